This is an optimization exercise on Yosys and OpenROAD, whose aim is a short achievable clock period and few clock cycles, not a production implementation. Where RTL was checked, it was by simulation tests only, not by an equivalence proof against the original. Order is by start time. A run may have started before the one above it ended, and the first run may already hold edits. The series may have gaps, and a smaller design here may also do less where the tests do not look. For run 2, only the layout was checked, not whether the RTL still works. Power is estimated from default activity; no workload was simulated.

[flow/design.v]
`timescale 1ns / 1ps
module ALU(
        input [31:0] a,         
        input [31:0] b,         
        input [3:0] aluc,     
        output [31:0] r,     
        output zero,
        output carry,
        output negative,
        output overflow);
    parameter Addu    =    4'b0000;     
    parameter Add    =    4'b0010;     
    parameter Subu    =    4'b0001;     
    parameter Sub    =    4'b0011;     
    parameter And    =    4'b0100;     
    parameter Or    =    4'b0101;     
    parameter Xor    =    4'b0110;     
    parameter Nor    =    4'b0111;     
    parameter Lui1    =    4'b1000;     
    parameter Lui2    =    4'b1001;     
    parameter Slt    =    4'b1011;     
    parameter Sltu    =    4'b1010;     
    parameter Sra    =    4'b1100;     
    parameter Sll    =    4'b1110;     
    parameter Srl    =    4'b1101;     
    parameter bits=31;
    parameter ENABLE=1,DISABLE=0;
    reg [32:0] result;
    wire signed [31:0] sa=a,sb=b;
    always@(*)begin
        case(aluc)
            Addu: begin
                result=a+b;
            end
            Subu: begin
                result=a-b;
            end
            Add: begin
                result=sa+sb;
            end
            Sub: begin
                result=sa-sb;
            end
            Sra: begin
                if(a==0) {result[31:0],result[32]}={b,1'b0};
                else {result[31:0],result[32]}=sb>>>(a-1);
            end
            Srl: begin
                if(a==0) {result[31:0],result[32]}={b,1'b0};
                else {result[31:0],result[32]}=b>>(a-1);
            end
            Sll: begin
                result=b<<a;
            end
            And: begin
                result=a&b;
            end
            Or: begin
                result=a|b;
            end
            Xor: begin
                result=a^b;
            end
            Nor: begin
                result=~(a|b);
            end
            Sltu: begin
                result=a<b?1:0;
            end
            Slt: begin
                result=sa<sb?1:0;
            end
            Lui1,Lui2: result = {b[15:0], 16'b0};
            default:
                result=a+b;
        endcase
    end
    assign r=result[31:0];
    assign carry = result[32]; 
    assign zero=(r==32'b0)?1:0;
    assign negative=result[31];
    assign overflow=result[32];
endmodule
`timescale 1ns / 1ps
module CP0(
    input clk,
    input rst,
    input mfc0,          
    input mtc0,          
    input [31:0] pc,    
    input [4:0] addr,     
    input [31:0] wdata,    
    input exception,      
    input eret,              
    input [4:0] cause,
    output [31:0]  rdata,   
    output [31:0] status,
    output [31:0] exc_addr   
    );
    parameter  SYSCALL = 5'b01000,
                        BREAK    = 5'b01001,
                        REQ         = 5'b01101;
reg [31:0] cp0_reg [0:31];  
assign  status = cp0_reg [12];
always @(posedge clk or posedge rst)
begin
    if(rst)
       begin 
         cp0_reg [0] <=0 ;
         cp0_reg [1] <=0 ;
         cp0_reg [2] <=0 ;
         cp0_reg [3] <=0 ;
         cp0_reg [4] <=0 ;
         cp0_reg [5] <=0 ;
         cp0_reg [6] <=0 ;
         cp0_reg [7] <=0 ;
         cp0_reg [8] <=0 ;
         cp0_reg [9] <=0 ;
         cp0_reg [10] <=0 ;
         cp0_reg [11] <=0 ;
         cp0_reg [12] <=0 ;
         cp0_reg [13] <=0 ;
         cp0_reg [14] <=0 ;
         cp0_reg [15] <=0 ;
         cp0_reg [16] <=0 ;
         cp0_reg [17] <=0 ;
         cp0_reg [18] <=0 ;
         cp0_reg [19] <=0 ;
         cp0_reg [20] <=0 ;
         cp0_reg [21] <=0 ;
         cp0_reg [22] <=0 ;
         cp0_reg [23] <=0 ;
         cp0_reg [24] <=0 ;
         cp0_reg [25] <=0 ;
         cp0_reg [26] <=0 ;
         cp0_reg [27] <=0 ;
         cp0_reg [28] <=0 ;
         cp0_reg [29] <=0 ;
         cp0_reg [30] <=0 ;
         cp0_reg [31] <=0 ;        
       end
    else 
       begin
          if(mtc0)
             cp0_reg [addr] <= wdata;
          else if (exception)    
             begin
                cp0_reg [14] <=   pc;  
                cp0_reg [12] <=   status<<5;  
                cp0_reg [13] <=   {24'b0,cause,2'b0};  
             end
          else if(eret)  
             begin
                 cp0_reg [12] <= status>>5;
             end
       end
end
assign exc_addr  = eret? cp0_reg [14]:32'h00400004;
assign rdata = cp0_reg [addr];   
endmodule
`timescale 1ns / 1ps
  module DIV(
  input [31:0]dividend,
  input [31:0]divisor,
  input start,
  input clock,
  input reset,
  output [31:0]q,
  output [31:0]r,
  output reg busy,
  output reg done
  );
  reg [4:0]count;
  reg [31:0]reg_q;
  reg [31:0]reg_r;
  reg [31:0]reg_b;
  reg q_sign;
  reg r_sign;
  reg a_sign;
  wire [32:0]sub_add=r_sign?{reg_r,reg_q[31]}+{1'b0,reg_b}:{reg_r,reg_q[31]}-{1'b0,reg_b};
  assign r=a_sign?(-(r_sign?reg_r+reg_b:reg_r)):(r_sign?reg_r+reg_b:reg_r);
  assign q=q_sign?-reg_q:reg_q;
  always@(posedge clock or posedge reset)
  begin
  if(reset)
  begin count<=0;busy<=0;done<=0;end
  else if(start&&(!busy)&&(!done))begin 
  count<=0;reg_q<=dividend[31]?-dividend:dividend;
  reg_r<=0;
  reg_b<=divisor[31]?-divisor:divisor;
  r_sign<=0;busy<=1'b1;
  q_sign<=dividend[31]^divisor[31];
  a_sign<=dividend[31];
  end
  else if(busy)begin
  reg_r<=sub_add[31:0];
  r_sign<=sub_add[32];
  reg_q<={reg_q[30:0],~sub_add[32]};
  count<=count+1;
  if(count==31)begin busy<=0;done<=1'b1;end
  end
  else done<=1'b0;
  end
  endmodule
`timescale 1ns / 1ps
module DIVU(
    input [31:0] dividend,
    input [31:0] divisor,
    input start,
    input clock,
    input reset,
    output [31:0] q,
    output [31:0] r,
    output reg busy,
    output reg done
    );
    reg [4:0]count;
    reg [31:0] reg_q;
    reg [31:0] reg_r;
    reg [31:0] reg_b;
    reg r_sign;
    wire [32:0] sub_add = r_sign?({reg_r,q[31]} + {1'b0,reg_b}):({reg_r,q[31]} - {1'b0,reg_b});  
    assign r = r_sign? reg_r + reg_b : reg_r;
    assign q = reg_q;
    always @ (posedge clock or posedge reset)begin
    if (reset == 1) begin  
    count <=5'b0;
    busy <= 0;
    done <= 0;
    end 
    else begin
    if (start&&(!busy)&&(!done)) begin  
    reg_r <= 32'b0;
    r_sign <= 0;
    reg_q <= dividend;
    reg_b <= divisor;
    count <= 5'b0;
    busy <= 1'b1;
    end else if (busy) 
    begin  
    reg_r <= sub_add[31:0];  
    r_sign <= sub_add[32];  
    reg_q <= {reg_q[30:0],~sub_add[32]};
    count <= count +5'b1;  
    if (count == 5'b11111) begin busy <= 0; done <= 1'b1; end
    end else done <= 1'b0;
    end
    end
endmodule
`timescale 1ns / 1ps
module HLreg(
input clk,
input rst,
input wena,
input [31:0]data_in,
output[31:0]data_out
);
reg     [31:0]data;
always @(posedge clk or posedge rst)
    if (rst)
        data <= 32'h00000000;
    else if ( wena)
        data <= data_in;
assign data_out = data;
endmodule
`timescale 1ns / 1ps
module MULTU(
    input clk,
    input reset,
    input start,
    input [31:0] a,
    input [31:0] b,
    output [63:0] z
    );
    wire [65:0] temp;
    assign temp={1'b0,a}*{1'b0,b};
    assign z=temp[63:0];
endmodule
`timescale 1ns / 1ps
 module regfile(
 input clk,    
 input rst,
 input ena,    
 input we, 
 input [4:0] raddr1,  
 input [4:0] raddr2, 
 input [4:0] waddr,   
 input  [31:0] wdata, 
 output wire [31:0] rdata1,
 output wire [31:0] rdata2
);
reg [31:0]array_reg[31:0];
assign rdata1 = array_reg[raddr1];
assign rdata2 = array_reg[raddr2];
    always @(posedge clk or posedge rst)
        begin
        if (rst) begin
        array_reg[0] <= 32'h0;
        array_reg[1] <= 32'h0;
        array_reg[2] <= 32'h0;
        array_reg[3] <= 32'h0;
        array_reg[4] <= 32'h0;
        array_reg[5] <= 32'h0;
        array_reg[6] <= 32'h0;
        array_reg[7] <= 32'h0;
        array_reg[8] <= 32'h0;
        array_reg[9] <= 32'h0;
        array_reg[10] <= 32'h0;
        array_reg[11] <= 32'h0;
        array_reg[12] <= 32'h0;
        array_reg[13] <= 32'h0;
        array_reg[14] <= 32'h0;
        array_reg[15] <= 32'h0;
        array_reg[16] <= 32'h0;
        array_reg[17] <= 32'h0;
        array_reg[18] <= 32'h0;
        array_reg[19] <= 32'h0;
        array_reg[20] <= 32'h0;
        array_reg[21] <= 32'h0;
        array_reg[22] <= 32'h0;
        array_reg[23] <= 32'h0;
        array_reg[24] <= 32'h0;
        array_reg[25] <= 32'h0;
        array_reg[26] <= 32'h0;
        array_reg[27] <= 32'h0;
        array_reg[28] <= 32'h0;
        array_reg[29] <= 32'h0;
        array_reg[30] <= 32'h0;
        array_reg[31] <= 32'h0;
        end
        else if ((ena&we)&& (waddr != 0))
            array_reg[waddr] <= wdata;
    end
endmodule
`timescale 1ns / 1ps
module pcreg(
input clk,
input rst,
input ena,
input wena,
input [31:0]data_in,
output[31:0]data_out
);
reg     [31:0]data;
always @(posedge clk or posedge rst)
    if (rst)
        data <= 32'h00400000;
    else if (ena & wena)
        data <= data_in;
assign data_out = data;
endmodule
`timescale 1ns / 1ps
module cpu(
    input clk_in,
    input reset,
    input [31:0]imem,
    input [31:0] ram_out,
    output  [31:0] dmem_in,
    output [2:0] select,  
    output [31:0] alu_r,
    output [31:0] pc,
    output [31:0] addr,
    output cs,  
    output dm_w,  
    output dm_r 
    );
    wire [31:0]Rt;
    wire [31:0]npc;
    wire M3,M3_2,M4,M4_2, M2,M5,M1,M1_2,M6,M7;  
    wire ALUC3,ALUC2,ALUC1,ALUC0;
    wire RF_W;  
    wire RL_CLK;  
    wire [3:0]ALUC; 
    wire [31:0] PC;
    wire [31:0] mux_out_1;
    wire [31:0] mux_out_1_2;
    reg [31:0] Rd;
    wire [31:0] mux_out_3;
    wire [31:0] mux_out_3_2;
    wire [31:0] mux_in_4;
    wire [31:0] mux_out_4;
    wire [31:0] mux_out_4_2;
    wire [31:0] mux_out_5;
    wire [31:0] Rs;  
    wire [31:0] ext18_sign;
    wire [4:0] rdc;
    wire [4:0] rsc;
    wire [4:0] rtc;
    wire [31:0] ext16;
    wire [31:0] ext16_sign;
    wire ext16_sin_judge;
    wire zero;
    wire carry;
    wire negative;
    wire overflow;
    assign pc = PC;
    assign addr = alu_r;
    assign  dmem_in    =   Rt;
 wire _add, _addu, _sub, _subu, _and, _or, _xor, _nor;
   wire _slt, _sltu, _sll, _srl, _sra, _sllv, _srlv, _srav, _jr;
   wire  _addi, _addiu, _andi, _ori, _xori, _lw, _sw;
   wire _beq, _bne, _slti, _sltiu, _lui, _j, _jal;
wire _break,_syscall,_teq,_eret,_mfc0,_mtc0;
   assign _add = (imem[31:26]==6'b000000&&imem[5:0]==6'b100000)?1'b1:1'b0;
   assign _addu = (imem[31:26]==6'b000000&&imem[5:0]==6'b100001)?1'b1:1'b0;
   assign _sub = (imem[31:26]==6'b000000&&imem[5:0]==6'b100010)?1'b1:1'b0;
   assign _subu = (imem[31:26]==6'b000000&&imem[5:0]==6'b100011)?1'b1:1'b0;
   assign _and = (imem[31:26]==6'b000000&&imem[5:0]==6'b100100)?1'b1:1'b0;
   assign _or = (imem[31:26]==6'b000000&&imem[5:0]==6'b100101)?1'b1:1'b0;
   assign _xor = (imem[31:26]==6'b000000&&imem[5:0]==6'b100110)?1'b1:1'b0;
   assign _nor = (imem[31:26]==6'b000000&&imem[5:0]==6'b100111)?1'b1:1'b0;
   assign _slt = (imem[31:26]==6'b000000&&imem[5:0]==6'b101010)?1'b1:1'b0;
   assign _sltu = (imem[31:26]==6'b000000&&imem[5:0]==6'b101011)?1'b1:1'b0;
   assign _sll = (imem[31:26]==6'b000000&&imem[5:0]==6'b000000)?1'b1:1'b0;
   assign _srl = (imem[31:26]==6'b000000&&imem[5:0]==6'b000010)?1'b1:1'b0;
   assign _sra = (imem[31:26]==6'b000000&&imem[5:0]==6'b000011)?1'b1:1'b0;
   assign _sllv = (imem[31:26]==6'b000000&&imem[5:0]==6'b000100)?1'b1:1'b0;
   assign _srlv = (imem[31:26]==6'b000000&&imem[5:0]==6'b000110)?1'b1:1'b0;
   assign _srav = (imem[31:26]==6'b000000&&imem[5:0]==6'b000111)?1'b1:1'b0;
   assign _jr = (imem[31:26]==6'b000000&&imem[5:0]==6'b001000)?1'b1:1'b0;
   assign _addi = (imem[31:26]==6'b001000)?1'b1:1'b0;
   assign _addiu = (imem[31:26]==6'b001001)?1'b1:1'b0;
   assign _andi = (imem[31:26]==6'b001100)?1'b1:1'b0;
   assign _ori = (imem[31:26]==6'b001101)?1'b1:1'b0;
   assign _xori = (imem[31:26]==6'b001110)?1'b1:1'b0;
   assign _lw = (imem[31:26]==6'b100011)?1'b1:1'b0;
   assign _sw = (imem[31:26]==6'b101011)?1'b1:1'b0;
   assign _beq = (imem[31:26]==6'b000100)?1'b1:1'b0;
   assign _bne = (imem[31:26]==6'b000101)?1'b1:1'b0;
   assign _slti = (imem[31:26]==6'b001010)?1'b1:1'b0;
   assign _sltiu = (imem[31:26]==6'b001011)?1'b1:1'b0;
   assign _lui = (imem[31:26]==6'b001111)?1'b1:1'b0;
   assign _j = (imem[31:26]==6'b000010)?1'b1:1'b0;
   assign _jal = (imem[31:26]==6'b000011)?1'b1:1'b0;
   wire _clz,_divu,_div,_multu,_mul;
   wire _lb,_lbu,_lhu, _lh;
   wire _sb,_sh;
   assign _clz = (imem[31:26]==6'b011100&&imem[5:0]==6'b100000)?1'b1:1'b0;
   assign _divu = (imem[31:26]==6'b000000&&imem[5:0]==6'b011011)?1'b1:1'b0;
   assign _div = (imem[31:26]==6'b000000&&imem[5:0]==6'b011010)?1'b1:1'b0;
   assign _multu = (imem[31:26]==6'b000000&&imem[5:0]==6'b011001)?1'b1:1'b0;
   assign _mul = (imem[31:26]==6'b011100&&imem[5:0]==6'b000010)?1'b1:1'b0;
   assign _lb = (imem[31:26]==6'b100_000)?1'b1:1'b0;
   assign _lbu = (imem[31:26]==6'b100_100)?1'b1:1'b0;
   assign _lh = (imem[31:26]==6'b100_001)?1'b1:1'b0;
   assign _lhu = (imem[31:26]==6'b100_101)?1'b1:1'b0;
   assign _sb = (imem[31:26]==6'b101_000)?1'b1:1'b0;
   assign _sh = (imem[31:26]==6'b101_001)?1'b1:1'b0;
   assign _mfhi = (imem[31:26]==6'b000000&&imem[5:0]==6'b010000)?1'b1:1'b0;
   assign _mflo = (imem[31:26]==6'b000000&&imem[5:0]==6'b010010)?1'b1:1'b0;
   assign _mthi = (imem[31:26]==6'b000000&&imem[5:0]==6'b010001)?1'b1:1'b0;
   assign _mtlo = (imem[31:26]==6'b000000&&imem[5:0]==6'b010011)?1'b1:1'b0;
   assign _bgez = (imem[31:26]==6'b000001)?1'b1:1'b0;
   assign _jalr = (imem[31:26]==6'b000000&&imem[5:0]==6'b001001)?1'b1:1'b0;
wire [31:0] CLZ;
  assign CLZ =Rs[31]==1? 32'h00000000:Rs[30]==1? 32'h00000001:Rs[29]==1? 32'h00000002:Rs[28]==1? 32'h00000003:Rs[27]==1? 32'h00000004:
          Rs[26]==1? 32'h00000005:Rs[25]==1? 32'h00000006:Rs[24]==1? 32'h00000007:Rs[23]==1? 32'h00000008:Rs[22]==1? 32'h00000009:
          Rs[21]==1? 32'h0000000a:Rs[20]==1? 32'h0000000b:Rs[19]==1? 32'h0000000c:Rs[18]==1? 32'h0000000d:Rs[17]==1? 32'h0000000e:
          Rs[16]==1? 32'h0000000f:Rs[15]==1? 32'h00000010:Rs[14]==1? 32'h00000011:Rs[13]==1? 32'h00000012:Rs[12]==1? 32'h00000013:
          Rs[11]==1? 32'h00000014:Rs[10]==1? 32'h00000015:Rs[9]==1? 32'h00000016:Rs[8]==1? 32'h00000017:Rs[7]==1? 32'h00000018:
          Rs[6]==1? 32'h00000019:Rs[5]==1? 32'h0000001a:Rs[4]==1? 32'h0000001b:Rs[3]==1? 32'h0000001c:Rs[2]==1? 32'h0000001d:
          Rs[1]==1? 32'h0000001e:Rs[0]==1? 32'h0000001f:32'h00000020;
   wire [31:0]divu_q;
   wire [31:0] du_q;
   wire [31:0]divu_r;
   wire [31:0] du_r;
   wire divu_busy;
   wire divu_done;
  DIVU divu(
  .dividend(Rs),
  .divisor(Rt),
  .start(_divu),
  .clock(clk_in),
   .reset(reset),
   .q(du_q),
   .r(du_r),
   .busy(divu_busy),
   .done(divu_done)
       );
  assign      divu_q=du_q;
  assign      divu_r=du_r;   
    wire [31:0]div_q;
    wire [31:0] d_q;
    wire [31:0]div_r;
    wire [31:0] d_r;
    wire div_busy;
    wire div_done;
       DIV div(
       .dividend(Rs),
       .divisor(Rt),
       .start(_div),
       .clock(clk_in),
        .reset(reset),
        .q(d_q),
        .r(d_r),
        .busy(div_busy),
        .done(div_done)
            );
       assign      div_q=d_q;
       assign      div_r=d_r;  
      wire [63:0]multu_r;
      wire [63:0] mu_r;
         MULTU  multu(
         .clk(clk_in),
          .reset(reset),
          .start(_multu),
          .a(Rs),
          .b(Rt),
          .z(mu_r)
              );
          assign      multu_r=mu_r;
      wire [63:0]mul_r;
      wire [63:0] m_r;
         assign      mul_r=Rs*Rt;
         assign m_r=mul_r[31:0];
  wire busy;
    assign busy= (_div&&!div_done)||(_divu&&!divu_done);
  wire [5:0]  op =  imem[31:26];
  reg [31:0] dmem_data;
  always@(*)begin
   case(op)
             6'b100_000:     dmem_data   =   {{24{ram_out[31]}},ram_out[31:24]};
             6'b100_100:    dmem_data   =   {24'b0,ram_out[31:24]};
             6'b100_001:     dmem_data   =   {{16{ram_out[31]}},ram_out[31:16]};
             6'b100_101:    dmem_data   =   {16'b0,ram_out[31:16]};
             6'b100011:     dmem_data   =   ram_out;
             default:dmem_data   =   ram_out;
         endcase
  end
  assign select = _sb?3'b001:(_sh?3'b010:3'b100);
  wire [31:0]lo_out;
  reg [31:0]lo_in;
  wire [31:0]hi_out;
  reg [31:0]hi_in;
  wire [11:0]  op12 = {imem[31:26],imem[5:0]};
  wire LO_ctrl,HI_ctrl;
  assign LO_ctrl=(_divu&&divu_done) || (_div&&div_done)||_mtlo||_multu?1'b1:1'b0;
  assign HI_ctrl=(_divu&&divu_done) || (_div&&div_done)||_mthi||_multu?1'b1:1'b0;
  always@(*)begin
     lo_in   =  Rs;
     hi_in   =  Rs;
     case(op12)
               12'b000000_011011:    begin
                lo_in   =  divu_q;
                hi_in   =  divu_r;
                end
               12'b000000_011010:    begin
               lo_in   =  div_q;
               hi_in   =  div_r;
               end
               12'b000000_011001:begin
               lo_in = multu_r[31:0];
               hi_in = multu_r[63:32];
               end
               12'b000000_010011:     lo_in   =  Rs;
               12'b000000_010001:    hi_in   =   Rs;
           endcase  
    end
 HLreg LO(
   .clk(clk_in),
   .rst(reset),
   .wena(LO_ctrl),
   .data_in(lo_in),
   .data_out(lo_out)
   );  
 HLreg HI(
  .clk(clk_in),
  .rst(reset),
  .wena(HI_ctrl),
  .data_in(hi_in),
  .data_out(hi_out)
  );
   assign _break = (imem[31:26]==6'b000000&&imem[5:0]==6'b001101)?1'b1:1'b0;
   assign _syscall = (imem[31:26]==6'b000000&&imem[5:0]==6'b001100)?1'b1:1'b0;
   assign _teq = (imem[31:26]==6'b000000&&imem[5:0]==6'b110100)?1'b1:1'b0;
   assign _eret = (imem[31:26]==6'b010000&&imem[5:0]==6'b011000)?1'b1:1'b0;
   assign _mfc0 = (imem[31:26]==6'b010000&&imem[25:21]==5'b00000)?1'b1:1'b0;
   assign _mtc0 = (imem[31:26]==6'b010000&&imem[25:21]==5'b00100)?1'b1:1'b0;
   wire exception;
   wire [4:0] cause;
   assign exception = (_break||_syscall||(_teq&&zero)) ?1'b1:1'b0;
   assign cause = _break?5'b01001:(_syscall?5'b01000:(_teq?5'b01101:5'b00000));
   wire [31:0] rdata; 
   wire [31:0] status;
   wire [31:0] exc_addr;   
CP0 cp0(clk_in,reset,_mfc0,_mtc0,PC,imem[15:11],
Rt, 
exception,_eret,
cause,
rdata, status,exc_addr );
   assign M3 = _sll || _srl || _sra ;
   assign M3_2 = _jal||_jalr ;
   assign M4 = _addi || _addiu || _andi || _ori || _xori || _slti || _sltiu || _lui || _lw||_lb || _lbu || _lh ||_lhu || _sw ||_sb||_sh;
   assign M4_2 = _jal ||_jalr;
   assign M6 =_addi||_addiu||_andi||_ori||_xori|||_slti||_sltiu||_lui||_lw ||_lb || _lbu || _lh ||_lhu||_mfc0;
   assign M7 =_jal;
   assign ALUC[3] = _slt || _sltu ||_sllv || _srlv || _srav || _sll || _srl || _sra || _slti || _sltiu || _lui ;
   assign ALUC[2] = _and || _or ||_xor || _nor || _sllv || _srlv || _srav || _sll || _srl || _sra || _andi || _ori || _xori ;
   assign ALUC[1] = _add || _sub ||_xor || _nor || _slt || _sltu || _sllv || _sll || _addi || _xori || _slti || _sltiu;
   assign ALUC[0] = _sub || _subu ||_or || _nor || _slt || _srlv || _srl || _ori || _slti || _beq || _bne ||_teq; 
   assign M2 = (!_lw) && (!_lb) && (!_lbu) &&  (!_lh) && (!_lhu);
   assign rdc = M6?imem[20:16]:(M7?5'd31:imem[15:11]);
   assign RF_W= (!_sw)&&(!_beq)&&(!_bne)&&(!_bgez)&&(!_j)&&(!_jr)&&(!_sb)&&(!_sh)&&(!_mtc0)&&(!_eret)&&(!_syscall)&&(!_teq)&&(!_break)&&(!_divu)&&(!_div)&&(!_multu)&&(!_mthi)&&(!_mtlo); 
   assign M5 = (_beq&&zero) || (_bne&&(!zero)) ||(_bgez&&(Rs[31]==1'b0));
   assign M1 = (!_j)&&(!_jal)&&(!_jalr) ;
   assign M1_2 = _jr||_jalr ;
   assign cs = _lw||_lb || _lbu || _lh ||_lhu || _sw||_sb||_sh;
   assign dm_r = _lw||_lb || _lbu || _lh ||_lhu;
   assign dm_w = _sw||_sb||_sh;
   assign ext16_sin_judge = _addi || _addiu || _slti||_sltiu || _lw||_lb || _lbu || _lh ||_lhu;  
    assign ext18_sign = {{14{imem[15]}},{imem[15:0],2'h0}};
    assign npc = PC + 4;
    assign ext16_sign = {{16{imem[15]}},imem[15:0]};
    assign ext16 = {16'h0,imem[15:0]};
    assign mux_in_4 = ext16_sin_judge?ext16_sign:ext16;
    assign rsc = imem[25:21];
    assign rtc = imem[20:16];
assign mux_out_1=M1?mux_out_5:{PC[31:28],imem[25:0],2'b00};   
assign mux_out_1_2=M1_2?Rs:((_eret||exception)?exc_addr:mux_out_1);  
wire [6:0]  op3 =  {M2,_mfc0,_clz,_mfhi,_mflo,_multu,_mul};
  always@(*)begin
   case(op3)
             7'b0000000:     Rd   =  dmem_data;
             7'b1000000:    Rd   =  alu_r;
             7'b1100000:     Rd   =  rdata;
             7'b1010000:    Rd   =  CLZ;
             7'b1001000:     Rd   =   hi_out;
             7'b1000100:     Rd   =   lo_out;
             7'b1000010:     Rd   =   mu_r[31:0];
             7'b1000001:     Rd   =   m_r[31:0];
             default:Rd   =   alu_r;
         endcase
  end
assign mux_out_3=M3?{27'b0,imem[10:6]}:Rs;
assign mux_out_3_2=M3_2?PC:mux_out_3;
assign mux_out_4=M4?mux_in_4:Rt;
assign mux_out_4_2=M4_2?32'd4:mux_out_4;
assign mux_out_5=M5?ext18_sign+npc:npc;
pcreg PCreg(
.clk(clk_in),
.rst(reset),
.ena(1),
.wena(!busy),
.data_in(mux_out_1_2),
.data_out(PC)
);
regfile cpu_ref(
.clk(clk_in),
.rst(reset),
.ena(1),
.we(RF_W),
.raddr1(rsc),  
.raddr2(rtc), 
.waddr(rdc),   
.wdata(Rd),  
.rdata1(Rs),  
.rdata2(Rt)  
        );
ALU alu(
.a(mux_out_3_2),
.b(mux_out_4_2),
.aluc(ALUC),
.r(alu_r),
.zero(zero),
.carry(carry),
.negative(negative),
.overflow(overflow)
            );
endmodule
[flow/run.sh]
#!/bin/bash
# synth_recipe.tcl (not shown) runs the flow's synth.tcl, then flattens the netlist and writes it again
# the make line also repeats each setting of config.mk as NAME=value (left out here)
make -C /OpenROAD-flow-scripts/flow DESIGN_CONFIG=/design/flow/config.mk WORK_HOME=/design/flow/orfs CLKGATE_MAP_FILE= SYNTH_SCRIPT=/design/flow/synth_recipe.tcl finish
[flow/config.mk]
export PLATFORM = sky130hd
export DESIGN_NAME = cpu
export DESIGN_NICKNAME = cpu
export VERILOG_FILES = /design/flow/design.v
export SDC_FILE = /design/flow/constraint.sdc
export NUM_CORES = 8
export LEC_CHECK = 0
export CAP_MARGIN = 20
export CORE_MARGIN = 2
export CORE_UTILIZATION = 40
export PLACE_DENSITY = 0.6
export SETUP_SLACK_MARGIN = 3
export SLEW_MARGIN = 20
[flow/constraint.sdc]
create_clock -name core_clock -period 16.0 [get_ports {clk_in}]
set_input_delay 3.2000 -clock core_clock [delete_from_list [all_inputs] [get_ports {clk_in}]]
set_output_delay 3.2000 -clock core_clock [all_outputs]
set_load 0.01 [all_outputs]
==> reports/metrics.cfg, run 1 <==
[worst_setup_path]
start_kind = input port
slowest_stage = or4_4
cpPeakStageDelay_ps = 580
criticalPathCategory = in2out
end_kind = primary output
path_max_fanout = 7
crit_arrival_ps = 10510
cp.required_ps = 12800
reg2reg_depth = 49
crit_top_cell = buf_12

[die]
floorplan.initialDensity_pct = 40.1
die_h_um = 653
fp.coreArea_um2 = 420000
dieArea_um2 = 426000
pin_count = 200
rows = 238
die_w_um = 653

[status]
status = complete, no violations

[route]
vias_per_cell = 6.61
finalWirelength_um = 1030000
drc_errors = 0
firstDrtPassIters = 10
antenna_left = 0
post_drt_wl_per_cell_um = 38.9
num_vias = 174000
drtIter0Drc = 27000

[logic_synthesis]
async_flop_share_pct = 91.7
synthCells = 19500
ys_seq_area_share_pct = 35.6
synth_edf_count = 196
synthFlopType = dfrtp_1
synth-seq-cells = 2354
synth_cell_types = 110
syn_area_um2 = 168000
syn_avg_cell_area_um2 = 8.61
yosysWarnings = 18

[place]
hpwl_um = 724000
dp_slack_ps = -240
place_congestion = 1.08
place_inst = 25200
port_buffers = 199

[cells_and_area]
instances_no_fill = 26400
multi_input_area_um2 = 103000
post-route-util_pct = 49.4
fillCellCount = 40100
seq_area_um2 = 59900
drive_gt1_share_pct = 19.8
nets = 22100
syn_to_final_growth_pct = 23.2

[clock_network]
clock_tree.htree_level_count = 5
clk_pin_slew_ps = 60
clock_path_buffers = 4
clock-root-buffer = clkbuf_16
cts_tree = built
cts_sinks = 2354
clock_latency_ps = 980
cts_buffers = 280

[global_route]
grt_overflow = 0
grt_pass1_wl_um = 1380000
grt_usage_pct = 46.6
antenna_found_initial = 109
grt_max_degree = 165
first_global_vias = 162000

[flow_run]
cap_violations = 0

[min_path]
hp-class = reg2reg
hold_path_depth = 0

[sta]
tightest_slew_ps = 1340
relSlewSlack_pct = 9.88
finClkSkew_ps = 65.3
hold_violations = 0
setup_tns_ps = 0
clock.fmax_mhz = 72.9
min_period_over_period_pct = 85.7
worst_slack_ps = 2290
rsz0062_at_grt = yes
finalSetupViolCount = 0
slew_viol_final = 0
finalCriticalPeriod_ps = 13710

## synthesized netlist by cell type (all sizes together) (73+ instances only)
cell | number | area, um2
a22oi | 655 | 4940
a211oi | 73 | 553
a31oi | 110 | 694
inv | 1277 | 4790
a21o | 89 | 668
a221oi | 287 | 2510
buf | 212 | 1080
a21oi | 677 | 3390
o22ai | 86 | 544
a2111oi | 92 | 825
nand2b | 82 | 513
nand3 | 563 | 2820
clkbuf | 1365 | 5120
nor2 | 1065 | 4000
or3 | 74 | 463
nor3 | 231 | 1170
mux2 | 428 | 4820
o21ai | 1804 | 9040
nand4 | 298 | 1870
and3 | 336 | 2110
xor2 | 167 | 1460
xnor2 | 322 | 2820
nor4 | 80 | 519
mux2i | 125 | 1250
a22o | 232 | 2030
ha | 566 | 7080
nand2 | 3941 | 14800
fa | 904 | 18100
edfxtp | 196 | 5890
dfrtp | 2157 | 54000
## kinds of logic (layout without fill, tap and decap cells)
family	count (synthesis)	in the layout	synth area share, %
buffers and inverters	2884	4116	6.61
AOI/OAI and AO/OA	4749	4749	18.2
xor gates and xnor gates	489	489	2.54
DFF	2354	2354	35.6
and+or+nand+nor	7038	7043	18.4
muxes	560	560	3.71
adders and majority gates	1470	1470	15.0
other	0	89	0
## area by class of cell
| cell class | count | area share, % |
|---|---|---|
| clock inverters | 88 | 0.544 |
| clock buffers | 411 | 4.09 |
| multi-input cells | 14300 | 49.7 |
| flip-flops and latches | 2354 | 28.9 |
| inverters | 1307 | 2.43 |
| repair buffers | 2310 | 10.9 |
| well taps | 5520 | 3.33 |
| diodes | 89 | 0.107 |
## metal layers
metal  wire, um  global-route usage, %  vias to the layer above
met2     403000                   64.2                    13700
met5        817                  0.181                        -
met3     142000                   17.2                     4275
li1           -                      -                    69700
met1     373000                   58.2                    86600
met4     108000                   37.8                       53
## final timing paths
kind | endpoint | slack [ps] | start
min reg2reg | cpu_ref.array_reg[0][19] | 400 | cpu_ref.array_reg[0][19]
min in group asynchronous | LO.data[28] | 3230 | reset
min | cpu_ref.array_reg[0][19] | 400 | cpu_ref.array_reg[0][19]
max reg2reg | HI.data[26] | 4860 | cpu_ref.array_reg[20][5]
max | addr[30] | 2290 | imem[21]
max in group asynchronous | cpu_ref.array_reg[16][18] | 9660 | reset
## stage by stage
step / area [um2] / hold slack [ps]
6_report: 207000 / 404
3_5_place_dp: 186000 / 391
4_1_cts: 201000 / 404
2_1_floorplan: 168000 / 437
3_3_place_gp: 186000 / 387
5_1_grt: 207000 / 421
## cells in the final DEF, fill, tap and decap left out, drive strengths merged, types with 69 or more instances in the layout
| cell | instances |
|---|---|
| o21ai | 1804 |
| mux2 | 428 |
| nand4 | 298 |
| nand3 | 563 |
| ha | 566 |
| dfrtp | 2157 |
| a22oi | 655 |
| or3 | 74 |
| a22o | 232 |
| nor3 | 231 |
| a221oi | 287 |
| and3 | 336 |
| o21bai | 72 |
| o22ai | 86 |
| nor2b | 69 |
| buf | 2111 |
| inv | 1295 |
| clkbuf | 444 |
| nand2 | 3941 |
| mux2i | 125 |
| a21oi | 677 |
| nand2b | 82 |
| nor4 | 80 |
| edfxtp | 196 |
| nor2 | 1066 |
| clkdlybuf4s50 | 117 |
| a2111oi | 92 |
| o31ai | 69 |
| xor2 | 167 |
| a211oi | 73 |
| xnor2 | 322 |
| a21o | 89 |
| diode | 89 |
| fa | 904 |
| a31oi | 110 |
## critical path: cells and delay by family
kind / cells / cell delay [ps]
buffers and inverters: 13 / 1860
adders and majority gates: 1 / 220
and+or+nand+nor: 11 / 2220
xor gates and xnor gates: 1 / 190
AOI/OAI and AO/OA: 14 / 2780
## timing repair
item                                    4_1_cts  5_1_grt
cloned                                       19       21
pin swaps                                   190      259
setup buffers                               283      270
endpoints found under the hold margin         0        0
resized for setup                           633      835
endpoints found under the setup margin      402      363
hold buffers                                  0        0
Testbench counts, summed over its fixed seeds: cycles 160,645.
Power of run 1 is left out: the tool's default activity adds up to more than one toggle a clock period on the data nets, which glitch-free logic cannot reach.
==> inputs of run 2 (changes only) <==
==> flow/design.v (replaced) <==
module divider(
    input clk,
    input rst,
    input start,
    input sgn,
    input [31:0] a,
    input [31:0] b,
    output busy,
    output done,
    output [31:0] q,
    output [31:0] r
    );
    localparam IDLE = 2'd0, NORM = 2'd1, ITER = 2'd2, FIX = 2'd3;
    reg [1:0]  st;
    reg [31:0] A, B;
    reg [31:0] R, Q;
    reg [62:0] D;
    reg [4:0]  cnt;
    reg        qneg, rneg;
    assign busy = (st != IDLE);
    assign done = (st == FIX);
    assign q = qneg ? -Q : Q;
    assign r = rneg ? -R : R;
    function [4:0] clz5;
        input [31:0] v;
        integer i;
        begin
            clz5 = 5'd31;
            for (i = 0; i < 32; i = i + 1)
                if (v[i]) clz5 = 5'd31 - i[4:0];
        end
    endfunction
    wire [4:0]  za = clz5(A);
    wire [4:0]  zb = clz5(B);
    wire [4:0]  sh = zb - za;
    wire [32:0] diff = {1'b0, R} - {1'b0, D[31:0]};
    wire        dhi  = |D[62:32];
    always @(posedge clk or posedge rst) begin
        if (rst) begin
            st <= IDLE;
        end else begin
            case (st)
            IDLE: if (start) st <= NORM;
            NORM: st <= (B == 32'h0 || A < B) ? FIX : ITER;
            ITER: if (cnt == 5'd0) st <= FIX;
            FIX:  st <= IDLE;
            endcase
        end
    end
    always @(posedge clk) begin
        case (st)
        IDLE: if (start) begin
            A    <= (sgn & a[31]) ? -a : a;
            B    <= (sgn & b[31]) ? -b : b;
            qneg <= sgn & (a[31] ^ b[31]);
            rneg <= sgn & a[31];
        end
        NORM: begin
            R   <= A;
            Q   <= (B == 32'h0) ? 32'hFFFFFFFF : 32'h0;
            D   <= {31'b0, B} << sh;
            cnt <= sh;
        end
        ITER: begin
            if (!dhi && !diff[32]) begin
                R <= diff[31:0];
                Q <= {Q[30:0], 1'b1};
            end else begin
                Q <= {Q[30:0], 1'b0};
            end
            D   <= D >> 1;
            cnt <= cnt - 5'd1;
        end
        default: ;
        endcase
    end
endmodule
module cpu(
    input clk_in,
    input reset,
    input [31:0] imem,
    input [31:0] ram_out,
    output [31:0] dmem_in,
    output [2:0] select,
    output [31:0] alu_r,
    output [31:0] pc,
    output [31:0] addr,
    output cs,
    output dm_w,
    output dm_r
    );
    reg  [31:0] PC;
    reg         d_valid;
    reg  [31:0] IR;
    reg  [31:0] IPC;
    reg  [31:0] IPC4;
    reg         d_ptaken;      
    reg  [29:0] d_bt;          
    reg  [31:0] d_pnpc;        
    reg         m_cs, m_r, m_w;
    reg  [31:0] m_addr;
    reg  [31:0] m_din;
    reg  [2:0]  m_sel;
    reg  [2:0]  m_ldt;         
    reg         m_ld;          
    reg  [4:0]  m_rd;
    reg         m_mul, m_multu;
    reg  [31:0] m_a, m_b;
    reg         p_mul, p_multu;
    reg  [4:0]  p_rd;
    reg  [63:0] p_prod;
    reg  [31:0] HI, LO;
    assign pc      = PC;
    assign addr    = m_addr;
    assign alu_r   = m_addr;
    assign dmem_in = m_din;
    assign select  = m_sel;
    assign cs      = m_cs;
    assign dm_r    = m_r;
    assign dm_w    = m_w;
    wire        wa_en;  wire [4:0] wa_addr; wire [31:0] wa_data;
    wire        wb_en;  wire [4:0] wb_addr; wire [31:0] wb_data;
    wire        wc_en;  wire [4:0] wc_addr; wire [31:0] wc_data;
    wire [31:0] rf [0:31];
    assign rf[0] = 32'h0;
    genvar gi;
    generate
        for (gi = 1; gi < 32; gi = gi + 1) begin : gpr
            reg [31:0] r;
            always @(posedge clk_in or posedge reset)
                if (reset) r <= 32'h0;
                else if (wa_en && wa_addr == gi) r <= wa_data;
                else if (wb_en && wb_addr == gi) r <= wb_data;
                else if (wc_en && wc_addr == gi) r <= wc_data;
            assign rf[gi] = r;
        end
    endgenerate
    wire        c_mtc0_en;
    wire        c_exc_en;
    wire        c_eret_en;
    wire [4:0]  c_cause;
    wire [31:0] cp0 [0:31];
    generate
        for (gi = 0; gi < 32; gi = gi + 1) begin : cp0r
            reg [31:0] r;
            always @(posedge clk_in or posedge reset)
                if (reset) r <= 32'h0;
                else if (c_mtc0_en && IR[15:11] == gi) r <= rt_val;
                else if (c_exc_en && gi == 14) r <= IPC;
                else if (c_exc_en && gi == 12) r <= {cp0[12][26:0], 5'b0};
                else if (c_exc_en && gi == 13) r <= {24'b0, c_cause, 2'b0};
                else if (c_eret_en && gi == 12) r <= {5'b0, cp0[12][31:5]};
            assign cp0[gi] = r;
        end
    endgenerate
    wire [31:0] EPC = cp0[14];
    wire [5:0]  f_op = imem[31:26];
    wire [5:0]  f_fn = imem[5:0];
    wire        f_r    = (f_op == 6'b000000);
    wire        f_same = (imem[25:21] == imem[20:16]);
    wire        f_j    = (f_op[5:1] == 5'b00001);
    wire        f_beq  = (f_op == 6'b000100);
    wire        f_bne  = (f_op == 6'b000101);
    wire        f_bgez = (f_op == 6'b000001);
    wire        f_bpt  = (f_beq & (f_same | imem[15])) | (f_bne & ~f_same) | f_bgez;
    wire        f_jr   = f_r & (f_fn == 6'b001000);
    wire        f_sys  = f_r & (f_fn[5:1] == 5'b00110);
    wire        f_teq  = f_r & (f_fn == 6'b110100);
    wire        f_tpt  = f_sys | (f_teq & f_same);
    wire        f_eret = (f_op == 6'b010000) & (f_fn == 6'b011000);
    wire [29:0] f_pc4w = PC[31:2] + 30'd1;
    wire [29:0] f_bt   = f_pc4w + {{14{imem[15]}}, imem[15:0]};
    wire [31:0] f_pc4  = {f_pc4w, PC[1:0]};
    wire [31:0] f_jt   = {PC[31:28], imem[25:0], 2'b00};
    wire [31:0] epc_fwd = (d_valid & d_mtc0 & (IR[15:11] == 5'd14)) ? rt_val : EPC;
    wire [31:0] f_pred = f_j    ? f_jt :
                         f_bpt  ? {f_bt, PC[1:0]} :
                         f_jr   ? rf[31] :
                         f_tpt  ? 32'h00400004 :
                         f_eret ? epc_fwd :
                         f_pc4;
    wire [5:0] op = IR[31:26];
    wire [5:0] fn = IR[5:0];
    wire [4:0] rs = IR[25:21];
    wire [4:0] rt = IR[20:16];
    wire [4:0] rd = IR[15:11];
    wire       rty = (op == 6'b000000);
    wire d_add   = rty & (fn == 6'b100000);
    wire d_addu  = rty & (fn == 6'b100001);
    wire d_sub   = rty & (fn == 6'b100010);
    wire d_subu  = rty & (fn == 6'b100011);
    wire d_and   = rty & (fn == 6'b100100);
    wire d_or    = rty & (fn == 6'b100101);
    wire d_xor   = rty & (fn == 6'b100110);
    wire d_nor   = rty & (fn == 6'b100111);
    wire d_slt   = rty & (fn == 6'b101010);
    wire d_sltu  = rty & (fn == 6'b101011);
    wire d_sll   = rty & (fn == 6'b000000);
    wire d_srl   = rty & (fn == 6'b000010);
    wire d_sra   = rty & (fn == 6'b000011);
    wire d_sllv  = rty & (fn == 6'b000100);
    wire d_srlv  = rty & (fn == 6'b000110);
    wire d_srav  = rty & (fn == 6'b000111);
    wire d_jr    = rty & (fn == 6'b001000);
    wire d_jalr  = rty & (fn == 6'b001001);
    wire d_syscall = rty & (fn == 6'b001100);
    wire d_break = rty & (fn == 6'b001101);
    wire d_mfhi  = rty & (fn == 6'b010000);
    wire d_mthi  = rty & (fn == 6'b010001);
    wire d_mflo  = rty & (fn == 6'b010010);
    wire d_mtlo  = rty & (fn == 6'b010011);
    wire d_multu = rty & (fn == 6'b011001);
    wire d_div   = rty & (fn == 6'b011010);
    wire d_divu  = rty & (fn == 6'b011011);
    wire d_teq   = rty & (fn == 6'b110100);
    wire d_addi  = (op == 6'b001000);
    wire d_addiu = (op == 6'b001001);
    wire d_slti  = (op == 6'b001010);
    wire d_sltiu = (op == 6'b001011);
    wire d_andi  = (op == 6'b001100);
    wire d_ori   = (op == 6'b001101);
    wire d_xori  = (op == 6'b001110);
    wire d_lui   = (op == 6'b001111);
    wire d_lb    = (op == 6'b100000);
    wire d_lh    = (op == 6'b100001);
    wire d_lw    = (op == 6'b100011);
    wire d_lbu   = (op == 6'b100100);
    wire d_lhu   = (op == 6'b100101);
    wire d_sb    = (op == 6'b101000);
    wire d_sh    = (op == 6'b101001);
    wire d_sw    = (op == 6'b101011);
    wire d_beq   = (op == 6'b000100);
    wire d_bne   = (op == 6'b000101);
    wire d_bgez  = (op == 6'b000001);
    wire d_j     = (op == 6'b000010);
    wire d_jal   = (op == 6'b000011);
    wire d_mul   = (op == 6'b011100) & (fn == 6'b000010);
    wire d_clz   = (op == 6'b011100) & (fn == 6'b100000);
    wire d_eret  = (op == 6'b010000) & (fn == 6'b011000);
    wire d_mfc0  = (op == 6'b010000) & (rs == 5'b00000);
    wire d_mtc0  = (op == 6'b010000) & (rs == 5'b00100);
    wire d_load  = d_lb | d_lh | d_lw | d_lbu | d_lhu;
    wire d_store = d_sb | d_sh | d_sw;
    wire d_br    = d_beq | d_bne | d_bgez;
    wire d_hilo  = d_mfhi | d_mflo | d_mthi | d_mtlo | d_multu | d_div | d_divu;
    wire d_wrt   = d_addi | d_addiu | d_slti | d_sltiu | d_andi | d_ori | d_xori | d_lui | d_mfc0;
    wire d_wrd   = d_add | d_addu | d_sub | d_subu | d_and | d_or | d_xor | d_nor | d_slt | d_sltu |
                   d_sll | d_srl | d_sra | d_sllv | d_srlv | d_srav | d_jalr | d_mfhi | d_mflo | d_clz;
    wire [4:0] d_dst = d_jal ? 5'd31 : d_wrt ? rt : d_wrd ? rd : 5'd0;
    wire [4:0] d_muldst = d_mul ? rd : 5'd0;
    wire [4:0] d_lddst  = d_load ? rt : 5'd0;
    wire d_urs = ~(d_sll | d_srl | d_sra | d_j | d_jal | d_lui | d_mfhi | d_mflo | d_syscall | d_break |
                   d_eret | d_mfc0 | d_mtc0);
    wire d_urt = d_add | d_addu | d_sub | d_subu | d_and | d_or | d_xor | d_nor | d_slt | d_sltu |
                 d_sll | d_srl | d_sra | d_sllv | d_srlv | d_srav | d_multu | d_div | d_divu | d_teq |
                 d_store | d_beq | d_bne | d_mul | d_mtc0;
    wire div_busy;
    wire haz_ld  = m_ld & (((m_rd == rs) & d_urs) | ((m_rd == rt) & d_urt));
    wire haz_mul = (m_mul & (((m_rd == rs) & d_urs) | ((m_rd == rt) & d_urt))) |
                   (p_mul & (((p_rd == rs) & d_urs) | ((p_rd == rt) & d_urt)));
    wire haz_hl  = d_hilo & (div_busy | m_multu | p_multu);
    wire stall   = d_valid & (haz_ld | haz_mul | haz_hl);
    wire go      = d_valid & ~stall;
    wire [31:0] rs_val = rf[rs];
    wire [31:0] rt_val = rf[rt];
    wire [31:0] imm_s = {{16{IR[15]}}, IR[15:0]};
    wire [31:0] imm_z = {16'h0, IR[15:0]};
    wire        use_imm_s = d_addi | d_addiu | d_slti | d_sltiu;
    wire        use_imm_z = d_andi | d_ori | d_xori;
    wire [31:0] opb = use_imm_s ? imm_s : use_imm_z ? imm_z : rt_val;
    wire [31:0] sum  = rs_val + opb;
    wire [32:0] dif  = {1'b0, rs_val} - {1'b0, opb};
    wire        ltu  = dif[32];
    wire        lts  = (rs_val[31] ^ opb[31]) ? rs_val[31] : dif[31];
    wire        shv     = d_sllv | d_srlv | d_srav;
    wire [4:0]  sh_amt  = shv ? rs_val[4:0] : IR[10:6];
    wire        sh_big  = shv & (|rs_val[31:5]);
    wire [31:0] sh_l    = rt_val << sh_amt;
    wire [31:0] sh_r    = rt_val >> sh_amt;
    wire [31:0] sh_a    = $signed(rt_val) >>> sh_amt;
    reg [5:0] clz_n;
    integer ci;
    always @(*) begin
        clz_n = 6'd32;
        for (ci = 0; ci < 32; ci = ci + 1)
            if (rs_val[ci]) clz_n = 6'd31 - ci[5:0];
    end
    reg [31:0] res;
    always @(*) begin
        res = sum;
        if (d_sub | d_subu)               res = dif[31:0];
        else if (d_and | d_andi)          res = rs_val & opb;
        else if (d_or  | d_ori)           res = rs_val | opb;
        else if (d_xor | d_xori)          res = rs_val ^ opb;
        else if (d_nor)                   res = ~(rs_val | opb);
        else if (d_slt | d_slti)          res = {31'b0, lts};
        else if (d_sltu | d_sltiu)        res = {31'b0, ltu};
        else if (d_sll | d_sllv)          res = sh_big ? 32'h0 : sh_l;
        else if (d_srl | d_srlv)          res = sh_big ? 32'h0 : sh_r;
        else if (d_sra | d_srav)          res = sh_big ? {32{rt_val[31]}} : sh_a;
        else if (d_lui)                   res = {IR[15:0], 16'h0};
        else if (d_jal | d_jalr)          res = IPC4;
        else if (d_mfhi)                  res = HI;
        else if (d_mflo)                  res = LO;
        else if (d_mfc0)                  res = cp0[rd];
        else if (d_clz)                   res = {26'b0, clz_n};
    end
    assign wa_en   = go & (d_dst != 5'd0);
    assign wa_addr = d_dst;
    assign wa_data = res;
    wire eq    = (rs_val == rt_val);
    wire taken = (d_beq & eq) | (d_bne & ~eq) | (d_bgez & ~rs_val[31]);
    wire trap  = d_syscall | d_break | (d_teq & eq);
    wire mis_br   = d_br  & (taken != d_ptaken);
    wire mis_teq  = d_teq & (eq != d_ptaken);
    wire mis_jr   = (d_jr | d_jalr) & (rs_val != d_pnpc);
    wire mis_eret = d_eret & (EPC != d_pnpc);
    wire redirect = go & (mis_br | mis_teq | mis_jr | mis_eret);
    wire [31:0] rtarget = (d_jr | d_jalr) ? rs_val :
                          d_eret ? EPC :
                          d_teq ? (eq ? 32'h00400004 : IPC4) :
                          (taken ? {d_bt, IPC[1:0]} : IPC4);
    assign c_mtc0_en = go & d_mtc0;
    assign c_exc_en  = go & trap;
    assign c_eret_en = go & d_eret;
    assign c_cause   = d_break ? 5'b01001 : d_syscall ? 5'b01000 : 5'b01101;
    always @(posedge clk_in or posedge reset) begin
        if (reset) begin
            PC      <= 32'h00400000;
            d_valid <= 1'b0;
        end else if (redirect) begin
            PC      <= rtarget;
            d_valid <= 1'b0;
        end else if (!stall) begin
            PC      <= f_pred;
            d_valid <= 1'b1;
        end
    end
    always @(posedge clk_in) begin
        if (!stall) begin
            IR       <= imem;
            IPC      <= PC;
            IPC4     <= f_pc4;
            d_ptaken <= f_bpt | f_tpt;
            d_bt     <= f_bt;
            d_pnpc   <= f_pred;
        end
    end
    wire [31:0] maddr = rs_val + (d_store ? imm_z : imm_s);
    always @(posedge clk_in or posedge reset) begin
        if (reset) begin
            m_cs <= 1'b0; m_r <= 1'b0; m_w <= 1'b0;
            m_ld <= 1'b0; m_mul <= 1'b0; m_multu <= 1'b0;
            m_rd <= 5'd0;
        end else begin
            m_cs    <= go & (d_load | d_store);
            m_r     <= go & d_load;
            m_w     <= go & d_store;
            m_ld    <= go & d_load & (rt != 5'd0);
            m_mul   <= go & d_mul & (rd != 5'd0);
            m_multu <= go & d_multu;
            m_rd    <= d_mul ? rd : rt;
        end
    end
    always @(posedge clk_in) begin
        m_addr <= maddr;
        m_din  <= rt_val;
        m_sel  <= d_sb ? 3'b001 : d_sh ? 3'b010 : 3'b100;
        m_ldt  <= {d_lw, d_lh | d_lhu, d_lb | d_lh};
        if (go & (d_mul | d_multu)) begin
            m_a <= rs_val;
            m_b <= rt_val;
        end
    end
    wire [31:0] ld_data = m_ldt[2] ? ram_out :
                          m_ldt[1] ? {{16{m_ldt[0] & ram_out[31]}}, ram_out[31:16]} :
                                     {{24{m_ldt[0] & ram_out[31]}}, ram_out[31:24]};
    assign wb_en   = m_ld;
    assign wb_addr = m_rd;
    assign wb_data = ld_data;
    wire mul_kill = wa_en & (wa_addr == m_rd);
    always @(posedge clk_in or posedge reset) begin
        if (reset) begin
            p_mul <= 1'b0; p_multu <= 1'b0; p_rd <= 5'd0;
        end else begin
            p_mul   <= m_mul & ~mul_kill;
            p_multu <= m_multu;
            p_rd    <= m_rd;
        end
    end
    always @(posedge clk_in) begin
        if (m_mul | m_multu) p_prod <= m_a * m_b;
    end
    assign wc_en   = p_mul;
    assign wc_addr = p_rd;
    assign wc_data = p_prod[31:0];
    wire        dv_done;
    wire [31:0] dv_q, dv_r;
    divider dv(
        .clk(clk_in), .rst(reset),
        .start(go & (d_div | d_divu)), .sgn(d_div),
        .a(rs_val), .b(rt_val),
        .busy(div_busy), .done(dv_done), .q(dv_q), .r(dv_r));
    always @(posedge clk_in or posedge reset) begin
        if (reset) begin
            HI <= 32'h0; LO <= 32'h0;
        end else begin
            if (go & d_mthi) HI <= rs_val;
            else if (p_multu) HI <= p_prod[63:32];
            else if (dv_done) HI <= dv_r;
            if (go & d_mtlo) LO <= rs_val;
            else if (p_multu) LO <= p_prod[31:0];
            else if (dv_done) LO <= dv_q;
        end
    end
endmodule
==> reports/metrics.cfg, run 2 <==
[power_and_ir_drop]
p_clk_share_pct = 30.5
seqPwrFrac_pct = 37.3
p_sw_share_pct = 40.9
peakVddDrop_uv = 112
p_int_mw = 15.2
p_leak_nw = 87.2
switching_power_mw = 10.5
power_density_nw_per_um2 = 119
combPwrFrac_pct = 32.3

[clock_network]
cts_sinks = 2686
postCtsSetupRepairBufs = 0
clock_path_buffers = 4
clock_latency_ps = 1070
clk_pin_slew_ps = 60
cts_tree = built
cts_resized = 0
cts_buffers = 320
clock-root-buffer = clkbuf_16
clock_tree.htree_level_count = 5
cts_hold_buf = 0

[logic_synthesis]
synth.top_cell.area_share_pct = 27.5
yosysWarnings = 2
syn_avg_cell_area_um2 = 8.55
syn_area_um2 = 194000
synthCells = 22700
synthTopCellsByCount = nor2_1, nand2_1, dfrtp_1, a21oi_1, clkbuf_1
synth_edf_count = 483
async_flop_share_pct = 79.4
synth.most_common_cell = nor2_1
synth_area_leaders = dfrtp_1, fa_1, edfxtp_1
synthFlopType = dfrtp_1
synth_area_leader_cell = dfrtp_1
synth-seq-cells = 2686
ys_seq_area_share_pct = 35.7
synth_cell_types = 110

[worst_setup_path]
cp.required_ps = 16920
path_max_fanout = 71
cpPeakStageDelay_ps = 1080
crit_buf_inv = 7
end_kind = register
path_cells = buf_4 > buf_12 > and2_4 > buf_4 > buf_4 > o21ai_0 > nand4_1 > or4_1 > or3_1 > buf_4 > clkinv_1 > ha_1 > nand3_1 > a211oi_1 > nor3_1 > nor4_1 > o31ai_1 > o21ai_0 > xor2_1 > a2111oi_0 > o31ai_1 > a31oi_2 > buf_4 > o21ai_0
criticalPathCategory = reg2reg
cp_top_family = buffers and inverters
slowest_stage = clkinv_1
start_kind = register
crit_arrival_ps = 12020
crit_top_cell = buf_4

[die]
die_w_um = 701
fp.coreArea_um2 = 483000
dieArea_um2 = 491000
pin_count = 200
floorplan.initialDensity_pct = 40.2
die_h_um = 701
rows = 255

[sta]
tightest_slew_ps = 1340
rsz0062_at_grt = no
finalSetupViolCount = 0
setup_tns_ps = 0
min_period_over_period_pct = 69.3
slew_viol_final = 0
relSlewSlack_pct = 10.4
finClkSkew_ps = 102
finalCriticalPeriod_ps = 11090
clock.fmax_mhz = 90.2
hold_violations = 0

[cells_and_area]
nets = 23300
largest-register = cp0r.r
largest_register_ffs = 1024
post-route-util_pct = 44.7
final_common_cell = nand2_1
final_cell_mix = nand2_1, dfrtp_1, nor2_1
instances_no_fill = 28700
drive_gt1_share_pct = 8.99
syn_to_final_growth_pct = 11.0

[global_route]
first_global_vias = 184000
grt_overflow = 0
grt_pass1_wl_um = 1500000
grt_max_degree = 161
antenna_found_initial = 160
grt_usage_pct = 43.1

[place]
hpwl_um = 718000
place_inst = 27900
place_congestion = 1.10
port_buffers = 199

[route]
drtIter0Drc = 39300
num_vias = 202000
antenna_left = 0
vias_per_cell = 7.05
drc_errors = 0
finalWirelength_um = 1090000
post_drt_wl_per_cell_um = 38.1
firstDrtPassIters = 22

[status]
status = complete, no violations

[flow_run]
cap_violations = 0

[min_path]
hp-class = reg2reg

## run 2: changes by cell type after synthesis, moves of 927 or more
cell	before	now
nand2_1	3941	2195
nand3_1	563	1490
nor2_1	1065	2213
o211ai_1	60	988
a211oi_1	72	1169
a21oi_1	676	2062
## run 2: stage by stage
step	total power [mW]	instance area (um2)	hold WS, ps	setup slack, ps
after floorplan	13.5	194000	352	-16830
after global placement	17.3	204000	458	5630
after detailed placement	17.3	204000	465	5730
after CTS	25.0	215000	478	5620
after global routing	26.1	215000	494	5190
final	25.6	216000	477	4910
## run 2: power groups by stage
stage	sequential (mW)	combinational, mW	clock [mW]
floorplan	8.93	4.62	0
CTS	9.42	7.81	7.77
detailed placement	9.53	7.77	0
global placement	9.55	7.75	0
finish	9.56	8.27	7.82
global route	9.55	8.46	8.05
## run 2: area by class of cell
type	instances	area [um2]
Antenna cell	198	495
Clock buffer	477	9610
Tap cell	6425	8040
Fill cell	47000	267000
Multi-Input combinational cell	16500	113000
Timing Repair Buffer	1072	8860
Clock inverter	100	1210
Sequential cell	2686	69300
Inverter	1220	4580
## run 2: final timing paths
check,depth (start not counted),from,to,slack (ps)
max in group asynchronous,5,reset,cp0r[16].r[26],10150
setup reg to reg,24,IR[25],gpr[22].r[31],4910
setup / recovery,24,IR[25],gpr[22].r[31],4910
hold reg to reg,1,IPC[11],cp0r[14].r[11],480
min in group asynchronous,2,reset,gpr[31].r[8],2770
hold / removal,1,IPC[11],cp0r[14].r[11],480
## run 2: cell families after synthesis
group / share of synthesized area, %
simple gates: 17.7
compound gates: 22.8
buf+inv: 7.21
flops: 35.7
fa+ha+maj: 12.5
xor+xnor: 2.08
mux: 2.01
## run 2: per-layer routing
layer / vias up / global-route usage [%] / wire [um]
li1: 79600 / - / -
met1: 98700 / 53.8 / 396000
met2: 18500 / 57.0 / 415000
met3: 5551 / 21.3 / 177000
met4: 76 / 30.8 / 104000
met5: - / 2.14 / 1430
## Run 3: large edit since run 2, in outline
flow/design.v: 416 -> 4295 lines; modules unchanged: 0
  divider: edited, 77 -> 94 lines
  clz32: new, 34 lines
  booth_enc: new, 14 lines
  mul_pp: new, 3029 lines, shown in part
  mul_fin: new, 618 lines, not shown
  opsel: new, 29 lines
  ifpred: new, 48 lines
  cpu: edited, 339 -> 429 lines
==> module divider as of run 3 <==
module divider(
    input clk,
    input rst,
    input start,
    input sgn,
    input [31:0] a,
    input [31:0] b,
    output busy,
    output done,
    output [31:0] q,
    output [31:0] r,
    output qn,
    output rn
    );
    localparam IDLE = 2'd0, NORM = 2'd1, SHIFT = 2'd2, ITER = 2'd3;
    reg [1:0]  st;
    reg [31:0] A, B;
    reg [33:0] B3;           
    reg [4:0]  SH;
    reg [31:0] R, Q;
    reg [31:0] D1;           
    reg [31:0] E;            
    reg [32:0] E3;           
    reg [4:0]  cnt;
    reg        qneg, rneg;
    wire [5:0]  za6, zb6;
    clz32 cza(.v(A), .n(za6));
    clz32 czb(.v(B), .n(zb6));
    wire [4:0]  sh = zb6[4:0] - za6[4:0];
    wire        bz = (B == 32'h0);
    wire        alb = (A < B);
    wire [65:0] b3s = {32'b0, B3} << SH;
    wire [63:0] b1s = {32'b0, B} << SH;
    wire [34:0] t3 = {3'b0, R} - {2'b0, E3};
    wire [32:0] t2 = {1'b0, R} - {1'b0, D1};
    wire [32:0] t1 = {1'b0, R} - {1'b0, E};
    wire        c3 = ~t3[34];
    wire        c2 = ~t2[32];
    wire        c1 = ~t1[32];
    wire        two = (cnt != 5'd0);    
    wire [1:0]  dig = c3 ? 2'd3 : c2 ? 2'd2 : c1 ? 2'd1 : 2'd0;
    wire [31:0] rn2 = c3 ? t3[31:0] : c2 ? t2[31:0] : c1 ? t1[31:0] : R;
    wire [31:0] rn1 = c2 ? t2[31:0] : R;
    wire        last = (cnt[4:1] == 4'd0);    
    assign busy = (st != IDLE);
    assign done = ((st == NORM) & (bz | alb)) | ((st == ITER) & last);
    assign q = (st == NORM) ? (bz ? 32'hFFFFFFFF : 32'h0) :
               (two ? {Q[29:0], dig} : {Q[30:0], c2});
    assign r = (st == NORM) ? A : (two ? rn2 : rn1);
    assign qn = qneg;
    assign rn = rneg;
    always @(posedge clk or posedge rst) begin
        if (rst) begin
            st <= IDLE;
        end else begin
            case (st)
            IDLE:  if (start) st <= NORM;
            NORM:  st <= (bz | alb) ? IDLE : SHIFT;
            SHIFT: st <= ITER;
            ITER:  if (last) st <= IDLE;
            endcase
        end
    end
    always @(posedge clk) begin
        case (st)
        IDLE: if (start) begin
            A    <= (sgn & a[31]) ? -a : a;
            B    <= (sgn & b[31]) ? -b : b;
            qneg <= sgn & (a[31] ^ b[31]);
            rneg <= sgn & a[31];
        end
        NORM: begin
            B3  <= {2'b0, B} + {1'b0, B, 1'b0};
            SH  <= sh;
        end
        SHIFT: begin
            R   <= A;
            Q   <= 32'h0;
            D1  <= b1s[31:0];
            E   <= b1s[32:1];
            E3  <= b3s[33:1];
            cnt <= SH;
        end
        ITER: begin
            R   <= rn2;
            Q   <= {Q[29:0], dig};
            D1  <= D1 >> 2;
            E   <= E >> 2;
            E3  <= E3 >> 2;
            cnt <= cnt - 5'd2;
        end
        endcase
    end
endmodule
==> module clz32 as of run 3 <==
module clz32(
    input [31:0] v,
    output [5:0] n
    );
    wire [15:0] a1;
    wire [15:0] c1;
    wire [7:0]  a2;
    wire [15:0] c2;
    wire [3:0]  a3;
    wire [11:0] c3;
    wire [1:0]  a4;
    wire [7:0]  c4;
    genvar i;
    generate
        for (i = 0; i < 16; i = i + 1) begin : l1
            assign a1[i] = v[2*i+1] | v[2*i];
            assign c1[i] = ~v[2*i+1];
        end
        for (i = 0; i < 8; i = i + 1) begin : l2
            assign a2[i] = a1[2*i+1] | a1[2*i];
            assign c2[2*i+1:2*i] = a1[2*i+1] ? {1'b0, c1[2*i+1]} : {1'b1, c1[2*i]};
        end
        for (i = 0; i < 4; i = i + 1) begin : l3
            assign a3[i] = a2[2*i+1] | a2[2*i];
            assign c3[3*i+2:3*i] = a2[2*i+1] ? {1'b0, c2[4*i+3:4*i+2]} : {1'b1, c2[4*i+1:4*i]};
        end
        for (i = 0; i < 2; i = i + 1) begin : l4
            assign a4[i] = a3[2*i+1] | a3[2*i];
            assign c4[4*i+3:4*i] = a3[2*i+1] ? {1'b0, c3[6*i+5:6*i+3]} : {1'b1, c3[6*i+2:6*i]};
        end
    endgenerate
    assign n = ~(a4[1] | a4[0]) ? 6'd32 :
               a4[1] ? {2'b00, c4[7:4]} : {2'b01, c4[3:0]};
endmodule
==> module booth_enc as of run 3 <==
module booth_enc(
    input [31:0] b,
    output [16:0] one,
    output [16:0] two,
    output [16:0] neg);
wire [34:0] bx = {2'b00, b, 1'b0};
genvar i;
generate for (i = 0; i < 17; i = i + 1) begin : dig
    wire b0 = bx[2*i], b1 = bx[2*i+1], b2 = bx[2*i+2];
    assign one[i] = b1 ^ b0;
    assign two[i] = (b2 & ~b1 & ~b0) | (~b2 & b1 & b0);
    assign neg[i] = b2;
end endgenerate
endmodule
==> module mul_pp as of run 3, first 135 of 3029 lines <==
module mul_pp(
    input [31:0] a,
    input [31:0] b,
    output [241:0] rows);
wire [16:0] one, two, neg;
booth_enc be(.b(b), .one(one), .two(two), .neg(neg));
wire pp0_0;
wire pp0_1;
wire pp0_2;
wire pp0_3;
wire pp0_4;
wire pp0_5;
wire pp0_6;
wire pp0_7;
wire pp0_8;
wire pp0_9;
wire pp0_10;
wire pp0_11;
wire pp0_12;
wire pp0_13;
wire pp0_14;
wire pp0_15;
wire pp0_16;
wire pp0_17;
wire pp0_18;
wire pp0_19;
wire pp0_20;
wire pp0_21;
wire pp0_22;
wire pp0_23;
wire pp0_24;
wire pp0_25;
wire pp0_26;
wire pp0_27;
wire pp0_28;
wire pp0_29;
wire pp0_30;
wire pp0_31;
wire pp0_32;
wire pp0_33;
wire pp1_0;
wire pp1_1;
wire pp1_2;
wire pp1_3;
wire pp1_4;
wire pp1_5;
wire pp1_6;
wire pp1_7;
wire pp1_8;
wire pp1_9;
wire pp1_10;
wire pp1_11;
wire pp1_12;
wire pp1_13;
wire pp1_14;
wire pp1_15;
wire pp1_16;
wire pp1_17;
wire pp1_18;
wire pp1_19;
wire pp1_20;
wire pp1_21;
wire pp1_22;
wire pp1_23;
wire pp1_24;
wire pp1_25;
wire pp1_26;
wire pp1_27;
wire pp1_28;
wire pp1_29;
wire pp1_30;
wire pp1_31;
wire pp1_32;
wire pp1_33;
wire pp2_0;
wire pp2_1;
wire pp2_2;
wire pp2_3;
wire pp2_4;
wire pp2_5;
wire pp2_6;
wire pp2_7;
wire pp2_8;
wire pp2_9;
wire pp2_10;
wire pp2_11;
wire pp2_12;
wire pp2_13;
wire pp2_14;
wire pp2_15;
wire pp2_16;
wire pp2_17;
wire pp2_18;
wire pp2_19;
wire pp2_20;
wire pp2_21;
wire pp2_22;
wire pp2_23;
wire pp2_24;
wire pp2_25;
wire pp2_26;
wire pp2_27;
wire pp2_28;
wire pp2_29;
wire pp2_30;
wire pp2_31;
wire pp2_32;
wire pp2_33;
wire pp3_0;
wire pp3_1;
wire pp3_2;
wire pp3_3;
wire pp3_4;
wire pp3_5;
wire pp3_6;
wire pp3_7;
wire pp3_8;
wire pp3_9;
wire pp3_10;
wire pp3_11;
wire pp3_12;
wire pp3_13;
wire pp3_14;
wire pp3_15;
wire pp3_16;
wire pp3_17;
wire pp3_18;
wire pp3_19;
wire pp3_20;
wire pp3_21;
wire pp3_22;
wire pp3_23;
wire pp3_24;
wire pp3_25;
wire pp3_26;
==> module opsel as of run 3 <==
module opsel(
    input [31:0] res,       
    input [31:0] ram,       
    input [31:0] prod,      
    input [31:0] ro,        
    input s_a,              
    input s_lw,             
    input s_lh,             
    input s_lb,             
    input s_sh,             
    input s_sb,             
    input s_mu,             
    input s_o,              
    output [31:0] v
    );
    genvar i;
    generate
        for (i = 0; i < 32; i = i + 1) begin : b
            wire ld;
            if (i < 8)
                assign ld = (s_lw & ram[i]) | (s_lh & ram[i+16]) | (s_lb & ram[i+24]);
            else if (i < 16)
                assign ld = (s_lw & ram[i]) | (s_lh & ram[i+16]) | (s_sb & ram[31]);
            else
                assign ld = (s_lw & ram[i]) | (s_sh & ram[31]);
            assign v[i] = (s_a & res[i]) | ld | (s_mu & prod[i]) | (s_o & ro[i]);
        end
    endgenerate
endmodule
==> module ifpred as of run 3 <==
module ifpred(
    input [31:0] imem,
    input [29:0] pcw4,        
    input [3:0]  pchi,        
    input [1:0]  pclo,        
    input [31:0] r31,
    output [31:0] pred,
    output pt                 
    );
    wire [5:0]  f_op   = imem[31:26];
    wire [5:0]  f_fn   = imem[5:0];
    wire        f_r    = (f_op == 6'b000000);
    wire        f_same = (imem[25:21] == imem[20:16]);
    wire        f_j    = (f_op[5:1] == 5'b00001);
    wire        f_beq  = (f_op == 6'b000100);
    wire        f_bne  = (f_op == 6'b000101);
    wire        f_bgez = (f_op == 6'b000001);
    wire        f_short = (imem[15:8] == 8'h00) | (imem[15:8] == 8'hFF);
    wire        f_bpt  = f_short & ((f_beq & (f_same | imem[15])) | (f_bne & ~f_same) | f_bgez);
    wire        f_jr   = f_r & (f_fn == 6'b001000);
    wire        f_sys  = f_r & (f_fn[5:1] == 5'b00110);
    wire        f_teq  = f_r & (f_fn == 6'b110100);
    wire        f_tpt  = f_sys | (f_teq & f_same);
    wire [7:0]  k_g0 = pcw4[7:0] & imem[7:0];
    wire [7:0]  k_p0 = pcw4[7:0] ^ imem[7:0];
    wire [7:0]  k_g1 = k_g0 | ({k_p0[7:1], 1'b0} & {k_g0[6:0], 1'b0});
    wire [7:0]  k_p1 = k_p0 & {k_p0[6:0], 1'b0};
    wire [7:0]  k_g2 = k_g1 | ({k_p1[7:2], 2'b0} & {k_g1[5:0], 2'b0});
    wire [7:0]  k_p2 = k_p1 & {k_p1[5:0], 2'b0};
    wire [7:0]  k_g3 = k_g2 | ({k_p2[7:4], 4'b0} & {k_g2[3:0], 4'b0});
    wire [7:0]  f_lo  = k_p0 ^ {k_g3[6:0], 1'b0};
    wire        f_c8  = k_g3[7];
    wire        f_bok = f_bpt & (f_c8 == imem[15]);
    wire [31:0] f_jt   = {pchi, imem[25:0], 2'b00};
    wire        f_hnone = ~(f_j | f_jr | f_tpt);
    wire [21:0] f_pred_h = ({22{f_j}}     & f_jt[31:10]) |
                           ({22{f_jr}}    & r31[31:10]) |
                           ({22{f_tpt}}   & 22'h001000) |
                           ({22{f_hnone}} & pcw4[29:8]);
    wire        f_lnone = ~(f_j | f_bok | f_jr | f_tpt);
    wire [9:0]  f_pred_l = ({10{f_j}}     & f_jt[9:0]) |
                           ({10{f_bok}}   & {f_lo, pclo}) |
                           ({10{f_jr}}    & r31[9:0]) |
                           ({10{f_tpt}}   & 10'h004) |
                           ({10{f_lnone}} & {pcw4[7:0], pclo});
    assign pred = {f_pred_h, f_pred_l};
    assign pt = f_bok | f_tpt;
endmodule
==> module cpu as of run 3 <==
module cpu(
    input clk_in,
    input reset,
    input [31:0] imem,
    input [31:0] ram_out,
    output [31:0] dmem_in,
    output [2:0] select,
    output [31:0] alu_r,
    output [31:0] pc,
    output [31:0] addr,
    output cs,
    output dm_w,
    output dm_r
    );
    genvar gi;
    reg  [31:0] PC;
    reg         i_valid;
    reg  [31:0] IR;
    reg  [31:0] i_pc;
    reg  [31:0] i_pc4;
    reg         i_pt;           
    reg  [31:0] i_pnpc;         
    reg         e_valid;
    reg  [31:0] e_a, e_b, e_s;        
    reg  [31:0] e_pc, e_pc4;
    reg  [29:0] e_bt;
    reg  [31:0] e_pnpc;
    reg         e_pt;
    reg  [4:0]  e_dst;          
    reg  [4:0]  e_ldst;         
    reg  [4:0]  e_rd;           
    reg  e_arith, e_sub, e_logic, e_slt, e_sltu;
    reg  [3:0]  e_lop;          
    reg  e_sll, e_srl, e_sra, e_link, e_mfhi, e_mflo, e_mfc0, e_clz;
    reg  e_beq, e_bne, e_bgez, e_jr, e_teq, e_sys, e_brk, e_eret, e_mtc0;
    reg  e_load, e_store, e_mul, e_multu, e_div, e_divu, e_mthi, e_mtlo;
    reg  [2:0]  e_sel;
    reg  [2:0]  e_ldt;
    reg         m_cs, m_r, m_w;
    reg  [31:0] m_addr;
    reg  [31:0] m_alu;
    reg  [31:0] m_din;
    reg  [2:0]  m_sel;
    reg  [2:0]  m_ldt;
    reg         m_ld;
    reg  [4:0]  m_rd;
    reg         m_mul, m_multu;
    reg  [241:0] m_rows;        
    reg         p_ld;
    reg  [4:0]  p_rd;
    reg  [31:0] ld_res;
    reg  [31:0] HI, LO;
    reg         hneg, lneg;
    reg         hv, lv;
    assign pc      = PC;
    assign addr    = m_addr;
    assign alu_r   = m_alu;
    assign dmem_in = m_din;
    assign select  = m_sel;
    assign cs      = m_cs;
    assign dm_r    = m_r;
    assign dm_w    = m_w;
    wire        wa_en;  wire [4:0] wa_addr; wire [31:0] wa_data;
    wire        wb_en;  wire [4:0] wb_addr; wire [31:0] wb_data;
    wire [31:0] rf [0:31];
    assign rf[0] = 32'h0;
    generate
        for (gi = 1; gi < 32; gi = gi + 1) begin : gpr
            reg [31:0] r;
            reg        v;
            wire       wea = wa_en && wa_addr == gi;
            wire       web = wb_en && wb_addr == gi;
            always @(posedge clk_in or posedge reset)
                if (reset) v <= 1'b0;
                else if (wea | web) v <= 1'b1;
            always @(posedge clk_in)
                if (wea) r <= wa_data;
                else if (web) r <= wb_data;
            assign rf[gi] = v ? r : 32'h0;
        end
    endgenerate
    wire        c_mtc0_en, c_exc_en, c_eret_en;
    wire [4:0]  c_cause;
    wire [31:0] c_wdata;
    wire [31:0] cp0 [0:31];
    generate
        for (gi = 0; gi < 32; gi = gi + 1) begin : cp0r
            reg [31:0] r;
            reg        v;
            wire       we_m = c_mtc0_en && e_rd == gi;
            wire       we_x = c_exc_en && (gi == 12 || gi == 13 || gi == 14);
            wire       we_e = c_eret_en && gi == 12;
            always @(posedge clk_in or posedge reset)
                if (reset) v <= 1'b0;
                else if (we_m | we_x | we_e) v <= 1'b1;
            always @(posedge clk_in)
                if (we_m) r <= c_wdata;
                else if (c_exc_en && gi == 14) r <= e_pc;
                else if (c_exc_en && gi == 12) r <= {cp0[12][26:0], 5'b0};
                else if (c_exc_en && gi == 13) r <= {24'b0, c_cause, 2'b0};
                else if (we_e) r <= {5'b0, cp0[12][31:5]};
            assign cp0[gi] = v ? r : 32'h0;
        end
    endgenerate
    wire [31:0] EPC = cp0[14];
    wire [29:0] f_pcw4 = PC[31:2] + 30'd1;
    wire [31:0] f_pc4  = {f_pcw4, PC[1:0]};
    wire [31:0] f_pred;
    wire        f_pt;
    ifpred ifp(.imem(imem), .pcw4(f_pcw4), .pchi(PC[31:28]), .pclo(PC[1:0]), .r31(rf[31]),
               .pred(f_pred), .pt(f_pt));
    wire [5:0] op = IR[31:26];
    wire [5:0] fn = IR[5:0];
    wire [4:0] rs = IR[25:21];
    wire [4:0] rt = IR[20:16];
    wire [4:0] rd = IR[15:11];
    wire       rty = (op == 6'b000000);
    wire d_add   = rty & (fn == 6'b100000);
    wire d_addu  = rty & (fn == 6'b100001);
    wire d_sub   = rty & (fn == 6'b100010);
    wire d_subu  = rty & (fn == 6'b100011);
    wire d_and   = rty & (fn == 6'b100100);
    wire d_or    = rty & (fn == 6'b100101);
    wire d_xor   = rty & (fn == 6'b100110);
    wire d_nor   = rty & (fn == 6'b100111);
    wire d_slt   = rty & (fn == 6'b101010);
    wire d_sltu  = rty & (fn == 6'b101011);
    wire d_sll   = rty & (fn == 6'b000000);
    wire d_srl   = rty & (fn == 6'b000010);
    wire d_sra   = rty & (fn == 6'b000011);
    wire d_sllv  = rty & (fn == 6'b000100);
    wire d_srlv  = rty & (fn == 6'b000110);
    wire d_srav  = rty & (fn == 6'b000111);
    wire d_jr    = rty & (fn == 6'b001000);
    wire d_jalr  = rty & (fn == 6'b001001);
    wire d_syscall = rty & (fn == 6'b001100);
    wire d_break = rty & (fn == 6'b001101);
    wire d_mfhi  = rty & (fn == 6'b010000);
    wire d_mthi  = rty & (fn == 6'b010001);
    wire d_mflo  = rty & (fn == 6'b010010);
    wire d_mtlo  = rty & (fn == 6'b010011);
    wire d_multu = rty & (fn == 6'b011001);
    wire d_div   = rty & (fn == 6'b011010);
    wire d_divu  = rty & (fn == 6'b011011);
    wire d_teq   = rty & (fn == 6'b110100);
    wire d_addi  = (op == 6'b001000);
    wire d_addiu = (op == 6'b001001);
    wire d_slti  = (op == 6'b001010);
    wire d_sltiu = (op == 6'b001011);
    wire d_andi  = (op == 6'b001100);
    wire d_ori   = (op == 6'b001101);
    wire d_xori  = (op == 6'b001110);
    wire d_lui   = (op == 6'b001111);
    wire d_lb    = (op == 6'b100000);
    wire d_lh    = (op == 6'b100001);
    wire d_lw    = (op == 6'b100011);
    wire d_lbu   = (op == 6'b100100);
    wire d_lhu   = (op == 6'b100101);
    wire d_sb    = (op == 6'b101000);
    wire d_sh    = (op == 6'b101001);
    wire d_sw    = (op == 6'b101011);
    wire d_beq   = (op == 6'b000100);
    wire d_bne   = (op == 6'b000101);
    wire d_bgez  = (op == 6'b000001);
    wire d_jal   = (op == 6'b000011);
    wire d_mul   = (op == 6'b011100) & (fn == 6'b000010);
    wire d_clz   = (op == 6'b011100) & (fn == 6'b100000);
    wire d_eret  = (op == 6'b010000) & (fn == 6'b011000);
    wire d_mfc0  = (op == 6'b010000) & (rs == 5'b00000);
    wire d_mtc0  = (op == 6'b010000) & (rs == 5'b00100);
    wire d_load  = d_lb | d_lh | d_lw | d_lbu | d_lhu;
    wire d_store = d_sb | d_sh | d_sw;
    wire d_hilo  = d_mfhi | d_mflo | d_mthi | d_mtlo | d_multu | d_div | d_divu;
    wire d_shimm = d_sll | d_srl | d_sra;
    wire d_wrt   = d_addi | d_addiu | d_slti | d_sltiu | d_andi | d_ori | d_xori | d_lui | d_mfc0;
    wire d_wrd   = d_add | d_addu | d_sub | d_subu | d_and | d_or | d_xor | d_nor | d_slt | d_sltu |
                   d_sll | d_srl | d_sra | d_sllv | d_srlv | d_srav | d_jalr | d_mfhi | d_mflo | d_clz;
    wire [4:0] d_dst  = d_jal ? 5'd31 : d_wrt ? rt : d_wrd ? rd : 5'd0;
    wire [4:0] d_ldst = d_load ? rt : d_mul ? rd : 5'd0;
    wire d_urs = ~(d_shimm | d_jal | (op == 6'b000010) | d_lui | d_mfhi | d_mflo | d_syscall | d_break |
                   d_eret | d_mfc0 | d_mtc0);
    wire d_urt = d_add | d_addu | d_sub | d_subu | d_and | d_or | d_xor | d_nor | d_slt | d_sltu |
                 d_shimm | d_sllv | d_srlv | d_srav | d_multu | d_div | d_divu | d_teq |
                 d_store | d_beq | d_bne | d_mul | d_mtc0;
    wire        d_imm_s = d_addi | d_addiu | d_slti | d_sltiu | d_load;
    wire        d_imm_z = d_andi | d_ori | d_xori | d_store;
    wire [31:0] d_imm   = d_lui   ? {IR[15:0], 16'h0} :
                          d_imm_s ? {{16{IR[15]}}, IR[15:0]} :
                                    {16'h0, IR[15:0]};
    wire        d_bimm  = d_imm_s | d_imm_z | d_lui;
    wire [29:0] d_bt = i_pc4[31:2] + {{14{IR[15]}}, IR[15:0]};
    wire div_busy, dv_done;
    wire ex_haz_ld  = e_valid & (e_load | e_mul) & (e_ldst != 5'd0) &
                      (((e_ldst == rs) & d_urs) | ((e_ldst == rt) & d_urt));
    wire        m_byp = m_ld | m_mul;
    wire [31:0] m_res;
    wire [31:0] ld_data;
    wire haz_hl     = d_hilo & ((e_valid & (e_multu | e_div | e_divu)) | (div_busy & ~dv_done));
    wire stall      = i_valid & (ex_haz_ld | haz_hl);
    wire [31:0] epc_id = (e_valid & e_mtc0 & (e_rd == 5'd14)) ? S :
                         (e_valid & trap) ? e_pc : EPC;
    wire d_bpt = (d_beq & ((rs == rt) | IR[15])) | (d_bne & (rs != rt)) | d_bgez;
    wire id_br  = d_bpt & ~i_pt;
    wire id_redirect = i_valid & (d_eret | id_br);
    wire [31:0] id_target = d_eret ? epc_id : {d_bt, i_pc[1:0]};
    wire [31:0] m_prod;
    wire        m_lw  = m_ld & m_ldt[2];
    wire        m_lh  = m_ld & m_ldt[1];
    wire        m_lb  = m_ld & ~m_ldt[2] & ~m_ldt[1];
    wire        m_sh  = m_ld & ~m_ldt[2] & m_ldt[0];
    wire        m_sb  = m_lb & m_ldt[0];
    wire        sa_rs = wa_en & (wa_addr == rs);
    wire        sm_rs = ~sa_rs & m_byp & (m_rd == rs);
    wire        so_rs = ~sa_rs & ~sm_rs;
    wire [31:0] ro_rs = (wb_en & (wb_addr == rs)) ? wb_data : rf[rs];
    wire [31:0] rs_val;
    opsel osa(.res(wa_data), .ram(ram_out), .prod(m_prod), .ro(ro_rs),
              .s_a(sa_rs), .s_lw(sm_rs & m_lw), .s_lh(sm_rs & m_lh), .s_lb(sm_rs & m_lb),
              .s_sh(sm_rs & m_sh), .s_sb(sm_rs & m_sb), .s_mu(sm_rs & m_mul), .s_o(so_rs),
              .v(rs_val));
    wire        sa_rt = wa_en & (wa_addr == rt);
    wire        sm_rt = ~sa_rt & m_byp & (m_rd == rt);
    wire        so_rt = ~sa_rt & ~sm_rt;
    wire [31:0] ro_rt = (wb_en & (wb_addr == rt)) ? wb_data : rf[rt];
    wire [31:0] rt_val;
    opsel ost(.res(wa_data), .ram(ram_out), .prod(m_prod), .ro(ro_rt),
              .s_a(sa_rt), .s_lw(sm_rt & m_lw), .s_lh(sm_rt & m_lh), .s_lb(sm_rt & m_lb),
              .s_sh(sm_rt & m_sh), .s_sb(sm_rt & m_sb), .s_mu(sm_rt & m_mul), .s_o(so_rt),
              .v(rt_val));
    wire [31:0] A = e_a;
    wire [31:0] B = e_b;
    wire [31:0] S = e_s;
    wire [32:0] sum33 = {1'b0, A} + {1'b0, B ^ {32{e_sub}}} + {32'b0, e_sub};
    wire [31:0] sum   = sum33[31:0];
    wire        ltu   = ~sum33[32];
    wire        lts   = (A[31] ^ B[31]) ? A[31] : sum[31];
    wire [31:0] lg;
    generate
        for (gi = 0; gi < 32; gi = gi + 1) begin : lgu
            assign lg[gi] = e_lop[{A[gi], B[gi]}];
        end
    endgenerate
    wire        sh_big = |A[31:5];
    wire [31:0] sh_l   = B << A[4:0];
    wire [63:0] sh_r64 = {{32{e_sra & B[31]}}, B} >> A[4:0];
    wire [31:0] sh_r   = sh_r64[31:0];
    wire [5:0] clz_n;
    clz32 cz(.v(A), .n(clz_n));
    wire [31:0] hi_val = hv ? (hneg ? -HI : HI) : 32'h0;
    wire [31:0] lo_val = lv ? (lneg ? -LO : LO) : 32'h0;
    wire [31:0] other = ({32{e_link}} & e_pc4) |
                        ({32{e_mfhi}} & hi_val) |
                        ({32{e_mflo}} & lo_val) |
                        ({32{e_mfc0}} & cp0[e_rd]) |
                        ({32{e_clz}}  & {26'b0, clz_n});
    wire [31:0] res = ({32{e_arith}} & sum) |
                      ({32{e_logic}} & lg) |
                      ({32{e_sll}}  & (sh_big ? 32'h0 : sh_l)) |
                      ({32{e_srl | e_sra}} & (sh_big ? {32{e_sra & B[31]}} : sh_r)) |
                      {31'b0, (e_slt & lts) | (e_sltu & ltu)} |
                      other;
    assign wa_en   = e_valid & (e_dst != 5'd0);
    assign wa_addr = e_dst;
    assign wa_data = res;
    wire eq    = (A == S);
    wire taken = (e_beq & eq) | (e_bne & ~eq) | (e_bgez & ~A[31]);
    wire trap  = e_sys | e_brk | (e_teq & eq);
    wire mis   = ((e_beq | e_bne | e_bgez) & (taken != e_pt)) |
                 (e_teq & (eq != e_pt)) |
                 (e_jr & (A != e_pnpc));
    wire redirect = e_valid & mis;
    wire [31:0] rtarget = e_jr   ? A :
                          e_teq  ? (eq ? 32'h00400004 : e_pc4) :
                          (taken ? {e_bt, e_pc[1:0]} : e_pc4);
    assign c_mtc0_en = e_valid & e_mtc0;
    assign c_exc_en  = e_valid & trap;
    assign c_eret_en = e_valid & e_eret;
    assign c_cause   = e_brk ? 5'b01001 : e_sys ? 5'b01000 : 5'b01101;
    assign c_wdata   = S;
    wire [241:0] t_rows;
    mul_pp mpp(.a(A), .b(S), .rows(t_rows));
    wire id_go = i_valid & ~stall & ~redirect;
    always @(posedge clk_in or posedge reset) begin
        if (reset) begin
            PC      <= 32'h00400000;
            i_valid <= 1'b0;
            e_valid <= 1'b0;
        end else begin
            e_valid <= id_go;
            if (redirect) begin
                PC      <= rtarget;
                i_valid <= 1'b0;
            end else if (id_redirect) begin
                PC      <= id_target;
                i_valid <= 1'b0;
            end else if (!stall) begin
                PC      <= f_pred;
                i_valid <= 1'b1;
            end
        end
    end
    always @(posedge clk_in) begin
        if (!stall) begin
            IR     <= imem;
            i_pc   <= PC;
            i_pc4  <= f_pc4;
            i_pt   <= f_pt;
            i_pnpc <= rf[31];
        end
    end
    always @(posedge clk_in) begin
        e_a    <= d_shimm ? {27'b0, IR[10:6]} : rs_val;
        e_b    <= d_bimm ? d_imm : rt_val;
        e_s    <= rt_val;
        e_pc   <= i_pc;
        e_pc4  <= i_pc4;
        e_bt   <= d_bt;
        e_pnpc <= i_pnpc;
        e_pt   <= i_pt | id_br;
        e_dst  <= d_dst;
        e_ldst <= d_ldst;
        e_rd   <= rd;
        e_arith <= d_add | d_addu | d_addi | d_addiu | d_load | d_store | d_sub | d_subu;
        e_sub  <= d_sub | d_subu | d_slt | d_slti | d_sltu | d_sltiu;
        e_logic <= d_and | d_andi | d_or | d_ori | d_xor | d_xori | d_nor | d_lui;
        e_lop  <= (d_and | d_andi) ? 4'b1000 :
                  (d_or  | d_ori)  ? 4'b1110 :
                  (d_xor | d_xori) ? 4'b0110 :
                  d_nor            ? 4'b0001 : 4'b1010;
        e_slt  <= d_slt | d_slti;
        e_sltu <= d_sltu | d_sltiu;
        e_sll  <= d_sll | d_sllv;
        e_srl  <= d_srl | d_srlv;
        e_sra  <= d_sra | d_srav;
        e_link <= d_jal | d_jalr;
        e_mfhi <= d_mfhi;
        e_mflo <= d_mflo;
        e_mfc0 <= d_mfc0;
        e_clz  <= d_clz;
        e_beq  <= d_beq;
        e_bne  <= d_bne;
        e_bgez <= d_bgez;
        e_jr   <= d_jr | d_jalr;
        e_teq  <= d_teq;
        e_sys  <= d_syscall;
        e_brk  <= d_break;
        e_eret <= d_eret;
        e_mtc0 <= d_mtc0;
        e_load <= d_load;
        e_store <= d_store;
        e_mul  <= d_mul;
        e_multu <= d_multu;
        e_div  <= d_div;
        e_divu <= d_divu;
        e_mthi <= d_mthi;
        e_mtlo <= d_mtlo;
        e_sel  <= d_sb ? 3'b001 : d_sh ? 3'b010 : 3'b100;
        e_ldt  <= {d_lw, d_lh | d_lhu, d_lb | d_lh};
    end
    always @(posedge clk_in or posedge reset) begin
        if (reset) begin
            m_cs <= 1'b0; m_r <= 1'b0; m_w <= 1'b0;
            m_ld <= 1'b0; m_mul <= 1'b0; m_multu <= 1'b0;
        end else begin
            m_cs    <= e_valid & (e_load | e_store);
            m_r     <= e_valid & e_load;
            m_w     <= e_valid & e_store;
            m_ld    <= e_valid & e_load & (e_ldst != 5'd0);
            m_mul   <= e_valid & e_mul & (e_ldst != 5'd0);
            m_multu <= e_valid & e_multu;
        end
    end
    always @(posedge clk_in) begin
        if (e_load | e_store) m_addr <= sum;
        m_alu  <= sum;
        m_din  <= S;
        m_sel  <= e_sel;
        m_ldt  <= e_ldt;
        m_rd   <= e_ldst;
        if (e_mul | e_multu) m_rows <= t_rows;
    end
    assign ld_data = m_ldt[2] ? ram_out :
                     m_ldt[1] ? {{16{m_ldt[0] & ram_out[31]}}, ram_out[31:16]} :
                                {{24{m_ldt[0] & ram_out[31]}}, ram_out[31:24]};
    wire [63:0] m_p64;
    mul_fin mfin(.rows(m_rows), .p(m_p64));
    assign m_prod = m_p64[31:0];
    assign m_res = m_mul ? m_prod : ld_data;
    wire m_kill = wa_en & (wa_addr == m_rd);
    always @(posedge clk_in or posedge reset) begin
        if (reset) begin
            p_ld <= 1'b0;
        end else begin
            p_ld <= m_byp & ~m_kill;
        end
    end
    always @(posedge clk_in) begin
        p_rd   <= m_rd;
        ld_res <= m_res;
    end
    assign wb_en   = p_ld;
    assign wb_addr = p_rd;
    assign wb_data = ld_res;
    wire [31:0] dv_q, dv_r;
    wire        dv_qn, dv_rn;
    divider dv(
        .clk(clk_in), .rst(reset),
        .start(e_valid & (e_div | e_divu)), .sgn(e_div),
        .a(A), .b(S),
        .busy(div_busy), .done(dv_done), .q(dv_q), .r(dv_r), .qn(dv_qn), .rn(dv_rn));
    wire hi_we = (e_valid & e_mthi) | m_multu | dv_done;
    wire lo_we = (e_valid & e_mtlo) | m_multu | dv_done;
    always @(posedge clk_in or posedge reset) begin
        if (reset) begin
            hv <= 1'b0; lv <= 1'b0;
        end else begin
            if (hi_we) hv <= 1'b1;
            if (lo_we) lv <= 1'b1;
        end
    end
    always @(posedge clk_in) begin
        if (e_valid & e_mthi) begin HI <= A; hneg <= 1'b0; end
        else if (m_multu) begin HI <= m_p64[63:32]; hneg <= 1'b0; end
        else if (dv_done) begin HI <= dv_r; hneg <= dv_rn; end
        if (e_valid & e_mtlo) begin LO <= A; lneg <= 1'b0; end
        else if (m_multu) begin LO <= m_p64[31:0]; lneg <= 1'b0; end
        else if (dv_done) begin LO <= dv_q; lneg <= dv_qn; end
    end
endmodule
removed: flow/run.sh
==> flow/flow/run.sh (new file) <==
#!/bin/bash
# Own layout flow: the standard ORFS flow (standard synthesis unchanged),
# with the resizer allowed to swap cells across footprints, 8x-drive port
# buffers, timing repair aimed at a 4.4 ns cycle (an 11.6 ns setup margin on
# the design's 16 ns clock), and wider slew and capacitance margins.
set -uo pipefail
bash standard.sh \
  MATCH_CELL_FOOTPRINT=0 \
  "BUFFER_PORTS_ARGS=-buffer_cell sky130_fd_sc_hd__buf_8" \
  SETUP_SLACK_MARGIN=11.6 \
  CAP_MARGIN=35 \
  SLEW_MARGIN=30 \
  finish > standard_flow.log 2>&1
status=$?
tail -20 standard_flow.log
exit $status
==> flow/standard.sh (new file) <==
#!/bin/bash
# synth_recipe.tcl (not shown) runs the flow's synth.tcl, then flattens the netlist and writes it again
# the make line also repeats each setting of config.mk as NAME=value (left out here)
make -C /OpenROAD-flow-scripts/flow DESIGN_CONFIG=/design/flow/config.mk WORK_HOME=/design/flow/orfs CLKGATE_MAP_FILE= SYNTH_SCRIPT=/design/flow/synth_recipe.tcl "${@:-finish}"
--- a/flow/config.mk
+++ b/flow/config.mk
@@ -12,2 +12,3 @@
 export SETUP_SLACK_MARGIN = 3
 export SLEW_MARGIN = 20
+export SYNTH_HIERARCHICAL = 1
==> reports/metrics.cfg, run 3 <==
[status]
status = complete, no violations

[worst_setup_path]
path_cells = buf_8
start_kind = register
end_kind = primary output
cp_top_family = flip-flops
cp.required_ps = 12800
criticalPathCategory = reg2out
slowest_stage = edfxtp_1
crit_arrival_ps = 1980
crit_buf_inv = 1
path_max_fanout = 1
cpPeakStageDelay_ps = 780

[route]
drtIter0Drc = 38700
wl_met2_um = 422000
antenna_left = 0
finalWirelength_um = 1080000
vias_per_cell = 7.17
drc_errors = 0
num_vias = 185000
top_layer_used = met5
wl_met3_um = 182000
post_drt_wl_per_cell_um = 42.0
firstDrtPassIters = 15
wl_met1_um = 361000

[cells_and_area]
nets = 19700
largest-register = cp0r.r
drive_gt1_share_pct = 19.9
final_cell_mix = edfxtp_1, nand3_1, nand2_1
syn_to_final_growth_pct = 16.7
largest_register_ffs = 1024
final_common_cell = edfxtp_1
fillCellCount = 45200
fin_area_um2 = 230000

[sta]
clock.fmax_mhz = 193
rsz0062_at_grt = yes
hold_violations = 0
finalSetupViolCount = 0
slew_viol_final = 0
relSlewSlack_pct = 15.9
hold_ws_ps = 321
min_period_over_period_pct = 32.4
tightest_slew_ps = 1260
finClkSkew_ps = 86.7
setup_tns_ps = 0
finalCriticalPeriod_ps = 5180

[logic_synthesis]
syn_avg_cell_area_um2 = 10.4
yosysWarnings = 8
synthCells = 19100
syn_area_um2 = 197000

[clock_network]
cts_hold_buf = 0
clock-root-buffer = clkbuf_16
clock_path_buffers = 4
clock_tree.htree_level_count = 5
clk_pin_slew_ps = 70
clock_latency_ps = 1090
cts_sinks = 3233
cts_buffers = 369
cts_tree = built

[place]
place_congestion = 1.06
hpwl_um = 677000
dpl_cell_area_um2 = 208000
port_buffers = 199

[power_and_ir_drop]
switching_power_mw = 12.2
seqPwrFrac_pct = 35.2
p_clk_share_pct = 28.9
p_leak_nw = 83.2
power_density_nw_per_um2 = 136
p_int_mw = 19.2
combPwrFrac_pct = 35.9
peakVddDrop_uv = 143
p_sw_share_pct = 38.8
p_total_mw = 31.3

[global_route]
grt_usage_pct = 41.2
grt_pass1_wl_um = 1430000
antenna_found_initial = 130
first_global_vias = 166000
grt_max_degree = 163
grt_overflow = 0

[min_path]
hp-class = reg2reg

[die]
die_h_um = 706
dieArea_um2 = 499000
die_w_um = 706
fp.coreArea_um2 = 491000
rows = 257
floorplan.initialDensity_pct = 40.2
pin_count = 200

[flow_run]
cap_violations = 0

## run 3: path summary, 6_finish.rpt
check,startpoint,endpoint,slack (ps),cells past startpoint
min in group asynchronous,reset,dv.st[0],2040,2
worst max register to register,m_rows[15],HI[17],11040,18
worst min register to register,e_ldt[1],m_ldt[1],320,0
worst min-delay path,e_ldt[1],m_ldt[1],320,0
worst max-delay path,m_addr[18],addr[18],10820,1
max in group asynchronous,reset,PC[15],11790,5
## run 3: metal layers
| metal | global-route usage [%] | vias to the layer above |
|---|---|---|
| met1 | 48.9 | 89500 |
| met4 | 31.9 | 111 |
| li1 | - | 70000 |
| met5 | 5.28 | - |
| met2 | 56.3 | 19100 |
| met3 | 19.9 | 5939 |
## run 3: area by class of cell
cell class              count  area [um2]  share of cell area, %
diodes                    142         355                  0.154
clock buffers             475       10000                   4.36
clock inverters           207        2480                   1.08
inverters                 733        2770                   1.20
multi-input cells       13100       98700                   42.9
flip-flops and latches   3233       93000                   40.4
well taps                6475        8100                   3.52
repair buffers           1354       14700                   6.40
repair inverters            1        7.51                0.00326
## run 3: repair_timing
item,4_1_cts,5_1_grt
gates cloned,24,28
pin swaps,182,197
setup buffers,198,131
gates resized for setup,858,417
endpoints found under the setup margin,1708,725
## run 3: per-stage QoR
stage,util (%),std cells,worst slack [ps]
after floorplan,-,19100,10650
after detailed placement,42.4,24500,9800
after global placement,42.2,24500,9900
final,46.9,25700,10820
after global routing,46.9,25700,10910
after CTS,46.1,25400,10830
## run 3: power groups by stage
stage	registers, mW	logic, mW	clock network [mW]
6_report	11.0	11.2	9.06
5_1_grt	11.0	11.6	9.30
4_1_cts	11.0	10.6	8.99
3_5_place_dp	11.2	9.84	0
3_3_place_gp	11.2	9.79	0
2_1_floorplan	10.7	6.50	0
Testbench counts for the RTL of run 3, summed over its fixed seeds: cycles 138,658.
==> inputs of run 4 (changes only) <==
--- a/flow/design.v
+++ b/flow/design.v
@@ -1,2 +1,64 @@
+module addk #(parameter W = 32, parameter L = 5) (    
+    input  [W-1:0] a,
+    input  [W-1:0] b,
+    input          cin,
+    output [W-1:0] s,
+    output         cout
+    );
+    wire [W-1:0] g [0:L];
+    wire [W-1:0] p [0:L];
+    wire [W-1:0] p0 = a ^ b;
+    assign g[0] = (a & b) | {{(W-1){1'b0}}, p0[0] & cin};
+    assign p[0] = p0;
+    genvar l, i;
+    generate
+        for (l = 0; l < L; l = l + 1) begin : lev
+            for (i = 0; i < W; i = i + 1) begin : bt
+                if (i >= (1 << l)) begin : m
+                    assign g[l+1][i] = g[l][i] | (p[l][i] & g[l][i-(1<<l)]);
+                    assign p[l+1][i] = p[l][i] & p[l][i-(1<<l)];
+                end else begin : k
+                    assign g[l+1][i] = g[l][i];
+                    assign p[l+1][i] = p[l][i];
+                end
+            end
+        end
+    endgenerate
+    assign s    = p0 ^ {g[L][W-2:0], cin};
+    assign cout = g[L][W-1];
+endmodule
+module alu(
+    input  [31:0] a,
+    input  [31:0] b,
+    input         sub,       
+    input         logic_op,  
+    input  [3:0]  lop,       
+    input         sll,
+    input         srl,
+    input         sra,
+    input         slt,
+    input         sltu,
+    output [31:0] res,       
+    output [31:0] sum,
+    output [31:0] lg
+    );
+    wire        cout;
+    addk #(32, 5) add(.a(a), .b(b ^ {32{sub}}), .cin(sub), .s(sum), .cout(cout));
+    wire        ltu = ~cout;
+    wire        lts = (a[31] ^ b[31]) ? a[31] : sum[31];
+    genvar i;
+    generate
+        for (i = 0; i < 32; i = i + 1) begin : lgu
+            assign lg[i] = lop[{a[i], b[i]}];
+        end
+    endgenerate
+    wire        big  = |a[31:5];
+    wire [31:0] shl  = b << a[4:0];
+    wire [63:0] shr64 = {{32{sra & b[31]}}, b} >> a[4:0];
+    assign res = ({32{logic_op}} & lg) |
+                 ({32{sll}}      & (big ? 32'h0 : shl)) |
+                 ({32{srl | sra}} & (big ? {32{sra & b[31]}} : shr64[31:0])) |
+                 {31'b0, (slt & lts) | (sltu & ltu)};
+endmodule
 module divider(
     input clk,
@@ -24,10 +86,11 @@
     reg [4:0]  cnt;
     reg        qneg, rneg;
+    reg        qk, bz;        
     wire [5:0]  za6, zb6;
     clz32 cza(.v(A), .n(za6));
     clz32 czb(.v(B), .n(zb6));
     wire [4:0]  sh = zb6[4:0] - za6[4:0];
-    wire        bz = (B == 32'h0);
-    wire        alb = (A < B);
+    wire [31:0] na = (sgn & a[31]) ? -a : a;
+    wire [31:0] nb = (sgn & b[31]) ? -b : b;
     wire [65:0] b3s = {32'b0, B3} << SH;
     wire [63:0] b1s = {32'b0, B} << SH;
@@ -44,5 +107,5 @@
     wire        last = (cnt[4:1] == 4'd0);    
     assign busy = (st != IDLE);
-    assign done = ((st == NORM) & (bz | alb)) | ((st == ITER) & last);
+    assign done = ((st == NORM) & qk) | ((st == ITER) & last);
     assign q = (st == NORM) ? (bz ? 32'hFFFFFFFF : 32'h0) :
                (two ? {Q[29:0], dig} : {Q[30:0], c2});
@@ -56,5 +119,5 @@
             case (st)
             IDLE:  if (start) st <= NORM;
-            NORM:  st <= (bz | alb) ? IDLE : SHIFT;
+            NORM:  st <= qk ? IDLE : SHIFT;
             SHIFT: st <= ITER;
             ITER:  if (last) st <= IDLE;
@@ -65,6 +128,8 @@
         case (st)
         IDLE: if (start) begin
-            A    <= (sgn & a[31]) ? -a : a;
-            B    <= (sgn & b[31]) ? -b : b;
+            A    <= na;
+            B    <= nb;
+            bz   <= (nb == 32'h0);
+            qk   <= (nb == 32'h0) | (na < nb);
             qneg <= sgn & (a[31] ^ b[31]);
             rneg <= sgn & a[31];
@@ -3172,5 +3237,6 @@
 module mul_fin(
     input [241:0] rows,
-    output [63:0] p);
+    output [63:0] s,
+    output [63:0] c);
 wire s1;
 wire c2;
@@ -3657,5 +3723,4 @@
 assign s241 = rows[240] ^ rows[241] ^ c118;
 assign c242 = (rows[240] & rows[241]) | (rows[240] & c118) | (rows[241] & c118);
-wire [63:0] s, c;
 assign s[0] = rows[0];
 assign c[0] = rows[1];
@@ -3786,36 +3851,22 @@
 assign s[63] = s241;
 assign c[63] = c240;
-assign p = s + c;
 endmodule
 module opsel(
-    input [31:0] res,       
-    input [31:0] ram,       
+    input [31:0] sum,       
+    input [31:0] oth,       
     input [31:0] prod,      
     input [31:0] ro,        
-    input s_a,              
-    input s_lw,             
-    input s_lh,             
-    input s_lb,             
-    input s_sh,             
-    input s_sb,             
-    input s_mu,             
-    input s_o,              
+    input [31:0] imm,       
+    input s_sum,
+    input s_oth,
+    input s_mu,
+    input s_o,
+    input s_imm,
     output [31:0] v
     );
-    genvar i;
-    generate
-        for (i = 0; i < 32; i = i + 1) begin : b
-            wire ld;
-            if (i < 8)
-                assign ld = (s_lw & ram[i]) | (s_lh & ram[i+16]) | (s_lb & ram[i+24]);
-            else if (i < 16)
-                assign ld = (s_lw & ram[i]) | (s_lh & ram[i+16]) | (s_sb & ram[31]);
-            else
-                assign ld = (s_lw & ram[i]) | (s_sh & ram[31]);
-            assign v[i] = (s_a & res[i]) | ld | (s_mu & prod[i]) | (s_o & ro[i]);
-        end
-    endgenerate
+    assign v = ({32{s_sum}} & sum) | ({32{s_oth}} & oth) | ({32{s_mu}} & prod) |
+               ({32{s_o}} & ro) | ({32{s_imm}} & imm);
 endmodule
-module ifpred(
+module ifpred #(parameter LO = 0, parameter HI = 31) (
     input [31:0] imem,
     input [29:0] pcw4,        
@@ -3823,21 +3874,20 @@
     input [1:0]  pclo,        
     input [31:0] r31,
-    output [31:0] pred,
-    output pt                 
+    input        sel_p,       
+    input [31:0] alt,         
+    output [HI:LO] npc,
+    output pt,                
+    output jrp                
     );
     wire [5:0]  f_op   = imem[31:26];
     wire [5:0]  f_fn   = imem[5:0];
     wire        f_r    = (f_op == 6'b000000);
-    wire        f_same = (imem[25:21] == imem[20:16]);
     wire        f_j    = (f_op[5:1] == 5'b00001);
     wire        f_beq  = (f_op == 6'b000100);
     wire        f_bne  = (f_op == 6'b000101);
     wire        f_bgez = (f_op == 6'b000001);
-    wire        f_short = (imem[15:8] == 8'h00) | (imem[15:8] == 8'hFF);
-    wire        f_bpt  = f_short & ((f_beq & (f_same | imem[15])) | (f_bne & ~f_same) | f_bgez);
+    wire        f_b    = (f_beq & imem[15]) | f_bne | f_bgez;
     wire        f_jr   = f_r & (f_fn == 6'b001000);
-    wire        f_sys  = f_r & (f_fn[5:1] == 5'b00110);
-    wire        f_teq  = f_r & (f_fn == 6'b110100);
-    wire        f_tpt  = f_sys | (f_teq & f_same);
+    wire        f_tpt  = f_r & (f_fn[5:1] == 5'b00110);    
     wire [7:0]  k_g0 = pcw4[7:0] & imem[7:0];
     wire [7:0]  k_p0 = pcw4[7:0] ^ imem[7:0];
@@ -3848,20 +3898,18 @@
     wire [7:0]  k_g3 = k_g2 | ({k_p2[7:4], 4'b0} & {k_g2[3:0], 4'b0});
     wire [7:0]  f_lo  = k_p0 ^ {k_g3[6:0], 1'b0};
-    wire        f_c8  = k_g3[7];
-    wire        f_bok = f_bpt & (f_c8 == imem[15]);
-    wire [31:0] f_jt   = {pchi, imem[25:0], 2'b00};
-    wire        f_hnone = ~(f_j | f_jr | f_tpt);
-    wire [21:0] f_pred_h = ({22{f_j}}     & f_jt[31:10]) |
-                           ({22{f_jr}}    & r31[31:10]) |
-                           ({22{f_tpt}}   & 22'h001000) |
-                           ({22{f_hnone}} & pcw4[29:8]);
-    wire        f_lnone = ~(f_j | f_bok | f_jr | f_tpt);
-    wire [9:0]  f_pred_l = ({10{f_j}}     & f_jt[9:0]) |
-                           ({10{f_bok}}   & {f_lo, pclo}) |
-                           ({10{f_jr}}    & r31[9:0]) |
-                           ({10{f_tpt}}   & 10'h004) |
-                           ({10{f_lnone}} & {pcw4[7:0], pclo});
-    assign pred = {f_pred_h, f_pred_l};
-    assign pt = f_bok | f_tpt;
+    wire [31:0] f_jt  = {pchi, imem[25:0], 2'b00};
+    wire [31:0] f_pc4 = {pcw4, pclo};
+    wire [31:0] f_bt  = {pcw4[29:8], f_lo, pclo};
+    wire [31:0] f_tv  = 32'h00400004;
+    wire        f_none = ~(f_j | f_b | f_jr | f_tpt);
+    wire [31:0] pred = ({32{f_j}}    & f_jt) |
+                       ({32{f_b}}    & f_bt) |
+                       ({32{f_jr}}   & r31) |
+                       ({32{f_tpt}}  & f_tv) |
+                       ({32{f_none}} & f_pc4);
+    wire [31:0] n = ({32{sel_p}} & pred) | ({32{~sel_p}} & alt);
+    assign npc = n[HI:LO];
+    assign pt  = f_b;
+    assign jrp = f_jr;
 endmodule
 module cpu(
@@ -3887,4 +3935,5 @@
     reg         i_pt;           
     reg  [31:0] i_pnpc;         
+    reg  [31:0] i_rsoh, i_rtoh;   
     reg         e_valid;
     reg  [31:0] e_a, e_b, e_s;        
@@ -3901,17 +3950,19 @@
     reg  e_beq, e_bne, e_bgez, e_jr, e_teq, e_sys, e_brk, e_eret, e_mtc0;
     reg  e_load, e_store, e_mul, e_multu, e_div, e_divu, e_mthi, e_mtlo;
-    reg  [2:0]  e_sel;
     reg  [2:0]  e_ldt;
     reg         m_cs, m_r, m_w;
     reg  [31:0] m_addr;
-    reg  [31:0] m_alu;
     reg  [31:0] m_din;
     reg  [2:0]  m_sel;
-    reg  [2:0]  m_ldt;
-    reg         m_ld;
     reg  [4:0]  m_rd;
     reg         m_mul, m_multu;
     reg  [241:0] m_rows;        
-    reg         p_ld;
+    reg         q_en;           
+    reg  [4:0]  q_addr;
+    reg  [31:0] q_data;
+    reg         p_ld;           
+    reg         p_multu;
+    reg  [31:0] p_hs, p_hc;     
+    reg         p_hci;          
     reg  [4:0]  p_rd;
     reg  [31:0] ld_res;
@@ -3921,5 +3972,5 @@
     assign pc      = PC;
     assign addr    = m_addr;
-    assign alu_r   = m_alu;
+    assign alu_r   = m_addr;
     assign dmem_in = m_din;
     assign select  = m_sel;
@@ -3927,6 +3978,6 @@
     assign dm_r    = m_r;
     assign dm_w    = m_w;
-    wire        wa_en;  wire [4:0] wa_addr; wire [31:0] wa_data;
-    wire        wb_en;  wire [4:0] wb_addr; wire [31:0] wb_data;
+    wire        wa_en;  wire [4:0] wa_addr; wire [31:0] wa_data;    
+    wire        wb_en;  wire [4:0] wb_addr; wire [31:0] wb_data;    
     wire [31:0] rf [0:31];
     assign rf[0] = 32'h0;
@@ -3935,5 +3986,5 @@
             reg [31:0] r;
             reg        v;
-            wire       wea = wa_en && wa_addr == gi;
+            wire       wea = q_en && q_addr == gi;
             wire       web = wb_en && wb_addr == gi;
             always @(posedge clk_in or posedge reset)
@@ -3941,5 +3992,5 @@
                 else if (wea | web) v <= 1'b1;
             always @(posedge clk_in)
-                if (wea) r <= wa_data;
+                if (wea) r <= q_data;
                 else if (web) r <= wb_data;
             assign rf[gi] = v ? r : 32'h0;
@@ -3972,8 +4023,16 @@
     wire [29:0] f_pcw4 = PC[31:2] + 30'd1;
     wire [31:0] f_pc4  = {f_pcw4, PC[1:0]};
-    wire [31:0] f_pred;
-    wire        f_pt;
-    ifpred ifp(.imem(imem), .pcw4(f_pcw4), .pchi(PC[31:28]), .pclo(PC[1:0]), .r31(rf[31]),
-               .pred(f_pred), .pt(f_pt));
+    wire        f_pt, f_jrp;
+    wire        pc_sel_p;
+    wire [31:0] pc_alt;
+    wire [31:0] pc_d;
+    ifpred #(0, 7) ifp0(.imem(imem), .pcw4(f_pcw4), .pchi(PC[31:28]), .pclo(PC[1:0]), .r31(rf[31]),
+               .sel_p(pc_sel_p), .alt(pc_alt), .npc(pc_d[7:0]), .pt(f_pt), .jrp(f_jrp));
+    ifpred #(8, 15) ifp1(.imem(imem), .pcw4(f_pcw4), .pchi(PC[31:28]), .pclo(PC[1:0]), .r31(rf[31]),
+               .sel_p(pc_sel_p), .alt(pc_alt), .npc(pc_d[15:8]), .pt(), .jrp());
+    ifpred #(16, 23) ifp2(.imem(imem), .pcw4(f_pcw4), .pchi(PC[31:28]), .pclo(PC[1:0]), .r31(rf[31]),
+               .sel_p(pc_sel_p), .alt(pc_alt), .npc(pc_d[23:16]), .pt(), .jrp());
+    ifpred #(24, 31) ifp3(.imem(imem), .pcw4(f_pcw4), .pchi(PC[31:28]), .pclo(PC[1:0]), .r31(rf[31]),
+               .sel_p(pc_sel_p), .alt(pc_alt), .npc(pc_d[31:24]), .pt(), .jrp());
     wire [5:0] op = IR[31:26];
     wire [5:0] fn = IR[5:0];
@@ -4039,9 +4098,9 @@
     wire d_hilo  = d_mfhi | d_mflo | d_mthi | d_mtlo | d_multu | d_div | d_divu;
     wire d_shimm = d_sll | d_srl | d_sra;
-    wire d_wrt   = d_addi | d_addiu | d_slti | d_sltiu | d_andi | d_ori | d_xori | d_lui | d_mfc0;
+    wire d_wrt   = d_addi | d_addiu | d_slti | d_sltiu | d_andi | d_ori | d_xori | d_lui | d_mfc0 | d_load;
     wire d_wrd   = d_add | d_addu | d_sub | d_subu | d_and | d_or | d_xor | d_nor | d_slt | d_sltu |
                    d_sll | d_srl | d_sra | d_sllv | d_srlv | d_srav | d_jalr | d_mfhi | d_mflo | d_clz;
     wire [4:0] d_dst  = d_jal ? 5'd31 : d_wrt ? rt : d_wrd ? rd : 5'd0;
-    wire [4:0] d_ldst = d_load ? rt : d_mul ? rd : 5'd0;
+    wire [4:0] d_ldst = d_mul ? rd : 5'd0;
     wire d_urs = ~(d_shimm | d_jal | (op == 6'b000010) | d_lui | d_mfhi | d_mflo | d_syscall | d_break |
                    d_eret | d_mfc0 | d_mtc0);
@@ -4055,64 +4114,110 @@
                                     {16'h0, IR[15:0]};
     wire        d_bimm  = d_imm_s | d_imm_z | d_lui;
-    wire [29:0] d_bt = i_pc4[31:2] + {{14{IR[15]}}, IR[15:0]};
+    wire [29:0] d_bt;
+    addk #(30, 5) abt(.a(i_pc4[31:2]), .b({{14{IR[15]}}, IR[15:0]}), .cin(1'b0), .s(d_bt), .cout());
     wire div_busy, dv_done;
-    wire ex_haz_ld  = e_valid & (e_load | e_mul) & (e_ldst != 5'd0) &
+    wire ex_haz_ld  = e_valid & e_mul & (e_ldst != 5'd0) &
                       (((e_ldst == rs) & d_urs) | ((e_ldst == rt) & d_urt));
-    wire        m_byp = m_ld | m_mul;
+    wire        m_byp = m_mul;
     wire [31:0] m_res;
-    wire [31:0] ld_data;
-    wire haz_hl     = d_hilo & ((e_valid & (e_multu | e_div | e_divu)) | (div_busy & ~dv_done));
-    wire stall      = i_valid & (ex_haz_ld | haz_hl);
+    wire haz_hl     = d_hilo & ((e_valid & (e_multu | e_div | e_divu)) | m_multu | (div_busy & ~dv_done));
+    wire haz_ag;
+    wire stall      = i_valid & (ex_haz_ld | haz_hl | haz_ag);
     wire [31:0] epc_id = (e_valid & e_mtc0 & (e_rd == 5'd14)) ? S :
                          (e_valid & trap) ? e_pc : EPC;
-    wire d_bpt = (d_beq & ((rs == rt) | IR[15])) | (d_bne & (rs != rt)) | d_bgez;
-    wire id_br  = d_bpt & ~i_pt;
-    wire id_redirect = i_valid & (d_eret | id_br);
-    wire [31:0] id_target = d_eret ? epc_id : {d_bt, i_pc[1:0]};
     wire [31:0] m_prod;
-    wire        m_lw  = m_ld & m_ldt[2];
-    wire        m_lh  = m_ld & m_ldt[1];
-    wire        m_lb  = m_ld & ~m_ldt[2] & ~m_ldt[1];
-    wire        m_sh  = m_ld & ~m_ldt[2] & m_ldt[0];
-    wire        m_sb  = m_lb & m_ldt[0];
     wire        sa_rs = wa_en & (wa_addr == rs);
     wire        sm_rs = ~sa_rs & m_byp & (m_rd == rs);
     wire        so_rs = ~sa_rs & ~sm_rs;
-    wire [31:0] ro_rs = (wb_en & (wb_addr == rs)) ? wb_data : rf[rs];
+    reg  [31:0] rfr_rs, rfr_rt;
+    integer ri;
+    always @(*) begin
+        rfr_rs = 32'h0;
+        rfr_rt = 32'h0;
+        for (ri = 1; ri < 32; ri = ri + 1) begin
+            rfr_rs = rfr_rs | ({32{i_rsoh[ri]}} & rf[ri]);
+            rfr_rt = rfr_rt | ({32{i_rtoh[ri]}} & rf[ri]);
+        end
+    end
+    wire        qa_rs = q_en & (q_addr == rs);
+    wire        wb_rs = ~qa_rs & wb_en & (wb_addr == rs);
+    wire [31:0] ro_rs = qa_rs ? q_data : wb_rs ? wb_data : rfr_rs;
     wire [31:0] rs_val;
-    opsel osa(.res(wa_data), .ram(ram_out), .prod(m_prod), .ro(ro_rs),
-              .s_a(sa_rs), .s_lw(sm_rs & m_lw), .s_lh(sm_rs & m_lh), .s_lb(sm_rs & m_lb),
-              .s_sh(sm_rs & m_sh), .s_sb(sm_rs & m_sb), .s_mu(sm_rs & m_mul), .s_o(so_rs),
-              .v(rs_val));
+    opsel osa(.sum(sum), .oth(res_o), .prod(m_prod), .ro(ro_rs), .imm(32'h0),
+              .s_sum(sa_rs & e_arith), .s_oth(sa_rs & ~e_arith), .s_mu(sm_rs), .s_o(so_rs),
+              .s_imm(1'b0), .v(rs_val));
+    wire [31:0] a_val;
+    opsel oaa(.sum(sum), .oth(res_o), .prod(m_prod), .ro(ro_rs), .imm({27'b0, IR[10:6]}),
+              .s_sum(~d_shimm & sa_rs & e_arith), .s_oth(~d_shimm & sa_rs & ~e_arith),
+              .s_mu(~d_shimm & sm_rs), .s_o(~d_shimm & so_rs), .s_imm(d_shimm), .v(a_val));
     wire        sa_rt = wa_en & (wa_addr == rt);
     wire        sm_rt = ~sa_rt & m_byp & (m_rd == rt);
     wire        so_rt = ~sa_rt & ~sm_rt;
-    wire [31:0] ro_rt = (wb_en & (wb_addr == rt)) ? wb_data : rf[rt];
+    wire        qa_rt = q_en & (q_addr == rt);
+    wire [31:0] ro_rt = qa_rt ? q_data : (wb_en & (wb_addr == rt)) ? wb_data : rfr_rt;
     wire [31:0] rt_val;
-    opsel ost(.res(wa_data), .ram(ram_out), .prod(m_prod), .ro(ro_rt),
-              .s_a(sa_rt), .s_lw(sm_rt & m_lw), .s_lh(sm_rt & m_lh), .s_lb(sm_rt & m_lb),
-              .s_sh(sm_rt & m_sh), .s_sb(sm_rt & m_sb), .s_mu(sm_rt & m_mul), .s_o(so_rt),
-              .v(rt_val));
-    wire [31:0] A = e_a;
-    wire [31:0] B = e_b;
-    wire [31:0] S = e_s;
-    wire [32:0] sum33 = {1'b0, A} + {1'b0, B ^ {32{e_sub}}} + {32'b0, e_sub};
-    wire [31:0] sum   = sum33[31:0];
-    wire        ltu   = ~sum33[32];
-    wire        lts   = (A[31] ^ B[31]) ? A[31] : sum[31];
-    wire [31:0] lg;
+    opsel ost(.sum(sum), .oth(res_o), .prod(m_prod), .ro(ro_rt), .imm(32'h0),
+              .s_sum(sa_rt & e_arith), .s_oth(sa_rt & ~e_arith), .s_mu(sm_rt), .s_o(so_rt),
+              .s_imm(1'b0), .v(rt_val));
+    wire [31:0] b_val;
+    opsel obb(.sum(sum), .oth(res_o), .prod(m_prod), .ro(ro_rt), .imm(d_imm),
+              .s_sum(~d_bimm & sa_rt & e_arith), .s_oth(~d_bimm & sa_rt & ~e_arith),
+              .s_mu(~d_bimm & sm_rt), .s_o(~d_bimm & so_rt), .s_imm(d_bimm), .v(b_val));
+    assign haz_ag = (d_load | d_store) & ~so_rs;
+    wire [31:0] d_maddr;
+    addk #(32, 5) aag(.a(ro_rs), .b(d_imm), .cin(1'b0), .s(d_maddr), .cout());
+    wire [31:0] fres;
+    wire        e_fast;
+    wire [31:0] zr, sr;         
+    assign zr[0] = 1'b1;
+    assign sr[0] = 1'b0;
     generate
-        for (gi = 0; gi < 32; gi = gi + 1) begin : lgu
-            assign lg[gi] = e_lop[{A[gi], B[gi]}];
+        for (gi = 1; gi < 32; gi = gi + 1) begin : zfl
+            assign zr[gi] = ~|rf[gi];
+            assign sr[gi] = rf[gi][31];
         end
     endgenerate
-    wire        sh_big = |A[31:5];
-    wire [31:0] sh_l   = B << A[4:0];
-    wire [63:0] sh_r64 = {{32{e_sra & B[31]}}, B} >> A[4:0];
-    wire [31:0] sh_r   = sh_r64[31:0];
+    wire        z_ro   = qa_rs ? ~|q_data : wb_rs ? ~|wb_data : |(i_rsoh & zr);
+    wire        s_ro   = qa_rs ? q_data[31] : wb_rs ? wb_data[31] : |(i_rsoh & sr);
+    wire [31:0] x_b    = B ^ {32{e_sub}};
+    wire        x_az   = ((A ^ x_b) ^ {(A[30:0] | x_b[30:0]), e_sub}) == 32'h0;
+    wire        z_ex   = e_arith ? x_az : e_logic ? ~|lg : ~|e_pc4;
+    wire        z_rs   = sa_rs ? z_ex : z_ro;
+    wire        s_rs   = sa_rs ? (e_logic ? lg[31] : e_pc4[31]) : s_ro;
+    wire        rs_ok  = ~sm_rs & (~sa_rs | e_fast);
+    wire        rs_sok = ~sm_rs & (~sa_rs | e_logic | e_link);
+    wire        d_br   = d_beq | d_bne | d_bgez;
+    wire        d_same = (rs == rt);
+    wire        br_ok  = (d_bgez & rs_sok) | ((d_beq | d_bne) & (d_same | ((rt == 5'd0) & rs_ok)));
+    wire        eq_id  = d_same | z_rs;
+    wire        tk_id  = (d_beq & eq_id) | (d_bne & ~eq_id) | (d_bgez & ~s_rs);
+    wire        d_bpt  = (d_beq & (d_same | IR[15])) | (d_bne & ~d_same) | d_bgez;
+    wire [8:0]  d_lo9  = {1'b0, i_pc4[9:2]} + {1'b0, IR[7:0]};
+    wire        if_ok  = ((IR[15:8] == 8'h00) | (IR[15:8] == 8'hFF)) & (d_lo9[8] == IR[15]);
+    wire        d_jx   = d_jr | d_jalr;
+    wire [31:0] f_rs   = sa_rs ? (e_logic ? lg : e_pc4) : ro_rs;
+    wire        jx_ok  = d_jalr & rs_sok;
+    wire        jx_mis = jx_ok;
+    wire        br_tk  = br_ok ? tk_id : d_bpt;
+    wire        br_mis = d_br & ((br_tk != i_pt) | (br_tk & ~if_ok));
+    wire        tq_tk  = d_teq & d_same;
+    wire id_redirect = i_valid & ~stall & (d_eret | br_mis | jx_mis | tq_tk);
+    wire [31:0] id_target = d_eret ? epc_id :
+                            d_jalr ? f_rs :
+                            d_teq  ? 32'h00400004 :
+                            br_tk  ? {d_bt, i_pc[1:0]} : i_pc4;
+    wire [31:0] A = e_a;
+    wire [31:0] B = e_b;
+    wire [31:0] S = e_s;
+    wire [31:0] alu_res, sum, lg;      
+    alu al(.a(A), .b(B), .sub(e_sub), .logic_op(e_logic), .lop(e_lop),
+           .sll(e_sll), .srl(e_srl), .sra(e_sra), .slt(e_slt), .sltu(e_sltu),
+           .res(alu_res), .sum(sum), .lg(lg));
     wire [5:0] clz_n;
     clz32 cz(.v(A), .n(clz_n));
     wire [31:0] hi_val = hv ? (hneg ? -HI : HI) : 32'h0;
     wire [31:0] lo_val = lv ? (lneg ? -LO : LO) : 32'h0;
+    assign e_fast = e_arith | e_logic | e_link;
+    assign fres   = ({32{e_arith}} & sum) | ({32{e_logic}} & lg) | ({32{e_link}} & e_pc4);
     wire [31:0] other = ({32{e_link}} & e_pc4) |
                         ({32{e_mfhi}} & hi_val) |
@@ -4120,13 +4225,20 @@
                         ({32{e_mfc0}} & cp0[e_rd]) |
                         ({32{e_clz}}  & {26'b0, clz_n});
-    wire [31:0] res = ({32{e_arith}} & sum) |
-                      ({32{e_logic}} & lg) |
-                      ({32{e_sll}}  & (sh_big ? 32'h0 : sh_l)) |
-                      ({32{e_srl | e_sra}} & (sh_big ? {32{e_sra & B[31]}} : sh_r)) |
-                      {31'b0, (e_slt & lts) | (e_sltu & ltu)} |
-                      other;
+    wire [31:0] ld_data = e_ldt[2] ? ram_out :
+                          e_ldt[1] ? {{16{e_ldt[0] & ram_out[31]}}, ram_out[31:16]} :
+                                     {{24{e_ldt[0] & ram_out[31]}}, ram_out[31:24]};
+    wire [31:0] res_o = alu_res | ({32{e_load}} & ld_data) | other;
+    wire [31:0] res = e_arith ? sum : res_o;
     assign wa_en   = e_valid & (e_dst != 5'd0);
     assign wa_addr = e_dst;
     assign wa_data = res;
+    always @(posedge clk_in or posedge reset) begin
+        if (reset) q_en <= 1'b0;
+        else       q_en <= wa_en;
+    end
+    always @(posedge clk_in) begin
+        q_addr <= wa_addr;
+        q_data <= res;
+    end
     wire eq    = (A == S);
     wire taken = (e_beq & eq) | (e_bne & ~eq) | (e_bgez & ~A[31]);
@@ -4147,4 +4259,6 @@
     mul_pp mpp(.a(A), .b(S), .rows(t_rows));
     wire id_go = i_valid & ~stall & ~redirect;
+    assign pc_sel_p = ~redirect & ~id_redirect & ~stall;
+    assign pc_alt   = redirect ? rtarget : id_redirect ? id_target : PC;
     always @(posedge clk_in or posedge reset) begin
         if (reset) begin
@@ -4154,17 +4268,16 @@
         end else begin
             e_valid <= id_go;
-            if (redirect) begin
-                PC      <= rtarget;
-                i_valid <= 1'b0;
-            end else if (id_redirect) begin
-                PC      <= id_target;
+            PC      <= pc_d;
+            if (redirect | id_redirect)
                 i_valid <= 1'b0;
-            end else if (!stall) begin
-                PC      <= f_pred;
+            else if (!stall)
                 i_valid <= 1'b1;
-            end
         end
     end
     always @(posedge clk_in) begin
+        i_rsoh <= 32'd1 << (stall ? IR[25:21] : imem[25:21]);
+        i_rtoh <= 32'd1 << (stall ? IR[20:16] : imem[20:16]);
+    end
+    always @(posedge clk_in) begin
         if (!stall) begin
             IR     <= imem;
@@ -4172,20 +4285,20 @@
             i_pc4  <= f_pc4;
             i_pt   <= f_pt;
-            i_pnpc <= rf[31];
+            i_pnpc <= f_jrp ? rf[31] : f_pc4;
         end
     end
     always @(posedge clk_in) begin
-        e_a    <= d_shimm ? {27'b0, IR[10:6]} : rs_val;
-        e_b    <= d_bimm ? d_imm : rt_val;
+        e_a    <= a_val;
+        e_b    <= b_val;
         e_s    <= rt_val;
         e_pc   <= i_pc;
         e_pc4  <= i_pc4;
         e_bt   <= d_bt;
-        e_pnpc <= i_pnpc;
-        e_pt   <= i_pt | id_br;
+        e_pnpc <= jx_ok ? f_rs : i_pnpc;
+        e_pt   <= d_br ? br_tk : tq_tk;
         e_dst  <= d_dst;
         e_ldst <= d_ldst;
         e_rd   <= rd;
-        e_arith <= d_add | d_addu | d_addi | d_addiu | d_load | d_store | d_sub | d_subu;
+        e_arith <= d_add | d_addu | d_addi | d_addiu | d_sub | d_subu;
         e_sub  <= d_sub | d_subu | d_slt | d_slti | d_sltu | d_sltiu;
         e_logic <= d_and | d_andi | d_or | d_ori | d_xor | d_xori | d_nor | d_lui;
@@ -4221,5 +4334,4 @@
         e_mthi <= d_mthi;
         e_mtlo <= d_mtlo;
-        e_sel  <= d_sb ? 3'b001 : d_sh ? 3'b010 : 3'b100;
         e_ldt  <= {d_lw, d_lh | d_lhu, d_lb | d_lh};
     end
@@ -4227,10 +4339,9 @@
         if (reset) begin
             m_cs <= 1'b0; m_r <= 1'b0; m_w <= 1'b0;
-            m_ld <= 1'b0; m_mul <= 1'b0; m_multu <= 1'b0;
+            m_mul <= 1'b0; m_multu <= 1'b0;
         end else begin
-            m_cs    <= e_valid & (e_load | e_store);
-            m_r     <= e_valid & e_load;
-            m_w     <= e_valid & e_store;
-            m_ld    <= e_valid & e_load & (e_ldst != 5'd0);
+            m_cs    <= id_go & (d_load | d_store);
+            m_r     <= id_go & d_load;
+            m_w     <= id_go & d_store;
             m_mul   <= e_valid & e_mul & (e_ldst != 5'd0);
             m_multu <= e_valid & e_multu;
@@ -4238,19 +4349,18 @@
     end
     always @(posedge clk_in) begin
-        if (e_load | e_store) m_addr <= sum;
-        m_alu  <= sum;
-        m_din  <= S;
-        m_sel  <= e_sel;
-        m_ldt  <= e_ldt;
+        m_addr <= d_maddr;
+        m_din  <= rt_val;
+        m_sel  <= d_sb ? 3'b001 : d_sh ? 3'b010 : 3'b100;
         m_rd   <= e_ldst;
         if (e_mul | e_multu) m_rows <= t_rows;
     end
-    assign ld_data = m_ldt[2] ? ram_out :
-                     m_ldt[1] ? {{16{m_ldt[0] & ram_out[31]}}, ram_out[31:16]} :
-                                {{24{m_ldt[0] & ram_out[31]}}, ram_out[31:24]};
-    wire [63:0] m_p64;
-    mul_fin mfin(.rows(m_rows), .p(m_p64));
-    assign m_prod = m_p64[31:0];
-    assign m_res = m_mul ? m_prod : ld_data;
+    wire [63:0] m_fs, m_fc;
+    mul_fin mfin(.rows(m_rows), .s(m_fs), .c(m_fc));
+    wire [32:0] m_lo33;
+    addk #(32, 5) amlo(.a(m_fs[31:0]), .b(m_fc[31:0]), .cin(1'b0), .s(m_lo33[31:0]), .cout(m_lo33[32]));
+    assign m_prod = m_lo33[31:0];
+    wire [31:0] p_hi;
+    addk #(32, 5) aphi(.a(p_hs), .b(p_hc), .cin(p_hci), .s(p_hi), .cout());
+    assign m_res = m_prod;
     wire m_kill = wa_en & (wa_addr == m_rd);
     always @(posedge clk_in or posedge reset) begin
@@ -4264,4 +4374,13 @@
         p_rd   <= m_rd;
         ld_res <= m_res;
+        if (m_multu) begin
+            p_hs  <= m_fs[63:32];
+            p_hc  <= m_fc[63:32];
+            p_hci <= m_lo33[32];
+        end
+    end
+    always @(posedge clk_in or posedge reset) begin
+        if (reset) p_multu <= 1'b0;
+        else       p_multu <= m_multu;
     end
     assign wb_en   = p_ld;
@@ -4275,5 +4394,5 @@
         .a(A), .b(S),
         .busy(div_busy), .done(dv_done), .q(dv_q), .r(dv_r), .qn(dv_qn), .rn(dv_rn));
-    wire hi_we = (e_valid & e_mthi) | m_multu | dv_done;
+    wire hi_we = (e_valid & e_mthi) | p_multu | dv_done;
     wire lo_we = (e_valid & e_mtlo) | m_multu | dv_done;
     always @(posedge clk_in or posedge reset) begin
@@ -4287,8 +4406,8 @@
     always @(posedge clk_in) begin
         if (e_valid & e_mthi) begin HI <= A; hneg <= 1'b0; end
-        else if (m_multu) begin HI <= m_p64[63:32]; hneg <= 1'b0; end
+        else if (p_multu) begin HI <= p_hi; hneg <= 1'b0; end
         else if (dv_done) begin HI <= dv_r; hneg <= dv_rn; end
         if (e_valid & e_mtlo) begin LO <= A; lneg <= 1'b0; end
-        else if (m_multu) begin LO <= m_p64[31:0]; lneg <= 1'b0; end
+        else if (m_multu) begin LO <= m_prod; lneg <= 1'b0; end
         else if (dv_done) begin LO <= dv_q; lneg <= dv_qn; end
     end
==> reports/metrics.cfg, run 4 <==
[status]
status = complete, no violations

[min_path]
hold_path_depth = 0
holdPathEnd = e_pc[3]
hp-class = reg2reg
min-delay-start = i_pc[3]

[power_and_ir_drop]
peakVddDrop_uv = 167
p_total_mw = 34.6
p_leak_nw = 85.2
power_density_nw_per_um2 = 144

[global_route]
grt_overflow = 0
first_global_vias = 168000
grt_max_degree = 126
grt_usage_pct = 42.7
antenna_found_initial = 126
grt_pass1_wl_um = 1520000

[die]
die_w_um = 719
rows = 262
die_h_um = 719
pin_count = 200
dieArea_um2 = 517000
floorplan.initialDensity_pct = 40.2
fp.coreArea_um2 = 509000

[sta]
finalSetupViolCount = 0
clock.fmax_mhz = 197
slew_viol_final = 0
finClkSkew_ps = 125
rsz0062_at_grt = yes
finalCriticalPeriod_ps = 5080
setup_tns_ps = 0
relSlewSlack_pct = 19.4
tightest_slew_ps = 1200
hold_violations = 0
min_period_over_period_pct = 31.8

[cells_and_area]
nets = 19200
multi_input_area_um2 = 105000
drive_gt1_share_pct = 25.3
final_cell_mix = edfxtp_1, a22oi_1, nand2_1
syn_to_final_growth_pct = 17.7
final_common_cell = edfxtp_1
fillCellCount = 46100
largest-register = cp0r.r
instances_no_fill = 25400
largest_register_ffs = 1024
seq_area_um2 = 95400

[worst_setup_path]
cp-startpoint = PC[22]
r2r-start = m_din[5]
reg2reg_to = PC[30]
reg2reg_depth = 19
crit_arrival_ps = 1880
start_kind = register
criticalPathCategory = reg2out
cp_top_family = flip-flops
path_cells = buf_8
end_kind = primary output
cpPeakStageDelay_ps = 660
cp.required_ps = 12800
rrSetupSlack_ps = 11050
slowest_stage = dfstp_4
path_max_fanout = 2
crit_buf_inv = 1

[place]
hpwl_um = 758000
port_buffers = 199
place_congestion = 1.10
place_inst = 24100

[route]
num_vias = 182000
finalWirelength_um = 1150000
firstDrtPassIters = 11
drc_errors = 0
antenna_left = 0
drtIter0Drc = 32200
vias_per_cell = 7.15
post_drt_wl_per_cell_um = 45.4

[clock_network]
clk_pin_slew_ps = 60
clock_tree.htree_level_count = 5
clock_path_buffers = 4
cts_sinks = 3330
cts_hold_buf = 0
clock-root-buffer = clkbuf_16
clock_latency_ps = 1120
cts_buffers = 384
cts_tree = built

[logic_synthesis]
syn_area_um2 = 205000
yosysWarnings = 10
syn_avg_cell_area_um2 = 11.2
synthCells = 18200

[flow_run]
cap_violations = 0

[run 4: layout make-up]
class | count | share of cell area, %
Timing Repair Buffer | 1462 | 6.66
Antenna cell | 79 | 0.0821
Clock inverter | 246 | 1.16
Clock buffer | 470 | 4.26
Tap cell | 6732 | 3.50
Sequential cell | 3330 | 39.6
Multi-Input combinational cell | 12400 | 43.7
Inverter | 650 | 1.03
[run 4: per-stage QoR]
| step | hold WS [ps] | utilization [%] | cell area, um2 | worst slack [ps] |
|---|---|---|---|---|
| after detailed placement | 327 | 42.4 | 216000 | 9510 |
| after floorplan | 323 | - | 205000 | 10950 |
| after global routing | 259 | 47.3 | 241000 | 10910 |
| final | 245 | 47.3 | 241000 | 10920 |
| after global placement | 324 | 42.1 | 214000 | 8950 |
| after CTS | 246 | 46.4 | 237000 | 10900 |
[run 4: worst max-delay path by stage]
stage / to / slack (ps) / depth (start not counted)
after global placement: q_data[20] / 8950 / 8
after CTS: pc[22] / 10900 / 1
after floorplan: i_pnpc[10] / 10950 / 5
after detailed placement: PC[18] / 9510 / 19
after global routing: pc[22] / 10910 / 1
final: pc[22] / 10920 / 1
[run 4: timing repair]
item / CTS / global route
setup buffers: 292 / 137
endpoints found under the setup margin: 740 / 481
pin swaps: 173 / 177
cloned: 45 / 10
gates resized for setup: 1079 / 484
[run 4: power breakdown]
group / switching (mW) / internal [mW] / leakage [nW]
clock network: 4.08 / 5.28 / 6.34
registers: 1.00 / 10.7 / 30.5
logic: 8.52 / 5.07 / 48.3
[run 4: routing by layer]
layer | GRT usage (%) | wire length, um | up-vias
met1 | 51.5 | 397000 | 90400
met5 | 1.08 | 1300 | -
met4 | 33.8 | 120000 | 70
met3 | 16.0 | 164000 | 4997
li1 | - | - | 69300
met2 | 61.2 | 471000 | 17000
Testbench counts for the RTL of run 4, summed over its fixed seeds: cycles 134,369.
==> inputs of run 5 (changes only) <==
--- a/flow/design.v
+++ b/flow/design.v
@@ -3854,4 +3854,5 @@
 module opsel(
     input [31:0] sum,       
+    input [31:0] ld,        
     input [31:0] oth,       
     input [31:0] prod,      
@@ -3859,4 +3860,5 @@
     input [31:0] imm,       
     input s_sum,
+    input s_ld,
     input s_oth,
     input s_mu,
@@ -3865,6 +3867,6 @@
     output [31:0] v
     );
-    assign v = ({32{s_sum}} & sum) | ({32{s_oth}} & oth) | ({32{s_mu}} & prod) |
-               ({32{s_o}} & ro) | ({32{s_imm}} & imm);
+    assign v = ({32{s_sum}} & sum) | ({32{s_ld}} & ld) | ({32{s_oth}} & oth) |
+               ({32{s_mu}} & prod) | ({32{s_o}} & ro) | ({32{s_imm}} & imm);
 endmodule
 module ifpred #(parameter LO = 0, parameter HI = 31) (
@@ -3876,4 +3878,6 @@
     input        sel_p,       
     input [31:0] alt,         
+    input        idr,         
+    input [31:0] idt,         
     output [HI:LO] npc,
     output pt,                
@@ -3908,9 +3912,55 @@
                        ({32{f_tpt}}  & f_tv) |
                        ({32{f_none}} & f_pc4);
-    wire [31:0] n = ({32{sel_p}} & pred) | ({32{~sel_p}} & alt);
+    wire [31:0] n0 = ({32{sel_p}} & pred) | ({32{~sel_p}} & alt);
+    wire [31:0] n  = idr ? idt : n0;
     assign npc = n[HI:LO];
     assign pt  = f_b;
     assign jrp = f_jr;
 endmodule
+module outregs(
+    input clk,
+    input rst,
+    input [31:0] pc_d,
+    input [31:0] addr_d,
+    input [31:0] din_d,
+    input [2:0]  sel_d,
+    input        cs_d,
+    input        r_d,
+    input        w_d,
+    output [31:0] pc,
+    output [31:0] addr,
+    output [31:0] alu_r,
+    output [31:0] dmem_in,
+    output [2:0]  select,
+    output        cs,
+    output        dm_r,
+    output        dm_w
+    );
+    oreg_r #(32, 32'h00400000) rpc(.clk(clk), .rst(rst), .d(pc_d), .q(pc));
+    oreg_r #(1, 1'b0) rcs(.clk(clk), .rst(rst), .d(cs_d), .q(cs));
+    oreg_r #(1, 1'b0) rdr(.clk(clk), .rst(rst), .d(r_d), .q(dm_r));
+    oreg_r #(1, 1'b0) rdw(.clk(clk), .rst(rst), .d(w_d), .q(dm_w));
+    oreg #(32) rad(.clk(clk), .d(addr_d), .q(addr));
+    oreg #(32) ral(.clk(clk), .d(addr_d), .q(alu_r));
+    oreg #(32) rdi(.clk(clk), .d(din_d), .q(dmem_in));
+    oreg #(3)  rse(.clk(clk), .d(sel_d), .q(select));
+endmodule
+module oreg_r #(parameter W = 1, parameter [W-1:0] RV = 0) (
+    input clk,
+    input rst,
+    input [W-1:0] d,
+    output reg [W-1:0] q
+    );
+    always @(posedge clk or posedge rst)
+        if (rst) q <= RV;
+        else     q <= d;
+endmodule
+module oreg #(parameter W = 1) (
+    input clk,
+    input [W-1:0] d,
+    output reg [W-1:0] q
+    );
+    always @(posedge clk) q <= d;
+endmodule
 module cpu(
     input clk_in,
@@ -3934,5 +3984,5 @@
     reg  [31:0] i_pc4;
     reg         i_pt;           
-    reg  [31:0] i_pnpc;         
+    reg  [31:0] i_r31;          
     reg  [31:0] i_rsoh, i_rtoh;   
     reg         e_valid;
@@ -3951,8 +4001,4 @@
     reg  e_load, e_store, e_mul, e_multu, e_div, e_divu, e_mthi, e_mtlo;
     reg  [2:0]  e_ldt;
-    reg         m_cs, m_r, m_w;
-    reg  [31:0] m_addr;
-    reg  [31:0] m_din;
-    reg  [2:0]  m_sel;
     reg  [4:0]  m_rd;
     reg         m_mul, m_multu;
@@ -3970,12 +4016,11 @@
     reg         hneg, lneg;
     reg         hv, lv;
-    assign pc      = PC;
-    assign addr    = m_addr;
-    assign alu_r   = m_addr;
-    assign dmem_in = m_din;
-    assign select  = m_sel;
-    assign cs      = m_cs;
-    assign dm_r    = m_r;
-    assign dm_w    = m_w;
+    wire [31:0] d_maddr;
+    outregs outr(.clk(clk_in), .rst(reset),
+                 .pc_d(pc_d), .addr_d(d_maddr), .din_d(rt_val),
+                 .sel_d(d_sb ? 3'b001 : d_sh ? 3'b010 : 3'b100),
+                 .cs_d(id_go & (d_load | d_store)), .r_d(id_go & d_load), .w_d(id_go & d_store),
+                 .pc(pc), .addr(addr), .alu_r(alu_r), .dmem_in(dmem_in), .select(select),
+                 .cs(cs), .dm_r(dm_r), .dm_w(dm_w));
     wire        wa_en;  wire [4:0] wa_addr; wire [31:0] wa_data;    
     wire        wb_en;  wire [4:0] wb_addr; wire [31:0] wb_data;    
@@ -4026,13 +4071,15 @@
     wire        pc_sel_p;
     wire [31:0] pc_alt;
+    wire        pc_idr;         
+    wire [31:0] id_target;
     wire [31:0] pc_d;
     ifpred #(0, 7) ifp0(.imem(imem), .pcw4(f_pcw4), .pchi(PC[31:28]), .pclo(PC[1:0]), .r31(rf[31]),
-               .sel_p(pc_sel_p), .alt(pc_alt), .npc(pc_d[7:0]), .pt(f_pt), .jrp(f_jrp));
+               .sel_p(pc_sel_p), .alt(pc_alt), .idr(pc_idr), .idt(id_target), .npc(pc_d[7:0]), .pt(f_pt), .jrp(f_jrp));
     ifpred #(8, 15) ifp1(.imem(imem), .pcw4(f_pcw4), .pchi(PC[31:28]), .pclo(PC[1:0]), .r31(rf[31]),
-               .sel_p(pc_sel_p), .alt(pc_alt), .npc(pc_d[15:8]), .pt(), .jrp());
+               .sel_p(pc_sel_p), .alt(pc_alt), .idr(pc_idr), .idt(id_target), .npc(pc_d[15:8]), .pt(), .jrp());
     ifpred #(16, 23) ifp2(.imem(imem), .pcw4(f_pcw4), .pchi(PC[31:28]), .pclo(PC[1:0]), .r31(rf[31]),
-               .sel_p(pc_sel_p), .alt(pc_alt), .npc(pc_d[23:16]), .pt(), .jrp());
+               .sel_p(pc_sel_p), .alt(pc_alt), .idr(pc_idr), .idt(id_target), .npc(pc_d[23:16]), .pt(), .jrp());
     ifpred #(24, 31) ifp3(.imem(imem), .pcw4(f_pcw4), .pchi(PC[31:28]), .pclo(PC[1:0]), .r31(rf[31]),
-               .sel_p(pc_sel_p), .alt(pc_alt), .npc(pc_d[31:24]), .pt(), .jrp());
+               .sel_p(pc_sel_p), .alt(pc_alt), .idr(pc_idr), .idt(id_target), .npc(pc_d[31:24]), .pt(), .jrp());
     wire [5:0] op = IR[31:26];
     wire [5:0] fn = IR[5:0];
@@ -4144,10 +4191,12 @@
     wire [31:0] ro_rs = qa_rs ? q_data : wb_rs ? wb_data : rfr_rs;
     wire [31:0] rs_val;
-    opsel osa(.sum(sum), .oth(res_o), .prod(m_prod), .ro(ro_rs), .imm(32'h0),
-              .s_sum(sa_rs & e_arith), .s_oth(sa_rs & ~e_arith), .s_mu(sm_rs), .s_o(so_rs),
+    opsel osa(.sum(sum), .ld(ld_data), .oth(res_o), .prod(m_prod), .ro(ro_rs), .imm(32'h0),
+              .s_sum(sa_rs & e_arith), .s_ld(sa_rs & e_load), .s_oth(sa_rs & ~e_arith & ~e_load),
+              .s_mu(sm_rs), .s_o(so_rs),
               .s_imm(1'b0), .v(rs_val));
     wire [31:0] a_val;
-    opsel oaa(.sum(sum), .oth(res_o), .prod(m_prod), .ro(ro_rs), .imm({27'b0, IR[10:6]}),
-              .s_sum(~d_shimm & sa_rs & e_arith), .s_oth(~d_shimm & sa_rs & ~e_arith),
+    opsel oaa(.sum(sum), .ld(ld_data), .oth(res_o), .prod(m_prod), .ro(ro_rs), .imm({27'b0, IR[10:6]}),
+              .s_sum(~d_shimm & sa_rs & e_arith), .s_ld(~d_shimm & sa_rs & e_load),
+              .s_oth(~d_shimm & sa_rs & ~e_arith & ~e_load),
               .s_mu(~d_shimm & sm_rs), .s_o(~d_shimm & so_rs), .s_imm(d_shimm), .v(a_val));
     wire        sa_rt = wa_en & (wa_addr == rt);
@@ -4157,13 +4206,14 @@
     wire [31:0] ro_rt = qa_rt ? q_data : (wb_en & (wb_addr == rt)) ? wb_data : rfr_rt;
     wire [31:0] rt_val;
-    opsel ost(.sum(sum), .oth(res_o), .prod(m_prod), .ro(ro_rt), .imm(32'h0),
-              .s_sum(sa_rt & e_arith), .s_oth(sa_rt & ~e_arith), .s_mu(sm_rt), .s_o(so_rt),
+    opsel ost(.sum(sum), .ld(ld_data), .oth(res_o), .prod(m_prod), .ro(ro_rt), .imm(32'h0),
+              .s_sum(sa_rt & e_arith), .s_ld(sa_rt & e_load), .s_oth(sa_rt & ~e_arith & ~e_load),
+              .s_mu(sm_rt), .s_o(so_rt),
               .s_imm(1'b0), .v(rt_val));
     wire [31:0] b_val;
-    opsel obb(.sum(sum), .oth(res_o), .prod(m_prod), .ro(ro_rt), .imm(d_imm),
-              .s_sum(~d_bimm & sa_rt & e_arith), .s_oth(~d_bimm & sa_rt & ~e_arith),
+    opsel obb(.sum(sum), .ld(ld_data), .oth(res_o), .prod(m_prod), .ro(ro_rt), .imm(d_imm),
+              .s_sum(~d_bimm & sa_rt & e_arith), .s_ld(~d_bimm & sa_rt & e_load),
+              .s_oth(~d_bimm & sa_rt & ~e_arith & ~e_load),
               .s_mu(~d_bimm & sm_rt), .s_o(~d_bimm & so_rt), .s_imm(d_bimm), .v(b_val));
     assign haz_ag = (d_load | d_store) & ~so_rs;
-    wire [31:0] d_maddr;
     addk #(32, 5) aag(.a(ro_rs), .b(d_imm), .cin(1'b0), .s(d_maddr), .cout());
     wire [31:0] fres;
@@ -4203,5 +4253,5 @@
     wire        tq_tk  = d_teq & d_same;
     wire id_redirect = i_valid & ~stall & (d_eret | br_mis | jx_mis | tq_tk);
-    wire [31:0] id_target = d_eret ? epc_id :
+    assign id_target = d_eret ? epc_id :
                             d_jalr ? f_rs :
                             d_teq  ? 32'h00400004 :
@@ -4228,6 +4278,6 @@
                           e_ldt[1] ? {{16{e_ldt[0] & ram_out[31]}}, ram_out[31:16]} :
                                      {{24{e_ldt[0] & ram_out[31]}}, ram_out[31:24]};
-    wire [31:0] res_o = alu_res | ({32{e_load}} & ld_data) | other;
-    wire [31:0] res = e_arith ? sum : res_o;
+    wire [31:0] res_o = alu_res | other;       
+    wire [31:0] res = ({32{e_arith}} & sum) | ({32{e_load}} & ld_data) | res_o;
     assign wa_en   = e_valid & (e_dst != 5'd0);
     assign wa_addr = e_dst;
@@ -4259,6 +4309,7 @@
     mul_pp mpp(.a(A), .b(S), .rows(t_rows));
     wire id_go = i_valid & ~stall & ~redirect;
-    assign pc_sel_p = ~redirect & ~id_redirect & ~stall;
-    assign pc_alt   = redirect ? rtarget : id_redirect ? id_target : PC;
+    assign pc_sel_p = ~redirect & ~stall;
+    assign pc_alt   = redirect ? rtarget : PC;
+    assign pc_idr   = ~redirect & id_redirect;
     always @(posedge clk_in or posedge reset) begin
         if (reset) begin
@@ -4285,5 +4336,5 @@
             i_pc4  <= f_pc4;
             i_pt   <= f_pt;
-            i_pnpc <= f_jrp ? rf[31] : f_pc4;
+            i_r31  <= rf[31];
         end
     end
@@ -4295,5 +4346,5 @@
         e_pc4  <= i_pc4;
         e_bt   <= d_bt;
-        e_pnpc <= jx_ok ? f_rs : i_pnpc;
+        e_pnpc <= jx_ok ? f_rs : d_jr ? i_r31 : i_pc4;
         e_pt   <= d_br ? br_tk : tq_tk;
         e_dst  <= d_dst;
@@ -4338,10 +4389,6 @@
     always @(posedge clk_in or posedge reset) begin
         if (reset) begin
-            m_cs <= 1'b0; m_r <= 1'b0; m_w <= 1'b0;
             m_mul <= 1'b0; m_multu <= 1'b0;
         end else begin
-            m_cs    <= id_go & (d_load | d_store);
-            m_r     <= id_go & d_load;
-            m_w     <= id_go & d_store;
             m_mul   <= e_valid & e_mul & (e_ldst != 5'd0);
             m_multu <= e_valid & e_multu;
@@ -4349,7 +4396,4 @@
     end
     always @(posedge clk_in) begin
-        m_addr <= d_maddr;
-        m_din  <= rt_val;
-        m_sel  <= d_sb ? 3'b001 : d_sh ? 3'b010 : 3'b100;
         m_rd   <= e_ldst;
         if (e_mul | e_multu) m_rows <= t_rows;
--- a/flow/config.mk
+++ b/flow/config.mk
@@ -8,6 +8,6 @@
 export CAP_MARGIN = 20
 export CORE_MARGIN = 2
-export CORE_UTILIZATION = 40
-export PLACE_DENSITY = 0.6
+export CORE_UTILIZATION = 60
+export PLACE_DENSITY = 0.75
 export SETUP_SLACK_MARGIN = 3
 export SLEW_MARGIN = 20
==> reports/metrics.cfg, run 5 <==
[status]
status = stopped before the end
lastStage = global routing
stop_error = [ERROR GRT-0116] Global routing finished with congestion. Check the congestion regions in the DRC Viewer.

[place]
hpwl_um = 835000
port_buffers = 199
place_congestion = 1.20

[logic_synthesis]
syn_avg_cell_area_um2 = 11.2
synthCells = 18400
yosysWarnings = 14
syn_area_um2 = 207000

[global_route]
grt_max_degree = 93

[clock_network]
clock-root-buffer = clkbuf_16
clock_tree.htree_level_count = 5
cts_sinks = 3426
clock_path_buffers = 4
cts_buffers = 364

[die]
pin_count = 200
floorplan.initialDensity_pct = 60.3
die_w_um = 591
die_h_um = 591
rows = 215

[run 5: worst min-delay path by stage]
stage          endpoint  slack (ps)
2_1_floorplan  e_pc[10]         320
3_3_place_gp   e_pc[21]         330
3_5_place_dp   e_pc[29]         330
4_1_cts        e_pc[27]         340
[run 5: timing repair]
| item | CTS |
|---|---|
| hold buffers | 0 |
| pin swaps | 112 |
| resized for setup | 838 |
| setup endpoints to repair | 766 |
| buffers inserted | 168 |
| gates cloned | 18 |
[run 5: stage by stage]
stage	utilization, %	area, um2	worst slack [ps]	hold WS, ps	instances
3_5_place_dp	62.9	216000	9880	327	22100
2_1_floorplan	-	207000	11360	323	18500
4_1_cts	67.9	233000	11020	338	23000
3_3_place_gp	62.4	214000	10050	325	22100
Testbench counts for the RTL of run 5, summed over its fixed seeds: cycles 134,369.
==> inputs of run 6 (changes only) <==
--- a/flow/design.v
+++ b/flow/design.v
@@ -3891,7 +3891,9 @@
     wire        f_bne  = (f_op == 6'b000101);
     wire        f_bgez = (f_op == 6'b000001);
-    wire        f_b    = (f_beq & imem[15]) | f_bne | f_bgez;
+    wire        f_same = (imem[25:21] == imem[20:16]);
+    wire        f_short = (imem[15:8] == 8'h00) | (imem[15:8] == 8'hFF);
     wire        f_jr   = f_r & (f_fn == 6'b001000);
-    wire        f_tpt  = f_r & (f_fn[5:1] == 5'b00110);    
+    wire        f_teq  = f_r & (f_fn == 6'b110100);
+    wire        f_tpt  = (f_r & (f_fn[5:1] == 5'b00110)) | (f_teq & f_same);    
     wire [7:0]  k_g0 = pcw4[7:0] & imem[7:0];
     wire [7:0]  k_p0 = pcw4[7:0] ^ imem[7:0];
@@ -3902,4 +3904,6 @@
     wire [7:0]  k_g3 = k_g2 | ({k_p2[7:4], 4'b0} & {k_g2[3:0], 4'b0});
     wire [7:0]  f_lo  = k_p0 ^ {k_g3[6:0], 1'b0};
+    wire        f_b   = f_short & (k_g3[7] == imem[15]) &
+                        ((f_beq & (f_same | imem[15])) | (f_bne & ~f_same) | f_bgez);
     wire [31:0] f_jt  = {pchi, imem[25:0], 2'b00};
     wire [31:0] f_pc4 = {pcw4, pclo};
@@ -3915,5 +3919,5 @@
     wire [31:0] n  = idr ? idt : n0;
     assign npc = n[HI:LO];
-    assign pt  = f_b;
+    assign pt  = f_b | (f_teq & f_same);
     assign jrp = f_jr;
 endmodule
@@ -4243,6 +4247,4 @@
     wire        tk_id  = (d_beq & eq_id) | (d_bne & ~eq_id) | (d_bgez & ~s_rs);
     wire        d_bpt  = (d_beq & (d_same | IR[15])) | (d_bne & ~d_same) | d_bgez;
-    wire [8:0]  d_lo9  = {1'b0, i_pc4[9:2]} + {1'b0, IR[7:0]};
-    wire        if_ok  = ((IR[15:8] == 8'h00) | (IR[15:8] == 8'hFF)) & (d_lo9[8] == IR[15]);
     wire        d_jx   = d_jr | d_jalr;
     wire [31:0] f_rs   = sa_rs ? (e_logic ? lg : e_pc4) : ro_rs;
@@ -4250,6 +4252,6 @@
     wire        jx_mis = jx_ok;
     wire        br_tk  = br_ok ? tk_id : d_bpt;
-    wire        br_mis = d_br & ((br_tk != i_pt) | (br_tk & ~if_ok));
-    wire        tq_tk  = d_teq & d_same;
+    wire        br_mis = d_br & (br_tk != i_pt);
+    wire        tq_tk  = d_teq & d_same & ~i_pt;
     wire id_redirect = i_valid & ~stall & (d_eret | br_mis | jx_mis | tq_tk);
     assign id_target = d_eret ? epc_id :
@@ -4347,5 +4349,5 @@
         e_bt   <= d_bt;
         e_pnpc <= jx_ok ? f_rs : d_jr ? i_r31 : i_pc4;
-        e_pt   <= d_br ? br_tk : tq_tk;
+        e_pt   <= d_br ? br_tk : (d_teq & d_same);
         e_dst  <= d_dst;
         e_ldst <= d_ldst;
--- a/flow/config.mk
+++ b/flow/config.mk
@@ -8,6 +8,6 @@
 export CAP_MARGIN = 20
 export CORE_MARGIN = 2
-export CORE_UTILIZATION = 60
-export PLACE_DENSITY = 0.75
+export CORE_UTILIZATION = 40
+export PLACE_DENSITY = 0.6
 export SETUP_SLACK_MARGIN = 3
 export SLEW_MARGIN = 20
==> reports/metrics.cfg, run 6 <==
[min_path]
hp-class = reg2reg
min-delay-start = i_pc[20]
hold_path_depth = 0
holdPathEnd = e_pc[20]

[route]
post_drt_wl_per_cell_um = 46.7
drc_errors = 0
finalWirelength_um = 1210000
num_vias = 187000
vias_per_cell = 7.22
antenna_left = 0
firstDrtPassIters = 17
drtIter0Drc = 36000

[logic_synthesis]
yosysWarnings = 14
syn_avg_cell_area_um2 = 11.2
syn_area_um2 = 208000
synthCells = 18600

[clock_network]
cts_tree = built
clock_latency_ps = 1150
clock_tree.htree_level_count = 5
cts_sinks = 3426
clock-root-buffer = clkbuf_16
clock_path_buffers = 4
clk_pin_slew_ps = 60
cts_buffers = 391

[status]
status = complete, but fails checks
checkFailReasons = capacitance limit, slew limit

[sta]
hold_ws_ps = 333
finalCriticalPeriod_ps = 5350
tightest_slew_ps = 1530
slew_viol_final = 2
relSlewSlack_pct = -3.08
clock.fmax_mhz = 187
min_period_over_period_pct = 33.5
setup_tns_ps = 0
rsz0062_at_grt = yes
finalSetupViolCount = 0
hold_violations = 0
finClkSkew_ps = 161

[worst_setup_path]
rrSetupSlack_ps = 10650
r2r-start = e_b[9]
cp.required_ps = 16870
cp-startpoint = e_b[9]
end_kind = register
reg2reg_depth = 18
crit_arrival_ps = 6230
path_max_fanout = 5
reg2reg_to = e_a[0]
start_kind = register
criticalPathCategory = reg2reg

[cells_and_area]
drive_gt1_share_pct = 24.3
final_common_cell = edfxtp_1
largest_register_ffs = 1024
final_cell_mix = edfxtp_1, a22oi_1, nand2_1
largest-register = cp0r.r
nets = 19500
syn_to_final_growth_pct = 16.7

[power_and_ir_drop]
peakVddDrop_uv = 156
p_total_mw = 34.9
p_leak_nw = 85.8
power_density_nw_per_um2 = 144

[place]
port_buffers = 199
place_congestion = 1.11
hpwl_um = 815000

[flow_run]
cap_violations = 1

[die]
die_w_um = 726
rows = 265
floorplan.initialDensity_pct = 40.1
pin_count = 200
fp.coreArea_um2 = 520000
dieArea_um2 = 527000
die_h_um = 726

[global_route]
grt_max_degree = 77
grt_usage_pct = 44.0
antenna_found_initial = 172
first_global_vias = 171000
grt_overflow = 0
grt_pass1_wl_um = 1590000

-- run 6: timing repair --
action                                 in CTS  in global routing
pin swaps                                 119                157
setup buffers                             193                105
setup endpoints to repair                 764                484
gates cloned                               25                  9
resized for setup                        1052                417
hold buffers                                0                  0
endpoints found under the hold margin       0                  0
-- run 6: per-layer routing --
metal / wire length [um] / global-route usage, % / up-vias
met5: 2470 / 2.02 / -
met4: 113000 / 30.9 / 124
met3: 190000 / 21.7 / 5128
met2: 475000 / 59.9 / 17800
met1: 430000 / 53.8 / 93600
li1: - / - / 70500
-- run 6: worst max path at each step --
stage	end	slack, ps	depth (start not counted)
floorplan	PC[7]	11040	9
global placement	PC[31]	8800	15
detailed placement	outr.rad.q[23]	9350	13
CTS	e_a[0]	10960	20
global route	e_a[0]	10750	20
finish	e_a[0]	10650	18
-- run 6: final cells by class --
cell class	count	area (um2)
multi-input cells	12700	107000
repair buffers	1376	14600
clock buffers	483	10400
diodes	132	330
fillers	47500	277000
flip-flops and latches	3426	97500
well taps	6942	8690
clock inverters	243	2670
inverters	668	2540
repair inverters	2	16.3
-- run 6: through the flow --
stage / worst slack [ps] / utilization (%) / area, um2 / cells
after global placement: 8800 / 42.1 / 219000 / 24700
after floorplan: 11040 / - / 209000 / 18700
after CTS: 10960 / 46.1 / 240000 / 25700
after detailed placement: 9350 / 42.4 / 220000 / 24700
final: 10650 / 46.8 / 243000 / 25900
after global routing: 10750 / 46.7 / 243000 / 25800
-- run 6: report_power, final --
group / internal, mW / switching [mW] / total (mW) / leakage, nW
Sequential: 11.0 / 1.06 / 12.0 / 31.7
Combinational: 4.87 / 8.64 / 13.5 / 47.8
Clock: 5.25 / 4.17 / 9.42 / 6.27
-- run 6: worst max-delay path, cell delays in order, from the launching register on --
cell and delay (ps):
dfxtp_1 640, xor2_1 150, ha_2 380, nand2_1 50, o21ai_0 270, nand3_1 300
a21oi_4 320, or3_4 190, a221oi_2 80, buf_4 180, maj3_2 290, a222oi_1 830
nand2_1 140, a31oi_1 170, nand3_1 160, a221oi_2 290, o311ai_4 270, a22oi_1 280
nand3_1 170
Testbench counts for the RTL of run 6, summed over its fixed seeds: cycles 133,371.
==> inputs of run 7 (changes only) <==
--- a/flow/design.v
+++ b/flow/design.v
@@ -40,4 +40,5 @@
     input         sltu,
     output [31:0] res,       
+    output        lt,        
     output [31:0] sum,
     output [31:0] lg
@@ -58,6 +59,6 @@
     assign res = ({32{logic_op}} & lg) |
                  ({32{sll}}      & (big ? 32'h0 : shl)) |
-                 ({32{srl | sra}} & (big ? {32{sra & b[31]}} : shr64[31:0])) |
-                 {31'b0, (slt & lts) | (sltu & ltu)};
+                 ({32{srl | sra}} & (big ? {32{sra & b[31]}} : shr64[31:0]));
+    assign lt  = (slt & lts) | (sltu & ltu);
 endmodule
 module divider(
@@ -75,5 +76,5 @@
     output rn
     );
-    localparam IDLE = 2'd0, NORM = 2'd1, SHIFT = 2'd2, ITER = 2'd3;
+    localparam IDLE = 2'd0, NORM = 2'd1, ITER = 2'd3;
     reg [1:0]  st;
     reg [31:0] A, B;
@@ -87,10 +88,10 @@
     reg        qneg, rneg;
     reg        qk, bz;        
-    wire [5:0]  za6, zb6;
-    clz32 cza(.v(A), .n(za6));
-    clz32 czb(.v(B), .n(zb6));
-    wire [4:0]  sh = zb6[4:0] - za6[4:0];
     wire [31:0] na = (sgn & a[31]) ? -a : a;
     wire [31:0] nb = (sgn & b[31]) ? -b : b;
+    wire [5:0]  za6, zb6;
+    clz32 cza(.v(na), .n(za6));
+    clz32 czb(.v(nb), .n(zb6));
+    wire [4:0]  sh = zb6[4:0] - za6[4:0];
     wire [65:0] b3s = {32'b0, B3} << SH;
     wire [63:0] b1s = {32'b0, B} << SH;
@@ -119,6 +120,5 @@
             case (st)
             IDLE:  if (start) st <= NORM;
-            NORM:  st <= qk ? IDLE : SHIFT;
-            SHIFT: st <= ITER;
+            NORM:  st <= qk ? IDLE : ITER;
             ITER:  if (last) st <= IDLE;
             endcase
@@ -132,12 +132,10 @@
             bz   <= (nb == 32'h0);
             qk   <= (nb == 32'h0) | (na < nb);
+            B3   <= {2'b0, nb} + {1'b0, nb, 1'b0};
+            SH   <= sh;
             qneg <= sgn & (a[31] ^ b[31]);
             rneg <= sgn & a[31];
         end
         NORM: begin
-            B3  <= {2'b0, B} + {1'b0, B, 1'b0};
-            SH  <= sh;
-        end
-        SHIFT: begin
             R   <= A;
             Q   <= 32'h0;
@@ -3854,4 +3852,5 @@
 module opsel(
     input [31:0] sum,       
+    input        lt,        
     input [31:0] ld,        
     input [31:0] oth,       
@@ -3868,4 +3867,5 @@
     );
     assign v = ({32{s_sum}} & sum) | ({32{s_ld}} & ld) | ({32{s_oth}} & oth) |
+               {31'b0, s_oth & lt} |
                ({32{s_mu}} & prod) | ({32{s_o}} & ro) | ({32{s_imm}} & imm);
 endmodule
@@ -3876,4 +3876,11 @@
     input [1:0]  pclo,        
     input [31:0] r31,
+    input        fz_v,        
+    input [4:0]  fz_dst,      
+    input        fz_zero,     
+    input [31:0] sgn,         
+    input        fj_v,        
+    input [4:0]  fj_dst,      
+    input [31:0] fj_val,      
     input        sel_p,       
     input [31:0] alt,         
@@ -3882,5 +3889,6 @@
     output [HI:LO] npc,
     output pt,                
-    output jrp                
+    output jrp,               
+    output jlp                
     );
     wire [5:0]  f_op   = imem[31:26];
@@ -3894,4 +3902,5 @@
     wire        f_short = (imem[15:8] == 8'h00) | (imem[15:8] == 8'hFF);
     wire        f_jr   = f_r & (f_fn == 6'b001000);
+    wire        f_jl   = f_r & (f_fn == 6'b001001) & fj_v & (imem[25:21] == fj_dst);
     wire        f_teq  = f_r & (f_fn == 6'b110100);
     wire        f_tpt  = (f_r & (f_fn[5:1] == 5'b00110)) | (f_teq & f_same);    
@@ -3904,21 +3913,33 @@
     wire [7:0]  k_g3 = k_g2 | ({k_p2[7:4], 4'b0} & {k_g2[3:0], 4'b0});
     wire [7:0]  f_lo  = k_p0 ^ {k_g3[6:0], 1'b0};
-    wire        f_b   = f_short & (k_g3[7] == imem[15]) &
-                        ((f_beq & (f_same | imem[15])) | (f_bne & ~f_same) | f_bgez);
+    wire        f_ok  = f_short & (k_g3[7] == imem[15]);
+    wire        f_fz  = fz_v & (f_beq | f_bne) & (imem[20:16] == 5'd0) & (imem[25:21] == fz_dst);
+    wire        f_bst = (f_beq & (f_same | imem[15])) | (f_bne & ~f_same);
+    wire        f_b   = f_ok & ~f_fz & f_bst;
+    wire        f_fzb = f_ok & f_fz;             
+    wire        f_fzt = f_fzb & (f_bne ^ fz_zero);
+    wire        f_bz  = f_ok & f_bgez;           
+    wire        f_sg  = sgn[imem[25:21]];
+    wire        f_bzt = f_bz & ~f_sg;
     wire [31:0] f_jt  = {pchi, imem[25:0], 2'b00};
     wire [31:0] f_pc4 = {pcw4, pclo};
     wire [31:0] f_bt  = {pcw4[29:8], f_lo, pclo};
     wire [31:0] f_tv  = 32'h00400004;
-    wire        f_none = ~(f_j | f_b | f_jr | f_tpt);
+    wire        f_none = ~(f_j | f_b | f_jr | f_tpt | f_jl | f_fzb | f_bz);
     wire [31:0] pred = ({32{f_j}}    & f_jt) |
                        ({32{f_b}}    & f_bt) |
                        ({32{f_jr}}   & r31) |
+                       ({32{f_jl}}   & fj_val) |
                        ({32{f_tpt}}  & f_tv) |
-                       ({32{f_none}} & f_pc4);
-    wire [31:0] n0 = ({32{sel_p}} & pred) | ({32{~sel_p}} & alt);
+                       ({32{f_none}} & f_pc4) |
+                       ({32{f_fzb | f_bz}} & {pcw4[29:8], 8'h00, pclo});
+    wire [7:0]  fzl = (f_fzb ? (fz_zero ^ f_bne) : ~f_sg) ? f_lo : pcw4[7:0];
+    wire [31:0] n1 = ({32{sel_p}} & pred) | ({32{~sel_p}} & alt);
+    wire [31:0] n0 = (sel_p & (f_fzb | f_bz)) ? {n1[31:10], fzl, n1[1:0]} : n1;
     wire [31:0] n  = idr ? idt : n0;
     assign npc = n[HI:LO];
-    assign pt  = f_b | (f_teq & f_same);
+    assign pt  = f_b | (f_teq & f_same) | f_fzt | f_bzt;
     assign jrp = f_jr;
+    assign jlp = f_jl;
 endmodule
 module outregs(
@@ -3941,5 +3962,7 @@
     output        dm_w
     );
-    oreg_r #(32, 32'h00400000) rpc(.clk(clk), .rst(rst), .d(pc_d), .q(pc));
+    wire [31:0] pc_q;
+    oreg_r #(32, 32'h00000000) rpc(.clk(clk), .rst(rst), .d(pc_d ^ 32'h00400000), .q(pc_q));
+    assign pc = pc_q ^ 32'h00400000;
     oreg_r #(1, 1'b0) rcs(.clk(clk), .rst(rst), .d(cs_d), .q(cs));
     oreg_r #(1, 1'b0) rdr(.clk(clk), .rst(rst), .d(r_d), .q(dm_r));
@@ -3989,4 +4012,6 @@
     reg         i_pt;           
     reg  [31:0] i_r31;          
+    reg  [31:0] i_jv;           
+    reg         i_jl;
     reg  [31:0] i_rsoh, i_rtoh;   
     reg         e_valid;
@@ -4011,8 +4036,6 @@
     reg  [4:0]  q_addr;
     reg  [31:0] q_data;
+    wire        q_nz = |q_data;
     reg         p_ld;           
-    reg         p_multu;
-    reg  [31:0] p_hs, p_hc;     
-    reg         p_hci;          
     reg  [4:0]  p_rd;
     reg  [31:0] ld_res;
@@ -4029,10 +4052,13 @@
     wire        wa_en;  wire [4:0] wa_addr; wire [31:0] wa_data;    
     wire        wb_en;  wire [4:0] wb_addr; wire [31:0] wb_data;    
-    wire [31:0] rf [0:31];
+    wire [31:0] rf [0:31];      
+    wire [31:0] rfd [0:31];     
     assign rf[0] = 32'h0;
+    assign rfd[0] = 32'h0;
     generate
         for (gi = 1; gi < 32; gi = gi + 1) begin : gpr
             reg [31:0] r;
             reg        v;
+            reg        nz;           
             wire       wea = q_en && q_addr == gi;
             wire       web = wb_en && wb_addr == gi;
@@ -4041,7 +4067,8 @@
                 else if (wea | web) v <= 1'b1;
             always @(posedge clk_in)
-                if (wea) r <= q_data;
-                else if (web) r <= wb_data;
+                if (wea) begin r <= q_data; nz <= q_nz; end
+                else if (web) begin r <= wb_data; nz <= |wb_data; end
             assign rf[gi] = v ? r : 32'h0;
+            assign rfd[gi] = r;
         end
     endgenerate
@@ -4072,5 +4099,12 @@
     wire [29:0] f_pcw4 = PC[31:2] + 30'd1;
     wire [31:0] f_pc4  = {f_pcw4, PC[1:0]};
-    wire        f_pt, f_jrp;
+    wire [31:0] zr, sr;         
+    wire        f_pt, f_jrp, f_jlp;
+    wire [31:0] r31p = (e_valid & e_link & (e_dst == 5'd31)) ? e_pc4 :
+                       (q_en & (q_addr == 5'd31)) ? q_data : rf[31];
+    wire        fj_v;
+    wire [31:0] fj_val;
+    wire        fz_v, fz_zero;
+    wire [4:0]  fz_dst;
     wire        pc_sel_p;
     wire [31:0] pc_alt;
@@ -4078,12 +4112,12 @@
     wire [31:0] id_target;
     wire [31:0] pc_d;
-    ifpred #(0, 7) ifp0(.imem(imem), .pcw4(f_pcw4), .pchi(PC[31:28]), .pclo(PC[1:0]), .r31(rf[31]),
-               .sel_p(pc_sel_p), .alt(pc_alt), .idr(pc_idr), .idt(id_target), .npc(pc_d[7:0]), .pt(f_pt), .jrp(f_jrp));
-    ifpred #(8, 15) ifp1(.imem(imem), .pcw4(f_pcw4), .pchi(PC[31:28]), .pclo(PC[1:0]), .r31(rf[31]),
-               .sel_p(pc_sel_p), .alt(pc_alt), .idr(pc_idr), .idt(id_target), .npc(pc_d[15:8]), .pt(), .jrp());
-    ifpred #(16, 23) ifp2(.imem(imem), .pcw4(f_pcw4), .pchi(PC[31:28]), .pclo(PC[1:0]), .r31(rf[31]),
-               .sel_p(pc_sel_p), .alt(pc_alt), .idr(pc_idr), .idt(id_target), .npc(pc_d[23:16]), .pt(), .jrp());
-    ifpred #(24, 31) ifp3(.imem(imem), .pcw4(f_pcw4), .pchi(PC[31:28]), .pclo(PC[1:0]), .r31(rf[31]),
-               .sel_p(pc_sel_p), .alt(pc_alt), .idr(pc_idr), .idt(id_target), .npc(pc_d[31:24]), .pt(), .jrp());
+    ifpred #(0, 7) ifp0(.imem(imem), .pcw4(f_pcw4), .pchi(PC[31:28]), .pclo(PC[1:0]), .r31(r31p), .sgn(sr), .fz_v(fz_v), .fz_dst(fz_dst), .fz_zero(fz_zero), .fj_v(fj_v), .fj_dst(rt), .fj_val(fj_val),
+               .sel_p(pc_sel_p), .alt(pc_alt), .idr(pc_idr), .idt(id_target), .npc(pc_d[7:0]), .pt(f_pt), .jrp(f_jrp), .jlp(f_jlp));
+    ifpred #(8, 15) ifp1(.imem(imem), .pcw4(f_pcw4), .pchi(PC[31:28]), .pclo(PC[1:0]), .r31(r31p), .sgn(sr), .fz_v(fz_v), .fz_dst(fz_dst), .fz_zero(fz_zero), .fj_v(fj_v), .fj_dst(rt), .fj_val(fj_val),
+               .sel_p(pc_sel_p), .alt(pc_alt), .idr(pc_idr), .idt(id_target), .npc(pc_d[15:8]), .pt(), .jrp(), .jlp());
+    ifpred #(16, 23) ifp2(.imem(imem), .pcw4(f_pcw4), .pchi(PC[31:28]), .pclo(PC[1:0]), .r31(r31p), .sgn(sr), .fz_v(fz_v), .fz_dst(fz_dst), .fz_zero(fz_zero), .fj_v(fj_v), .fj_dst(rt), .fj_val(fj_val),
+               .sel_p(pc_sel_p), .alt(pc_alt), .idr(pc_idr), .idt(id_target), .npc(pc_d[23:16]), .pt(), .jrp(), .jlp());
+    ifpred #(24, 31) ifp3(.imem(imem), .pcw4(f_pcw4), .pchi(PC[31:28]), .pclo(PC[1:0]), .r31(r31p), .sgn(sr), .fz_v(fz_v), .fz_dst(fz_dst), .fz_zero(fz_zero), .fj_v(fj_v), .fj_dst(rt), .fj_val(fj_val),
+               .sel_p(pc_sel_p), .alt(pc_alt), .idr(pc_idr), .idt(id_target), .npc(pc_d[31:24]), .pt(), .jrp(), .jlp());
     wire [5:0] op = IR[31:26];
     wire [5:0] fn = IR[5:0];
@@ -4172,5 +4206,5 @@
     wire        m_byp = m_mul;
     wire [31:0] m_res;
-    wire haz_hl     = d_hilo & ((e_valid & (e_multu | e_div | e_divu)) | m_multu | (div_busy & ~dv_done));
+    wire haz_hl     = d_hilo & ((e_valid & (e_multu | e_div | e_divu)) | (div_busy & ~dv_done));
     wire haz_ag;
     wire stall      = i_valid & (ex_haz_ld | haz_hl | haz_ag);
@@ -4181,4 +4215,13 @@
     wire        sm_rs = ~sa_rs & m_byp & (m_rd == rs);
     wire        so_rs = ~sa_rs & ~sm_rs;
+    wire [31:0] rvl;
+    assign rvl[0] = 1'b0;
+    generate
+        for (gi = 1; gi < 32; gi = gi + 1) begin : rvf
+            assign rvl[gi] = gpr[gi].v;
+        end
+    endgenerate
+    wire [31:0] rsel_s = i_rsoh & rvl;
+    wire [31:0] rsel_t = i_rtoh & rvl;
     reg  [31:0] rfr_rs, rfr_rt;
     integer ri;
@@ -4187,6 +4230,6 @@
         rfr_rt = 32'h0;
         for (ri = 1; ri < 32; ri = ri + 1) begin
-            rfr_rs = rfr_rs | ({32{i_rsoh[ri]}} & rf[ri]);
-            rfr_rt = rfr_rt | ({32{i_rtoh[ri]}} & rf[ri]);
+            rfr_rs = rfr_rs | ({32{rsel_s[ri]}} & rfd[ri]);
+            rfr_rt = rfr_rt | ({32{rsel_t[ri]}} & rfd[ri]);
         end
     end
@@ -4195,10 +4238,10 @@
     wire [31:0] ro_rs = qa_rs ? q_data : wb_rs ? wb_data : rfr_rs;
     wire [31:0] rs_val;
-    opsel osa(.sum(sum), .ld(ld_data), .oth(res_o), .prod(m_prod), .ro(ro_rs), .imm(32'h0),
+    opsel osa(.sum(sum), .lt(alu_lt), .ld(ld_data), .oth(res_o), .prod(m_prod), .ro(ro_rs), .imm(32'h0),
               .s_sum(sa_rs & e_arith), .s_ld(sa_rs & e_load), .s_oth(sa_rs & ~e_arith & ~e_load),
               .s_mu(sm_rs), .s_o(so_rs),
               .s_imm(1'b0), .v(rs_val));
     wire [31:0] a_val;
-    opsel oaa(.sum(sum), .ld(ld_data), .oth(res_o), .prod(m_prod), .ro(ro_rs), .imm({27'b0, IR[10:6]}),
+    opsel oaa(.sum(sum), .lt(alu_lt), .ld(ld_data), .oth(res_o), .prod(m_prod), .ro(ro_rs), .imm({27'b0, IR[10:6]}),
               .s_sum(~d_shimm & sa_rs & e_arith), .s_ld(~d_shimm & sa_rs & e_load),
               .s_oth(~d_shimm & sa_rs & ~e_arith & ~e_load),
@@ -4210,27 +4253,42 @@
     wire [31:0] ro_rt = qa_rt ? q_data : (wb_en & (wb_addr == rt)) ? wb_data : rfr_rt;
     wire [31:0] rt_val;
-    opsel ost(.sum(sum), .ld(ld_data), .oth(res_o), .prod(m_prod), .ro(ro_rt), .imm(32'h0),
+    opsel ost(.sum(sum), .lt(alu_lt), .ld(ld_data), .oth(res_o), .prod(m_prod), .ro(ro_rt), .imm(32'h0),
               .s_sum(sa_rt & e_arith), .s_ld(sa_rt & e_load), .s_oth(sa_rt & ~e_arith & ~e_load),
               .s_mu(sm_rt), .s_o(so_rt),
               .s_imm(1'b0), .v(rt_val));
     wire [31:0] b_val;
-    opsel obb(.sum(sum), .ld(ld_data), .oth(res_o), .prod(m_prod), .ro(ro_rt), .imm(d_imm),
+    opsel obb(.sum(sum), .lt(alu_lt), .ld(ld_data), .oth(res_o), .prod(m_prod), .ro(ro_rt), .imm(d_imm),
               .s_sum(~d_bimm & sa_rt & e_arith), .s_ld(~d_bimm & sa_rt & e_load),
               .s_oth(~d_bimm & sa_rt & ~e_arith & ~e_load),
               .s_mu(~d_bimm & sm_rt), .s_o(~d_bimm & so_rt), .s_imm(d_bimm), .v(b_val));
     assign haz_ag = (d_load | d_store) & ~so_rs;
-    addk #(32, 5) aag(.a(ro_rs), .b(d_imm), .cin(1'b0), .s(d_maddr), .cout());
+    wire [31:0] fz_ir  = {{16{IR[15]}}, IR[15:0]};
+    wire        fz_zq  = ((q_data ^ fz_ir) ^ {(q_data[30:0] | fz_ir[30:0]), 1'b0}) == 32'h0;
+    wire        fz_zw  = ((wb_data ^ fz_ir) ^ {(wb_data[30:0] | fz_ir[30:0]), 1'b0}) == 32'h0;
+    wire        fz_zr  = ((rfr_rs ^ fz_ir) ^ {(rfr_rs[30:0] | fz_ir[30:0]), 1'b0}) == 32'h0;
+    assign fz_zero = qa_rs ? fz_zq : wb_rs ? fz_zw : fz_zr;
+    assign fz_dst  = rt;
+    assign fz_v    = i_valid & (d_addi | d_addiu) & so_rs;
+    wire        fj_li  = d_ori | d_andi | d_xori;
+    assign fj_val = d_lui ? {IR[15:0], 16'h0} :
+                    d_ori ? (lg | {16'h0, IR[15:0]}) :
+                    d_andi ? (lg & {16'h0, IR[15:0]}) : (lg ^ {16'h0, IR[15:0]});
+    assign fj_v   = i_valid & (d_lui | (fj_li & sa_rs & e_logic));
+    wire [31:0] ag_r, ag_q, ag_w;
+    addk #(32, 5) aagr(.a(rfr_rs), .b(d_imm), .cin(1'b0), .s(ag_r), .cout());
+    addk #(32, 5) aagq(.a(q_data), .b(d_imm), .cin(1'b0), .s(ag_q), .cout());
+    addk #(32, 5) aagw(.a(wb_data), .b(d_imm), .cin(1'b0), .s(ag_w), .cout());
+    assign d_maddr = qa_rs ? ag_q : wb_rs ? ag_w : ag_r;
     wire [31:0] fres;
     wire        e_fast;
-    wire [31:0] zr, sr;         
     assign zr[0] = 1'b1;
     assign sr[0] = 1'b0;
     generate
         for (gi = 1; gi < 32; gi = gi + 1) begin : zfl
-            assign zr[gi] = ~|rf[gi];
+            assign zr[gi] = ~(gpr[gi].v & gpr[gi].nz);
             assign sr[gi] = rf[gi][31];
         end
     endgenerate
-    wire        z_ro   = qa_rs ? ~|q_data : wb_rs ? ~|wb_data : |(i_rsoh & zr);
+    wire        z_ro   = qa_rs ? ~q_nz : wb_rs ? ~|wb_data : |(i_rsoh & zr);
     wire        s_ro   = qa_rs ? q_data[31] : wb_rs ? wb_data[31] : |(i_rsoh & sr);
     wire [31:0] x_b    = B ^ {32{e_sub}};
@@ -4250,5 +4308,5 @@
     wire [31:0] f_rs   = sa_rs ? (e_logic ? lg : e_pc4) : ro_rs;
     wire        jx_ok  = d_jalr & rs_sok;
-    wire        jx_mis = jx_ok;
+    wire        jx_mis = jx_ok & ~(i_jl & sa_rs & e_logic & (lg == i_jv));
     wire        br_tk  = br_ok ? tk_id : d_bpt;
     wire        br_mis = d_br & (br_tk != i_pt);
@@ -4263,7 +4321,8 @@
     wire [31:0] S = e_s;
     wire [31:0] alu_res, sum, lg;      
+    wire        alu_lt;                
     alu al(.a(A), .b(B), .sub(e_sub), .logic_op(e_logic), .lop(e_lop),
            .sll(e_sll), .srl(e_srl), .sra(e_sra), .slt(e_slt), .sltu(e_sltu),
-           .res(alu_res), .sum(sum), .lg(lg));
+           .res(alu_res), .lt(alu_lt), .sum(sum), .lg(lg));
     wire [5:0] clz_n;
     clz32 cz(.v(A), .n(clz_n));
@@ -4281,5 +4340,5 @@
                                      {{24{e_ldt[0] & ram_out[31]}}, ram_out[31:24]};
     wire [31:0] res_o = alu_res | other;       
-    wire [31:0] res = ({32{e_arith}} & sum) | ({32{e_load}} & ld_data) | res_o;
+    wire [31:0] res = ({32{e_arith}} & sum) | ({32{e_load}} & ld_data) | res_o | {31'b0, alu_lt};
     assign wa_en   = e_valid & (e_dst != 5'd0);
     assign wa_addr = e_dst;
@@ -4338,5 +4397,7 @@
             i_pc4  <= f_pc4;
             i_pt   <= f_pt;
-            i_r31  <= rf[31];
+            i_r31  <= r31p;
+            i_jv   <= fj_val;
+            i_jl   <= f_jlp;
         end
     end
@@ -4403,9 +4464,7 @@
     wire [63:0] m_fs, m_fc;
     mul_fin mfin(.rows(m_rows), .s(m_fs), .c(m_fc));
-    wire [32:0] m_lo33;
-    addk #(32, 5) amlo(.a(m_fs[31:0]), .b(m_fc[31:0]), .cin(1'b0), .s(m_lo33[31:0]), .cout(m_lo33[32]));
-    assign m_prod = m_lo33[31:0];
-    wire [31:0] p_hi;
-    addk #(32, 5) aphi(.a(p_hs), .b(p_hc), .cin(p_hci), .s(p_hi), .cout());
+    wire [63:0] m_p64;
+    addk #(64, 6) amp(.a(m_fs), .b(m_fc), .cin(1'b0), .s(m_p64), .cout());
+    assign m_prod = m_p64[31:0];
     assign m_res = m_prod;
     wire m_kill = wa_en & (wa_addr == m_rd);
@@ -4420,13 +4479,4 @@
         p_rd   <= m_rd;
         ld_res <= m_res;
-        if (m_multu) begin
-            p_hs  <= m_fs[63:32];
-            p_hc  <= m_fc[63:32];
-            p_hci <= m_lo33[32];
-        end
-    end
-    always @(posedge clk_in or posedge reset) begin
-        if (reset) p_multu <= 1'b0;
-        else       p_multu <= m_multu;
     end
     assign wb_en   = p_ld;
@@ -4440,5 +4490,5 @@
         .a(A), .b(S),
         .busy(div_busy), .done(dv_done), .q(dv_q), .r(dv_r), .qn(dv_qn), .rn(dv_rn));
-    wire hi_we = (e_valid & e_mthi) | p_multu | dv_done;
+    wire hi_we = (e_valid & e_mthi) | m_multu | dv_done;
     wire lo_we = (e_valid & e_mtlo) | m_multu | dv_done;
     always @(posedge clk_in or posedge reset) begin
@@ -4452,5 +4502,5 @@
     always @(posedge clk_in) begin
         if (e_valid & e_mthi) begin HI <= A; hneg <= 1'b0; end
-        else if (p_multu) begin HI <= p_hi; hneg <= 1'b0; end
+        else if (m_multu) begin HI <= m_p64[63:32]; hneg <= 1'b0; end
         else if (dv_done) begin HI <= dv_r; hneg <= dv_rn; end
         if (e_valid & e_mtlo) begin LO <= A; lneg <= 1'b0; end
--- a/flow/flow/run.sh
+++ b/flow/flow/run.sh
@@ -9,6 +9,6 @@
   "BUFFER_PORTS_ARGS=-buffer_cell sky130_fd_sc_hd__buf_8" \
   SETUP_SLACK_MARGIN=11.6 \
-  CAP_MARGIN=35 \
-  SLEW_MARGIN=30 \
+  CAP_MARGIN=45 \
+  SLEW_MARGIN=45 \
   finish > standard_flow.log 2>&1
 status=$?
==> reports/metrics.cfg, run 7 <==
[status]
status = complete, no violations

[die]
pin_count = 200
die_h_um = 740
die_w_um = 740
fp.coreArea_um2 = 540000
rows = 270
dieArea_um2 = 548000
floorplan.initialDensity_pct = 40.1

[sta]
hold_violations = 0
clock.fmax_mhz = 198
finalCriticalPeriod_ps = 5060
relSlewSlack_pct = 31.6
rsz0062_at_grt = yes
slew_viol_final = 0
setup_tns_ps = 0
min_period_over_period_pct = 31.6
tightest_slew_ps = 1020
finalSetupViolCount = 0
finClkSkew_ps = 177

[cells_and_area]
post-route-util_pct = 47.4
final_common_cell = edfxtp_1
drive_gt1_share_pct = 19.7
largest-register = cp0r.r
nets = 22200
largest_register_ffs = 1024
syn_to_final_growth_pct = 18.0
fillCellCount = 49300
final_cell_mix = edfxtp_1, nand2_1, o21ai_0

[clock_network]
clk_pin_slew_ps = 60
cts_sinks = 3423
cts_tree = built
clock_tree.htree_level_count = 5
clock_path_buffers = 4
clock-root-buffer = clkbuf_16
cts_buffers = 390
clock_latency_ps = 1170

[global_route]
grt_overflow = 0
busiest_layer = met2
grt_util_met3_pct = 21.3
grt_pass1_wl_um = 1650000
antenna_found_initial = 139
grt_usage_pct = 43.7
grt_max_degree = 109
first_global_vias = 185000
met2_usage_pct = 58.7
grt.met1_usage_pct = 53.6

[flow_run]
cap_violations = 0

[worst_setup_path]
cp-startpoint = outr.rcs.q
start_kind = register
reg2reg_depth = 17
end_kind = primary output
crit_arrival_ps = 1860
reg2reg_to = outr.ral.q[28]
rrSetupSlack_ps = 10960
slowest_stage = dfrtp_2
cp.required_ps = 12800
cpPeakStageDelay_ps = 640
r2r-start = gpr[3].v
path_cells = buf_8
criticalPathCategory = reg2out
cp_top_family = flip-flops
path_max_fanout = 1
crit_buf_inv = 1

[power_and_ir_drop]
combPwrFrac_pct = 29.4
power_density_nw_per_um2 = 114
p_leak_nw = 92.4
p_clk_share_pct = 32.7
peakVddDrop_uv = 101
switching_power_mw = 10.3
p_int_mw = 18.9
seqPwrFrac_pct = 37.9
p_sw_share_pct = 35.3

[logic_synthesis]
synthCells = 21100
syn_area_um2 = 217000
yosysWarnings = 15
syn_avg_cell_area_um2 = 10.3

[place]
port_buffers = 199
hpwl_um = 810000
place_congestion = 1.05

[min_path]
min-delay-start = i_pc[11]
holdPathEnd = e_pc[11]
hp-class = reg2reg
hold_path_depth = 0

[route]
num_vias = 205000
vias_per_cell = 7.14
antenna_left = 0
post_drt_wl_per_cell_um = 43.7
drc_errors = 0
firstDrtPassIters = 22
finalWirelength_um = 1250000
drtIter0Drc = 40200

==> run 7: layout make-up <==
type	count	area [um2]	area share, %
inverter	819	3120	1.22
clock buffer	508	10700	4.19
sequential	3423	97400	38.1
timing repair buffer	1568	17800	6.95
antenna	171	428	0.167
multi-input combinational	14800	115000	44.9
tap	7208	9020	3.52
clock inverter	216	2480	0.970
==> run 7: worst reg2reg max path: stages, from the launching register on <==
cell     delay, ps
dfrtp_1        420
and2_4         250
buf_16         210
a22oi_1        380
nand4_1        120
or4_4          710
fa_2           520
fa_2           370
a21o_1         180
a221o_1        360
a41oi_4        180
buf_12         160
buf_6          110
nor4_4          40
o32ai_2        280
xnor2_1        110
mux2i_2        290
o21ai_2        160
==> run 7: stage by stage <==
stage | std cells | worst slack (ps) | cell area [um2] | power [mW] | hold WS, ps
floorplan | 21200 | 10600 | 217000 | 16.2 | 323
global placement | 27200 | 9410 | 226000 | 18.5 | 325
detailed placement | 27300 | 9510 | 228000 | 18.6 | 327
CTS | 28300 | 11000 | 249000 | 28.4 | 329
global route | 28600 | 10980 | 256000 | 29.8 | 342
finish | 28700 | 10940 | 256000 | 29.2 | 322
==> run 7: worst max path at each step <==
| stage | end | slack (ps) | cells after the start |
|---|---|---|---|
| CTS | cs | 11000 | 1 |
| detailed placement | outr.rpc.q[22] | 9510 | 20 |
| global placement | PC[9] | 9410 | 16 |
| floorplan | PC[3] | 10600 | 10 |
| finish | cs | 10940 | 1 |
| global route | dv.SH[4] | 10980 | 23 |
==> run 7: repair_timing <==
item                                    4_1_cts  5_1_grt
gates cloned                                 32       19
setup buffers                               296      217
gates resized for setup                    1304      688
pin swaps                                   248      267
endpoints found under the setup margin      955      481
hold buffers                                  0        0
==> run 7: power by group through the flow <==
stage          sequential [mW]  clock, mW  combinational [mW]
2_1_floorplan             10.9          0                5.27
3_3_place_gp              11.3          0                7.24
3_5_place_dp              11.3          0                7.31
4_1_cts                   11.1       9.50                7.84
5_1_grt                   11.1       9.82                8.87
6_report                  11.1       9.55                8.57
==> run 7: layer usage <==
layer | wire (um) | part of all wire, % | vias to the layer above
li1 | - | - | 78500
met2 | 483000 | 39 | 20100
met3 | 203000 | 16 | 5907
met4 | 124000 | 9.9 | 131
met1 | 440000 | 35 | 101000
met5 | 3940 | 0.31 | -
Testbench counts for the RTL of run 7, summed over its fixed seeds: cycles 129,121.
==> inputs of run 8 (changes only) <==
--- a/flow/config.mk
+++ b/flow/config.mk
@@ -8,6 +8,6 @@
 export CAP_MARGIN = 20
 export CORE_MARGIN = 2
-export CORE_UTILIZATION = 40
-export PLACE_DENSITY = 0.6
+export CORE_UTILIZATION = 35
+export PLACE_DENSITY = 0.55
 export SETUP_SLACK_MARGIN = 3
 export SLEW_MARGIN = 20
==> reports/metrics.cfg, run 8 <==
[worst_setup_path]
path_cells = buf_8
reg2reg_depth = 19
crit_arrival_ps = 1960
crit_buf_inv = 1
reg2reg_to = outr.rpc.q[3]
slowest_stage = dfrtp_4
cp-startpoint = outr.rdr.q
cp.required_ps = 12800
end_kind = primary output
criticalPathCategory = reg2out
start_kind = register
rrSetupSlack_ps = 10870
r2r-start = gpr[11].v
cp_top_family = flip-flops
path_max_fanout = 1
cpPeakStageDelay_ps = 610
cp.depth = 1

[cells_and_area]
fillCellCount = 58900
final_common_cell = edfxtp_1
final_cell_mix = edfxtp_1, nand2_1, o21ai_0
nets = 22300
drive_gt1_share_pct = 20.0
largest-register = cp0r.r
largest_register_ffs = 1024
seq_area_um2 = 97500
post-route-util_pct = 41.7
syn_to_final_growth_pct = 18.9
multi_input_area_um2 = 115000

[place]
place_congestion = 1.05
dp_slack_ps = 9730
hpwl_um = 847000
port_buffers = 199

[min_path]
min-delay-start = i_pc[7]
hold_path_depth = 0
holdPathEnd = e_pc[7]
hp-class = reg2reg

[logic_synthesis]
yosysWarnings = 15
syn_avg_cell_area_um2 = 10.3
synthCells = 21100
syn_area_um2 = 217000

[clock_network]
clock-root-buffer = clkbuf_16
clock_latency_ps = 1200
clk_pin_slew_ps = 60
clock_tree.htree_level_count = 5
clock_path_buffers = 4
cts_tree = built
cts_buffers = 396
cts_sinks = 3423

[sta]
hold_ws_ps = 338
finalSetupViolCount = 0
clock.fmax_mhz = 194
slew_viol_final = 0
tightest_slew_ps = 1010
finalCriticalPeriod_ps = 5160
worst_slack_ps = 10840
rsz0062_at_grt = yes
relSlewSlack_pct = 33.0
min_period_over_period_pct = 32.3
hold_violations = 0
setup_tns_ps = 0
finClkSkew_ps = 178

[route]
vias_per_cell = 6.86
finalWirelength_um = 1300000
antenna_left = 1
post_drt_wl_per_cell_um = 43.8
drtIter0Drc = 38400
num_vias = 204000
firstDrtPassIters = 14
drc_errors = 0

[die]
fp.coreArea_um2 = 618000
pin_count = 200
die_h_um = 791
floorplan.initialDensity_pct = 35.1
dieArea_um2 = 626000
die_w_um = 791
rows = 289

[global_route]
first_global_vias = 184000
grt_usage_pct = 39.7
grt_pass1_wl_um = 1700000
grt_max_degree = 143
antenna_found_initial = 151
grt_overflow = 0

[power_and_ir_drop]
p_total_mw = 29.2
p_leak_nw = 92.8
power_density_nw_per_um2 = 113
peakVddDrop_uv = 116

[status]
status = complete, but fails checks
checkFailReasons = antenna rules

[flow_run]
cap_violations = 0

-- run 8: cell count changes in the layout (fill, tap and decap cells not counted), moves of 12 or more --
cell / previous run / this run
a22oi_1: 1528 / 1516
dfxtp_4: 63 / 85
a22oi_2: 33 / 45
xnor2_2: 41 / 57
a21oi_1: 634 / 648
clkinv_1: 56 / 72
xnor2_1: 832 / 820
buf_4: 882 / 965
nor4_1: 97 / 109
a21oi_4: 15 / 34
a21oi_2: 117 / 84
clkbuf_8: 40 / 26
dfxtp_2: 143 / 130
-- run 8: worst max path at each step --
stage | endpoint
after floorplan | PC[3]
after global placement | outr.rpc.q[22]
after detailed placement | outr.rpc.q[22]
after CTS | dm_r
after global routing | dm_r
final | dm_r
-- run 8: metrics by stage --
step,cells,cell area (um2)
2_1_floorplan,21200,217000
3_3_place_gp,28200,228000
3_5_place_dp,28200,229000
4_1_cts,29400,252000
5_1_grt,29600,257000
6_report,29800,258000
-- run 8: repair_timing --
action | CTS | global route
endpoints found under the setup margin | 925 | 502
pin swaps | 237 | 233
resized for setup | 1438 | 554
hold buffers | 0 | 0
setup buffers | 389 | 173
gates cloned | 42 | 16
-- run 8: layout make-up --
| class | count | share of cell area [%] |
|---|---|---|
| Multi-Input combinational cell | 14800 | 44.6 |
| Sequential cell | 3423 | 37.8 |
| Timing Repair Buffer | 1645 | 7.15 |
| Tap cell | 8148 | 3.96 |
| Antenna cell | 179 | 0.174 |
| Inverter | 819 | 1.22 |
| Clock inverter | 221 | 0.840 |
| Clock buffer | 512 | 4.18 |
-- run 8: metal layers --
metal / share of wire [%] / vias to the layer above / GRT usage [%]
li1: - / 78600 / -
met1: 36 / 101000 / 48.7
met2: 39 / 19200 / 54.0
met3: 16 / 5402 / 19.4
met4: 9.1 / 121 / 27.1
met5: 0.25 / - / 2.98
-- run 8: power breakdown --
group	internal (mW)	switching (mW)	leakage, nW
Clock	5.24	4.19	6.30
Combinational	3.07	5.55	54.9
Sequential	10.4	0.758	31.5

port drivers added, routing unchanged:
No port has a modelled driver above. Below, the same layouts with a new extraction and two added sets of constraints. Step 1, drivers: a clkbuf_16 drives clk_in and a buf_2 each remaining input, both assumed. Step 2, shift: input delay + t, output delay - t, t = (earliest + latest rising clock arrival at the registers) / 2. This alone moves slack from input paths to output paths. a / b / c = no drivers / after step 1 / after step 2; a / b = the first two.
run | t, ns | slack for setup (ns) | worst setup path after step 2 | cell pins on the clock port's net
run 1 | 1.089 | 2.290 / 2.033 / 1.118 | input to register | 1
run 2 | 1.142 | 4.907 / 4.907 / 4.907 | register to register | 1
run 3 | 1.174 | 10.819 / 10.691 / 10.403 | input to register | 1
run 4 | 1.178 | 10.915 / 10.780 / 10.427 | input to register | 1
run 6 | 1.219 | 10.646 / 10.646 / 10.513 | input to register | 1
run 7 | 1.218 | 10.942 / 10.809 / 10.027 | input to register | 1
run 8 | 1.231 | 10.839 / 10.713 / 9.894 | input to register | 1
The setup slack of run 1, which loses most, moves by -0.257 ns with the drivers and by -1.172 ns with both steps.
